Background: an optimization exercise with open tools, aiming at small area. Do not read the settings as production practice. At most, simulation tests tie the RTL to the original design; equivalence was not proved. The runs stand in the order in which they began. Some may have run side by side, so a run need not build on the results above it, and the first need not be the original design. Not every run is shown, and edits may drop behaviour that the tests do not exercise. For runs 3 to 5, 7 and 8, only the layout was checked, not whether the RTL still works. In runs 5 to 12 the design's own scripts or RTL, not TritonCTS, make the clock network. No driver is modelled on the clock port, so clock power and skew are understated where the tree is cut down; a real chip needs a root buffer or a tree. Power figures rest on the tool's default switching activity, not on a simulated workload.

==> design.v <==
module FabUART(input clk,                        
               input reset,                      
               input uart_txrdy,                 
               input uart_rxrdy,                 
               input rx_val_i,                   
               input rx_lock_i,                  
               input rx_error_i,                 
               input crc_error_i,                
               input payload_err_i,              
               input [7:0]uart_data_in,          
               input [15:0]tx_words_in,          
               input [15:0]rx_words_in,          
               input start_test,
               output uart_wen,                  
               output uart_oen,                  
               output start_o,                   
               output clear_o,                   
               output payload_err_o,             
               output crc_err_o,                 
               output connect_o,                 
               output [7:0]uart_data_out         
               );
reg uart_wen_t;
reg uart_oen_t;
reg start_t;
reg clear_t;
reg [7:0]uart_data_out_t;
reg payload_err_t;
reg crc_err_t;
reg data_flag;
reg connect_t;
reg scan_t;
parameter [4:0] INIT =5'b00000;
parameter [4:0] UART_TX_CMD=5'b00001;
parameter [4:0] UART_WAIT0=5'b00010;
parameter [4:0] UART_TX1=5'b00011;
parameter [4:0] UART_WAIT1=5'b00100;
parameter [4:0] UART_TX2=5'b00101;
parameter [4:0] UART_TX_CNT =5'b 00110;
parameter [4:0] UART_WAIT2=5'b00111;
parameter [4:0] UART_TX_CNT1=5'b01000;
parameter [4:0] UART_WAIT3=5'b01001;
parameter [4:0] UART_TX_CNT2=5'b01010;
parameter [4:0] UART_WAIT4=5'b01011; 
parameter [4:0] UART_TX_SCAN =5'b01100;
parameter [4:0] UART_WAIT5=5'b01101;
parameter [4:0] UART_TX_SCAN1=5'b01110;
parameter [4:0] UART_WAIT6=5'b01111;
parameter [4:0] UART_TX_SCAN2=5'b10000;
parameter [4:0] UART_WAIT7=5'b10001; 
parameter [4:0] UART_WAIT1_EXT1=5'b10010;
parameter [4:0] UART_TX3=5'b10011;
parameter [4:0] UART_WAIT1_EXT2=5'b10100;
parameter [4:0] UART_TX4=5'b10101;
parameter [4:0] UART_WAIT1_EXT3=5'b10110;
parameter [4:0] UART_TX5=5'b10111;
reg [4:0] state  ;
always @(posedge clk, negedge reset)begin
  if(reset==1'b0)
    begin
	uart_wen_t <= 1'b1;
	uart_oen_t <= 1'b1;
	uart_data_out_t <= 8'h00;
	state <= INIT;
	start_t <=1'b0;
	clear_t<=1'b0;
	connect_t <=1'b0;
	scan_t<=1'b0;
	payload_err_t <=1'b0;
    crc_err_t <=1'b0;
	data_flag <=1'b0;
    end
  else
    begin
      case (state)
       INIT: 
          begin
	        uart_wen_t <= 1'b1;
           if (uart_rxrdy ==1'b1) 
           begin
			case (uart_data_in)                             
                           8'h61: begin  
                                     start_t <=1'b1;
                                     clear_t <=1'b1;
                      		         uart_oen_t <= 1'b0;               
                                     end                                
                             8'h02:  begin                              
                      		         uart_oen_t <= 1'b0;               
                                     end                              
                             8'h03:  begin                              
                      		         uart_oen_t <= 1'b0;               
                                     end                             
                             8'h62: begin  
                                     scan_t <=1'b1;
                      		         uart_oen_t <= 1'b0;  
		                             state <= UART_TX_SCAN;
                                     end                              
                            8'h63: begin  
                                     start_t <=1'b0;
                      		         uart_oen_t <= 1'b0;  
                                     end                             
                           8'h64: begin  
                                     data_flag <=1'b1;
                                     clear_t <=1'b0;
                      		         uart_oen_t <= 1'b0;  
		                             state <= UART_TX_CMD;
                                     end                                                                                       
                           8'h65: begin  
                                     payload_err_t <=1'b1;
                      		         uart_oen_t <= 1'b0;  
                                     end                             
                           8'h66: begin  
                                     payload_err_t <=1'b0;
                                     clear_t <=1'b1;
                      		         uart_oen_t <= 1'b0;  
                                     end                                                 
                          8'h67: begin  
                                     connect_t <=1'b1;
                      		         uart_oen_t <= 1'b0;  
		                             state <= UART_TX_CNT;
                                     end                              
                          8'h68: begin  
                                     crc_err_t <=1'b1;
                      		         uart_oen_t <= 1'b0;  
                                     end                                
                          8'h69: begin  
                                     crc_err_t <=1'b0;
                                     clear_t <=1'b1;
                      		         uart_oen_t <= 1'b0;  
                                     end                             
                             default : begin                            
                                     clear_t <=1'b0; 
                                     payload_err_t <=1'b0; 
                                     crc_err_t <=1'b0; 
                                     end                             
                         endcase                      
            end
           else 
		   begin
		   state <= INIT;
		   uart_oen_t <= 1'b1;
	       end 
          end
      UART_TX_CMD :
               begin
		        uart_oen_t <= 1'b1;              
	            if (uart_txrdy == 1'b1) begin
				 if(data_flag==1'b1) begin
                   uart_data_out_t <= 8'h06;                                   
				   uart_wen_t <= 1'b0;
                 end
                 else;
                end		  
                else
                begin
				uart_wen_t <= 1'b1;
                state <= UART_WAIT0;
		        end 
               end
      UART_WAIT0:        
               begin
                if (uart_txrdy == 1'b0) 
                 uart_wen_t <= 1'b1;
                else
                 state <= UART_TX1;
               end
      UART_TX1:
               begin
                if (uart_txrdy == 1'b1) begin
				 if(data_flag==1'b1) begin
                   uart_data_out_t <= {3'b000,rx_val_i,rx_error_i,         
                                      rx_lock_i,crc_error_i,payload_err_i};    
                   uart_wen_t <= 1'b0;
                 end
                 else;
                end		  
                else
                begin
				  uart_wen_t <= 1'b1;
				  state <= UART_WAIT1;
		        end 
           end
      UART_WAIT1:
               begin
                if (uart_txrdy == 1'b0) 
                 uart_wen_t <= 1'b1;
                else
                 state <= UART_TX2;
               end
      UART_TX2:
              begin
               if (uart_txrdy == 1'b1) begin
				if(data_flag==1'b1) begin
                   uart_data_out_t <= {{rx_words_in[3:0],tx_words_in[3:0]}};   
				   uart_wen_t <= 1'b0;
                end
                else;
               end		  
               else
               begin
				 uart_wen_t <= 1'b1;
				 state <= UART_WAIT1_EXT1;
		       end 
              end
      UART_WAIT1_EXT1:
               begin
                if (uart_txrdy == 1'b0) 
                    uart_wen_t <= 1'b1;
                else
                   state <= UART_TX3;
               end
      UART_TX3:
             begin
              if (uart_txrdy == 1'b1) begin
			   if(data_flag==1'b1) begin
                   uart_data_out_t <=  {rx_words_in[7:4],tx_words_in[7:4]};    
				   uart_wen_t <= 1'b0;
               end
               else;
              end		  
              else
              begin
				 uart_wen_t <= 1'b1;
				 state <= UART_WAIT1_EXT2;
		      end 
             end
      UART_WAIT1_EXT2:
               begin
                if (uart_txrdy == 1'b0) 
                    uart_wen_t <= 1'b1;
                else
                   state <= UART_TX4;
               end
      UART_TX4:
                begin
                 if (uart_txrdy == 1'b1) begin
				  if(data_flag==1'b1) begin
                   uart_data_out_t <={rx_words_in[11:8],tx_words_in[11:8]};    
				   uart_wen_t <= 1'b0;
                  end
                  else;
                 end		  
                 else
                 begin
				 uart_wen_t <= 1'b1;
				 state <= UART_WAIT1_EXT3;
		         end 
                end
      UART_WAIT1_EXT3:
               begin
                if (uart_txrdy == 1'b0) 
                    uart_wen_t <= 1'b1;
                else
                   state <= UART_TX5;
               end
      UART_TX5:
              begin
               if (uart_txrdy == 1'b1) begin
				if(data_flag==1'b1) begin
                  uart_data_out_t <= {rx_words_in[15:12],tx_words_in[15:12]};  
				  uart_wen_t <= 1'b0;
                end
                else;
               end		  
               else
               begin
				 uart_wen_t <= 1'b1;
				 state <= INIT;
		       end 
              end
      UART_TX_CNT :
               begin
		        uart_oen_t <= 1'b1;              
	            if (uart_txrdy == 1'b1) begin
				 if(connect_t==1'b1) begin
                   uart_data_out_t <= 8'h09;     
				   uart_wen_t <= 1'b0;
                 end
                 else;
                 end		  
                else
                begin
				 uart_wen_t <= 1'b1;
                 state <= UART_WAIT2;
		        end 
               end
      UART_WAIT2:
               begin
                if (uart_txrdy == 1'b0) 
                    uart_wen_t <= 1'b1;
                else
                   state <= UART_TX_CNT1;
               end
      UART_TX_CNT1:
                  begin
                   if (uart_txrdy == 1'b1) begin
				    if(connect_t==1'b1) begin                     
		             uart_data_out_t <= 8'h00;   
				     uart_wen_t <= 1'b0;
                    end
                    else;
                   end		  
                   else
                   begin
				    uart_wen_t <= 1'b1;
				    state <= UART_WAIT3;
		           end 
                  end
      UART_WAIT3:
               begin
                if (uart_txrdy == 1'b0) 
                    uart_wen_t <= 1'b1;
                else
                   state <= UART_TX_CNT2;
               end
      UART_TX_CNT2:
                begin
                 if (uart_txrdy == 1'b1) begin
				  if(connect_t==1'b1) begin                    
		            uart_data_out_t <= 8'h0F;    
				    uart_wen_t <= 1'b0; 
                  end
                  else;
                 end		  
                 else
                 begin
				  uart_wen_t <= 1'b1;
				  state <= UART_WAIT4;
		         end 
                end
      UART_WAIT4:
               begin
                if (uart_txrdy == 1'b0) 
                    uart_wen_t <= 1'b1;
                else
                   state <= INIT;
               end
      UART_TX_SCAN :
                begin
		         uart_oen_t <= 1'b1;              
	             if (uart_txrdy == 1'b1) begin
				  if(scan_t==1'b1) begin                   
                   uart_data_out_t <= 8'h04;    
				   uart_wen_t <= 1'b0;
                  end
                  else;
                 end		  
                 else
                 begin
				 uart_wen_t <= 1'b1;
                 state <= UART_WAIT5;
		         end 
               end
      UART_WAIT5:
               begin
                if (uart_txrdy == 1'b0) 
                    uart_wen_t <= 1'b1;
                else
                   state <= UART_TX_SCAN1;
               end
      UART_TX_SCAN1:
               begin
                if (uart_txrdy == 1'b1) begin
				 if(scan_t==1'b1) begin                   
		           uart_data_out_t <= 8'h00;    
				   uart_wen_t <= 1'b0;
                 end
                 else;
                end		  
                else
                begin
				 uart_wen_t <= 1'b1;
				 state <= UART_WAIT6;
		        end 
              end
      UART_WAIT6:
              begin
                if (uart_txrdy == 1'b0) 
                    uart_wen_t <= 1'b1;
                else
                   state <= UART_TX_SCAN2;
              end
      UART_TX_SCAN2:
              begin
               if (uart_txrdy == 1'b1) begin
				if(scan_t==1'b1) begin                   
		           uart_data_out_t <= 8'h0E;    
				   uart_wen_t <= 1'b0;
                end
                else;
               end		  
               else
               begin
				 uart_wen_t <= 1'b1;
				 state <= UART_WAIT7;
		       end 
             end
      UART_WAIT7:
               begin
                if (uart_txrdy == 1'b0) 
                    uart_wen_t <= 1'b1;
                else
                   state <= INIT;
               end
      default :	state <= INIT;
  endcase
 end
end
assign uart_data_out=uart_data_out_t;
assign start_o=start_t || start_test;
assign uart_wen=uart_wen_t;
assign uart_oen=uart_oen_t;
assign clear_o= clear_t;
assign payload_err_o= payload_err_t;
assign crc_err_o= crc_err_t;
assign connect_o=connect_t;
endmodule
module Count_Checker( input clk_i,                         
                      input reset_n_i,                     
                      input [31:0]data_i,                  
                      input start_i,                       
                      input rx_val_in,                     
                      input usr_data_valid_i,              
                      input clear_i,                       
                      input crc_error_result_i,            
                      output rx_val_o,                     
                      output lock_o,                       
                      output error_o,                      
                      output crc_error_o,                  
                      output [31:0]data_tx_o,              
                      output [31:0]data_rx_o);             
reg [31:0] s_data ;
reg [31:0] s_data_in ;
reg [31:0] s_data_in_d ;
reg [31:0] data_rx_o_reg;
reg start_count ;
reg [1:0]count ;
reg [1:0]crc_count ;
reg s_rx_val ;
reg s_lock ;
reg s_error ;
reg s_crc_error;
always @ (posedge clk_i, negedge reset_n_i)
 if (reset_n_i==1'b0)
    begin
        s_data<= 32'h00000000;
        start_count<=1'b0;
    end
    else 
    begin
      if(start_i==1'b1)begin
      if(usr_data_valid_i==1'b1)begin
        if(start_count==1'b0)begin
        s_data <=data_i;
        start_count<=1'b1;
        end
        else
        s_data <=s_data+1;
        begin
        end
      end
      else
      begin
        s_data<= s_data; 
        start_count<=1'b0;
      end
      end
      else
      begin
        s_data<= 32'h00000000;
        start_count<=1'b0;
      end
    end       
always @ (posedge clk_i, negedge reset_n_i)
 if (reset_n_i==1'b0)
    begin
        s_data_in<= 32'h00000000;
        s_data_in_d<= 32'h00000000;
    end
    else 
    begin
      if(start_i==1'b1)begin
        s_data_in <=data_i;
        if(usr_data_valid_i==1'b1)
        s_data_in_d <=s_data_in;
        else
        s_data_in_d <=s_data_in_d; 
      end
      else
      begin
        s_data_in<= 32'h00000000;
        s_data_in_d<= 32'h00000000;
      end
    end    
always @ (posedge clk_i, negedge reset_n_i)
 if (reset_n_i==1'b0)
    begin
        s_lock<= 1'b0;
        s_error<= 1'b0;
        count<=2'b00;
    end
    else 
    begin
      if(start_i==1'b1)begin
       if(usr_data_valid_i==1'b1)begin
        if(s_data_in_d==data_rx_o_reg)begin
            if(count==2'b11)begin
             s_lock<= 1'b1;
             s_error<= 1'b0;
             count<=2'b00;
            end
            else
            begin
             s_lock<= s_lock;
             s_error<= s_error;
             count<=count+1'b1;
            end
        end
        else
        begin
            if(count==2'b11)begin
             s_lock<= 1'b0;
             s_error<= 1'b1;
             count<=2'b00;
            end
            else
            begin
             s_lock<= s_lock;
             s_error<= s_error;
             count<=count+1'b1;
            end
        end
      end
      else
      begin
        s_lock<= s_lock;
        s_error<= s_error;
        count<=2'b00;
      end
      end
      else
      begin
        s_lock<= 1'b0;
        s_error<= 1'b1;
        count<=2'b00;
      end
    end    
always @ (posedge clk_i, negedge reset_n_i)
 if (reset_n_i==1'b0)
    begin
        s_crc_error<=1'b0;
        crc_count<=2'b00;
    end
    else 
    begin
     if(start_i==1'b1)begin
       if(usr_data_valid_i==1'b1)begin
         if(crc_error_result_i==1'b1)
            crc_count<=crc_count+1'b1;
         else begin
            if(crc_count==2'b11)
            crc_count<=2'b00;
            else
            crc_count<=crc_count;
         end
         if(crc_count==2'b10)begin
            if(clear_i==1'b1)
            s_crc_error<=1'b0;
            else
            s_crc_error<=1'b1;
         end
         else begin
            if(clear_i==1'b1)
            s_crc_error<=1'b0;
            else
            s_crc_error<=s_crc_error;
         end
       end
       else
       begin
         s_crc_error<=s_crc_error;
       end
     end
     else
     begin
        s_crc_error<=1'b0;
     end  
    end   
always @ (posedge clk_i, negedge reset_n_i)
 if (reset_n_i==1'b0)
    begin
        data_rx_o_reg <= 32'h00000000;    
    end
    else 
    begin
        case (usr_data_valid_i)
            1'b1: data_rx_o_reg <= s_data;
            default: data_rx_o_reg <= data_rx_o_reg;
        endcase
    end  
always @ (posedge clk_i, negedge reset_n_i)
 if (reset_n_i==1'b0)
    begin
        s_rx_val <= 1'b0;   
    end
    else 
    begin
        case (start_i)
            1'b0: s_rx_val <= 1'b0;
            1'b1: s_rx_val <= rx_val_in;
            default: s_rx_val <= s_rx_val;
        endcase
    end  
assign lock_o=s_lock;
assign data_tx_o=s_data_in_d;
assign rx_val_o=s_rx_val;
assign error_o=(clear_i)?1'b0:s_error;
assign crc_error_o=(clear_i)?1'b0:s_crc_error;
assign data_rx_o = data_rx_o_reg;
endmodule
module link_test_ctrl(
    input         clk,
    input         reset_n,               
    input         uart_txrdy,
    input         uart_rxrdy,
    input  [7:0]  uart_data_in,
    output        uart_wen,
    output        uart_oen,
    output [7:0]  uart_data_out,
    input         start_test,
    input  [31:0] rx_data_i,
    input         rx_usr_data_valid_i,
    input         rx_val_in,
    input         rx_crc_error_i,
    output        start_o,
    output        clear_o,
    output        payload_err_o,
    output        crc_err_o,
    output        connect_o,
    output        rx_val_o,
    output        lock_o,
    output        error_o,
    output        crc_error_o,
    output [31:0] data_tx_o,
    output [31:0] data_rx_o
);
FabUART u_uart(
    .clk           (clk),
    .reset         (reset_n),
    .uart_txrdy    (uart_txrdy),
    .uart_rxrdy    (uart_rxrdy),
    .rx_val_i      (rx_val_o),
    .rx_lock_i     (lock_o),
    .rx_error_i    (error_o),
    .crc_error_i   (crc_error_o),
    .payload_err_i (error_o),
    .uart_data_in  (uart_data_in),
    .tx_words_in   (data_rx_o[15:0]),
    .rx_words_in   (data_tx_o[15:0]),
    .start_test    (start_test),
    .uart_wen      (uart_wen),
    .uart_oen      (uart_oen),
    .start_o       (start_o),
    .clear_o       (clear_o),
    .payload_err_o (payload_err_o),
    .crc_err_o     (crc_err_o),
    .connect_o     (connect_o),
    .uart_data_out (uart_data_out)
);
Count_Checker u_check(
    .clk_i              (clk),
    .reset_n_i          (reset_n),
    .data_i             (rx_data_i),
    .start_i            (start_o),
    .rx_val_in          (rx_val_in),
    .usr_data_valid_i   (rx_usr_data_valid_i),
    .clear_i            (clear_o),
    .crc_error_result_i (rx_crc_error_i),
    .rx_val_o           (rx_val_o),
    .lock_o             (lock_o),
    .error_o            (error_o),
    .crc_error_o        (crc_error_o),
    .data_tx_o          (data_tx_o),
    .data_rx_o          (data_rx_o)
);
endmodule
==> run.sh <==
#!/bin/bash
# synth_recipe.tcl (not shown) runs the flow's synth.tcl, then flattens the netlist and writes it again
# the make line also repeats each setting of config.mk as NAME=value (left out here)
make -C /OpenROAD-flow-scripts/flow DESIGN_CONFIG=/design/flow/config.mk WORK_HOME=/design/flow/orfs CLKGATE_MAP_FILE= SYNTH_SCRIPT=/design/flow/synth_recipe.tcl finish
==> config.mk <==
export PLATFORM = sky130hd
export DESIGN_NAME = link_test_ctrl
export DESIGN_NICKNAME = link_test_ctrl
export VERILOG_FILES = /design/flow/design.v
export SDC_FILE = /design/flow/constraint.sdc
export NUM_CORES = 4
export LEC_CHECK = 0
export CAP_MARGIN = 20
export CORE_MARGIN = 2
export CORE_UTILIZATION = 40
export SLEW_MARGIN = 20
==> constraint.sdc <==
create_clock -name core_clock -period 8.0 [get_ports {clk}]
set_input_delay 1.6000 -clock core_clock [delete_from_list [all_inputs] [get_ports {clk}]]
set_output_delay 1.6000 -clock core_clock [all_outputs]
set_load 0.01 [all_outputs]
==> impl_metrics.sql, run 1 <==
INSERT INTO impl_metrics (metric_group, metric, value, unit) VALUES
('placed_design', 'io_buffer_count', '130', ''),
('final_layout', 'post_route_cells_drive_above_1_share', '0.0963', ''),
('synth', 'synthTopCellsByCount', 'sky130_fd_sc_hd__dfrtp_1, sky130_fd_sc_hd__nor2_1, sky130_fd_sc_hd__a21oi_1', ''),
('power', 'power.density', '241', 'nW/um^2'),
('clock_network', 'post_cts_buffers', '0', ''),
('route', 'drc', '0', ''),
('sta', 'slew_violations', '0', ''),
('synth', 'post_synth_inst_count', '860', ''),
('clock_network', 'cts_sinks', '159', ''),
('sta', 'max-slew-margin-rel', '0.270', ''),
('synth', 'synth_nets', '912', ''),
('synth', 'netlist.top_cell.by_area', 'sky130_fd_sc_hd__dfrtp_1', ''),
('route', 'route.vias.total', '7023', ''),
('floorplanning', 'placement_rows', '53', ''),
('sta', 'report.final.hold_viol_count', '0', ''),
('global_route', 'first_global_vias', '6595', ''),
('final_layout', 'area.growth.synth_to_final', '23.9', '%'),
('sta', 'worst_slew_pin_slew', '1080', 'ps'),
('placed_design', 'place.detailed.hpwl', '16500', 'microns'),
('synth', 'synth_async_sr_flop_share', '1.00', ''),
('synth', 'number_of_distinct_library_cells_after_synthesis', '76', ''),
('clock_network', 'max-clock-path-buffers', '2', ''),
('placed_design', 'placed_cells', '1209', ''),
('route', 'routed_via_density', '5.66', ''),
('clock_network', 'cts.repair.resized', '0', ''),
('synth', 'synth_edf_count', '0', ''),
('worst_setup_path', 'maximum_fanout_along_the_worst_path', '48', ''),
('synth', 'synthesis.area', '8510', 'sq um'),
('worst_setup_path', 'cp_data_arrival_time', '3250', 'ps'),
('final_layout', 'instances_no_fill', '1241', ''),
('global_route', 'grt_overflow_total', '0', ''),
('sta', 'rsz0062_at_grt', 'no', ''),
('sta', 'achievable-frequency', '0.206', 'GHz'),
('floorplanning', 'design.portCount', '131', ''),
('synth', 'synth_top_cells_by_area', 'sky130_fd_sc_hd__dfrtp_1, sky130_fd_sc_hd__mux2i_1, sky130_fd_sc_hd__mux2_2, sky130_fd_sc_hd__a21oi_1, sky130_fd_sc_hd__xor2_1', ''),
('sta', 'setup_total_negative_slack', '0', 'ps'),
('clock_network', 'tritoncts.num_buffers', '17', ''),
('worst_setup_path', 'worstSetupEndpointType', 'output pin', ''),
('floorplanning', 'fp.dieH', '150', 'microns'),
('power', 'power_leakage', '4.55', 'nW'),
('floorplanning', 'start_util', '0.406', ''),
('worst_setup_path', 'cp.required', '6400', 'ps'),
('synth', 'syn-mean-instance-area', '9.89', 'sq um'),
('sta', 'timing.final.crit_period', '4850', 'ps'),
('synth', 'postSynth.topFlopCell', 'sky130_fd_sc_hd__dfrtp_1', ''),
('floorplanning', 'dieArea', '22500', 'sq um'),
('route', 'post_drt_wl_per_cell', '19.4', 'microns'),
('global_route', 'grt_max_degree', '86', ''),
('sta', 'setup_viol_count_final', '0', ''),
('power', 'worst_ir_drop_vdd', '149', 'uV'),
('synth', 'synthDominantCellAreaShare', '0.462', ''),
('final_layout', 'final_nets', '1005', ''),
('clock_network', 'clock_insertion_delay_worst_skew', '430', 'ps'),
('sta', 'postLayoutSetupSlackWorst', '3150', 'ps'),
('synth', 'post-synth-top-count-cell', 'sky130_fd_sc_hd__dfrtp_1', ''),
('route', 'routed_wl', '24100', 'microns'),
('clock_network', 'clock_tree.root_cell', 'sky130_fd_sc_hd__clkbuf_16', ''),
('global_route', 'overall_global_routing_resource_usage', '0.221', ''),
('clock_network', 'cts.reportedPaths.clkPinSlew', '60', 'ps'),
('route', 'first_iter_violations', '504', ''),
('final_layout', 'diodes', '0', ''),
('sta', 'fin_skew', '16.6', 'ps'),
('clock_network', 'cts_hold_buf', '0', ''),
('route', 'antenna_violating_nets_post_route', '0', ''),
('placed_design', 'place_worst_setup_slack', '3140', 'ps'),
('floorplanning', 'die-width', '150', 'microns'),
('final_layout', 'nFillCells', '1985', ''),
('worst_setup_path', 'startpoint_type', 'input pin', ''),
('route', 'first_pass_iters', '6', ''),
('floorplanning', 'placeableCoreArea', '21000', 'sq um'),
('clock_network', 'cts_tree', 'yes', ''),
('outcome', 'outcome', 'no timing/DRC/antenna violations', ''),
('job', 'cap_violations', '0', ''),
('clock_network', 'htree_num_levels', '4', ''),
('global_route', 'grt_antenna_before_repair', '0', ''),
('synth', 'synth_warnings', '2', ''),
('worst_hold_path', 'class_of_the_worst_hold_path', 'reg -> reg', ''),
('sta', 'finalCritPeriodShare', '0.606', ''),
('worst_setup_path', 'worstSetupPathType', 'in -> out', ''),
('synth', 'synth-seq-cells', '159', ''),
('global_route', 'wire_length_of_the_first_global_routing_pass', '38100', 'microns'),
('placed_design', 'place_congestion', '0.882', ''),
('synth', 'yosysSeqAreaShare', '0.468', '');
==> layer usage <==
layer / part of all wire / GRT usage
met1: 0.49 / 0.334
met2: 0.44 / 0.323
met3: 0.055 / 0.0463
met4: 0.017 / 0.0580
met5: 0 / 0
==> final cells by class <==
cell class | count | area [sq um] | area share
multi-input cells | 616 | 4190 | 0.397
clock buffers | 21 | 460 | 0.0437
repair buffers | 138 | 1360 | 0.129
clock inverters | 11 | 131 | 0.0125
flip-flops and latches | 159 | 3980 | 0.378
inverters | 21 | 78.8 | 0.00748
well taps | 275 | 344 | 0.0326
==> cell families (layout without fill, tap and decap cells) <==
logic type / after synthesis / in the layout / synth area share
and+or+nand+nor: 294 / 294 / 0.192
AOI/OAI and AO/OA: 193 / 193 / 0.146
DFF: 159 / 159 / 0.468
buffers and inverters: 85 / 191 / 0.0409
muxes: 83 / 83 / 0.103
xor gates and xnor gates: 41 / 41 / 0.0422
adders and majority gates: 5 / 5 / 0.00706
==> power by group <==
part           total (mW)  switching [mW]  leakage [nW]  internal, mW
sequential           1.01           0.129          2.10         0.879
combinational       0.711           0.386          2.17         0.325
clock               0.825           0.346         0.280         0.479
==> worst max-delay path: stages <==
cell                              delay, ps
sky130_fd_sc_hd__clkdlybuf4s50_1        500
sky130_fd_sc_hd__nor2_4                  40
sky130_fd_sc_hd__inv_1                   50
sky130_fd_sc_hd__buf_4                  410
sky130_fd_sc_hd__clkdlybuf4s50_1        630
==> through the flow <==
| step | util | hold slack (ps) | total power, mW | area (sq um) |
|---|---|---|---|---|
| 6_report | 0.503 | 443 | 2.54 | 10500 |
| 5_1_grt | 0.503 | 463 | 2.68 | 10500 |
| 4_1_cts | 0.503 | 449 | 2.55 | 10500 |
| 3_5_place_dp | 0.475 | 441 | 1.73 | 9950 |
| 3_3_place_gp | 0.475 | 434 | 1.72 | 9950 |
| 2_1_floorplan | - | 414 | 1.47 | 8510 |
==> final timing paths <==
path                             startpoint            endpoint  slack (ps)  depth (start not counted)
max                              start_test             start_o        3150                          5
min                        u_check.count[0]    u_check.count[0]         440                          1
max reg2reg                 u_uart.state[2]     u_uart.state[1]        5280                          5
min reg2reg                u_check.count[0]    u_check.count[0]         440                          1
max in group asynchronous           reset_n       u_uart.scan_t        5300                          2
min in group asynchronous           reset_n  u_check.s_data[18]        1230                          1
==> placed cells by master (no fill, tap or decap), types with 13 or more instances in the layout <==
master	n
sky130_fd_sc_hd__mux2i_1	45
sky130_fd_sc_hd__o21ai_0	37
sky130_fd_sc_hd__clkdlybuf4s50_1	128
sky130_fd_sc_hd__and2_1	36
sky130_fd_sc_hd__nand4_1	18
sky130_fd_sc_hd__xor2_1	31
sky130_fd_sc_hd__clkbuf_16	17
sky130_fd_sc_hd__a21oi_1	59
sky130_fd_sc_hd__nor2b_1	24
sky130_fd_sc_hd__mux2_2	38
sky130_fd_sc_hd__nand3_1	21
sky130_fd_sc_hd__o22ai_1	18
sky130_fd_sc_hd__nand2_1	44
sky130_fd_sc_hd__dfrtp_1	157
sky130_fd_sc_hd__nor2_1	67
sky130_fd_sc_hd__nor3_1	13
sky130_fd_sc_hd__inv_1	20
sky130_fd_sc_hd__nor4_1	13
==> run 2: changes to the inputs <==
==> flow/run.sh (new file) <==
#!/bin/bash
# Standard layout with smaller port buffers and a clock tree without dummy loads.
set -o pipefail
cp standard.sh flow/standard.sh.seen 2>/dev/null
export BUFFER_PORTS_ARGS="-buffer_cell sky130_fd_sc_hd__buf_1"
export CTS_ARGS="-sink_clustering_enable -repair_clock_nets -dont_use_dummy_load"
bash standard.sh > standard.log 2>&1
==> flow/standard.sh.seen (new file) <==
#!/bin/bash
# The standard flow's own layout of this design, on the ORFS make targets given (by default finish). After
# finish it leaves the final layout's DEF at /design/flow/out/final.def.
set -euo pipefail
make -C /OpenROAD-flow-scripts/flow DESIGN_CONFIG=/design/flow/config.mk WORK_HOME=/design/flow/orfs CLKGATE_MAP_FILE= SYNTH_SCRIPT=/design/flow/synth_recipe.tcl CAP_MARGIN=20 CORE_MARGIN=2 CORE_UTILIZATION=40 SLEW_MARGIN=20 "${@:-finish}"
if [[ -f /design/flow/orfs/results/sky130hd/link_test_ctrl/base/6_final.odb ]]; then
  : # left out here: write the final layout as DEF
fi
==> standard.sh (new file) <==
#!/bin/bash
# synth_recipe.tcl (not shown) runs the flow's synth.tcl, then flattens the netlist and writes it again
# the make line also repeats each setting of config.mk as NAME=value (left out here)
make -C /OpenROAD-flow-scripts/flow DESIGN_CONFIG=/design/flow/config.mk WORK_HOME=/design/flow/orfs CLKGATE_MAP_FILE= SYNTH_SCRIPT=/design/flow/synth_recipe.tcl "${@:-finish}"
removed: run.sh
==> run 2 against run 1 <==
Compared with the run above: cell area fell by 9.1%; combinational power down 5.5%; still clean on timing, DRC and antenna; sequential cell count unchanged; synthesized cell count did not move; clock power fell by about 20%; first-iteration DRC count up 6.5%; area after synthesis did not move; die area unchanged; power is 8.9% lower; sequential share of layout area increased by 3.8 points; non-clock buffer count up 2; cell count decreased by 1.0%.
==> impl_metrics.sql, run 2 <==
INSERT INTO impl_metrics (metric_group, metric, value, unit) VALUES
('outcome', 'outcome', 'no timing/DRC/antenna violations', ''),
('global_route', 'grt_overflow_total', '0', ''),
('floorplanning', 'dieArea', '22500', 'sq um'),
('sta', 'achievable-frequency', '0.248', 'GHz'),
('sta', 'slew_violations', '0', ''),
('global_route', 'grt_max_degree', '65', ''),
('clock_network', 'tritoncts.num_buffers', '17', ''),
('route', 'route.vias.total', '6957', ''),
('worst_setup_path', 'r2r_cells', '5', ''),
('route', 'maxUsedRoutingLayer', 'met4', ''),
('route', 'first_pass_iters', '6', ''),
('sta', 'fin_worst_hold_slack', '442', 'ps'),
('placed_design', 'place_congestion', '0.839', ''),
('floorplanning', 'design.portCount', '131', ''),
('worst_setup_path', 'total_buffers_and_inverters_traversed_by_the_critical_path', '4', ''),
('final_layout', 'post_route_cells_drive_above_1_share', '0.0860', ''),
('power', 'internal_power', '1.51', 'mW'),
('floorplanning', 'fp.dieH', '150', 'microns'),
('synth', 'synthDominantCellAreaShare', '0.462', ''),
('route', 'met3_length', '1400', 'microns'),
('clock_network', 'cts.repair.resized', '0', ''),
('sta', 'timing.final.crit_period', '4040', 'ps'),
('floorplanning', 'start_util', '0.406', ''),
('synth', 'yosysSeqAreaShare', '0.468', ''),
('worst_hold_path', 'class_of_the_worst_hold_path', 'reg -> reg', ''),
('sta', 'report.final.hold_viol_count', '0', ''),
('sta', 'worst_slew_pin_slew', '959', 'ps'),
('final_layout', 'area.growth.synth_to_final', '12.7', '%'),
('global_route', 'grt_antenna_before_repair', '0', ''),
('route', 'routed_wl', '23600', 'microns'),
('synth', 'synthesis.area', '8510', 'sq um'),
('power', 'power.net_switching', '0.806', 'mW'),
('worst_setup_path', 'cp_slowest_cell', 'sky130_fd_sc_hd__buf_4', ''),
('final_layout', 'diodes', '0', ''),
('clock_network', 'cts.reportedPaths.clkPinSlew', '50', 'ps'),
('worst_hold_path', 'hp-start', 'u_check.count[0]', ''),
('final_layout', 'commonest_non_fill_non_tap_cell_in_the_layout', 'sky130_fd_sc_hd__dfrtp_1', ''),
('synth', 'postSynth.topFlopCell', 'sky130_fd_sc_hd__dfrtp_1', ''),
('global_route', 'first_global_vias', '6476', ''),
('worst_setup_path', 'cp_common_cell', 'sky130_fd_sc_hd__buf_1', ''),
('clock_network', 'htree_num_levels', '4', ''),
('power', 'power_leakage', '4.17', 'nW'),
('power', 'net_switching_share_of_the_total_power', '0.348', ''),
('sta', 'rsz0062_at_grt', 'no', ''),
('job', 'cap_violations', '0', ''),
('final_layout', 'final_nets', '1007', ''),
('synth', 'synth_async_sr_flop_share', '1.00', ''),
('route', 'antenna_violating_nets_post_route', '0', ''),
('worst_hold_path', 'min_to', 'u_check.count[0]', ''),
('placed_design', 'place.detailed.hpwl', '16500', 'microns'),
('sta', 'max-slew-margin-rel', '0.355', ''),
('worst_setup_path', 'worst-r2r-setup-slack', '5510', 'ps'),
('synth', 'synth_warnings', '2', ''),
('floorplanning', 'placeableCoreArea', '21000', 'sq um'),
('synth', 'number_of_distinct_library_cells_after_synthesis', '76', ''),
('worst_setup_path', 'cp_top_family', 'buffers and inverters', ''),
('synth', 'synth_edf_count', '0', ''),
('worst_setup_path', 'startpoint_type', 'input pin', ''),
('sta', 'fin_skew', '21.8', 'ps'),
('worst_setup_path', 'crit_start', 'start_test', ''),
('worst_setup_path', 'regToRegEndpoint', 'u_uart.uart_data_out_t[3]', ''),
('worst_setup_path', 'maximum_fanout_along_the_worst_path', '48', ''),
('synth', 'synth_top_cells_by_area', 'sky130_fd_sc_hd__dfrtp_1, sky130_fd_sc_hd__mux2i_1, sky130_fd_sc_hd__mux2_2, sky130_fd_sc_hd__a21oi_1, sky130_fd_sc_hd__xor2_1', ''),
('clock_network', 'clock_insertion_delay_worst_skew', '430', 'ps'),
('power', 'clkPwrFrac', '0.283', ''),
('final_layout', 'layout.cells.most_common_list', 'sky130_fd_sc_hd__dfrtp_1, sky130_fd_sc_hd__buf_1, sky130_fd_sc_hd__nor2_1', ''),
('sta', 'setup_total_negative_slack', '0', 'ps'),
('power', 'comb_power_share', '0.290', ''),
('floorplanning', 'die-width', '150', 'microns'),
('floorplanning', 'placement_rows', '53', ''),
('worst_setup_path', 'worstSetupPathType', 'in -> out', ''),
('route', 'post_drt_wl_per_cell', '19.2', 'microns'),
('worst_hold_path', 'timing.hold.worst_path_depth', '1', ''),
('sta', 'finalCritPeriodShare', '0.505', ''),
('clock_network', 'cts_tree', 'yes', ''),
('route', 'routed_via_density', '5.67', ''),
('placed_design', 'io_buffer_count', '130', ''),
('global_route', 'wire_length_of_the_first_global_routing_pass', '37000', 'microns'),
('synth', 'post_synth_inst_count', '860', ''),
('worst_setup_path', 'crit_path_cell_trace', 'buf_1, nor2_4, inv_1, buf_4, buf_1', ''),
('synth', 'synthTopCellsByCount', 'sky130_fd_sc_hd__dfrtp_1, sky130_fd_sc_hd__nor2_1, sky130_fd_sc_hd__a21oi_1', ''),
('synth', 'synth_nets', '912', ''),
('worst_setup_path', 'crit-reg2reg-launch', 'u_uart.state[3]', ''),
('worst_setup_path', 'cp.required', '6400', 'ps'),
('power', 'sequential_group_share_of_total_power', '0.427', ''),
('synth', 'post-synth-top-count-cell', 'sky130_fd_sc_hd__dfrtp_1', ''),
('route', 'first_iter_violations', '537', ''),
('clock_network', 'post_cts_buffers', '0', ''),
('power', 'worst_ir_drop_vdd', '140', 'uV'),
('clock_network', 'cts_hold_buf', '0', ''),
('route', 'met2WireLength', '10600', 'microns'),
('worst_setup_path', 'cp_data_arrival_time', '2440', 'ps'),
('global_route', 'overall_global_routing_resource_usage', '0.215', ''),
('clock_network', 'cts_sinks', '159', ''),
('synth', 'syn-mean-instance-area', '9.89', 'sq um'),
('synth', 'netlist.top_cell.by_area', 'sky130_fd_sc_hd__dfrtp_1', ''),
('worst_setup_path', 'worstSetupEndpointType', 'output pin', ''),
('final_layout', 'finalCoreUtilization', '0.457', ''),
('route', 'drc', '0', ''),
('clock_network', 'max-clock-path-buffers', '2', ''),
('power', 'power.density', '242', 'nW/um^2'),
('sta', 'setup_viol_count_final', '0', ''),
('clock_network', 'clock_tree.root_cell', 'sky130_fd_sc_hd__clkbuf_16', ''),
('route', 'routedLengthMet1', '11100', 'microns'),
('synth', 'synth-seq-cells', '159', ''),
('worst_setup_path', 'crit_path_max_incr_delay', '410', 'ps');
-- run 2: cell counts after synthesis --
Identical to the previous run, type by type.
-- run 2: worst reg2reg max path, delay by kind of cell (launching register included) --
| kind | cells | cell delay [ps] |
|---|---|---|
| flops | 1 | 820 |
| simple gates | 1 | 450 |
| mux | 1 | 390 |
| compound gates | 3 | 700 |
-- run 2: metrics by stage --
step / cells / power, mW / worst slack (ps) / cell area (sq um)
floorplan: 860 / 1.47 / 4080 / 8510
global placement: 1211 / 1.66 / 3830 / 9160
detailed placement: 1211 / 1.67 / 3830 / 9160
CTS: 1228 / 2.33 / 3940 / 9590
global route: 1228 / 2.45 / 3870 / 9590
finish: 1228 / 2.32 / 3960 / 9590
-- run 2: metal layers --
layer,up-vias,global-route usage
met5,-,0
met4,0,0.0689
li1,3285,-
met1,3399,0.325
met2,245,0.314
met3,28,0.0360
-- run 2: logic make-up after synthesis --
group / after synthesis / synth area share
flops: 159 / 0.468
xor+xnor: 41 / 0.0422
simple gates: 294 / 0.192
mux: 83 / 0.103
buf+inv: 85 / 0.0409
compound gates: 193 / 0.146
fa+ha+maj: 5 / 0.00706
-- run 2: final cells by class --
class                      instances  area (sq um)
inverter                          21          78.8
tap                              275           344
timing repair buffer             140           571
multi-input combinational        616          4190
sequential                       159          3980
fill                            2090         11400
clock buffer                      17           425
-- run 2: how the worst max path moves through the flow --
stage / to / slack, ps / depth (start not counted)
finish: start_o / 3960 / 5
global route: start_o / 3870 / 5
detailed placement: u_check.s_data[24] / 3830 / 5
global placement: u_check.s_data[24] / 3830 / 5
CTS: start_o / 3940 / 5
floorplan: start_o / 4080 / 4
-- run 2: power groups by stage --
stage	Combinational (mW)	Sequential, mW	Clock [mW]
2_1_floorplan	0.503	0.963	0
3_3_place_gp	0.664	0.999	0
3_5_place_dp	0.667	1.00	0
4_1_cts	0.671	0.987	0.670
5_1_grt	0.744	1.00	0.706
6_report	0.672	0.988	0.657
==> run 3: changes to the inputs <==
==> design.v (replaced) <==
module FabUART(
    input         clk,
    input         reset,
    input         uart_txrdy,
    input         uart_rxrdy,
    input         rx_val_i,
    input         rx_lock_i,
    input         rx_error_i,
    input         crc_error_i,
    input         payload_err_i,
    input  [7:0]  uart_data_in,
    input  [15:0] tx_words_in,
    input  [15:0] rx_words_in,
    input         start_test,
    output        uart_wen,
    output        uart_oen,
    output        start_o,
    output        clear_o,
    output        payload_err_o,
    output        crc_err_o,
    output        connect_o,
    output [7:0]  uart_data_out
);
reg       uart_wen_t, uart_oen_t;
reg       start_t, clear_t, payload_err_t, crc_err_t, connect_t;
reg [7:0] uart_data_out_t;
reg       busy, stat, scan;
reg [3:0] pos;
wire [7:0] c = uart_data_in;
wire cmd_start = c == 8'h61;
wire cmd_scan  = c == 8'h62;
wire cmd_stop  = c == 8'h63;
wire cmd_stat  = c == 8'h64;
wire cmd_pset  = c == 8'h65;
wire cmd_pclr  = c == 8'h66;
wire cmd_conn  = c == 8'h67;
wire cmd_cset  = c == 8'h68;
wire cmd_cclr  = c == 8'h69;
wire cmd_ack   = c == 8'h02 || c == 8'h03;
wire known = cmd_start | cmd_scan | cmd_stop | cmd_stat | cmd_pset | cmd_pclr |
             cmd_conn | cmd_cset | cmd_cclr | cmd_ack;
wire take = !busy & uart_rxrdy;
wire send = busy & !pos[0] & uart_txrdy;
wire adv  = busy & (pos[0] == uart_txrdy);
wire last = stat ? (pos == 4'd10) : (pos == 4'd5);
wire [2:0] k = pos[3:1];
wire [3:0] nib_t = k[2] ? (k[0] ? rx_words_in[15:12] : rx_words_in[11:8])
                        : (k[0] ? rx_words_in[7:4]   : rx_words_in[3:0]);
wire [3:0] nib_r = k[2] ? (k[0] ? tx_words_in[15:12] : tx_words_in[11:8])
                        : (k[0] ? tx_words_in[7:4]   : tx_words_in[3:0]);
reg  [7:0] val;
always @* begin
  if (stat) begin
    if (k == 3'd0)
      val = 8'h06;
    else if (k == 3'd1)
      val = {3'b000, rx_val_i, rx_error_i, rx_lock_i, crc_error_i, payload_err_i};
    else
      val = {nib_t, nib_r};
  end else begin
    if (k == 3'd0)
      val = scan ? 8'h04 : 8'h09;
    else if (k == 3'd1)
      val = 8'h00;
    else
      val = scan ? 8'h0E : 8'h0F;
  end
end
always @(posedge clk, negedge reset)
  if (!reset) begin
    uart_wen_t      <= 1'b1;
    uart_oen_t      <= 1'b1;
    uart_data_out_t <= 8'h00;
    start_t         <= 1'b0;
    clear_t         <= 1'b0;
    connect_t       <= 1'b0;
    payload_err_t   <= 1'b0;
    crc_err_t       <= 1'b0;
    busy            <= 1'b0;
    stat            <= 1'b0;
    scan            <= 1'b0;
    pos             <= 4'd0;
  end else begin
    uart_wen_t <= !send;
    if (send)
      uart_data_out_t <= val;
    uart_oen_t <= busy | !uart_rxrdy | (!known & uart_oen_t);
    if (take) begin
      if (cmd_start)                          start_t <= 1'b1;
      if (cmd_stop)                           start_t <= 1'b0;
      if (cmd_start | cmd_pclr | cmd_cclr)    clear_t <= 1'b1;
      if (cmd_stat | !known)                  clear_t <= 1'b0;
      if (cmd_pset)                           payload_err_t <= 1'b1;
      if (cmd_pclr | !known)                  payload_err_t <= 1'b0;
      if (cmd_cset)                           crc_err_t <= 1'b1;
      if (cmd_cclr | !known)                  crc_err_t <= 1'b0;
      if (cmd_conn)                           connect_t <= 1'b1;
      if (cmd_stat | cmd_scan | cmd_conn) begin
        busy <= 1'b1;
        stat <= cmd_stat;
        scan <= cmd_scan;
        pos  <= 4'd0;
      end
    end else if (adv) begin
      if (last)
        busy <= 1'b0;
      else
        pos <= pos + 4'd1;
    end
  end
assign uart_data_out = uart_data_out_t;
assign start_o       = start_t | start_test;
assign uart_wen      = uart_wen_t;
assign uart_oen      = uart_oen_t;
assign clear_o       = clear_t;
assign payload_err_o = payload_err_t;
assign crc_err_o     = crc_err_t;
assign connect_o     = connect_t;
endmodule
module Count_Checker(
    input         clk_i,
    input         reset_n_i,
    input  [31:0] data_i,
    input         start_i,
    input         rx_val_in,
    input         usr_data_valid_i,
    input         clear_i,
    input         crc_error_result_i,
    output        rx_val_o,
    output        lock_o,
    output        error_o,
    output        crc_error_o,
    output [31:0] data_tx_o,
    output [31:0] data_rx_o
);
wire v = usr_data_valid_i;
reg  [31:0] s_data;
reg         s_zero;
reg         start_count;
wire [32:0] cy;
assign cy[0] = v & start_count;
genvar gi;
generate for (gi=0; gi<32; gi=gi+1) begin : g
  assign cy[gi+1] = cy[gi] & s_data[gi];
end endgenerate
always @(posedge clk_i)
  s_data <= (v & !start_count) ? data_i : s_data ^ cy[31:0];
reg  [31:0] s_data_in;
reg         s_in_ok;
always @(posedge clk_i)
  s_data_in <= data_i;
reg  [31:0] s_data_in_d;
reg  [31:0] data_rx_o_reg;
reg         s_lock, s_error, s_crc_error, s_rx_val;
reg  [1:0]  count, crc_count;
always @(posedge clk_i, negedge reset_n_i)
  if (!reset_n_i) begin
    s_zero      <= 1'b1;
    start_count <= 1'b0;
    s_in_ok     <= 1'b0;
  end else begin
    s_zero      <= !start_i | (s_zero & !v);
    start_count <= start_i & v;
    s_in_ok     <= start_i;
  end
always @(posedge clk_i, negedge reset_n_i)
  if (!reset_n_i)
    s_data_in_d <= 32'h0;
  else if (!start_i)
    s_data_in_d <= 32'h0;
  else if (v)
    s_data_in_d <= s_in_ok ? s_data_in : 32'h0;
always @(posedge clk_i, negedge reset_n_i)
  if (!reset_n_i)
    data_rx_o_reg <= 32'h0;
  else if (v)
    data_rx_o_reg <= s_zero ? 32'h0 : s_data;
wire match = (s_data_in_d == data_rx_o_reg);
always @(posedge clk_i, negedge reset_n_i)
  if (!reset_n_i) begin
    s_lock  <= 1'b0;
    s_error <= 1'b0;
    count   <= 2'b00;
  end else if (!start_i) begin
    s_lock  <= 1'b0;
    s_error <= 1'b1;
    count   <= 2'b00;
  end else if (!v) begin
    count   <= 2'b00;
  end else begin
    count   <= count + 2'b01;
    if (count == 2'b11) begin
      s_lock  <= match;
      s_error <= !match;
    end
  end
always @(posedge clk_i, negedge reset_n_i)
  if (!reset_n_i) begin
    s_crc_error <= 1'b0;
    crc_count   <= 2'b00;
  end else if (!start_i) begin
    s_crc_error <= 1'b0;
  end else if (v) begin
    if (crc_error_result_i)
      crc_count <= crc_count + 2'b01;
    else if (crc_count == 2'b11)
      crc_count <= 2'b00;
    if (clear_i)
      s_crc_error <= 1'b0;
    else if (crc_count == 2'b10)
      s_crc_error <= 1'b1;
  end
always @(posedge clk_i, negedge reset_n_i)
  if (!reset_n_i)
    s_rx_val <= 1'b0;
  else
    s_rx_val <= start_i & rx_val_in;
assign lock_o      = s_lock;
assign data_tx_o   = s_data_in_d;
assign rx_val_o    = s_rx_val;
assign error_o     = clear_i ? 1'b0 : s_error;
assign crc_error_o = clear_i ? 1'b0 : s_crc_error;
assign data_rx_o   = data_rx_o_reg;
endmodule
module link_test_ctrl(
    input         clk,
    input         reset_n,               
    input         uart_txrdy,
    input         uart_rxrdy,
    input  [7:0]  uart_data_in,
    output        uart_wen,
    output        uart_oen,
    output [7:0]  uart_data_out,
    input         start_test,
    input  [31:0] rx_data_i,
    input         rx_usr_data_valid_i,
    input         rx_val_in,
    input         rx_crc_error_i,
    output        start_o,
    output        clear_o,
    output        payload_err_o,
    output        crc_err_o,
    output        connect_o,
    output        rx_val_o,
    output        lock_o,
    output        error_o,
    output        crc_error_o,
    output [31:0] data_tx_o,
    output [31:0] data_rx_o
);
FabUART u_uart(
    .clk           (clk),
    .reset         (reset_n),
    .uart_txrdy    (uart_txrdy),
    .uart_rxrdy    (uart_rxrdy),
    .rx_val_i      (rx_val_o),
    .rx_lock_i     (lock_o),
    .rx_error_i    (error_o),
    .crc_error_i   (crc_error_o),
    .payload_err_i (error_o),
    .uart_data_in  (uart_data_in),
    .tx_words_in   (data_rx_o[15:0]),
    .rx_words_in   (data_tx_o[15:0]),
    .start_test    (start_test),
    .uart_wen      (uart_wen),
    .uart_oen      (uart_oen),
    .start_o       (start_o),
    .clear_o       (clear_o),
    .payload_err_o (payload_err_o),
    .crc_err_o     (crc_err_o),
    .connect_o     (connect_o),
    .uart_data_out (uart_data_out)
);
Count_Checker u_check(
    .clk_i              (clk),
    .reset_n_i          (reset_n),
    .data_i             (rx_data_i),
    .start_i            (start_o),
    .rx_val_in          (rx_val_in),
    .usr_data_valid_i   (rx_usr_data_valid_i),
    .clear_i            (clear_o),
    .crc_error_result_i (rx_crc_error_i),
    .rx_val_o           (rx_val_o),
    .lock_o             (lock_o),
    .error_o            (error_o),
    .crc_error_o        (crc_error_o),
    .data_tx_o          (data_tx_o),
    .data_rx_o          (data_rx_o)
);
endmodule
==> flow/run.sh (replaced) <==
#!/bin/bash
# The standard layout (standard.sh, unchanged synthesis) with two changes:
# - port buffers are sky130_fd_sc_hd__buf_1 rather than the flow's default pick;
# - the clock tree uses small clock buffers and no dummy loads.
set -o pipefail
export BUFFER_PORTS_ARGS="-buffer_cell sky130_fd_sc_hd__buf_1"
export CTS_ARGS="-sink_clustering_enable -repair_clock_nets -dont_use_dummy_load -buf_list sky130_fd_sc_hd__clkbuf_8 -root_buf sky130_fd_sc_hd__clkbuf_8 -sink_clustering_size 30 -sink_clustering_max_diameter 100"
bash standard.sh > standard.log 2>&1
removed: flow/standard.sh.seen
==> run 3 against run 2 <==
Compared with the run above: clock-buffer cell count unchanged; area after synthesis down 21%; still clean on timing, DRC and antenna; sequential power about the same; combinational power down 55%; critical endpoint is now u_check.s_data[30]; clock skew up 15 ps.
==> impl_metrics.sql, run 3 <==
INSERT INTO impl_metrics (metric_group, metric, value, unit) VALUES
('outcome', 'outcome', 'no timing/DRC/antenna violations', ''),
('synth', 'synth_edf_count', '0', ''),
('sta', 'setup_total_negative_slack', '0', 'ps'),
('power', 'power_leakage', '3.40', 'nW'),
('global_route', 'groute.layer.met1.usage', '0.248', ''),
('sta', 'rsz0062_at_grt', 'no', ''),
('clock_network', 'cts.repair.resized', '0', ''),
('clock_network', 'tritoncts.num_buffers', '17', ''),
('floorplanning', 'fp.dieH', '133', 'microns'),
('power', 'power.net_switching', '0.511', 'mW'),
('final_layout', 'post_route_cells_drive_above_1_share', '0.143', ''),
('job', 'cap_violations', '0', ''),
('clock_network', 'post_cts_buffers', '0', ''),
('placed_design', 'place_congestion', '0.833', ''),
('final_layout', 'commonest_non_fill_non_tap_cell_in_the_layout', 'sky130_fd_sc_hd__buf_1', ''),
('route', 'first_pass_iters', '4', ''),
('power', 'clkPwrFrac', '0.254', ''),
('final_layout', 'area.growth.synth_to_final', '14.4', '%'),
('synth', 'synthesis.area', '6690', 'sq um'),
('sta', 'setup_viol_count_final', '0', ''),
('power', 'net_switching_share_of_the_total_power', '0.295', ''),
('synth', 'yosysSeqAreaShare', '0.555', ''),
('clock_network', 'clock_insertion_delay_worst_skew', '450', 'ps'),
('route', 'routed_wl', '16200', 'microns'),
('floorplanning', 'design.portCount', '131', ''),
('worst_setup_path', 'worstSetupEndpointType', 'flip-flop', ''),
('placed_design', 'place.detailed.hpwl', '11700', 'microns'),
('sta', 'achievable-frequency', '0.132', 'GHz'),
('sta', 'fin_worst_hold_slack', '431', 'ps'),
('route', 'drc', '0', ''),
('synth', 'synth-seq-cells', '161', ''),
('floorplanning', 'placement_rows', '47', ''),
('floorplanning', 'dieArea', '17800', 'sq um'),
('route', 'antenna_violating_nets_post_route', '0', ''),
('worst_setup_path', 'worstSetupPathType', 'in -> reg', ''),
('sta', 'fin_skew', '36.4', 'ps'),
('final_layout', 'layout.cells.most_common_list', 'sky130_fd_sc_hd__buf_1, sky130_fd_sc_hd__dfrtp_1, sky130_fd_sc_hd__dfxtp_1', ''),
('clock_network', 'htree_num_levels', '4', ''),
('clock_network', 'cts_hold_buf', '0', ''),
('final_layout', 'final_nets', '784', ''),
('clock_network', 'cts.reportedPaths.clkPinSlew', '90', 'ps'),
('synth', 'post-synth-top-count-cell', 'sky130_fd_sc_hd__dfrtp_1', ''),
('sta', 'max-slew-margin-rel', '0.288', ''),
('sta', 'slew_violations', '0', ''),
('floorplanning', 'placeableCoreArea', '16500', 'sq um'),
('global_route', 'top_usage_layer', 'met2', ''),
('synth', 'postSynth.topFlopCell', 'sky130_fd_sc_hd__dfrtp_1', ''),
('floorplanning', 'die-width', '133', 'microns'),
('sta', 'timing.final.crit_period', '7580', 'ps'),
('global_route', 'grt_overflow_total', '0', ''),
('power', 'internal_power', '1.22', 'mW'),
('worst_hold_path', 'class_of_the_worst_hold_path', 'reg -> reg', ''),
('global_route', 'overall_global_routing_resource_usage', '0.185', ''),
('global_route', 'grt.met2_usage', '0.290', ''),
('synth', 'netlist.top_cell.by_area', 'sky130_fd_sc_hd__dfrtp_1', ''),
('route', 'route.vias.total', '4685', ''),
('worst_setup_path', 'cp_data_arrival_time', '7930', 'ps'),
('synth', 'synth_nets', '659', ''),
('placed_design', 'io_buffer_count', '130', ''),
('worst_setup_path', 'startpoint_type', 'input pin', ''),
('synth', 'synthTopCellsByCount', 'sky130_fd_sc_hd__dfrtp_1, sky130_fd_sc_hd__dfxtp_1, sky130_fd_sc_hd__nand2_1', ''),
('global_route', 'wire_length_of_the_first_global_routing_pass', '25200', 'microns'),
('placed_design', 'placed_cells', '902', ''),
('synth', 'synthDominantCellAreaShare', '0.352', ''),
('worst_setup_path', 'cp_slowest_cell', 'sky130_fd_sc_hd__ha_1', ''),
('sta', 'finalCritPeriodShare', '0.948', ''),
('clock_network', 'cts_tree', 'yes', ''),
('final_layout', 'nFillCells', '1601', ''),
('global_route', 'grt_antenna_before_repair', '0', ''),
('sta', 'report.final.hold_viol_count', '0', ''),
('clock_network', 'cts_sinks', '161', ''),
('final_layout', 'finalCoreUtilization', '0.465', ''),
('route', 'routed_via_density', '5.10', ''),
('synth', 'post_synth_inst_count', '576', ''),
('worst_setup_path', 'maximum_fanout_along_the_worst_path', '2', ''),
('worst_setup_path', 'cp.required', '8350', 'ps'),
('synth', 'number_of_distinct_library_cells_after_synthesis', '52', ''),
('clock_network', 'max-clock-path-buffers', '2', ''),
('sta', 'worst_slew_pin_slew', '1060', 'ps'),
('synth', 'syn-mean-instance-area', '11.6', 'sq um'),
('synth', 'synth_async_sr_flop_share', '0.602', ''),
('synth', 'synth_warnings', '2', ''),
('final_layout', 'instances_no_fill', '919', ''),
('power', 'sequential_group_share_of_total_power', '0.570', ''),
('synth', 'synth_top_cells_by_area', 'sky130_fd_sc_hd__dfrtp_1, sky130_fd_sc_hd__dfxtp_1, sky130_fd_sc_hd__ha_1, sky130_fd_sc_hd__mux2_2, sky130_fd_sc_hd__a22o_1', ''),
('power', 'worst_ir_drop_vdd', '127', 'uV'),
('clock_network', 'clock_tree.root_cell', 'sky130_fd_sc_hd__clkbuf_8', ''),
('worst_setup_path', 'crit_path_max_incr_delay', '270', 'ps'),
('route', 'first_iter_violations', '267', ''),
('power', 'power.density', '226', 'nW/um^2'),
('worst_setup_path', 'total_buffers_and_inverters_traversed_by_the_critical_path', '1', ''),
('worst_setup_path', 'cp_top_family', 'adder cells', ''),
('worst_setup_path', 'cp_common_cell', 'sky130_fd_sc_hd__ha_2', ''),
('floorplanning', 'start_util', '0.406', ''),
('route', 'post_drt_wl_per_cell', '17.6', 'microns'),
('global_route', 'grt.met3_usage', '0.0468', ''),
('global_route', 'first_global_vias', '4664', ''),
('final_layout', 'diodes', '0', ''),
('global_route', 'grt_max_degree', '55', ''),
('power', 'comb_power_share', '0.176', '');
## run 3: cell types whose count changed after synthesis, sizes merged, moves of 15 or more
| cell | delta |
|---|---|
| nand4 | -15 |
| a21oi | -46 |
| nor2 | -54 |
| o22ai | -18 |
| and2 | -32 |
| clkbuf | -24 |
| a22o | +34 |
| ha | +31 |
| dfrtp | -63 |
| mux2i | -42 |
| dfxtp | +64 |
## run 3: final timing paths
check                                      startpoint                   endpoint  slack, ps  depth (start not counted)
max in group asynchronous                     reset_n  u_check.data_rx_o_reg[16]       5650                          2
worst max-delay path              rx_usr_data_valid_i         u_check.s_data[30]        420                         34
min in group asynchronous                     reset_n  u_check.data_rx_o_reg[10]       1200                          1
worst max register to register    u_check.start_count         u_check.s_data[30]       1300                         33
worst min-delay path            u_check.s_data_in[15]    u_check.s_data_in_d[15]        430                          1
worst min register to register  u_check.s_data_in[15]    u_check.s_data_in_d[15]        430                          1
## run 3: area by class of cell
cell class / instances / area [sq um] / area share
Clock buffer: 17 / 234 / 0.0306
Inverter: 32 / 120 / 0.0157
Multi-Input combinational cell: 356 / 2790 / 0.365
Sequential cell: 161 / 3710 / 0.485
Tap cell: 220 / 275 / 0.0360
Timing Repair Buffer: 133 / 515 / 0.0674
## run 3: metrics by stage
stage	power (mW)	cell area (sq um)	setup WS, ps
2_1_floorplan	1.19	6750	11.7
3_3_place_gp	1.30	7420	-36.6
3_5_place_dp	1.31	7420	-105
4_1_cts	1.75	7650	386
5_1_grt	1.83	7650	199
6_report	1.73	7650	417
## run 3: power by group through the flow
stage          Combinational [mW]  Clock (mW)  Sequential, mW
2_1_floorplan               0.224           0           0.970
3_3_place_gp                0.302           0           0.998
3_5_place_dp                0.307           0            1.00
4_1_cts                     0.309       0.453           0.987
5_1_grt                     0.341       0.484            1.00
6_report                    0.304       0.439           0.987
## run 3: cells by family (layout without fill, tap and decap cells)
kind of cell	Yosys count	count (layout)	share of synthesized area
DFF	161	161	0.555
AOI/OAI and AO/OA	125	125	0.130
and+or+nand+nor	117	117	0.0877
buffers and inverters	59	182	0.0359
muxes	42	42	0.0769
xor gates and xnor gates	37	37	0.0485
adders and majority gates	35	35	0.0655
## run 3: layer usage
layer	vias to the layer above	wire, microns
li1	2267	-
met1	2258	7530
met2	134	7480
met3	26	801
met4	0	334
met5	-	0
==> run 4: changes to the inputs <==
==> flow/run.sh (replaced) <==
#!/bin/bash
# Layout flow: the standard flow (standard.sh) with three changes.
# - Synthesis is the standard flow's own script (synth_recipe.tcl, run by ORFS's synth.tcl
#   unchanged), except that its one ABC call gets an area-oriented script
#   (flow/abc_area_map.script). Registers are mapped by dfflibmap before
#   ABC runs, so they are the standard synthesis's, with the same names.
# - Port buffers are sky130_fd_sc_hd__buf_1.
# - The clock tree uses clkbuf_8 buffers and no dummy loads.
# Every tool's full output goes to the ORFS logs and to flow_*.log here.
set -euo pipefail
WD=$(pwd)
{
  cat <<EOF
proc abc {args} {
  set i [lsearch -exact \$args -script]
  if {\$i >= 0} { lset args [expr {\$i + 1}] $WD/flow/abc_area_map.script }
  yosys abc {*}\$args
}
EOF
  cat synth_recipe.tcl
} > my_synth.tcl
sed "s#SYNTH_SCRIPT=[^ ]*#SYNTH_SCRIPT=$WD/my_synth.tcl#" standard.sh > my_standard.sh
grep -q "SYNTH_SCRIPT=$WD/my_synth.tcl" my_standard.sh
export BUFFER_PORTS_ARGS="-buffer_cell sky130_fd_sc_hd__buf_1"
export CTS_ARGS="-sink_clustering_enable -repair_clock_nets -dont_use_dummy_load -buf_list sky130_fd_sc_hd__clkbuf_8 -root_buf sky130_fd_sc_hd__clkbuf_8"
bash my_standard.sh synth > flow_synth.log 2>&1
bash my_standard.sh > flow_layout.log 2>&1
==> flow/abc_area_map.script (new file) <==
strash
dc2
dch -f
amap
--- a/config.mk
+++ b/config.mk
@@ -7,5 +7,6 @@
 export LEC_CHECK = 0
 export CAP_MARGIN = 20
 export CORE_MARGIN = 2
-export CORE_UTILIZATION = 40
+export CORE_UTILIZATION = 70
+export PLACE_DENSITY = 0.8
 export SLEW_MARGIN = 20
==> run 4 against run 3 <==
Compared with the run above: still clean; sequential cell count stayed put; hold slack better by 7.7 ps; global-route usage is 18 points higher; clock skew is 5.9 ps higher; critical path depth is 1 higher; via count is 18% higher; critical endpoint unchanged; largest cell class unchanged.
==> impl_metrics.sql, run 4 <==
INSERT INTO impl_metrics (metric_group, metric, value, unit) VALUES
('synth', 'synthTopCellsByCount', 'sky130_fd_sc_hd__dfrtp_1, sky130_fd_sc_hd__clkinv_1, sky130_fd_sc_hd__dfxtp_1', ''),
('clock_network', 'cts_tree', 'yes', ''),
('placed_design', 'io_buffer_count', '130', ''),
('global_route', 'grt_antenna_before_repair', '0', ''),
('power', 'sequential_group_share_of_total_power', '0.538', ''),
('final_layout', 'register_area', '3710', 'sq um'),
('power', 'power.net_switching', '0.653', 'mW'),
('clock_network', 'tritoncts.num_buffers', '17', ''),
('sta', 'report.final.hold_viol_count', '0', ''),
('sta', 'slew_violations', '0', ''),
('final_layout', 'multi_input_comb_area', '2410', 'sq um'),
('synth', 'synthesis.area', '6420', 'sq um'),
('final_layout', 'nFillCells', '537', ''),
('route', 'routed_wl', '17300', 'microns'),
('power', 'clkPwrFrac', '0.223', ''),
('route', 'antenna_violating_nets_post_route', '0', ''),
('synth', 'synth_warnings', '2', ''),
('worst_setup_path', 'cp.required', '8320', 'ps'),
('worst_setup_path', 'crit_path_max_incr_delay', '280', 'ps'),
('global_route', 'first_global_vias', '5349', ''),
('route', 'route.vias.total', '5548', ''),
('final_layout', 'area.growth.synth_to_final', '15.0', '%'),
('sta', 'max-slew-margin-rel', '0.359', ''),
('clock_network', 'cts_hold_buf', '0', ''),
('floorplanning', 'fp.dieH', '99.8', 'microns'),
('synth', 'number_of_distinct_library_cells_after_synthesis', '43', ''),
('power', 'power.density', '264', 'nW/um^2'),
('sta', 'fin_worst_hold_slack', '439', 'ps'),
('final_layout', 'final_nets', '834', ''),
('sta', 'achievable-frequency', '0.128', 'GHz'),
('job', 'cap_violations', '0', ''),
('final_layout', 'layout.cells.most_common_list', 'sky130_fd_sc_hd__buf_1, sky130_fd_sc_hd__dfrtp_1, sky130_fd_sc_hd__clkinv_1', ''),
('final_layout', 'post_route_cells_drive_above_1_share', '0.0628', ''),
('power', 'power.total', '1.95', 'mW'),
('synth', 'yosys.area_share.adder', '0.0682', ''),
('route', 'routed_via_density', '6.47', ''),
('route', 'post_drt_wl_per_cell', '20.2', 'microns'),
('floorplanning', 'dieArea', '9960', 'sq um'),
('global_route', 'overall_global_routing_resource_usage', '0.361', ''),
('worst_setup_path', 'cp_slowest_cell', 'sky130_fd_sc_hd__ha_1', ''),
('clock_network', 'clock_tree.root_cell', 'sky130_fd_sc_hd__clkbuf_8', ''),
('clock_network', 'post_cts_buffers', '0', ''),
('power', 'power_leakage', '3.06', 'nW'),
('clock_network', 'clock_insertion_delay_worst_skew', '450', 'ps'),
('synth', 'netlist.top_cell.by_area', 'sky130_fd_sc_hd__dfrtp_1', ''),
('floorplanning', 'placement_rows', '34', ''),
('synth', 'synth_top_family_by_area', 'compound AO/OA/AOI/OAI gates', ''),
('synth', 'syn-mean-instance-area', '10.8', 'sq um'),
('final_layout', 'instances_no_fill', '857', ''),
('final_layout', 'commonest_non_fill_non_tap_cell_in_the_layout', 'sky130_fd_sc_hd__buf_1', ''),
('synth', 'synthDominantCellAreaShare', '0.366', ''),
('sta', 'rsz0062_at_grt', 'no', ''),
('clock_network', 'htree_num_levels', '4', ''),
('worst_setup_path', 'cp_data_arrival_time', '8140', 'ps'),
('final_layout', 'diodes', '0', ''),
('floorplanning', 'start_util', '0.729', ''),
('synth', 'synth_edf_count', '0', ''),
('power', 'net_switching_share_of_the_total_power', '0.335', ''),
('placed_design', 'place.detailed.hpwl', '12200', 'microns'),
('sta', 'worst_slew_pin_slew', '961', 'ps'),
('worst_hold_path', 'class_of_the_worst_hold_path', 'reg -> reg', ''),
('synth', 'yosys.area_share.simple', '0.0842', ''),
('global_route', 'grt_overflow_total', '0', ''),
('worst_setup_path', 'startpoint_type', 'input pin', ''),
('global_route', 'grt_max_degree', '68', ''),
('synth', 'synth-seq-cells', '161', ''),
('route', 'drc', '0', ''),
('sta', 'timing.final.crit_period', '7820', 'ps'),
('placed_design', 'place_congestion', '0.923', ''),
('route', 'first_pass_iters', '6', ''),
('synth', 'synth_top_cells_by_area', 'sky130_fd_sc_hd__dfrtp_1, sky130_fd_sc_hd__dfxtp_1, sky130_fd_sc_hd__ha_1, sky130_fd_sc_hd__clkinv_1, sky130_fd_sc_hd__a32o_1', ''),
('worst_setup_path', 'maximum_fanout_along_the_worst_path', '2', ''),
('worst_setup_path', 'cp_common_cell', 'sky130_fd_sc_hd__ha_1', ''),
('worst_setup_path', 'worstSetupPathType', 'in -> reg', ''),
('power', 'comb_power_share', '0.239', ''),
('synth', 'post-synth-top-count-cell', 'sky130_fd_sc_hd__dfrtp_1', ''),
('synth', 'muxShareOfSynthArea', '0', ''),
('clock_network', 'cts_sinks', '161', ''),
('clock_network', 'max-clock-path-buffers', '2', ''),
('synth', 'synth-compound-area-share', '0.217', ''),
('floorplanning', 'placeableCoreArea', '8810', 'sq um'),
('worst_setup_path', 'worstSetupEndpointType', 'flip-flop', ''),
('global_route', 'wire_length_of_the_first_global_routing_pass', '27400', 'microns'),
('sta', 'finalCritPeriodShare', '0.978', ''),
('floorplanning', 'design.portCount', '131', ''),
('power', 'internal_power', '1.30', 'mW'),
('sta', 'setup_total_negative_slack', '0', 'ps'),
('synth', 'post_synth_inst_count', '594', ''),
('sta', 'fin_skew', '42.4', 'ps'),
('route', 'first_iter_violations', '445', ''),
('synth', 'postSynth.topFlopCell', 'sky130_fd_sc_hd__dfrtp_1', ''),
('synth', 'yosys.area_share.xor_xnor', '0', ''),
('synth', 'yosysSeqAreaShare', '0.578', ''),
('synth', 'synth_async_sr_flop_share', '0.602', ''),
('clock_network', 'cts.reportedPaths.clkPinSlew', '80', 'ps'),
('sta', 'setup_viol_count_final', '0', ''),
('synth', 'synth_nets', '677', ''),
('floorplanning', 'die-width', '99.8', 'microns'),
('outcome', 'outcome', 'no timing/DRC/antenna violations', ''),
('power', 'worst_ir_drop_vdd', '148', 'uV'),
('placed_design', 'placed_cells', '840', ''),
('final_layout', 'finalCoreUtilization', '0.839', '');
-- run 4: metal layers --
layer / wire [microns] / global-route usage / up-vias
met5: 0 / 0 / -
li1: - / - / 2484
met1: 6770 / 0.473 / 2634
met3: 1630 / 0.0857 / 67
met4: 705 / 0.185 / 0
met2: 8180 / 0.566 / 363
-- run 4: kinds of logic (layout without fill, tap and decap cells) --
logic type,Yosys count,count (layout)
compound gates,185,185
flops,161,161
simple gates,123,123
buf+inv,90,245
fa+ha+maj,35,35
-- run 4: critical path: cells and delay by family --
family	cells	cell delay, ps
simple gates	1	50
buf+inv	2	150
fa+ha+maj	31	6160
compound gates	1	180
-- run 4: area by class of cell --
cell class,instances,share of cell area
inverters,90,0.0459
multi-input cells,343,0.327
clock buffers,17,0.0317
flip-flops and latches,161,0.503
well taps,108,0.0183
repair buffers,138,0.0747
-- run 4: metrics by stage --
stage          setup WS [ps]  instance area, sq um
2_1_floorplan           48.3                  6420
4_1_cts                 31.1                  7370
6_report                 176                  7390
3_5_place_dp            -593                  7120
5_1_grt                 28.2                  7390
3_3_place_gp            -282                  7120
-- run 4: worst paths after layout --
kind,start,to,slack [ps],cells past startpoint
setup / recovery,rx_usr_data_valid_i,u_check.s_data[30],180,35
hold / removal,u_check.count[0],u_check.count[0],440,1
setup reg to reg,u_check.start_count,u_check.s_data[30],1010,33
hold reg to reg,u_check.count[0],u_check.count[0],440,1
max in group asynchronous,reset_n,u_check.s_data_in_d[15],5650,2
min in group asynchronous,reset_n,u_check.s_data_in_d[10],1100,1
-- run 4: power groups by stage --
stage / logic (mW) / clock network [mW] / registers (mW)
floorplan: 0.261 / 0 / 1.06
global placement: 0.435 / 0 / 1.05
detailed placement: 0.455 / 0 / 1.06
CTS: 0.460 / 0.431 / 1.04
global route: 0.516 / 0.464 / 1.06
finish: 0.466 / 0.434 / 1.05
-- run 4: repair_timing --
action,CTS,global route
hold endpoints to repair,0,0
setup endpoints to repair,2,2
resized for setup,7,8
==> run 5: changes to the inputs <==
--- a/design.v
+++ b/design.v
@@ -44,28 +44,26 @@
 wire adv  = busy & (pos[0] == uart_txrdy);
 wire last = stat ? (pos == 4'd10) : (pos == 4'd5);
 wire [2:0] k = pos[3:1];
-wire [3:0] nib_t = k[2] ? (k[0] ? rx_words_in[15:12] : rx_words_in[11:8])
-                        : (k[0] ? rx_words_in[7:4]   : rx_words_in[3:0]);
-wire [3:0] nib_r = k[2] ? (k[0] ? tx_words_in[15:12] : tx_words_in[11:8])
-                        : (k[0] ? tx_words_in[7:4]   : tx_words_in[3:0]);
-reg  [7:0] val;
-always @* begin
-  if (stat) begin
-    if (k == 3'd0)
-      val = 8'h06;
-    else if (k == 3'd1)
-      val = {3'b000, rx_val_i, rx_error_i, rx_lock_i, crc_error_i, payload_err_i};
-    else
-      val = {nib_t, nib_r};
-  end else begin
-    if (k == 3'd0)
-      val = scan ? 8'h04 : 8'h09;
-    else if (k == 3'd1)
-      val = 8'h00;
-    else
-      val = scan ? 8'h0E : 8'h0F;
-  end
-end
+wire hold  = !send;
+wire s_06  = send &  stat & (k == 3'd0);
+wire s_sts = send &  stat & (k == 3'd1);
+wire s_n0  = send &  stat & (k == 3'd2);
+wire s_n1  = send &  stat & (k == 3'd3);
+wire s_n2  = send &  stat & (k == 3'd4);
+wire s_n3  = send &  stat & (k == 3'd5);
+wire s_c0  = send & !stat & (k == 3'd0);
+wire s_c2  = send & !stat & (k == 3'd2);
+wire [7:0] status = {3'b000, rx_val_i, rx_error_i, rx_lock_i, crc_error_i, payload_err_i};
+wire [7:0] data_next =
+    ({8{hold}}  & uart_data_out_t) |
+    ({8{s_06}}  & 8'h06) |
+    ({8{s_sts}} & status) |
+    ({8{s_n0}}  & {rx_words_in[3:0],   tx_words_in[3:0]}) |
+    ({8{s_n1}}  & {rx_words_in[7:4],   tx_words_in[7:4]}) |
+    ({8{s_n2}}  & {rx_words_in[11:8],  tx_words_in[11:8]}) |
+    ({8{s_n3}}  & {rx_words_in[15:12], tx_words_in[15:12]}) |
+    ({8{s_c0}}  & (scan ? 8'h04 : 8'h09)) |
+    ({8{s_c2}}  & (scan ? 8'h0E : 8'h0F));
 always @(posedge clk, negedge reset)
   if (!reset) begin
     uart_wen_t      <= 1'b1;
@@ -82,8 +80,7 @@
     pos             <= 4'd0;
   end else begin
     uart_wen_t <= !send;
-    if (send)
-      uart_data_out_t <= val;
+    uart_data_out_t <= data_next;
     uart_oen_t <= busy | !uart_rxrdy | (!known & uart_oen_t);
     if (take) begin
       if (cmd_start)                          start_t <= 1'b1;
@@ -135,16 +132,20 @@
 );
 wire v = usr_data_valid_i;
 reg  [31:0] s_data;
+reg         s_pend;
 reg         s_zero;
 reg         start_count;
 wire [32:0] cy;
-assign cy[0] = v & start_count;
+assign cy[0] = s_pend;
 genvar gi;
 generate for (gi=0; gi<32; gi=gi+1) begin : g
   assign cy[gi+1] = cy[gi] & s_data[gi];
 end endgenerate
-always @(posedge clk_i)
-  s_data <= (v & !start_count) ? data_i : s_data ^ cy[31:0];
+wire [31:0] s_now = s_data ^ cy[31:0];
+always @(posedge clk_i) begin
+  s_data <= (v & !start_count) ? data_i : s_now;
+  s_pend <= v & start_count;
+end
 reg  [31:0] s_data_in;
 reg         s_in_ok;
 always @(posedge clk_i)
@@ -174,7 +175,7 @@
   if (!reset_n_i)
     data_rx_o_reg <= 32'h0;
   else if (v)
-    data_rx_o_reg <= s_zero ? 32'h0 : s_data;
+    data_rx_o_reg <= s_zero ? 32'h0 : s_now;
 wire match = (s_data_in_d == data_rx_o_reg);
 always @(posedge clk_i, negedge reset_n_i)
   if (!reset_n_i) begin
--- a/flow/run.sh
+++ b/flow/run.sh
@@ -5,7 +5,9 @@
 #   (flow/abc_area_map.script). Registers are mapped by dfflibmap before
 #   ABC runs, so they are the standard synthesis's, with the same names.
 # - Port buffers are sky130_fd_sc_hd__buf_1.
-# - The clock tree uses clkbuf_8 buffers and no dummy loads.
+# - The clock tree is built by flow/clock_tree.tcl (sourced by ORFS's cts.tcl
+#   as PRE_CTS_TCL) instead of TritonCTS: a root buffer and ten leaf buffers,
+#   each leaf driving a group of nearby flip-flops.
 # Every tool's full output goes to the ORFS logs and to flow_*.log here.
 set -euo pipefail
 WD=$(pwd)
@@ -22,6 +24,9 @@
 sed "s#SYNTH_SCRIPT=[^ ]*#SYNTH_SCRIPT=$WD/my_synth.tcl#" standard.sh > my_standard.sh
 grep -q "SYNTH_SCRIPT=$WD/my_synth.tcl" my_standard.sh
 export BUFFER_PORTS_ARGS="-buffer_cell sky130_fd_sc_hd__buf_1"
-export CTS_ARGS="-sink_clustering_enable -repair_clock_nets -dont_use_dummy_load -buf_list sky130_fd_sc_hd__clkbuf_8 -root_buf sky130_fd_sc_hd__clkbuf_8"
+export PRE_CTS_TCL=$WD/flow/clock_tree.tcl
+export CLK_TREE_GROUPS=10
+export CLK_TREE_LEAF=sky130_fd_sc_hd__clkbuf_8
+export CLK_TREE_ROOT=sky130_fd_sc_hd__clkbuf_8
 bash my_standard.sh synth > flow_synth.log 2>&1
 bash my_standard.sh > flow_layout.log 2>&1
==> flow/abc_area_map.script (replaced) <==
strash
dc2
dch -f
amap -m -F 4 -A 10
==> flow/clock_tree.tcl (new file) <==
# Clock tree of two levels, built in place of clock_tree_synthesis (sourced
# as PRE_CTS_TCL by ORFS's cts.tcl, which then legalizes, repairs timing and
# writes the result as usual).
# The flip-flops are split by position into CLK_TREE_GROUPS groups of near
# equal size (recursive bisection along the longer side); each group gets a
# leaf clock buffer at its centre. The clock port drives one root buffer at
# the centre of the leaves, which drives every leaf.

proc ct_split {ids xs ys k} {
  # split the sinks ids into k groups; returns a list of groups
  if {$k <= 1} { return [list $ids] }
  set minx 1e30; set maxx -1e30; set miny 1e30; set maxy -1e30
  foreach i $ids {
    set x [lindex $xs $i]; set y [lindex $ys $i]
    if {$x < $minx} {set minx $x}; if {$x > $maxx} {set maxx $x}
    if {$y < $miny} {set miny $y}; if {$y > $maxy} {set maxy $y}
  }
  set key [expr {($maxx - $minx) >= ($maxy - $miny) ? "x" : "y"}]
  set pairs {}
  foreach i $ids {
    lappend pairs [list $i [expr {$key eq "x" ? [lindex $xs $i] : [lindex $ys $i]}]]
  }
  set sorted [lsort -real -index 1 $pairs]
  set k1 [expr {$k / 2}]
  set n [llength $ids]
  set n1 [expr {int(round(double($n) * $k1 / $k))}]
  set a {}; set b {}
  set j 0
  foreach p $sorted {
    if {$j < $n1} { lappend a [lindex $p 0] } else { lappend b [lindex $p 0] }
    incr j
  }
  return [concat [ct_split $a $xs $ys $k1] [ct_split $b $xs $ys [expr {$k - $k1}]]]
}

proc ct_build {} {
  set K $::env(CLK_TREE_GROUPS)
  set leafcell $::env(CLK_TREE_LEAF)
  set rootcell $::env(CLK_TREE_ROOT)
  set block [ord::get_db_block]
  set db [ord::get_db]
  set clknet [$block findNet clk]
  set sinks {}
  foreach it [$clknet getITerms] {
    if {[$it isInputSignal]} { lappend sinks $it }
  }
  set n [llength $sinks]
  set xs {}; set ys {}; set ids {}
  set i 0
  foreach it $sinks {
    set bb [[$it getInst] getBBox]
    lappend xs [expr {([$bb xMin] + [$bb xMax]) / 2.0}]
    lappend ys [expr {([$bb yMin] + [$bb yMax]) / 2.0}]
    lappend ids $i
    incr i
  }
  set groups [ct_split $ids $xs $ys $K]

  set rootnet [odb::dbNet_create $block "clk_root"]
  $rootnet setSigType CLOCK
  set rinst [odb::dbInst_create $block [$db findMaster $rootcell] "clkbuf_root"]
  [$rinst findITerm A] connect $clknet
  [$rinst findITerm X] connect $rootnet

  set lmaster [$db findMaster $leafcell]
  set g 0
  set rx 0.0; set ry 0.0
  foreach grp $groups {
    set sx 0.0; set sy 0.0
    foreach i $grp { set sx [expr {$sx + [lindex $xs $i]}]; set sy [expr {$sy + [lindex $ys $i]}] }
    set cx [expr {$sx / [llength $grp]}]; set cy [expr {$sy / [llength $grp]}]
    set rx [expr {$rx + $cx / $K}]; set ry [expr {$ry + $cy / $K}]
    set inst [odb::dbInst_create $block $lmaster "clkbuf_leaf_$g"]
    set net [odb::dbNet_create $block "clk_leaf_$g"]
    $net setSigType CLOCK
    [$inst findITerm A] connect $rootnet
    [$inst findITerm X] connect $net
    $inst setLocation [expr {int($cx)}] [expr {int($cy)}]
    $inst setPlacementStatus PLACED
    foreach i $grp {
      set it [lindex $sinks $i]
      $it disconnect
      $it connect $net
    }
    puts "clock tree: leaf $g ($leafcell) at [expr {int($cx)}] [expr {int($cy)}] drives [llength $grp] flip-flops"
    incr g
  }
  $rinst setLocation [expr {int($rx)}] [expr {int($ry)}]
  $rinst setPlacementStatus PLACED
  puts "clock tree: root ($rootcell) at [expr {int($rx)}] [expr {int($ry)}] drives $K leaf buffers"
}

ct_build
set_propagated_clock [all_clocks]
# cts.tcl's own clock_tree_synthesis call becomes a no-op: the tree is built
rename clock_tree_synthesis orfs_clock_tree_synthesis_unused
proc clock_tree_synthesis {args} {
  puts "clock_tree_synthesis skipped: flow/clock_tree.tcl built the clock tree"
}
--- a/config.mk
+++ b/config.mk
@@ -7,6 +7,6 @@
 export LEC_CHECK = 0
 export CAP_MARGIN = 20
 export CORE_MARGIN = 2
-export CORE_UTILIZATION = 70
-export PLACE_DENSITY = 0.8
+export CORE_UTILIZATION = 55
+export PLACE_DENSITY = 0.7
 export SLEW_MARGIN = 20
==> run 5 against run 4 <==
Compared with the run above: worst setup slack better by 770 ps; fmax rose by 11%; power decreased by 4.7%; highest routed layer unchanged.
==> impl_metrics.sql, run 5 <==
INSERT INTO impl_metrics (metric_group, metric, value, unit) VALUES
('worst_setup_path', 'endpoint', 'u_check.s_data[31]', ''),
('synth', 'synth_top_cells_by_area', 'sky130_fd_sc_hd__dfrtp_1, sky130_fd_sc_hd__dfxtp_1, sky130_fd_sc_hd__ha_1, sky130_fd_sc_hd__clkinv_1, sky130_fd_sc_hd__nor2_1', ''),
('final_layout', 'register_area', '3730', 'sq um'),
('route', 'routed_via_density', '5.98', ''),
('worst_setup_path', 'worst-path-stages', '33', ''),
('global_route', 'overall_global_routing_resource_usage', '0.273', ''),
('power', 'worst_ir_drop_vdd', '132', 'uV'),
('global_route', 'grt_antenna_before_repair', '0', ''),
('synth', 'synth_warnings', '2', ''),
('placed_design', 'place_congestion', '0.926', ''),
('clock_network', 'cts.repair.resized', '0', ''),
('sta', 'report.final.hold_viol_count', '0', ''),
('sta', 'max-slew-margin-rel', '0.309', ''),
('sta', 'fin_worst_hold_slack', '432', 'ps'),
('clock_network', 'cts.reportedPaths.clkPinSlew', '100', 'ps'),
('synth', 'yosysSeqAreaShare', '0.585', ''),
('route', 'route.vias.total', '5410', ''),
('power', 'power.net_switching', '0.629', 'mW'),
('floorplanning', 'start_util', '0.561', ''),
('sta', 'finalCritPeriodShare', '0.881', ''),
('final_layout', 'post_route_cells_drive_above_1_share', '0.0302', ''),
('route', 'routed_wl', '17500', 'microns'),
('synth', 'syn-mean-instance-area', '10.4', 'sq um'),
('final_layout', 'area.growth.synth_to_final', '13.7', '%'),
('synth', 'number_of_distinct_library_cells_after_synthesis', '35', ''),
('power', 'comb_power_share', '0.240', ''),
('final_layout', 'multi_input_comb_area', '2300', 'sq um'),
('synth', 'synth-seq-cells', '162', ''),
('worst_setup_path', 'cp.required', '8270', 'ps'),
('global_route', 'grt_overflow_total', '0', ''),
('global_route', 'wire_length_of_the_first_global_routing_pass', '27400', 'microns'),
('final_layout', 'layout.cells.most_common_list', 'sky130_fd_sc_hd__buf_1, sky130_fd_sc_hd__dfrtp_1, sky130_fd_sc_hd__clkinv_1', ''),
('final_layout', 'commonest_non_fill_non_tap_cell_in_the_layout', 'sky130_fd_sc_hd__buf_1', ''),
('route', 'antenna_violating_nets_post_route', '0', ''),
('worst_setup_path', 'worst-r2r-setup-slack', '950', 'ps'),
('final_layout', 'nFillCells', '998', ''),
('power', 'internal_power', '1.23', 'mW'),
('floorplanning', 'dieArea', '12500', 'sq um'),
('global_route', 'grt.met2_usage', '0.452', ''),
('global_route', 'grt_max_degree', '65', ''),
('global_route', 'top_usage_layer', 'met2', ''),
('power', 'power.density', '256', 'nW/um^2'),
('synth', 'synth_edf_count', '0', ''),
('route', 'first_iter_violations', '529', ''),
('worst_setup_path', 'crit_path_max_incr_delay', '310', 'ps'),
('synth', 'synthTopCellsByCount', 'sky130_fd_sc_hd__dfrtp_1, sky130_fd_sc_hd__clkinv_1, sky130_fd_sc_hd__nor2_1', ''),
('power', 'sequential_group_share_of_total_power', '0.564', ''),
('synth', 'synth_nets', '697', ''),
('synth', 'netlist.top_cell.by_area', 'sky130_fd_sc_hd__dfrtp_1', ''),
('worst_setup_path', 'maximum_fanout_along_the_worst_path', '2', ''),
('global_route', 'first_global_vias', '5326', ''),
('sta', 'fin_skew', '14.7', 'ps'),
('clock_network', 'cts_hold_buf', '0', ''),
('placed_design', 'place.detailed.hpwl', '12500', 'microns'),
('floorplanning', 'fp.dieH', '112', 'microns'),
('route', 'post_drt_wl_per_cell', '19.3', 'microns'),
('power', 'power_leakage', '2.94', 'nW'),
('synth', 'post-synth-top-count-cell', 'sky130_fd_sc_hd__dfrtp_1', ''),
('worst_setup_path', 'cp_data_arrival_time', '7330', 'ps'),
('synth', 'postSynth.topFlopCell', 'sky130_fd_sc_hd__dfrtp_1', ''),
('worst_setup_path', 'r2r_cells', '33', ''),
('power', 'clkPwrFrac', '0.196', ''),
('placed_design', 'place_worst_setup_slack', '956', 'ps'),
('worst_hold_path', 'class_of_the_worst_hold_path', 'reg -> reg', ''),
('global_route', 'grt.met3_usage', '0.0359', ''),
('final_layout', 'finalCoreUtilization', '0.638', ''),
('worst_setup_path', 'worstSetupPathType', 'reg -> reg', ''),
('global_route', 'groute.layer.met1.usage', '0.380', ''),
('floorplanning', 'die-width', '112', 'microns'),
('worst_setup_path', 'crit_start', 'u_check.s_pend', ''),
('floorplanning', 'design.portCount', '131', ''),
('worst_setup_path', 'worstSetupEndpointType', 'flip-flop', ''),
('placed_design', 'io_buffer_count', '130', ''),
('sta', 'timing.final.crit_period', '7050', 'ps'),
('worst_setup_path', 'cp_slowest_cell', 'sky130_fd_sc_hd__dfxtp_1', ''),
('clock_network', 'post_cts_buffers', '0', ''),
('worst_setup_path', 'crit-reg2reg-launch', 'u_check.s_pend', ''),
('route', 'drc', '0', ''),
('worst_setup_path', 'total_buffers_and_inverters_traversed_by_the_critical_path', '0', ''),
('sta', 'setup_viol_count_final', '0', ''),
('job', 'cap_violations', '0', ''),
('route', 'first_pass_iters', '7', ''),
('outcome', 'outcome', 'no timing/DRC/antenna violations', ''),
('synth', 'synthDominantCellAreaShare', '0.369', ''),
('worst_setup_path', 'cp_top_family', 'adder cells', ''),
('floorplanning', 'placement_rows', '39', ''),
('sta', 'achievable-frequency', '0.142', 'GHz'),
('sta', 'postLayoutSetupSlackWorst', '950', 'ps'),
('worst_setup_path', 'regToRegEndpoint', 'u_check.s_data[31]', ''),
('synth', 'synthesis.area', '6380', 'sq um'),
('worst_setup_path', 'cp_common_cell', 'sky130_fd_sc_hd__ha_1', ''),
('clock_network', 'clock_insertion_delay_worst_skew', '420', 'ps'),
('sta', 'rsz0062_at_grt', 'no', ''),
('sta', 'setup_total_negative_slack', '0', 'ps'),
('synth', 'post_synth_inst_count', '614', ''),
('worst_setup_path', 'startpoint_type', 'flip-flop', ''),
('final_layout', 'diodes', '0', ''),
('floorplanning', 'placeableCoreArea', '11400', 'sq um'),
('sta', 'worst_slew_pin_slew', '1010', 'ps'),
('sta', 'slew_violations', '0', ''),
('power', 'net_switching_share_of_the_total_power', '0.339', ''),
('power', 'power.total', '1.86', 'mW'),
('final_layout', 'final_nets', '846', ''),
('synth', 'synth_async_sr_flop_share', '0.599', '');
==> run 5: cell count changes after synthesis, moves of 4 or more <==
cell / change
sky130_fd_sc_hd__o2111ai_1: +5
sky130_fd_sc_hd__nand3_1: +5
sky130_fd_sc_hd__or3_1: +4
sky130_fd_sc_hd__a22o_1: -28
sky130_fd_sc_hd__a32o_1: -7
sky130_fd_sc_hd__a221oi_1: -8
sky130_fd_sc_hd__o21ai_0: +9
sky130_fd_sc_hd__nor2_1: +11
sky130_fd_sc_hd__a222oi_1: +5
sky130_fd_sc_hd__a21oi_1: +26
==> run 5: area by class of cell <==
cell class | instances | area share
Sequential cell | 162 | 0.515
Multi-Input combinational cell | 359 | 0.318
Timing Repair Buffer | 136 | 0.0740
Inverter | 93 | 0.0481
Tap cell | 143 | 0.0247
Buffer | 11 | 0.0209
==> run 5: cells by family after synthesis <==
group           share of synthesized area
compound gates                      0.192
flops                               0.585
simple gates                       0.0994
buf+inv                            0.0547
fa+ha+maj                          0.0687
==> run 5: per-layer routing <==
metal,up-vias,wire (microns)
li1,2507,-
met1,2606,7490
met2,254,8060
met3,43,1350
met4,0,554
met5,-,0
==> run 5: power by group through the flow <==
stage	Sequential, mW	Combinational, mW	Clock [mW]
4_1_cts	1.04	0.446	0.370
2_1_floorplan	1.06	0.249	0
6_report	1.05	0.445	0.364
3_5_place_dp	1.06	0.443	0
3_3_place_gp	1.06	0.428	0
5_1_grt	1.06	0.498	0.396
==> run 5: how the worst min path moves through the flow <==
stage	from	to	slack [ps]	cells past startpoint
floorplan	u_check.count[0]	u_check.count[0]	410	1
global placement	u_check.count[0]	u_check.count[0]	420	1
detailed placement	u_check.count[0]	u_check.count[0]	420	1
CTS	u_check.count[0]	u_check.count[0]	440	1
global route	u_check.count[0]	u_check.count[0]	450	1
finish	u_check.count[0]	u_check.count[0]	430	1
==> run 5: metrics by stage <==
stage,std cells,area (sq um)
2_1_floorplan,614,6380
3_3_place_gp,893,7100
3_5_place_dp,893,7100
4_1_cts,904,7250
5_1_grt,904,7250
6_report,904,7250
==> run 5: worst reg2reg max path, delay by kind of cell, from the launching register on <==
| family | cells | cell delay (ps) |
|---|---|---|
| adders and majority gates | 31 | 6300 |
| DFF | 1 | 310 |
| AOI/OAI and AO/OA | 2 | 300 |
==> run 6: changes to the inputs <==
--- a/design.v
+++ b/design.v
@@ -132,20 +132,16 @@
 );
 wire v = usr_data_valid_i;
 reg  [31:0] s_data;
-reg         s_pend;
 reg         s_zero;
 reg         start_count;
 wire [32:0] cy;
-assign cy[0] = s_pend;
+assign cy[0] = v & start_count;
 genvar gi;
 generate for (gi=0; gi<32; gi=gi+1) begin : g
   assign cy[gi+1] = cy[gi] & s_data[gi];
 end endgenerate
-wire [31:0] s_now = s_data ^ cy[31:0];
-always @(posedge clk_i) begin
-  s_data <= (v & !start_count) ? data_i : s_now;
-  s_pend <= v & start_count;
-end
+always @(posedge clk_i)
+  s_data <= (v & !start_count) ? data_i : s_data ^ cy[31:0];
 reg  [31:0] s_data_in;
 reg         s_in_ok;
 always @(posedge clk_i)
@@ -175,7 +171,7 @@
   if (!reset_n_i)
     data_rx_o_reg <= 32'h0;
   else if (v)
-    data_rx_o_reg <= s_zero ? 32'h0 : s_now;
+    data_rx_o_reg <= s_zero ? 32'h0 : s_data;
 wire match = (s_data_in_d == data_rx_o_reg);
 always @(posedge clk_i, negedge reset_n_i)
   if (!reset_n_i) begin
==> run 6 against run 5 <==
Compared with the run above: still clean on timing, DRC and antenna; cell area rose by 0.59%; synthesized cell count is 5.4% lower; power fell by 2.0%; sequential share of layout area is 0.57 points lower; highest routed layer unchanged.
==> impl_metrics.sql, run 6 <==
INSERT INTO impl_metrics (metric_group, metric, value, unit) VALUES
('worst_hold_path', 'hp-start', 'u_check.count[0]', ''),
('synth', 'number_of_distinct_library_cells_after_synthesis', '37', ''),
('global_route', 'overall_global_routing_resource_usage', '0.268', ''),
('floorplanning', 'design.portCount', '131', ''),
('sta', 'achievable-frequency', '0.129', 'GHz'),
('synth', 'yosysSeqAreaShare', '0.583', ''),
('synth', 'synthesis.area', '6360', 'sq um'),
('global_route', 'wire_length_of_the_first_global_routing_pass', '27000', 'microns'),
('floorplanning', 'die-width', '112', 'microns'),
('final_layout', 'commonest_non_fill_non_tap_cell_in_the_layout', 'sky130_fd_sc_hd__buf_1', ''),
('synth', 'synth_warnings', '2', ''),
('worst_setup_path', 'worstSetupPathType', 'in -> reg', ''),
('floorplanning', 'placeableCoreArea', '11400', 'sq um'),
('global_route', 'first_global_vias', '5075', ''),
('worst_setup_path', 'maximum_fanout_along_the_worst_path', '2', ''),
('synth', 'post-synth-top-count-cell', 'sky130_fd_sc_hd__clkinv_1', ''),
('worst_setup_path', 'worstSetupEndpointType', 'flip-flop', ''),
('final_layout', 'area.growth.synth_to_final', '14.6', '%'),
('global_route', 'grt_max_degree', '53', ''),
('outcome', 'outcome', 'no timing/DRC/antenna violations', ''),
('worst_setup_path', 'cp_slowest_cell', 'sky130_fd_sc_hd__ha_1', ''),
('synth', 'synth_nets', '664', ''),
('synth', 'synthDominantCellAreaShare', '0.370', ''),
('route', 'drc', '0', ''),
('sta', 'worst_slew_pin_slew', '905', 'ps'),
('synth', 'synth_top_cells_by_area', 'sky130_fd_sc_hd__dfrtp_1, sky130_fd_sc_hd__dfxtp_1, sky130_fd_sc_hd__ha_1, sky130_fd_sc_hd__clkinv_1, sky130_fd_sc_hd__a22o_1', ''),
('route', 'first_iter_violations', '462', ''),
('route', 'post_drt_wl_per_cell', '19.5', 'microns'),
('worst_setup_path', 'crit-reg2reg-launch', 'u_check.start_count', ''),
('placed_design', 'placed_cells', '863', ''),
('sta', 'fin_worst_hold_slack', '443', 'ps'),
('final_layout', 'nFillCells', '962', ''),
('route', 'route.vias.total', '5240', ''),
('worst_setup_path', 'cp_common_cell', 'sky130_fd_sc_hd__ha_1', ''),
('sta', 'fin_skew', '11.5', 'ps'),
('sta', 'finalCritPeriodShare', '0.967', ''),
('worst_setup_path', 'startpoint_type', 'input pin', ''),
('final_layout', 'instances_no_fill', '874', ''),
('placed_design', 'place_congestion', '0.991', ''),
('floorplanning', 'start_util', '0.560', ''),
('worst_setup_path', 'cp_data_arrival_time', '8040', 'ps'),
('final_layout', 'layout.cells.most_common_list', 'sky130_fd_sc_hd__buf_1, sky130_fd_sc_hd__clkinv_1, sky130_fd_sc_hd__dfrtp_1', ''),
('sta', 'report.final.hold_viol_count', '0', ''),
('route', 'antenna_violating_nets_post_route', '0', ''),
('worst_setup_path', 'crit_start', 'rx_usr_data_valid_i', ''),
('synth', 'post_synth_inst_count', '581', ''),
('sta', 'timing.final.crit_period', '7730', 'ps'),
('final_layout', 'post_route_cells_drive_above_1_share', '0.0561', ''),
('sta', 'max-slew-margin-rel', '0.393', ''),
('synth', 'syn-mean-instance-area', '11.0', 'sq um'),
('worst_setup_path', 'cp.required', '8300', 'ps'),
('sta', 'postLayoutSetupSlackWorst', '266', 'ps'),
('synth', 'synth_async_sr_flop_share', '0.602', ''),
('synth', 'synth-seq-cells', '161', ''),
('power', 'power.density', '250', 'nW/um^2'),
('floorplanning', 'dieArea', '12400', 'sq um'),
('floorplanning', 'placement_rows', '39', ''),
('synth', 'netlist.top_cell.by_area', 'sky130_fd_sc_hd__dfrtp_1', ''),
('route', 'first_pass_iters', '5', ''),
('sta', 'setup_viol_count_final', '0', ''),
('final_layout', 'final_nets', '816', ''),
('clock_network', 'cts.reportedPaths.clkPinSlew', '100', 'ps'),
('global_route', 'grt_overflow_total', '0', ''),
('final_layout', 'diodes', '0', ''),
('global_route', 'grt_antenna_before_repair', '0', ''),
('synth', 'postSynth.topFlopCell', 'sky130_fd_sc_hd__dfrtp_1', ''),
('sta', 'setup_total_negative_slack', '0', 'ps'),
('final_layout', 'register_area', '3710', 'sq um'),
('power', 'power_leakage', '2.98', 'nW'),
('synth', 'synthTopCellsByCount', 'sky130_fd_sc_hd__clkinv_1, sky130_fd_sc_hd__dfrtp_1, sky130_fd_sc_hd__dfxtp_1', ''),
('final_layout', 'multi_input_comb_area', '2330', 'sq um'),
('placed_design', 'io_buffer_count', '130', ''),
('sta', 'slew_violations', '0', ''),
('placed_design', 'place_worst_setup_slack', '-562', 'ps'),
('job', 'cap_violations', '0', ''),
('clock_network', 'clock_insertion_delay_worst_skew', '420', 'ps'),
('route', 'routed_via_density', '6.00', ''),
('power', 'worst_ir_drop_vdd', '167', 'uV'),
('route', 'routed_wl', '17000', 'microns'),
('worst_setup_path', 'crit_path_max_incr_delay', '280', 'ps'),
('placed_design', 'place.detailed.hpwl', '12400', 'microns'),
('worst_hold_path', 'class_of_the_worst_hold_path', 'reg -> reg', ''),
('clock_network', 'cts_hold_buf', '0', ''),
('synth', 'synth_edf_count', '0', ''),
('floorplanning', 'fp.dieH', '112', 'microns');
[run 6: area by class of cell]
type | count | area share
inverter | 95 | 0.0491
multi-input combinational | 325 | 0.320
sequential | 161 | 0.509
timing repair buffer | 139 | 0.0767
buffer | 11 | 0.0208
tap | 143 | 0.0245
[run 6: worst paths after layout]
kind                                                  end  slack (ps)  cells past startpoint
worst max register to register         u_check.s_data[30]        1110                     33
worst min register to register           u_check.count[0]         440                      1
max in group asynchronous         u_check.s_data_in_d[30]        5660                      2
worst min-delay path                     u_check.count[0]         440                      1
worst max-delay path                   u_check.s_data[30]         270                     35
min in group asynchronous       u_uart.uart_data_out_t[4]        1210                      1
[run 6: stage by stage]
step,util,area (sq um),total power [mW]
after global routing,0.641,7290,1.92
after global placement,0.625,7110,1.45
after detailed placement,0.625,7110,1.47
after floorplan,-,6360,1.29
after CTS,0.639,7270,1.82
final,0.641,7290,1.82
[run 6: worst max-delay path, delay by kind of cell]
family                   cells  cell delay (ps)
AO/OA/AOI/OAI                1              180
buffers and inverters        2              170
AND/OR/NAND/NOR              1               60
adder cells (fa/ha/maj)     31             6010
[run 6: kinds of logic (layout without fill, tap and decap cells)]
family / after synthesis / after routing / share of synthesized area
fa+ha+maj: 35 / 35 / 0.0688
simple gates: 116 / 116 / 0.0859
compound gates: 174 / 174 / 0.206
flops: 161 / 161 / 0.583
buf+inv: 95 / 245 / 0.0560
[run 6: repair_timing]
item	4_1_cts	5_1_grt
gates resized for setup	4	10
setup endpoints to repair	2	3
buffers inserted	0	0
pin swaps	0	1
[run 6: power by group]
group | switching, mW | internal [mW]
sequential | 0.112 | 0.931
combinational | 0.253 | 0.162
clock | 0.238 | 0.124
[run 6: layer usage]
layer | track usage | vias to the layer above | wire [microns]
met5 | 0 | - | 0
met4 | 0.0584 | 0 | 351
met3 | 0.0256 | 29 | 1230
met2 | 0.458 | 229 | 8210
met1 | 0.378 | 2534 | 7260
li1 | - | 2448 | -
==> run 7: changes to the inputs <==
--- a/design.v
+++ b/design.v
@@ -24,8 +24,10 @@
 reg       uart_wen_t, uart_oen_t;
 reg       start_t, clear_t, payload_err_t, crc_err_t, connect_t;
 reg [7:0] uart_data_out_t;
-reg       busy, stat, scan;
+reg       stat;
 reg [3:0] pos;
+wire      busy = !(&pos);
+wire      scan = pos[3];
 wire [7:0] c = uart_data_in;
 wire cmd_start = c == 8'h61;
 wire cmd_scan  = c == 8'h62;
@@ -42,8 +44,8 @@
 wire take = !busy & uart_rxrdy;
 wire send = busy & !pos[0] & uart_txrdy;
 wire adv  = busy & (pos[0] == uart_txrdy);
-wire last = stat ? (pos == 4'd10) : (pos == 4'd5);
-wire [2:0] k = pos[3:1];
+wire last = stat ? (pos == 4'd10) : (pos[2:0] == 3'd5);
+wire [2:0] k = stat ? pos[3:1] : {1'b0, pos[2:1]};
 wire hold  = !send;
 wire s_06  = send &  stat & (k == 3'd0);
 wire s_sts = send &  stat & (k == 3'd1);
@@ -74,10 +76,8 @@
     connect_t       <= 1'b0;
     payload_err_t   <= 1'b0;
     crc_err_t       <= 1'b0;
-    busy            <= 1'b0;
     stat            <= 1'b0;
-    scan            <= 1'b0;
-    pos             <= 4'd0;
+    pos             <= 4'd15;
   end else begin
     uart_wen_t <= !send;
     uart_data_out_t <= data_next;
@@ -93,15 +93,14 @@
       if (cmd_cclr | !known)                  crc_err_t <= 1'b0;
       if (cmd_conn)                           connect_t <= 1'b1;
       if (cmd_stat | cmd_scan | cmd_conn) begin
-        busy <= 1'b1;
         stat <= cmd_stat;
-        scan <= cmd_scan;
-        pos  <= 4'd0;
+        pos  <= cmd_scan ? 4'd8 : 4'd0;
       end
     end else if (adv) begin
-      if (last)
-        busy <= 1'b0;
-      else
+      if (last) begin
+        stat <= 1'b0;
+        pos  <= 4'd15;
+      end else
         pos <= pos + 4'd1;
     end
   end
@@ -132,16 +131,20 @@
 );
 wire v = usr_data_valid_i;
 reg  [31:0] s_data;
+reg         s_pend;
 reg         s_zero;
 reg         start_count;
 wire [32:0] cy;
-assign cy[0] = v & start_count;
+assign cy[0] = s_pend;
 genvar gi;
 generate for (gi=0; gi<32; gi=gi+1) begin : g
   assign cy[gi+1] = cy[gi] & s_data[gi];
 end endgenerate
-always @(posedge clk_i)
-  s_data <= (v & !start_count) ? data_i : s_data ^ cy[31:0];
+wire [31:0] s_now = s_data ^ cy[31:0];
+always @(posedge clk_i) begin
+  s_data <= (v & !start_count) ? data_i : s_now;
+  s_pend <= v & start_count;
+end
 reg  [31:0] s_data_in;
 reg         s_in_ok;
 always @(posedge clk_i)
@@ -171,7 +174,7 @@
   if (!reset_n_i)
     data_rx_o_reg <= 32'h0;
   else if (v)
-    data_rx_o_reg <= s_zero ? 32'h0 : s_data;
+    data_rx_o_reg <= s_zero ? 32'h0 : s_now;
 wire match = (s_data_in_d == data_rx_o_reg);
 always @(posedge clk_i, negedge reset_n_i)
   if (!reset_n_i) begin
==> run 7 against run 6 <==
Compared with the run above: global-route usage increased by 0.98 points; clock skew increased by 1.0 ps; power decreased by 6.1%; sequential share of layout area increased by 0.12 points; cell area decreased by 0.91%; register-to-register slack got worse by 60 ps; combinational power decreased by 9.9%; via count increased by 3.0%; cell count increased by 3.2%; first-iteration DRC count increased by 22%; highest routed layer unchanged; still clean; critical path depth decreased by 2; area after synthesis decreased by 0.31%.
==> impl_metrics.sql, run 7 <==
INSERT INTO impl_metrics (metric_group, metric, value, unit) VALUES
('outcome', 'outcome', 'no timing/DRC/antenna violations', ''),
('floorplanning', 'design.portCount', '131', ''),
('synth', 'synth_nets', '696', ''),
('final_layout', 'area.growth.synth_to_final', '13.9', '%'),
('sta', 'setup_total_negative_slack', '0', 'ps'),
('worst_setup_path', 'maximum_fanout_along_the_worst_path', '2', ''),
('clock_network', 'cts.reportedPaths.clkPinSlew', '100', 'ps'),
('sta', 'postLayoutSetupSlackWorst', '1050', 'ps'),
('route', 'routed_via_density', '5.98', ''),
('power', 'power.density', '236', 'nW/um^2'),
('route', 'drc', '0', ''),
('worst_setup_path', 'worst-r2r-setup-slack', '1050', 'ps'),
('final_layout', 'register_area', '3690', 'sq um'),
('floorplanning', 'placement_rows', '39', ''),
('sta', 'finalCritPeriodShare', '0.869', ''),
('synth', 'syn-mean-instance-area', '10.4', 'sq um'),
('synth', 'synth_top_cells_by_area', 'sky130_fd_sc_hd__dfrtp_1, sky130_fd_sc_hd__dfxtp_1, sky130_fd_sc_hd__ha_1, sky130_fd_sc_hd__clkinv_1, sky130_fd_sc_hd__nor2_1', ''),
('worst_hold_path', 'class_of_the_worst_hold_path', 'reg -> reg', ''),
('synth', 'yosysSeqAreaShare', '0.581', ''),
('power', 'internal_power', '1.16', 'mW'),
('power', 'power.net_switching', '0.551', 'mW'),
('worst_setup_path', 'crit-reg2reg-launch', 'u_check.s_pend', ''),
('worst_setup_path', 'cp_common_cell', 'sky130_fd_sc_hd__ha_1', ''),
('synth', 'netlist.top_cell.by_area', 'sky130_fd_sc_hd__dfrtp_1', ''),
('sta', 'rsz0062_at_grt', 'no', ''),
('route', 'post_drt_wl_per_cell', '19.4', 'microns'),
('floorplanning', 'placeableCoreArea', '11300', 'sq um'),
('final_layout', 'layout.cells.most_common_list', 'sky130_fd_sc_hd__buf_1, sky130_fd_sc_hd__clkinv_1, sky130_fd_sc_hd__dfrtp_1', ''),
('worst_hold_path', 'timing.hold.worst_path_depth', '1', ''),
('global_route', 'grt_antenna_before_repair', '0', ''),
('floorplanning', 'dieArea', '12400', 'sq um'),
('route', 'first_pass_iters', '5', ''),
('worst_hold_path', 'hp-start', 'u_check.count[0]', ''),
('route', 'met3_length', '1200', 'microns'),
('placed_design', 'io_buffer_count', '130', ''),
('synth', 'post-synth-top-count-cell', 'sky130_fd_sc_hd__clkinv_1', ''),
('route', 'routedLengthMet1', '7340', 'microns'),
('route', 'route.vias.total', '5395', ''),
('synth', 'number_of_distinct_library_cells_after_synthesis', '37', ''),
('synth', 'synth_warnings', '2', ''),
('global_route', 'grt_max_degree', '67', ''),
('power', 'net_switching_share_of_the_total_power', '0.322', ''),
('sta', 'setup_viol_count_final', '0', ''),
('route', 'routed_wl', '17500', 'microns'),
('synth', 'synth_edf_count', '0', ''),
('floorplanning', 'start_util', '0.560', ''),
('worst_setup_path', 'cp.required', '8290', 'ps'),
('floorplanning', 'die-width', '111', 'microns'),
('synth', 'synthesis.area', '6340', 'sq um'),
('final_layout', 'post_route_cells_drive_above_1_share', '0.0395', ''),
('route', 'maxUsedRoutingLayer', 'met4', ''),
('power', 'clkPwrFrac', '0.210', ''),
('power', 'sequential_group_share_of_total_power', '0.571', ''),
('final_layout', 'commonest_non_fill_non_tap_cell_in_the_layout', 'sky130_fd_sc_hd__buf_1', ''),
('final_layout', 'final_nets', '846', ''),
('worst_setup_path', 'total_buffers_and_inverters_traversed_by_the_critical_path', '0', ''),
('sta', 'report.final.hold_viol_count', '0', ''),
('sta', 'worst_slew_pin_slew', '1060', 'ps'),
('route', 'first_iter_violations', '562', ''),
('worst_setup_path', 'worstSetupPathType', 'reg -> reg', ''),
('final_layout', 'diodes', '0', ''),
('clock_network', 'cts_hold_buf', '0', ''),
('sta', 'timing.final.crit_period', '6950', 'ps'),
('sta', 'fin_worst_hold_slack', '442', 'ps'),
('worst_setup_path', 'worstSetupEndpointType', 'flip-flop', ''),
('final_layout', 'multi_input_comb_area', '2320', 'sq um'),
('synth', 'synth-seq-cells', '160', ''),
('synth', 'synthTopCellsByCount', 'sky130_fd_sc_hd__clkinv_1, sky130_fd_sc_hd__dfrtp_1, sky130_fd_sc_hd__nor2_1', ''),
('job', 'cap_violations', '0', ''),
('sta', 'slew_violations', '0', ''),
('route', 'met2WireLength', '8440', 'microns'),
('synth', 'postSynth.topFlopCell', 'sky130_fd_sc_hd__dfrtp_1', ''),
('worst_setup_path', 'startpoint_type', 'flip-flop', ''),
('sta', 'achievable-frequency', '0.144', 'GHz'),
('worst_setup_path', 'cp_data_arrival_time', '7240', 'ps'),
('global_route', 'wire_length_of_the_first_global_routing_pass', '28200', 'microns'),
('worst_setup_path', 'cp_slowest_cell', 'sky130_fd_sc_hd__dfxtp_1', ''),
('clock_network', 'cts.repair.resized', '0', ''),
('placed_design', 'place.detailed.hpwl', '12700', 'microns'),
('placed_design', 'place_congestion', '0.977', ''),
('worst_setup_path', 'crit_path_max_incr_delay', '310', 'ps'),
('sta', 'max-slew-margin-rel', '0.286', ''),
('clock_network', 'post_cts_buffers', '0', ''),
('sta', 'fin_skew', '12.6', 'ps'),
('synth', 'post_synth_inst_count', '611', ''),
('synth', 'synth_async_sr_flop_share', '0.594', ''),
('worst_setup_path', 'crit_start', 'u_check.s_pend', ''),
('global_route', 'grt_overflow_total', '0', ''),
('final_layout', 'nFillCells', '1004', ''),
('worst_setup_path', 'cp_top_family', 'adder cells', ''),
('placed_design', 'place_worst_setup_slack', '1060', 'ps'),
('global_route', 'overall_global_routing_resource_usage', '0.278', ''),
('power', 'power_leakage', '3.02', 'nW'),
('global_route', 'first_global_vias', '5330', ''),
('worst_setup_path', 'r2r_cells', '33', ''),
('power', 'worst_ir_drop_vdd', '176', 'uV'),
('synth', 'synthDominantCellAreaShare', '0.347', ''),
('clock_network', 'clock_insertion_delay_worst_skew', '420', 'ps'),
('floorplanning', 'fp.dieH', '111', 'microns'),
('power', 'comb_power_share', '0.219', ''),
('route', 'antenna_violating_nets_post_route', '0', ''),
('worst_setup_path', 'worst-path-stages', '33', '');
run 7: cell count changes after synthesis, sizes merged, moves of 3 or more:
cell and delta:
a31oi +3, nor2 +36, or3 -6, a21oi +38, a221oi -4, o21ai -3, a22o -29, dfstp +4
clkinv -4, dfrtp -6, nand2 -6, nand3 +4
run 7: worst reg2reg max path, delay by kind of cell (launching register included):
| kind | cells | cell delay, ps |
|---|---|---|
| flops | 1 | 310 |
| compound gates | 2 | 320 |
| fa+ha+maj | 31 | 6190 |
run 7: worst paths after layout:
| kind | to |
|---|---|
| worst max-delay path | u_check.s_data[31] |
| worst min-delay path | u_check.count[0] |
| worst max register to register | u_check.s_data[31] |
| worst min register to register | u_check.count[0] |
| max in group asynchronous | u_check.data_rx_o_reg[13] |
| min in group asynchronous | u_check.crc_count[1] |
run 7: metrics by stage:
step	utilization	power (mW)	cells	area (sq um)
2_1_floorplan	-	1.21	611	6340
3_3_place_gp	0.625	1.35	891	7070
3_5_place_dp	0.625	1.36	891	7070
4_1_cts	0.638	1.72	902	7220
5_1_grt	0.638	1.79	902	7230
6_report	0.638	1.71	902	7230
run 7: area by class of cell:
class,instances,share of cell area
timing repair buffer,137,0.0753
sequential,160,0.510
inverter,91,0.0473
multi-input combinational,360,0.322
tap,143,0.0248
buffer,11,0.0209
run 7: power groups by stage:
stage / Sequential, mW / Clock, mW / Combinational [mW]
2_1_floorplan: 0.989 / 0 / 0.223
3_3_place_gp: 0.987 / 0 / 0.363
3_5_place_dp: 0.991 / 0 / 0.371
4_1_cts: 0.975 / 0.367 / 0.373
5_1_grt: 0.986 / 0.388 / 0.420
6_report: 0.976 / 0.358 / 0.374
run 7: per-layer routing:
layer  GRT usage  vias up
met5           0        -
met1       0.385     2613
li1            -     2515
met3      0.0250       38
met4      0.0716        0
met2       0.478      229
run 7: cells by family after synthesis:
logic type,synth area share
AO/OA/AOI/OAI,0.194
adder cells (fa/ha/maj),0.0730
buffers and inverters,0.0539
flip-flops,0.581
AND/OR/NAND/NOR,0.0982
==> run 8: changes to the inputs <==
--- a/flow/run.sh
+++ b/flow/run.sh
@@ -4,6 +4,8 @@
 #   unchanged), except that its one ABC call gets an area-oriented script
 #   (flow/abc_area_map.script). Registers are mapped by dfflibmap before
 #   ABC runs, so they are the standard synthesis's, with the same names.
+#   ADDER_MAP_FILE is empty, so adders are left to ABC rather than mapped to
+#   half/full adder cells first.
 # - Port buffers are sky130_fd_sc_hd__buf_1.
 # - The clock tree is built by flow/clock_tree.tcl (sourced by ORFS's cts.tcl
 #   as PRE_CTS_TCL) instead of TritonCTS: a root buffer and ten leaf buffers,
@@ -23,6 +25,7 @@
 } > my_synth.tcl
 sed "s#SYNTH_SCRIPT=[^ ]*#SYNTH_SCRIPT=$WD/my_synth.tcl#" standard.sh > my_standard.sh
 grep -q "SYNTH_SCRIPT=$WD/my_synth.tcl" my_standard.sh
+export ADDER_MAP_FILE=
 export BUFFER_PORTS_ARGS="-buffer_cell sky130_fd_sc_hd__buf_1"
 export PRE_CTS_TCL=$WD/flow/clock_tree.tcl
 export CLK_TREE_GROUPS=10
==> run 8 against run 7 <==
Compared with the run above: register-to-register slack improved by 1500 ps; area after synthesis fell by 3.1%; sequential power shrank 0.6%; synthesized cell count rose by 3.3%; cell count rose by 2.0%; largest cell class unchanged; utilization rose by 0.71 points; combinational power shrank about 10%; critical path type unchanged; hold slack improved by 23 ps; critical path depth rose by 31; sequential cell count did not move; wire length fell by 4.6%; cell area down 2.8%.
==> impl_metrics.sql, run 8 <==
INSERT INTO impl_metrics (metric_group, metric, value, unit) VALUES
('global_route', 'first_global_vias', '5250', ''),
('worst_setup_path', 'cp_common_cell', 'sky130_fd_sc_hd__nand2_1', ''),
('sta', 'rsz0062_at_grt', 'no', ''),
('power', 'power_leakage', '2.82', 'nW'),
('worst_setup_path', 'crit_path_max_incr_delay', '320', 'ps'),
('outcome', 'outcome', 'no timing/DRC/antenna violations', ''),
('job', 'cap_violations', '0', ''),
('synth', 'number_of_distinct_library_cells_after_synthesis', '36', ''),
('clock_network', 'cts.reportedPaths.clkPinSlew', '100', 'ps'),
('placed_design', 'io_buffer_count', '130', ''),
('placed_design', 'place.detailed.hpwl', '11900', 'microns'),
('synth', 'synthTopCellsByCount', 'sky130_fd_sc_hd__dfrtp_1, sky130_fd_sc_hd__clkinv_1, sky130_fd_sc_hd__nor2_1', ''),
('clock_network', 'cts.repair.resized', '0', ''),
('final_layout', 'layout.cells.most_common_list', 'sky130_fd_sc_hd__buf_1, sky130_fd_sc_hd__dfrtp_1, sky130_fd_sc_hd__clkinv_1', ''),
('power', 'worst_ir_drop_vdd', '153', 'uV'),
('worst_setup_path', 'cp_top_family', 'simple AND/OR/NAND/NOR gates', ''),
('synth', 'synthDominantCellAreaShare', '0.358', ''),
('worst_setup_path', 'cp.required', '8320', 'ps'),
('synth', 'synth_top_cells_by_area', 'sky130_fd_sc_hd__dfrtp_1, sky130_fd_sc_hd__dfxtp_1, sky130_fd_sc_hd__clkinv_1, sky130_fd_sc_hd__o21ai_0, sky130_fd_sc_hd__nor2_1', ''),
('synth', 'yosysSeqAreaShare', '0.600', ''),
('final_layout', 'nFillCells', '952', ''),
('clock_network', 'cts_hold_buf', '0', ''),
('final_layout', 'post_route_cells_drive_above_1_share', '0.0385', ''),
('worst_hold_path', 'class_of_the_worst_hold_path', 'reg -> reg', ''),
('final_layout', 'multi_input_comb_area', '2140', 'sq um'),
('synth', 'postSynth.topFlopCell', 'sky130_fd_sc_hd__dfrtp_1', ''),
('global_route', 'grt_max_degree', '54', ''),
('worst_setup_path', 'worstSetupPathType', 'reg -> reg', ''),
('worst_setup_path', 'worstSetupEndpointType', 'flip-flop', ''),
('sta', 'fin_worst_hold_slack', '465', 'ps'),
('synth', 'synth_edf_count', '0', ''),
('clock_network', 'clock_insertion_delay_worst_skew', '430', 'ps'),
('worst_setup_path', 'worst-r2r-setup-slack', '2510', 'ps'),
('floorplanning', 'die-width', '110', 'microns'),
('route', 'drc', '0', ''),
('synth', 'synth-seq-cells', '160', ''),
('global_route', 'overall_global_routing_resource_usage', '0.283', ''),
('placed_design', 'placed_cells', '909', ''),
('global_route', 'grt_antenna_before_repair', '0', ''),
('worst_setup_path', 'cp_data_arrival_time', '5810', 'ps'),
('final_layout', 'instances_no_fill', '920', ''),
('final_layout', 'register_area', '3690', 'sq um'),
('synth', 'post-synth-top-count-cell', 'sky130_fd_sc_hd__dfrtp_1', ''),
('synth', 'syn-mean-instance-area', '9.74', 'sq um'),
('route', 'antenna_violating_nets_post_route', '0', ''),
('sta', 'finalCritPeriodShare', '0.686', ''),
('worst_setup_path', 'cp_slowest_cell', 'sky130_fd_sc_hd__dfxtp_1', ''),
('synth', 'synth_nets', '679', ''),
('power', 'power.total', '1.67', 'mW'),
('final_layout', 'final_nets', '830', ''),
('sta', 'worst_slew_pin_slew', '1020', 'ps'),
('sta', 'slew_violations', '0', ''),
('worst_setup_path', 'total_buffers_and_inverters_traversed_by_the_critical_path', '30', ''),
('power', 'power.density', '237', 'nW/um^2'),
('worst_hold_path', 'hp-start', 'u_uart.connect_t', ''),
('sta', 'timing.final.crit_period', '5490', 'ps'),
('final_layout', 'area.growth.synth_to_final', '14.4', '%'),
('floorplanning', 'dieArea', '12000', 'sq um'),
('floorplanning', 'placement_rows', '38', ''),
('worst_setup_path', 'crit-reg2reg-launch', 'u_check.s_data[0]', ''),
('sta', 'report.final.hold_viol_count', '0', ''),
('floorplanning', 'fp.dieH', '110', 'microns'),
('worst_setup_path', 'crit_start', 'u_check.s_data[0]', ''),
('synth', 'netlist.top_cell.by_area', 'sky130_fd_sc_hd__dfrtp_1', ''),
('final_layout', 'commonest_non_fill_non_tap_cell_in_the_layout', 'sky130_fd_sc_hd__buf_1', ''),
('sta', 'setup_total_negative_slack', '0', 'ps'),
('global_route', 'grt_overflow_total', '0', ''),
('route', 'routed_wl', '16700', 'microns'),
('sta', 'achievable-frequency', '0.182', 'GHz'),
('route', 'route.vias.total', '5420', ''),
('floorplanning', 'start_util', '0.564', ''),
('route', 'routed_via_density', '5.89', ''),
('sta', 'setup_viol_count_final', '0', ''),
('synth', 'synth_async_sr_flop_share', '0.594', ''),
('sta', 'fin_skew', '9.85', 'ps'),
('synth', 'synthesis.area', '6140', 'sq um'),
('sta', 'max-slew-margin-rel', '0.299', ''),
('floorplanning', 'design.portCount', '131', ''),
('clock_network', 'post_cts_buffers', '0', ''),
('synth', 'synth_warnings', '2', ''),
('final_layout', 'diodes', '0', ''),
('worst_setup_path', 'startpoint_type', 'flip-flop', ''),
('placed_design', 'place_congestion', '0.931', ''),
('route', 'post_drt_wl_per_cell', '18.1', 'microns'),
('route', 'first_pass_iters', '5', ''),
('floorplanning', 'placeableCoreArea', '10900', 'sq um'),
('global_route', 'wire_length_of_the_first_global_routing_pass', '26900', 'microns'),
('synth', 'post_synth_inst_count', '631', ''),
('worst_setup_path', 'maximum_fanout_along_the_worst_path', '3', ''),
('route', 'first_iter_violations', '560', '');
[run 8: cell count changes in the layout (fill, tap and decap cells not counted), sizes merged, moves of 4 or more]
cell,previous run,this run
a2111oi,0,4
a31oi,5,0
clkinv,91,86
ha,37,0
nand2,24,56
nand3,18,13
nor3,14,10
o21ai,28,61
o221ai,3,7
[run 8: logic make-up after synthesis]
| group | share of synthesized area |
|---|---|
| AO/OA/AOI/OAI | 0.227 |
| AND/OR/NAND/NOR | 0.120 |
| flip-flops | 0.600 |
| buffers and inverters | 0.0525 |
[run 8: worst paths after layout]
kind / to / cells after the start
setup reg to reg: u_check.data_rx_o_reg[31] / 64
min in group asynchronous: u_uart.payload_err_t / 1
setup / recovery: u_check.data_rx_o_reg[31] / 64
hold reg to reg: u_uart.connect_t / 1
max in group asynchronous: u_check.s_data_in_d[23] / 2
hold / removal: u_uart.connect_t / 1
[run 8: metal layers]
metal | up-vias | wire [microns] | track usage
met5 | - | 0 | 0
met4 | 0 | 238 | 0.0515
met3 | 20 | 1420 | 0.0439
met2 | 217 | 7890 | 0.472
met1 | 2593 | 7110 | 0.397
li1 | 2590 | - | -
[run 8: area by class of cell]
class	instances	share of cell area
Tap cell	140	0.0249
Buffer	11	0.0215
Inverter	86	0.0459
Timing Repair Buffer	138	0.0785
Sequential cell	160	0.525
Multi-Input combinational cell	385	0.304
[run 8: where the power goes]
group          internal (mW)  switching [mW]  total (mW)
clock network          0.124           0.239       0.363
registers              0.901          0.0686       0.970
logic                  0.119           0.216       0.335
[run 8: per-stage QoR]
| stage | cell area (sq um) | util | setup WS (ps) |
|---|---|---|---|
| after global routing | 7030 | 0.645 | 1220 |
| after detailed placement | 6880 | 0.632 | 2560 |
| after global placement | 6880 | 0.632 | 2760 |
| after floorplan | 6140 | - | 3120 |
| after CTS | 7030 | 0.645 | 2520 |
| final | 7030 | 0.645 | 2510 |
==> run 9: changes to the inputs <==
--- a/design.v
+++ b/design.v
@@ -26,7 +26,7 @@
 reg [7:0] uart_data_out_t;
 reg       stat;
 reg [3:0] pos;
-wire      busy = !(&pos);
+wire      busy = |pos;
 wire      scan = pos[3];
 wire [7:0] c = uart_data_in;
 wire cmd_start = c == 8'h61;
@@ -42,19 +42,19 @@
 wire known = cmd_start | cmd_scan | cmd_stop | cmd_stat | cmd_pset | cmd_pclr |
              cmd_conn | cmd_cset | cmd_cclr | cmd_ack;
 wire take = !busy & uart_rxrdy;
-wire send = busy & !pos[0] & uart_txrdy;
-wire adv  = busy & (pos[0] == uart_txrdy);
-wire last = stat ? (pos == 4'd10) : (pos[2:0] == 3'd5);
-wire [2:0] k = stat ? pos[3:1] : {1'b0, pos[2:1]};
+wire send = pos[0] & uart_txrdy;
+wire adv  = busy & (pos[0] != uart_txrdy);
+wire last = stat ? (pos[3] & pos[1] & pos[0]) : (pos[2] & pos[1] & !pos[0]);
 wire hold  = !send;
-wire s_06  = send &  stat & (k == 3'd0);
-wire s_sts = send &  stat & (k == 3'd1);
-wire s_n0  = send &  stat & (k == 3'd2);
-wire s_n1  = send &  stat & (k == 3'd3);
-wire s_n2  = send &  stat & (k == 3'd4);
-wire s_n3  = send &  stat & (k == 3'd5);
-wire s_c0  = send & !stat & (k == 3'd0);
-wire s_c2  = send & !stat & (k == 3'd2);
+wire s_06  = send &  stat & !pos[3] & !pos[2] & !pos[1];
+wire s_sts = send &  stat & !pos[3] & !pos[2] &  pos[1];
+wire s_nib = send &  stat & (pos[3] | pos[2]);
+wire s_n0  = s_nib & !pos[3] & !pos[1];
+wire s_n1  = s_nib & !pos[3] &  pos[1];
+wire s_n2  = s_nib &  pos[3] & !pos[1];
+wire s_n3  = s_nib &  pos[3] &  pos[1];
+wire s_c0  = send & !stat & !pos[2] & !pos[1];
+wire s_c2  = send & !stat &  pos[2];
 wire [7:0] status = {3'b000, rx_val_i, rx_error_i, rx_lock_i, crc_error_i, payload_err_i};
 wire [7:0] data_next =
     ({8{hold}}  & uart_data_out_t) |
@@ -77,7 +77,7 @@
     payload_err_t   <= 1'b0;
     crc_err_t       <= 1'b0;
     stat            <= 1'b0;
-    pos             <= 4'd15;
+    pos             <= 4'd0;
   end else begin
     uart_wen_t <= !send;
     uart_data_out_t <= data_next;
@@ -94,12 +94,12 @@
       if (cmd_conn)                           connect_t <= 1'b1;
       if (cmd_stat | cmd_scan | cmd_conn) begin
         stat <= cmd_stat;
-        pos  <= cmd_scan ? 4'd8 : 4'd0;
+        pos  <= cmd_scan ? 4'd9 : 4'd1;
       end
     end else if (adv) begin
       if (last) begin
         stat <= 1'b0;
-        pos  <= 4'd15;
+        pos  <= 4'd0;
       end else
         pos <= pos + 4'd1;
     end
==> run 9 against run 8 <==
Compared with the run above: power fell by 0.16%; critical path depth unchanged; first-iteration DRC count fell by 8.8%; utilization barely moved; critical path type unchanged.
==> impl_metrics.sql, run 9 <==
INSERT INTO impl_metrics (metric_group, metric, value, unit) VALUES
('outcome', 'outcome', 'no timing/DRC/antenna violations', ''),
('synth', 'synth_top_cells_by_area', 'sky130_fd_sc_hd__dfrtp_1, sky130_fd_sc_hd__dfxtp_1, sky130_fd_sc_hd__a32o_1, sky130_fd_sc_hd__clkinv_1, sky130_fd_sc_hd__nor2_1', ''),
('final_layout', 'final_design_area_no_fill', '7000', 'sq um'),
('placed_design', 'postPlaceCellArea', '6840', 'sq um'),
('final_layout', 'layout.cells.most_common_list', 'sky130_fd_sc_hd__buf_1, sky130_fd_sc_hd__dfrtp_1, sky130_fd_sc_hd__clkinv_1', ''),
('worst_hold_path', 'timing.hold.worst_path_depth', '1', ''),
('worst_setup_path', 'cp_data_arrival_time', '5830', 'ps'),
('power', 'power_leakage', '2.79', 'nW'),
('placed_design', 'place_worst_setup_slack', '2510', 'ps'),
('sta', 'rsz0062_at_grt', 'no', ''),
('job', 'cap_violations', '0', ''),
('power', 'power.total', '1.66', 'mW'),
('route', 'first_iter_violations', '511', ''),
('route', 'route.vias.total', '5440', ''),
('final_layout', 'finalCoreUtilization', '0.645', ''),
('worst_setup_path', 'regToRegEndpoint', 'u_check.data_rx_o_reg[31]', ''),
('synth', 'post_synth_inst_count', '618', ''),
('sta', 'postLayoutSetupSlackWorst', '2470', 'ps'),
('placed_design', 'place.detailed.hpwl', '11900', 'microns'),
('floorplanning', 'placeableCoreArea', '10800', 'sq um'),
('sta', 'achievable-frequency', '0.181', 'GHz'),
('synth', 'post-synth-top-count-cell', 'sky130_fd_sc_hd__dfrtp_1', ''),
('sta', 'max-slew-margin-rel', '0.480', ''),
('clock_network', 'cts_hold_buf', '0', ''),
('final_layout', 'instances_no_fill', '907', ''),
('global_route', 'grt_max_degree', '56', ''),
('synth', 'postSynth.topFlopCell', 'sky130_fd_sc_hd__dfrtp_1', ''),
('sta', 'fin_worst_hold_slack', '470', 'ps'),
('sta', 'setup_viol_count_final', '0', ''),
('global_route', 'wire_length_of_the_first_global_routing_pass', '25400', 'microns'),
('synth', 'synth_nets', '666', ''),
('clock_network', 'cts.repair.resized', '0', ''),
('global_route', 'overall_global_routing_resource_usage', '0.272', ''),
('sta', 'worst_slew_pin_slew', '780', 'ps'),
('floorplanning', 'design.portCount', '131', ''),
('global_route', 'grt_antenna_before_repair', '0', ''),
('power', 'worst_ir_drop_vdd', '157', 'uV'),
('route', 'first_pass_iters', '9', ''),
('sta', 'timing.final.crit_period', '5530', 'ps'),
('final_layout', 'post_route_cells_drive_above_1_share', '0.0339', ''),
('route', 'antenna_violating_nets_post_route', '0', ''),
('clock_network', 'post_cts_buffers', '0', ''),
('floorplanning', 'placement_rows', '38', ''),
('worst_hold_path', 'min_to', 'u_check.count[0]', ''),
('sta', 'setup_total_negative_slack', '0', 'ps'),
('worst_hold_path', 'class_of_the_worst_hold_path', 'reg -> reg', ''),
('route', 'post_drt_wl_per_cell', '18.3', 'microns'),
('worst_setup_path', 'r2r_cells', '64', ''),
('floorplanning', 'start_util', '0.564', ''),
('synth', 'number_of_distinct_library_cells_after_synthesis', '37', ''),
('synth', 'syn-mean-instance-area', '9.89', 'sq um'),
('global_route', 'grt_overflow_total', '0', ''),
('sta', 'finalCritPeriodShare', '0.692', ''),
('route', 'routed_wl', '16600', 'microns'),
('synth', 'netlist.top_cell.by_area', 'sky130_fd_sc_hd__dfrtp_1', ''),
('worst_setup_path', 'maximum_fanout_along_the_worst_path', '3', ''),
('worst_setup_path', 'cp.required', '8290', 'ps'),
('floorplanning', 'fp.dieH', '109', 'microns'),
('final_layout', 'nFillCells', '900', ''),
('synth', 'synth-seq-cells', '160', ''),
('synth', 'synth_warnings', '2', ''),
('worst_setup_path', 'cp_slowest_cell', 'sky130_fd_sc_hd__dfxtp_1', ''),
('placed_design', 'placed_cells', '896', ''),
('synth', 'synthesis.area', '6110', 'sq um'),
('placed_design', 'place_congestion', '0.959', ''),
('worst_setup_path', 'crit_path_max_incr_delay', '320', 'ps'),
('worst_setup_path', 'crit-reg2reg-launch', 'u_check.s_data[0]', ''),
('placed_design', 'io_buffer_count', '130', ''),
('final_layout', 'final_nets', '817', ''),
('final_layout', 'commonest_non_fill_non_tap_cell_in_the_layout', 'sky130_fd_sc_hd__buf_1', ''),
('route', 'routed_via_density', '6.00', ''),
('global_route', 'first_global_vias', '5049', ''),
('synth', 'synth_async_sr_flop_share', '0.594', ''),
('sta', 'slew_violations', '0', ''),
('clock_network', 'cts.reportedPaths.clkPinSlew', '100', 'ps'),
('sta', 'report.final.hold_viol_count', '0', ''),
('floorplanning', 'dieArea', '12000', 'sq um'),
('worst_setup_path', 'cp_common_cell', 'sky130_fd_sc_hd__nand2_1', ''),
('final_layout', 'area.growth.synth_to_final', '14.5', '%'),
('route', 'drc', '0', ''),
('worst_setup_path', 'worstSetupEndpointType', 'flip-flop', ''),
('worst_setup_path', 'worst-r2r-setup-slack', '2470', 'ps'),
('synth', 'synthTopCellsByCount', 'sky130_fd_sc_hd__dfrtp_1, sky130_fd_sc_hd__clkinv_1, sky130_fd_sc_hd__nor2_1', ''),
('clock_network', 'clock_insertion_delay_worst_skew', '420', 'ps'),
('synth', 'yosysSeqAreaShare', '0.602', ''),
('sta', 'fin_skew', '13.6', 'ps'),
('floorplanning', 'die-width', '109', 'microns'),
('worst_setup_path', 'startpoint_type', 'flip-flop', ''),
('worst_hold_path', 'hp-start', 'u_check.count[0]', ''),
('synth', 'synth_edf_count', '0', ''),
('synth', 'synthDominantCellAreaShare', '0.377', ''),
('power', 'power.density', '238', 'nW/um^2'),
('final_layout', 'diodes', '0', ''),
('worst_setup_path', 'worstSetupPathType', 'reg -> reg', '');
## run 9: cell types whose count changed after synthesis, moves of 4 or more
cell,delta
sky130_fd_sc_hd__nand3_1,-10
sky130_fd_sc_hd__o21ai_0,-10
sky130_fd_sc_hd__a32o_1,+9
sky130_fd_sc_hd__clkinv_1,-8
sky130_fd_sc_hd__nor2_1,+5
sky130_fd_sc_hd__a2111oi_0,-4
sky130_fd_sc_hd__dfrtp_1,+4
sky130_fd_sc_hd__dfstp_2,-4
sky130_fd_sc_hd__o2111ai_1,+4
## run 9: cell families after synthesis
family          share of synthesized area
flops                               0.602
compound gates                      0.226
simple gates                        0.124
buf+inv                            0.0479
## run 9: worst max-delay path, delay by kind of cell (launching register included)
kind / cells / cell delay, ps
AND/OR/NAND/NOR: 32 / 2610
flip-flops: 1 / 320
AO/OA/AOI/OAI: 2 / 260
buffers and inverters: 30 / 2140
## run 9: layer usage
metal,GRT usage,share of wire,vias to the layer above,routed length (microns)
met3,0.0373,0.077,39,1280
met5,0,0,-,0
met4,0.0678,0.030,0,490
met1,0.366,0.42,2621,6950
li1,-,-,2554,-
met2,0.466,0.48,226,7900
## run 9: cell type report
cell class / instances / area, sq um / area share
Sequential cell: 160 / 3680 / 0.526
Inverter: 78 / 293 / 0.0419
Multi-Input combinational cell: 380 / 2140 / 0.306
Tap cell: 140 / 175 / 0.0250
Buffer: 11 / 151 / 0.0216
Timing Repair Buffer: 138 / 552 / 0.0789
## run 9: report_power, final
part           switching [mW]  internal (mW)  total, mW
clock network           0.235          0.124      0.359
logic                   0.213          0.114      0.327
registers              0.0822          0.896      0.978
## run 9: worst max-delay path by stage
stage / startpoint / to / slack [ps] / cells past startpoint
2_1_floorplan: u_check.s_data[0] / u_check.s_data[31] / 3110 / 64
3_3_place_gp: u_check.s_data[0] / u_check.data_rx_o_reg[31] / 2720 / 64
3_5_place_dp: u_check.s_data[0] / u_check.data_rx_o_reg[31] / 2510 / 64
4_1_cts: u_check.s_data[0] / u_check.data_rx_o_reg[31] / 2470 / 64
5_1_grt: u_check.s_data[0] / u_check.data_rx_o_reg[31] / 1450 / 64
6_report: u_check.s_data[0] / u_check.data_rx_o_reg[31] / 2470 / 64
==> run 10: changes to the inputs <==
--- a/flow/run.sh
+++ b/flow/run.sh
@@ -30,6 +30,6 @@
 export PRE_CTS_TCL=$WD/flow/clock_tree.tcl
 export CLK_TREE_GROUPS=10
 export CLK_TREE_LEAF=sky130_fd_sc_hd__clkbuf_8
-export CLK_TREE_ROOT=sky130_fd_sc_hd__clkbuf_8
+export CLK_TREE_ROOT=sky130_fd_sc_hd__clkbuf_4
 bash my_standard.sh synth > flow_synth.log 2>&1
 bash my_standard.sh > flow_layout.log 2>&1
==> config.mk (replaced) <==
export PLATFORM = sky130hd
export DESIGN_NAME = link_test_ctrl
export DESIGN_NICKNAME = link_test_ctrl
export VERILOG_FILES = /design/flow/design.v
export SDC_FILE = /design/flow/constraint.sdc
export NUM_CORES = 4
export LEC_CHECK = 0
export CAP_MARGIN = 10
export CORE_MARGIN = 2
export CORE_UTILIZATION = 65
export PLACE_DENSITY = 0.75
export SLEW_MARGIN = 10
==> run 10 against run 9 <==
Compared with the run above: global-route usage grew 5.4 points; register-to-register slack lost 160 ps; sequential share of layout area grew 0.24 points; critical endpoint unchanged; highest routed layer unchanged; hold slack gained 8.9 ps; still clean on timing, DRC and antenna; clock skew is essentially flat.
==> impl_metrics.sql, run 10 <==
INSERT INTO impl_metrics (metric_group, metric, value, unit) VALUES
('synth', 'synth_top_cells_by_area', 'sky130_fd_sc_hd__dfrtp_1, sky130_fd_sc_hd__dfxtp_1, sky130_fd_sc_hd__a32o_1, sky130_fd_sc_hd__clkinv_1, sky130_fd_sc_hd__nor2_1', ''),
('clock_network', 'cts_hold_buf', '0', ''),
('floorplanning', 'fp.dieH', '101', 'microns'),
('power', 'power_leakage', '2.79', 'nW'),
('synth', 'synth-seq-cells', '160', ''),
('final_layout', 'commonest_non_fill_non_tap_cell_in_the_layout', 'sky130_fd_sc_hd__buf_1', ''),
('placed_design', 'place.detailed.hpwl', '11700', 'microns'),
('worst_setup_path', 'worstSetupPathType', 'reg -> reg', ''),
('clock_network', 'cts.repair.resized', '0', ''),
('route', 'first_pass_iters', '6', ''),
('route', 'first_iter_violations', '444', ''),
('job', 'cap_violations', '0', ''),
('sta', 'fin_skew', '13.5', 'ps'),
('final_layout', 'instances_no_fill', '877', ''),
('route', 'routed_via_density', '6.27', ''),
('sta', 'worst_slew_pin_slew', '737', 'ps'),
('sta', 'timing.final.crit_period', '5690', 'ps'),
('worst_setup_path', 'cp_slowest_cell', 'sky130_fd_sc_hd__dfxtp_1', ''),
('sta', 'achievable-frequency', '0.176', 'GHz'),
('sta', 'max-slew-margin-rel', '0.509', ''),
('sta', 'finalCritPeriodShare', '0.712', ''),
('outcome', 'outcome', 'no timing/DRC/antenna violations', ''),
('clock_network', 'cts.reportedPaths.clkPinSlew', '100', 'ps'),
('floorplanning', 'die-width', '101', 'microns'),
('synth', 'number_of_distinct_library_cells_after_synthesis', '37', ''),
('floorplanning', 'placement_rows', '35', ''),
('worst_setup_path', 'startpoint_type', 'flip-flop', ''),
('clock_network', 'post_cts_buffers', '0', ''),
('route', 'drc', '0', ''),
('worst_setup_path', 'cp_data_arrival_time', '6090', 'ps'),
('route', 'route.vias.total', '5499', ''),
('power', 'worst_ir_drop_vdd', '167', 'uV'),
('synth', 'yosysSeqAreaShare', '0.602', ''),
('global_route', 'wire_length_of_the_first_global_routing_pass', '26400', 'microns'),
('final_layout', 'post_route_cells_drive_above_1_share', '0.0339', ''),
('clock_network', 'clock_insertion_delay_worst_skew', '530', 'ps'),
('global_route', 'first_global_vias', '5350', ''),
('worst_setup_path', 'worstSetupEndpointType', 'flip-flop', ''),
('synth', 'synth_async_sr_flop_share', '0.594', ''),
('worst_setup_path', 'crit_path_max_incr_delay', '330', 'ps'),
('floorplanning', 'start_util', '0.665', ''),
('synth', 'synthesis.area', '6110', 'sq um'),
('synth', 'post_synth_inst_count', '618', ''),
('worst_setup_path', 'maximum_fanout_along_the_worst_path', '3', ''),
('worst_hold_path', 'class_of_the_worst_hold_path', 'reg -> reg', ''),
('floorplanning', 'design.portCount', '131', ''),
('floorplanning', 'placeableCoreArea', '9200', 'sq um'),
('synth', 'syn-mean-instance-area', '9.89', 'sq um'),
('global_route', 'grt_antenna_before_repair', '0', ''),
('route', 'post_drt_wl_per_cell', '18.9', 'microns'),
('synth', 'post-synth-top-count-cell', 'sky130_fd_sc_hd__dfrtp_1', ''),
('sta', 'rsz0062_at_grt', 'no', ''),
('route', 'antenna_violating_nets_post_route', '0', ''),
('worst_setup_path', 'cp_common_cell', 'sky130_fd_sc_hd__nand2_1', ''),
('sta', 'setup_total_negative_slack', '0', 'ps'),
('synth', 'synthDominantCellAreaShare', '0.377', ''),
('sta', 'fin_worst_hold_slack', '479', 'ps'),
('final_layout', 'area.growth.synth_to_final', '14.0', '%'),
('floorplanning', 'dieArea', '10200', 'sq um'),
('global_route', 'grt_overflow_total', '0', ''),
('route', 'routed_wl', '16600', 'microns'),
('global_route', 'grt_max_degree', '65', ''),
('sta', 'setup_viol_count_final', '0', ''),
('placed_design', 'placed_cells', '865', ''),
('global_route', 'overall_global_routing_resource_usage', '0.326', ''),
('synth', 'synth_edf_count', '0', ''),
('worst_setup_path', 'cp.required', '8400', 'ps'),
('synth', 'postSynth.topFlopCell', 'sky130_fd_sc_hd__dfrtp_1', ''),
('synth', 'synth_warnings', '2', ''),
('sta', 'slew_violations', '0', ''),
('final_layout', 'diodes', '0', ''),
('placed_design', 'io_buffer_count', '130', ''),
('synth', 'synthTopCellsByCount', 'sky130_fd_sc_hd__dfrtp_1, sky130_fd_sc_hd__clkinv_1, sky130_fd_sc_hd__nor2_1', ''),
('placed_design', 'place_congestion', '0.970', ''),
('synth', 'netlist.top_cell.by_area', 'sky130_fd_sc_hd__dfrtp_1', ''),
('power', 'power.density', '238', 'nW/um^2'),
('synth', 'synth_nets', '666', ''),
('sta', 'report.final.hold_viol_count', '0', ''),
('final_layout', 'layout.cells.most_common_list', 'sky130_fd_sc_hd__buf_1, sky130_fd_sc_hd__dfrtp_1, sky130_fd_sc_hd__clkinv_1', ''),
('final_layout', 'final_nets', '816', '');
## run 10: cell counts after synthesis
No cell type changed its count.
## run 10: through the flow
stage | instance area, sq um | setup WS, ps | util | power, mW
2_1_floorplan | 6110 | 3110 | - | 1.18
3_3_place_gp | 6790 | 2720 | 0.739 | 1.30
3_5_place_dp | 6790 | 2410 | 0.739 | 1.31
4_1_cts | 6940 | 2340 | 0.754 | 1.65
5_1_grt | 6970 | 1120 | 0.758 | 1.73
6_report | 6970 | 2310 | 0.758 | 1.66
## run 10: layout make-up
class	instances	area, sq um
Fill cell	709	2230
Timing Repair Buffer	137	564
Sequential cell	160	3680
Buffer	11	145
Multi-Input combinational cell	380	2140
Tap cell	111	139
Inverter	78	293
## run 10: layer usage
layer / GRT usage / part of all wire
met5: 0 / 0
met4: 0.0748 / 0.022
met3: 0.0603 / 0.10
met2: 0.553 / 0.48
met1: 0.442 / 0.40
## run 10: worst max-delay path, delay by kind of cell (launching register included)
kind / cells / cell delay (ps)
buffers and inverters: 30 / 2220
flip-flops: 1 / 330
AND/OR/NAND/NOR: 32 / 2710
AO/OA/AOI/OAI: 2 / 280
## run 10: where the power goes
group / switching [mW] / leakage [nW] / internal (mW)
sequential: 0.0841 / 1.79 / 0.896
combinational: 0.212 / 0.920 / 0.115
clock: 0.231 / 0.0765 / 0.117
## run 10: final timing paths
kind,cells after the start,slack (ps),start,end
worst max-delay path,64,2310,u_check.s_data[0],u_check.data_rx_o_reg[31]
worst min-delay path,2,480,u_uart.uart_oen_t,u_uart.uart_oen_t
worst max register to register,64,2310,u_check.s_data[0],u_check.data_rx_o_reg[31]
worst min register to register,2,480,u_uart.uart_oen_t,u_uart.uart_oen_t
max in group asynchronous,2,5730,reset_n,u_check.s_in_ok
min in group asynchronous,1,1080,reset_n,u_uart.connect_t
## run 10: cells by family (layout without fill, tap and decap cells)
family	Yosys count	count (layout)	share of synthesized area
simple gates	176	176	0.124
flops	160	160	0.602
compound gates	204	204	0.226
buf+inv	78	226	0.0479
==> run 11: changes to the inputs <==
--- a/design.v
+++ b/design.v
@@ -135,14 +135,10 @@
 reg         s_zero;
 reg         start_count;
 wire [32:0] cy;
+wire [31:0] s_next, t_next, r_next, eqb;
 assign cy[0] = s_pend;
-genvar gi;
-generate for (gi=0; gi<32; gi=gi+1) begin : g
-  assign cy[gi+1] = cy[gi] & s_data[gi];
-end endgenerate
-wire [31:0] s_now = s_data ^ cy[31:0];
 always @(posedge clk_i) begin
-  s_data <= (v & !start_count) ? data_i : s_now;
+  s_data <= s_next;
   s_pend <= v & start_count;
 end
 reg  [31:0] s_data_in;
@@ -163,19 +159,28 @@
     start_count <= start_i & v;
     s_in_ok     <= start_i;
   end
-always @(posedge clk_i, negedge reset_n_i)
-  if (!reset_n_i)
-    s_data_in_d <= 32'h0;
-  else if (!start_i)
-    s_data_in_d <= 32'h0;
-  else if (v)
-    s_data_in_d <= s_in_ok ? s_data_in : 32'h0;
-always @(posedge clk_i, negedge reset_n_i)
-  if (!reset_n_i)
+wire sel_t  = start_i & v & s_in_ok;
+wire hold_t = start_i & !v;
+wire sel_r  = v & !s_zero;
+wire hold_r = !v;
+wire ld     = v & !start_count;
+genvar gi;
+generate for (gi=0; gi<32; gi=gi+1) begin : g_bit
+  Count_Checker_bit u_bit(
+    .d(data_i[gi]), .i(s_data_in[gi]), .t(s_data_in_d[gi]), .r(data_rx_o_reg[gi]),
+    .s(s_data[gi]), .c(cy[gi]), .sel_t(sel_t), .hold_t(hold_t), .sel_r(sel_r),
+    .hold_r(hold_r), .ld(ld), .nld(!ld), .t_next(t_next[gi]), .r_next(r_next[gi]),
+    .s_next(s_next[gi]), .c_next(cy[gi+1]), .eq(eqb[gi]));
+end endgenerate
+always @(posedge clk_i, negedge reset_n_i)
+  if (!reset_n_i) begin
+    s_data_in_d   <= 32'h0;
     data_rx_o_reg <= 32'h0;
-  else if (v)
-    data_rx_o_reg <= s_zero ? 32'h0 : s_now;
-wire match = (s_data_in_d == data_rx_o_reg);
+  end else begin
+    s_data_in_d   <= t_next;
+    data_rx_o_reg <= r_next;
+  end
+wire match = &eqb;
 always @(posedge clk_i, negedge reset_n_i)
   if (!reset_n_i) begin
     s_lock  <= 1'b0;
@@ -221,6 +226,18 @@
 assign error_o     = clear_i ? 1'b0 : s_error;
 assign crc_error_o = clear_i ? 1'b0 : s_crc_error;
 assign data_rx_o   = data_rx_o_reg;
+endmodule
+module Count_Checker_bit(
+    input  d, i, t, r, s, c,
+    input  sel_t, hold_t, sel_r, hold_r, ld, nld,
+    output t_next, r_next, s_next, c_next, eq
+);
+  wire n = s ^ c;
+  assign c_next = s & c;
+  assign t_next = (i & sel_t) | (t & hold_t);
+  assign r_next = (n & sel_r) | (r & hold_r);
+  assign s_next = (d & ld) | (n & nld);
+  assign eq     = !(t ^ r);
 endmodule
 module link_test_ctrl(
     input         clk,
==> flow/run.sh (replaced) <==
#!/bin/bash
set -euo pipefail
WD=$(pwd)
{
  cat <<EOF
proc abc {args} {
  if {![info exists ::ckbit_mapped]} {
    set ::ckbit_mapped 1
    yosys delete Count_Checker_bit
    yosys read_verilog $WD/flow/ckbit_cells.v
    yosys setattr -mod -set keep_hierarchy 1 Count_Checker_bit
  }
  set i [lsearch -exact \$args -script]
  if {\$i >= 0} { lset args [expr {\$i + 1}] $WD/flow/abc_area_map.script }
  yosys abc {*}\$args
}
EOF
  cat synth_recipe.tcl
} > my_synth.tcl
sed "s#SYNTH_SCRIPT=[^ ]*#SYNTH_SCRIPT=$WD/my_synth.tcl#" standard.sh > my_standard.sh
grep -q "SYNTH_SCRIPT=$WD/my_synth.tcl" my_standard.sh
export ADDER_MAP_FILE=
export SYNTH_KEEP_MODULES=Count_Checker_bit
export BUFFER_PORTS_ARGS="-buffer_cell sky130_fd_sc_hd__buf_1"
export PRE_CTS_TCL=$WD/flow/clock_tree.tcl
export CLK_TREE_GROUPS=10
export CLK_TREE_LEAF=sky130_fd_sc_hd__clkbuf_8
export CLK_TREE_ROOT=sky130_fd_sc_hd__clkbuf_4
bash my_standard.sh synth > flow_synth.log 2>&1
bash my_standard.sh > flow_layout.log 2>&1
==> flow/ckbit_cells.v (new file) <==
// Count_Checker_bit (rtl/Count_Checker.v) mapped by hand to sky130hd cells.
// flow/run.sh puts this netlist in place of the RTL module before ABC runs.
module Count_Checker_bit(
    input  d, i, t, r, s, c,
    input  sel_t, hold_t, sel_r, hold_r, ld, nld,
    output t_next, r_next, s_next, c_next, eq
);
  wire n;
  sky130_fd_sc_hd__ha_1   u_ha (.A(s), .B(c), .SUM(n), .COUT(c_next));
  sky130_fd_sc_hd__a22o_1 u_t  (.A1(i), .A2(sel_t), .B1(t), .B2(hold_t), .X(t_next));
  sky130_fd_sc_hd__a22o_1 u_r  (.A1(n), .A2(sel_r), .B1(r), .B2(hold_r), .X(r_next));
  sky130_fd_sc_hd__a22o_1 u_s  (.A1(d), .A2(ld), .B1(n), .B2(nld), .X(s_next));
  sky130_fd_sc_hd__xnor2_1 u_eq (.A(t), .B(r), .Y(eq));
endmodule
==> config.mk (replaced) <==
export PLATFORM = sky130hd
export DESIGN_NAME = link_test_ctrl
export DESIGN_NICKNAME = link_test_ctrl
export VERILOG_FILES = /design/flow/design.v
export SDC_FILE = /design/flow/constraint.sdc
export NUM_CORES = 4
export LEC_CHECK = 0
export CAP_MARGIN = 20
export CORE_MARGIN = 2
export CORE_UTILIZATION = 55
export PLACE_DENSITY = 0.7
export SLEW_MARGIN = 20
==> run 11 against run 10 <==
Compared with the run above: fmax is 14% lower; worst setup slack worse by 950 ps; utilization shrank 12 points; combinational power fell by 5%; wire length decreased by 9.2%; sequential power fell by 2%; sequential share of layout area is 0.28 points higher; die area increased by 16%; critical path depth fell by 31; hold slack worse by 16 ps.
==> impl_metrics.sql, run 11 <==
INSERT INTO impl_metrics (metric_group, metric, value, unit) VALUES
('outcome', 'outcome', 'no timing/DRC/antenna violations', ''),
('worst_setup_path', 'worstSetupEndpointType', 'flip-flop', ''),
('worst_setup_path', 'crit_path_max_incr_delay', '320', 'ps'),
('global_route', 'grt.met3_usage', '0.0365', ''),
('route', 'first_iter_violations', '371', ''),
('clock_network', 'post_cts_buffers', '0', ''),
('sta', 'fin_worst_hold_slack', '463', 'ps'),
('sta', 'slew_violations', '0', ''),
('power', 'power_leakage', '3.04', 'nW'),
('sta', 'report.final.hold_viol_count', '0', ''),
('worst_setup_path', 'cp_data_arrival_time', '7060', 'ps'),
('clock_network', 'cts.reportedPaths.clkPinSlew', '100', 'ps'),
('synth', 'yosysSeqAreaShare', '0.608', ''),
('global_route', 'groute.layer.met1.usage', '0.350', ''),
('route', 'drc', '0', ''),
('clock_network', 'clock_insertion_delay_worst_skew', '530', 'ps'),
('power', 'sequential_group_share_of_total_power', '0.593', ''),
('sta', 'timing.final.crit_period', '6650', 'ps'),
('floorplanning', 'fp.dieH', '109', 'microns'),
('synth', 'synthesis.area', '6060', 'sq um'),
('power', 'comb_power_share', '0.192', ''),
('power', 'power.density', '234', 'nW/um^2'),
('sta', 'finalCritPeriodShare', '0.831', ''),
('sta', 'rsz0062_at_grt', 'no', ''),
('worst_setup_path', 'worstSetupPathType', 'reg -> reg', ''),
('route', 'routed_via_density', '6.00', ''),
('placed_design', 'io_buffer_count', '130', ''),
('final_layout', 'area.growth.synth_to_final', '14.4', '%'),
('power', 'clkPwrFrac', '0.215', ''),
('synth', 'synth-seq-cells', '160', ''),
('clock_network', 'cts.repair.resized', '0', ''),
('synth', 'post-synth-top-count-cell', 'sky130_fd_sc_hd__a22o_1', ''),
('synth', 'synthTopCellsByCount', 'sky130_fd_sc_hd__a22o_1, sky130_fd_sc_hd__dfrtp_1, sky130_fd_sc_hd__dfxtp_1', ''),
('sta', 'max-slew-margin-rel', '0.340', ''),
('final_layout', 'commonest_non_fill_non_tap_cell_in_the_layout', 'sky130_fd_sc_hd__buf_1', ''),
('synth', 'synth_async_sr_flop_share', '0.594', ''),
('worst_setup_path', 'total_buffers_and_inverters_traversed_by_the_critical_path', '0', ''),
('worst_setup_path', 'startpoint_type', 'flip-flop', ''),
('final_layout', 'nFillCells', '910', ''),
('worst_hold_path', 'class_of_the_worst_hold_path', 'reg -> reg', ''),
('worst_setup_path', 'cp.required', '8420', 'ps'),
('global_route', 'first_global_vias', '4502', ''),
('global_route', 'grt_max_degree', '59', ''),
('synth', 'postSynth.topFlopCell', 'sky130_fd_sc_hd__dfrtp_1', ''),
('synth', 'synth_edf_count', '0', ''),
('clock_network', 'cts_hold_buf', '0', ''),
('worst_setup_path', 'cp_slowest_cell', 'sky130_fd_sc_hd__dfxtp_1', ''),
('floorplanning', 'dieArea', '11900', 'sq um'),
('route', 'antenna_violating_nets_post_route', '0', ''),
('final_layout', 'final_nets', '705', ''),
('sta', 'fin_skew', '10.2', 'ps'),
('global_route', 'grt_antenna_before_repair', '0', ''),
('power', 'net_switching_share_of_the_total_power', '0.301', ''),
('global_route', 'grt_overflow_total', '0', ''),
('synth', 'netlist.top_cell.by_area', 'sky130_fd_sc_hd__dfrtp_1', ''),
('power', 'power.net_switching', '0.488', 'mW'),
('final_layout', 'diodes', '0', ''),
('worst_setup_path', 'maximum_fanout_along_the_worst_path', '2', ''),
('route', 'post_drt_wl_per_cell', '19.7', 'microns'),
('sta', 'achievable-frequency', '0.150', 'GHz'),
('floorplanning', 'die-width', '109', 'microns'),
('route', 'routed_wl', '15100', 'microns'),
('power', 'worst_ir_drop_vdd', '118', 'uV'),
('worst_setup_path', 'cp_top_family', 'adder cells', ''),
('floorplanning', 'design.portCount', '131', ''),
('final_layout', 'layout.cells.most_common_list', 'sky130_fd_sc_hd__buf_1, sky130_fd_sc_hd__a22o_1, sky130_fd_sc_hd__dfrtp_1', ''),
('final_layout', 'post_route_cells_drive_above_1_share', '0.0401', ''),
('synth', 'synth_top_cells_by_area', 'sky130_fd_sc_hd__dfrtp_1, sky130_fd_sc_hd__dfxtp_1, sky130_fd_sc_hd__a22o_1, sky130_fd_sc_hd__ha_1, sky130_fd_sc_hd__xnor2_1', ''),
('placed_design', 'place_congestion', '0.919', ''),
('sta', 'setup_viol_count_final', '0', ''),
('placed_design', 'place.detailed.hpwl', '10700', 'microns'),
('route', 'route.vias.total', '4575', ''),
('floorplanning', 'placeableCoreArea', '10800', 'sq um'),
('route', 'first_pass_iters', '7', ''),
('sta', 'setup_total_negative_slack', '0', 'ps'),
('worst_setup_path', 'cp_common_cell', 'sky130_fd_sc_hd__ha_1', ''),
('job', 'cap_violations', '0', ''),
('power', 'power.total', '1.62', 'mW'),
('synth', 'number_of_distinct_library_cells_after_synthesis', '33', ''),
('power', 'internal_power', '1.13', 'mW'),
('floorplanning', 'start_util', '0.561', ''),
('synth', 'synthDominantCellAreaShare', '0.380', ''),
('global_route', 'wire_length_of_the_first_global_routing_pass', '23300', 'microns'),
('sta', 'worst_slew_pin_slew', '984', 'ps'),
('synth', 'synth_nets', '555', ''),
('synth', 'synth_warnings', '2', ''),
('synth', 'post_synth_inst_count', '475', ''),
('floorplanning', 'placement_rows', '38', ''),
('global_route', 'overall_global_routing_resource_usage', '0.250', ''),
('synth', 'syn-mean-instance-area', '12.7', 'sq um'),
('global_route', 'grt.met2_usage', '0.421', ''),
('global_route', 'top_usage_layer', 'met2', '');
==> run 11: cell families (layout without fill, tap and decap cells) <==
group,Yosys count,count (layout),share of synthesized area
flops,160,160,0.608
compound gates,140,140,0.194
simple gates,87,87,0.0707
fa+ha+maj,32,32,0.0661
xor+xnor,32,32,0.0463
buf+inv,24,172,0.0149
==> run 11: metal layers <==
| metal | wire, microns | share of wire |
|---|---|---|
| met5 | 0 | 0 |
| met4 | 235 | 0.016 |
| met3 | 1090 | 0.072 |
| met2 | 7300 | 0.48 |
| met1 | 6430 | 0.43 |
==> run 11: worst register-to-register path, delay by kind of cell (launching register included) <==
kind,cells,cell delay (ps)
flops,1,320
fa+ha+maj,32,6020
compound gates,1,210
==> run 11: per-module statistics from Yosys, one instance, submodules excluded <==
module,times used,cell area (sq um),cells inside
Count_Checker_bit,32,47.5,5
link_test_ctrl,1,4530,315
==> run 11: per-stage QoR <==
step                      worst slack [ps]  utilization  cells  cell area, sq um
final                                 1350        0.642    763              6930
after global routing                  1040        0.642    763              6930
after CTS                             1310        0.642    763              6930
after detailed placement              1370        0.628    752              6780
after global placement                1440        0.628    752              6780
after floorplan                       1790            -    475              6060
==> run 11: worst paths after layout <==
path / slack (ps) / cells past startpoint / to / start
min: 460 / 1 / u_check.s_data_in_d[9] / u_check.s_data_in[9]
min reg2reg: 460 / 1 / u_check.s_data_in_d[9] / u_check.s_data_in[9]
max in group asynchronous: 5770 / 2 / u_check.s_data_in_d[20] / reset_n
min in group asynchronous: 1080 / 1 / u_uart.uart_data_out_t[7] / reset_n
max reg2reg: 1350 / 33 / u_check.data_rx_o_reg[31] / u_check.s_data[0]
max: 1350 / 33 / u_check.data_rx_o_reg[31] / u_check.s_data[0]
==> run 11: layout make-up <==
cell class,instances,area (sq um),area share
plain buffers,11,145,0.0209
well taps,140,175,0.0253
flip-flops and latches,160,3680,0.532
multi-input cells,291,2290,0.331
inverters,24,90.1,0.0130
repair buffers,137,544,0.0786
==> run 11: power groups by stage <==
| stage | Clock [mW] | Combinational (mW) | Sequential, mW |
|---|---|---|---|
| finish | 0.349 | 0.311 | 0.961 |
| global route | 0.382 | 0.345 | 0.971 |
| CTS | 0.357 | 0.311 | 0.960 |
| detailed placement | 0 | 0.310 | 0.977 |
| global placement | 0 | 0.300 | 0.975 |
| floorplan | 0 | 0.186 | 0.975 |
==> run 12: changes to the inputs <==
--- a/flow/run.sh
+++ b/flow/run.sh
@@ -23,7 +23,7 @@
 export SYNTH_KEEP_MODULES=Count_Checker_bit
 export BUFFER_PORTS_ARGS="-buffer_cell sky130_fd_sc_hd__buf_1"
 export PRE_CTS_TCL=$WD/flow/clock_tree.tcl
-export CLK_TREE_GROUPS=10
+export CLK_TREE_GROUPS=9
 export CLK_TREE_LEAF=sky130_fd_sc_hd__clkbuf_8
 export CLK_TREE_ROOT=sky130_fd_sc_hd__clkbuf_4
 bash my_standard.sh synth > flow_synth.log 2>&1
==> run 12 against run 11 <==
Compared with the run above: utilization fell by 0.13 points; area after synthesis unchanged; global-route usage is 0.10 points higher; die area did not move; sequential cell count unchanged; synthesized cell count unchanged; register-to-register slack better by 20 ps; worst setup slack better by 21 ps; fmax up 0.32%; hold slack worse by 2.2 ps; cell area down 0.20%; clock skew increased by 2.0 ps.
==> impl_metrics.sql, run 12 <==
INSERT INTO impl_metrics (metric_group, metric, value, unit) VALUES
('synth', 'synth_async_sr_flop_share', '0.594', ''),
('final_layout', 'post_route_cells_drive_above_1_share', '0.0386', ''),
('final_layout', 'diodes', '0', ''),
('clock_network', 'post_cts_buffers', '0', ''),
('job', 'cap_violations', '0', ''),
('floorplanning', 'dieArea', '11900', 'sq um'),
('power', 'worst_ir_drop_vdd', '166', 'uV'),
('final_layout', 'commonest_non_fill_non_tap_cell_in_the_layout', 'sky130_fd_sc_hd__buf_1', ''),
('global_route', 'grt_antenna_before_repair', '0', ''),
('sta', 'report.final.hold_viol_count', '0', ''),
('synth', 'yosys.area_share.xor_xnor', '0.0463', ''),
('final_layout', 'final_nets', '704', ''),
('placed_design', 'place_congestion', '0.919', ''),
('synth', 'post-synth-top-count-cell', 'sky130_fd_sc_hd__a22o_1', ''),
('sta', 'worst_slew_pin_slew', '952', 'ps'),
('route', 'post_drt_wl_per_cell', '19.7', 'microns'),
('synth', 'synthDominantCellAreaShare', '0.380', ''),
('worst_setup_path', 'worstSetupEndpointType', 'flip-flop', ''),
('route', 'first_iter_violations', '341', ''),
('synth', 'synth_top_cells_by_area', 'sky130_fd_sc_hd__dfrtp_1, sky130_fd_sc_hd__dfxtp_1, sky130_fd_sc_hd__a22o_1, sky130_fd_sc_hd__ha_1, sky130_fd_sc_hd__xnor2_1', ''),
('route', 'first_pass_iters', '5', ''),
('worst_setup_path', 'maximum_fanout_along_the_worst_path', '2', ''),
('sta', 'max-slew-margin-rel', '0.362', ''),
('worst_setup_path', 'startpoint_type', 'flip-flop', ''),
('worst_setup_path', 'cp_data_arrival_time', '7030', 'ps'),
('synth', 'post_synth_inst_count', '475', ''),
('final_layout', 'layout.cells.most_common_list', 'sky130_fd_sc_hd__buf_1, sky130_fd_sc_hd__a22o_1, sky130_fd_sc_hd__dfrtp_1', ''),
('global_route', 'grt_max_degree', '59', ''),
('route', 'drc', '0', ''),
('sta', 'fin_skew', '12.2', 'ps'),
('route', 'routed_via_density', '6.03', ''),
('worst_setup_path', 'worstSetupPathType', 'reg -> reg', ''),
('synth', 'synth_edf_count', '0', ''),
('synth', 'muxShareOfSynthArea', '0', ''),
('worst_setup_path', 'cp.required', '8410', 'ps'),
('placed_design', 'placed_cells', '752', ''),
('global_route', 'grt_overflow_total', '0', ''),
('sta', 'finalCritPeriodShare', '0.828', ''),
('floorplanning', 'placement_rows', '38', ''),
('synth', 'synthesis.area', '6060', 'sq um'),
('placed_design', 'io_buffer_count', '130', ''),
('worst_hold_path', 'class_of_the_worst_hold_path', 'reg -> reg', ''),
('global_route', 'first_global_vias', '4494', ''),
('power', 'power_leakage', '3.03', 'nW'),
('synth', 'synth_warnings', '2', ''),
('sta', 'setup_total_negative_slack', '0', 'ps'),
('synth', 'synth-seq-cells', '160', ''),
('final_layout', 'instances_no_fill', '762', ''),
('synth', 'yosys.area_share.simple', '0.0707', ''),
('worst_setup_path', 'crit_path_max_incr_delay', '320', 'ps'),
('synth', 'postSynth.topFlopCell', 'sky130_fd_sc_hd__dfrtp_1', ''),
('synth', 'synth-compound-area-share', '0.194', ''),
('sta', 'timing.final.crit_period', '6620', 'ps'),
('synth', 'netlist.top_cell.by_area', 'sky130_fd_sc_hd__dfrtp_1', ''),
('synth', 'syn-mean-instance-area', '12.7', 'sq um'),
('clock_network', 'cts_hold_buf', '0', ''),
('synth', 'yosys.area_share.adder', '0.0661', ''),
('sta', 'postLayoutSetupSlackWorst', '1380', 'ps'),
('placed_design', 'postPlaceCellArea', '6780', 'sq um'),
('sta', 'achievable-frequency', '0.151', 'GHz'),
('sta', 'fin_worst_hold_slack', '461', 'ps'),
('sta', 'setup_viol_count_final', '0', ''),
('clock_network', 'clock_insertion_delay_worst_skew', '510', 'ps'),
('global_route', 'wire_length_of_the_first_global_routing_pass', '23400', 'microns'),
('floorplanning', 'design.portCount', '131', ''),
('sta', 'rsz0062_at_grt', 'no', ''),
('clock_network', 'cts.reportedPaths.clkPinSlew', '110', 'ps'),
('final_layout', 'final_design_area_no_fill', '6910', 'sq um'),
('synth', 'yosysSeqAreaShare', '0.608', ''),
('route', 'routed_wl', '15000', 'microns'),
('final_layout', 'area.growth.synth_to_final', '14.2', '%'),
('route', 'antenna_violating_nets_post_route', '0', ''),
('placed_design', 'place_worst_setup_slack', '1370', 'ps'),
('floorplanning', 'placeableCoreArea', '10800', 'sq um'),
('floorplanning', 'start_util', '0.561', ''),
('sta', 'slew_violations', '0', ''),
('floorplanning', 'die-width', '109', 'microns'),
('synth', 'synthTopCellsByCount', 'sky130_fd_sc_hd__a22o_1, sky130_fd_sc_hd__dfrtp_1, sky130_fd_sc_hd__dfxtp_1', ''),
('final_layout', 'finalCoreUtilization', '0.641', ''),
('power', 'power.total', '1.61', 'mW'),
('synth', 'synth_nets', '555', ''),
('worst_setup_path', 'cp_slowest_cell', 'sky130_fd_sc_hd__dfxtp_1', ''),
('worst_setup_path', 'cp_common_cell', 'sky130_fd_sc_hd__ha_1', ''),
('synth', 'synth_top_family_by_area', 'compound AO/OA/AOI/OAI gates', ''),
('route', 'route.vias.total', '4596', ''),
('global_route', 'overall_global_routing_resource_usage', '0.251', ''),
('placed_design', 'place.detailed.hpwl', '10700', 'microns'),
('power', 'power.density', '232', 'nW/um^2'),
('clock_network', 'cts.repair.resized', '0', ''),
('synth', 'number_of_distinct_library_cells_after_synthesis', '33', ''),
('floorplanning', 'fp.dieH', '109', 'microns'),
('outcome', 'outcome', 'no timing/DRC/antenna violations', '');
[run 12: cells by family after synthesis]
| kind of cell | Yosys count |
|---|---|
| compound gates | 140 |
| fa+ha+maj | 32 |
| xor+xnor | 32 |
| buf+inv | 24 |
| simple gates | 87 |
| flops | 160 |
[run 12: routing by layer]
metal	track usage	routed length (microns)	share of wire
met3	0.0395	1010	0.067
met5	0	0	0
met4	0.0513	325	0.022
met2	0.415	7220	0.48
met1	0.352	6490	0.43
[run 12: modules after synthesis, one instance, submodules excluded]
module             flip-flops and latches  cell area (sq um)  times used  cells
Count_Checker_bit                       0               47.5          32      5
link_test_ctrl                        160               4530           1    315
[run 12: worst paths after layout]
kind                                             from                   endpoint  slack (ps)  cells past startpoint
worst max-delay path                u_check.s_data[0]  u_check.data_rx_o_reg[31]        1380                     33
worst max register to register      u_check.s_data[0]  u_check.data_rx_o_reg[31]        1380                     33
worst min-delay path            u_check.s_data_in[11]    u_check.s_data_in_d[11]         460                      1
max in group asynchronous                     reset_n       u_uart.payload_err_t        5750                      2
min in group asynchronous                     reset_n  u_check.data_rx_o_reg[10]        1100                      1
worst min register to register  u_check.s_data_in[11]    u_check.s_data_in_d[11]         460                      1
[run 12: power breakdown]
part           leakage, nW  internal [mW]  total, mW  switching [mW]
sequential            1.81          0.891      0.963          0.0715
combinational         1.15          0.126      0.312           0.187
clock               0.0693          0.106      0.332           0.226
total                 3.03           1.12       1.61           0.484
[run 12: area by class of cell]
class	count	area (sq um)
inverter	24	90.1
sequential	160	3680
fill	913	3880
tap	140	175
multi-input combinational	291	2290
timing repair buffer	137	544
buffer	10	131
[run 12: worst max-delay path, delay by kind of cell (launching register included)]
family                   cells  cell delay (ps)
AO/OA/AOI/OAI                1              210
flip-flops                   1              320
adder cells (fa/ha/maj)     32             6000

## what the ideal ports hide
Ports are ideal in the flow. The routed layouts listed here were re-timed in OpenROAD. Step 1 assumes that a clkbuf_16 drives the clock port and a buf_2 every other input. Step 2 also shifts input and output timing later by t, the mid clock arrival at the registers, as if the neighbouring blocks saw the same clock. Three values: ideal ports, drivers, drivers and shift; two values: the first two.
run | t (ns) | setup WS [ns] | hold slack, ns | latest minus earliest clock arrival (ns) | worst slew at a driven data input, ns
run 1 | 0.472 | 3.153 / 3.129 / 3.129 | 0.443 / 0.443 / 0.443 | 0.017 / 0.017 | 0.04
run 2 | 0.466 | 3.963 / 3.940 / 3.830 | 0.442 / 0.442 / 0.442 | 0.025 / 0.025 | 0.04
run 3 | 0.469 | 0.417 / 0.429 / -0.040 | 0.431 / 0.431 / 0.431 | 0.038 / 0.038 | 0.07
run 4 | 0.465 | 0.176 / 0.189 / -0.275 | 0.439 / 0.438 / 0.438 | 0.042 / 0.043 | 0.05
run 5 | 0.451 | 0.950 / 0.950 / 0.950 | 0.432 / 0.432 / 0.432 | 0.015 / 0.015 | 0.05
run 6 | 0.445 | 0.266 / 0.275 / -0.170 | 0.443 / 0.443 / 0.443 | 0.012 / 0.012 | 0.03
run 7 | 0.452 | 1.049 / 1.049 / 1.049 | 0.442 / 0.442 / 0.442 | 0.013 / 0.012 | 0.05
run 8 | 0.463 | 2.508 / 2.508 / 2.508 | 0.465 / 0.465 / 0.465 | 0.010 / 0.010 | 0.05
run 9 | 0.449 | 2.466 / 2.466 / 2.466 | 0.470 / 0.470 / 0.470 | 0.014 / 0.013 | 0.06
run 10 | 0.554 | 2.308 / 2.308 / 2.308 | 0.479 / 0.479 / 0.479 | 0.014 / 0.013 | 0.05
run 11 | 0.552 | 1.354 / 1.354 / 1.354 | 0.463 / 0.463 / 0.463 | 0.011 / 0.010 | 0.05
run 12 | 0.537 | 1.375 / 1.375 / 1.375 | 0.461 / 0.461 / 0.461 | 0.012 / 0.012 | 0.05
Met with ideal ports but missed after step 2: setup timing in run 3, run 4 and run 6. For run 3, which loses most, drivers alone change the setup slack by +0.012 ns; drivers and shift together by -0.457 ns.
